Background: an optimization exercise with open tools, aiming at small area. Do not read the settings as production practice. Where RTL was checked, it was by simulation tests only, not by an equivalence proof against the original. The runs stand in the order in which they began. Some may have run side by side, so a run need not build on the results above it, and the first need not be the original design. The series may have gaps, and a smaller design here may also do less where the tests do not look. For runs 4 to 6 and 10, only the layout was checked, not whether the RTL still works. Power and IR drop assume default switching activity.

File: flow/constraint.sdc
create_clock -name core_clock -period 10.0 [get_ports {clk}]
set_input_delay 2.0000 -clock core_clock [delete_from_list [all_inputs] [get_ports {clk}]]
set_output_delay 2.0000 -clock core_clock [all_outputs]
set_load 0.01 [all_outputs]
File: flow/config.mk
export PLATFORM = sky130hd
export DESIGN_NAME = badapple_top
export DESIGN_NICKNAME = badapple_top
export VERILOG_FILES = /design/flow/design.v
export SDC_FILE = /design/flow/constraint.sdc
export NUM_CORES = 4
export LEC_CHECK = 0
export CAP_MARGIN = 20
export CORE_MARGIN = 2
export CORE_UTILIZATION = 40
export PLACE_DENSITY = 0.6
export SLEW_MARGIN = 20
File: flow/run.sh
#!/bin/bash
# synth_recipe.tcl (not shown) runs the flow's synth.tcl, then flattens the netlist and writes it again
# the make line also repeats each setting of config.mk as NAME=value (left out here)
make -C /OpenROAD-flow-scripts/flow DESIGN_CONFIG=/design/flow/config.mk WORK_HOME=/design/flow/orfs CLKGATE_MAP_FILE= SYNTH_SCRIPT=/design/flow/synth_recipe.tcl finish
File: flow/design.v
module spi_master
(
	output reg sck,
	output reg miso,
	output reg cs,
	input rst,                   
	input spi_send,
	input[7:0] spi_data_out,
	output reg spi_send_done,
	input clk,
	input dc_in,
	output dc_out,
	output reg sck_reg,
	output sck_rise,
	output sck_fall
);
   assign dc_out= (!cs)?dc_in:0;
   reg [3:0]count;
   localparam IDLE=0,
   	      CS_L=1,
   	      DATA=2,
   	      FINISH=3;
   reg [4:0]cur_st,nxt_st;
   reg [7:0] reg_data;
   reg [31:0]delay_count;
   always@(posedge clk)
   if(~rst)
      delay_count<=0;
   else if(delay_count==50)
      delay_count<=0;
   else delay_count<=delay_count+1;
   always@(posedge clk)
   if(~rst)
      sck_reg<=0;
   else if(delay_count==50)
      sck_reg<=!sck_reg;
   assign sck_rise = (delay_count==50) && !sck_reg;
   assign sck_fall = (delay_count==50) && sck_reg;
	always@(*)
	if(cs) sck=1;
	else if(cur_st==FINISH) sck=1;
	else if(!cs) sck=sck_reg;
	else sck=1;
   always@(posedge clk)
   if(~rst)
   	cur_st<=0;
   else if(sck_rise)
   	cur_st<=nxt_st;
   always@(*)
   begin
   	nxt_st=cur_st;
   	case(cur_st)
   		IDLE:if(spi_send) nxt_st=CS_L;
   		CS_L:nxt_st=DATA;
   		DATA:if(count==7) nxt_st=FINISH;
   		FINISH:nxt_st=IDLE;
   	  default:nxt_st=IDLE;
   	endcase
   end
   always@(*)
   if(~rst)
      spi_send_done=0;
   else if(cur_st==FINISH)
      spi_send_done=1;
   else spi_send_done=0;
   always@(posedge clk)
   	if(~rst) cs<=1;
   	else if(sck_rise) begin
   	   if(cur_st==CS_L) cs<=0;
   	   else if(cur_st==DATA) cs<=0;
   	   else cs<=1;
   	end
   always@(posedge clk)
   	if(~rst)
   		count<=0;
   	else if(sck_rise) begin
   	   if(cur_st==DATA)
   		count<=count+1;
   	   else if(cur_st==IDLE | cur_st==FINISH)
   		count<=0;
   	end
   always@(posedge clk)
   	if(~rst) begin
   		miso<=0;
   		reg_data<=0;
   	end
   	else if(sck_fall) begin
   	   if(cur_st==DATA)
   	   begin
   		reg_data[7:1]<=reg_data[6:0];
   		miso<=reg_data[7];
   	   end
   	   else if(spi_send)
   		reg_data<=spi_data_out;
   	end
endmodule
module oled_init(
    input clk,
    input en,                   
    input reset,
    input send_done,
    output spi_send,
    output reg [7:0]spi_data,
    output init_done,
    output dc
    );
    assign dc=0;  
    wire[7:0]   Display_on=8'haf,
                Display_off=8'hae,
                Set_display_clock_0=8'hd5,
                Set_display_clock_1=8'h80,
                Set_charge_pump_0=8'h8d,
                Set_charge_pump_1=8'h14,
                Set_contrast_0=8'h81,
                Set_contrast_1=8'hcf,
                Set_precharge_0=8'hd9,
                Set_inverse=8'ha0,
                Set_precharge_1=8'hf1;
    reg [5:0]cur_st,nxt_st;
    assign init_done=(cur_st==11)?1:0;
    assign spi_send=(cur_st!=11)?1:0;
    always@(posedge clk)
        if(reset)
            cur_st<=0;
        else if(en && send_done)
            cur_st<=nxt_st;
    always@(*)
    begin
        spi_data=0;
        nxt_st=cur_st;
        case(cur_st)
            0:begin spi_data=Display_off;        nxt_st=1;  end
            1:begin spi_data=Set_display_clock_0;nxt_st=2;  end
            2:begin spi_data=Set_display_clock_1;nxt_st=3;  end
            3:begin spi_data=Set_charge_pump_0;  nxt_st=4 ; end
            4:begin spi_data=Set_charge_pump_1;  nxt_st=5 ; end
            5:begin spi_data=Set_contrast_0;     nxt_st=6 ; end
            6:begin spi_data=Set_contrast_1;     nxt_st=7;  end
            7:begin spi_data=Set_precharge_0;    nxt_st=8;  end
            8:begin spi_data=Set_precharge_1;    nxt_st=9;  end
            9:begin spi_data=Set_inverse;        nxt_st=10; end
            10:begin spi_data=Display_on;         nxt_st=11; end
            11:begin spi_data=0;                  nxt_st=11;  end
            default:begin spi_data=0;nxt_st=0;end
        endcase
    end
endmodule
module oled_clear(
    input clk,
    input en,                   
    input reset,
    input send_done,
    input clear_start,
    output reg spi_send,
    output reg[7:0] spi_data,
    output clear_done,
    output dc
);
    assign dc=(cur_st==4)?1:0;  
    assign clear_done=(cur_st==6)?1:0;
    reg [3:0]cur_st,nxt_st;
    always@(posedge clk)
        if(reset)
            cur_st<=0;
        else if(en) begin
            if(cur_st==1 | cur_st==2 | cur_st==3 | cur_st==4) begin
                if(send_done)
                    cur_st<=nxt_st;
            end
            else
                cur_st<=nxt_st;
        end
    always@(*) begin
        nxt_st=cur_st;
        case(cur_st)
            0:begin if(clear_start)  nxt_st=cur_st+1; end
            1:begin nxt_st=cur_st+1; end
            2:begin nxt_st=cur_st+1; end
            3:begin nxt_st=cur_st+1; end
            4:begin nxt_st=cur_st+1; end
            5:if(x_tmp==127 && y_tmp==7) begin nxt_st=6;         end
              else begin nxt_st=1;   end
            6:begin nxt_st=0;        end
            default:begin nxt_st=0;  end
        endcase
    end
    wire [7:0] Set_pos_0= 8'hb0 | y_tmp,
               Set_pos_1= (x_tmp[7:4] & 4'hf) | 8'h10,
               Set_pos_2= (x_tmp[3:0] & 4'hf) | 8'h00;
    always@(*) begin
        spi_data=0;
        spi_send=0;
        if(!reset) begin
            case(cur_st)
                1:begin spi_data = Set_pos_0; spi_send=1;    end
                2:begin spi_data = Set_pos_1; spi_send=1;    end
                3:begin spi_data = Set_pos_2; spi_send=1;    end
                4:begin spi_data = 0;         spi_send=1;    end
                default:begin spi_data = 0;   spi_send=0;    end
            endcase
        end
    end
    reg [7:0]x_tmp,y_tmp;  
    reg [47:0]write_data_tmp;
    reg [3:0]count;
    always@(posedge clk)
        if(reset) begin
            x_tmp<=0;
            y_tmp<=0;
            count<=0;
            write_data_tmp<=0;
        end
        else if(en) case(cur_st)
            0:begin
                x_tmp<=0;
                y_tmp<=0;
                count<=0;
            end
            5:begin
                if(x_tmp==127) begin
                    if(y_tmp==7) y_tmp<=0; else y_tmp<=y_tmp+1;
                    x_tmp<=0;
                end
                else
                    x_tmp<=x_tmp+1;
            end
        endcase
endmodule
module oled_write_data(
    input clk,
    input en,                   
    input reset,
    input send_done,
    input [7:0]write_data,
    input [7:0]set_pos_x,
    input [7:0]set_pos_y,
    input write_start,
    output reg spi_send,
    output reg[7:0] spi_data,
    output dc,
    output write_done,
    output write_done_rise      
);
    assign dc=(cur_st==4)?1:0;  
    assign write_done=(cur_st==6)?1:0;
    assign write_done_rise = en && !reset && cur_st==5;
    wire [7:0]  Set_pos_0=8'hb0 | set_pos_y,
                Set_pos_1= (set_pos_x[7:4] & 4'hf) | 8'h10,
                Set_pos_2= (set_pos_x[3:0] & 4'hf) | 8'h00;
    reg [3:0]cur_st,nxt_st;
    always@(posedge clk)
        if(reset)
            cur_st<=0;
        else if(en) begin
            if(cur_st==1 | cur_st==2 | cur_st==3 | cur_st==4 )
               begin if(send_done)  cur_st<=nxt_st; end
            else cur_st<=nxt_st;
        end
    always@(*) begin
        nxt_st=cur_st;
        case(cur_st)
            0:begin if(write_start)  nxt_st=cur_st+1; end
            1:begin                  nxt_st=cur_st+1; end
            2:begin                  nxt_st=cur_st+1; end
            3:begin                  nxt_st=cur_st+1; end
            4:begin                  nxt_st=cur_st+1; end
            5:nxt_st=6;
            6:nxt_st=0;
            default:nxt_st=0;
        endcase
    end
    always@(*) begin
        spi_data=0;
        spi_send=0;
        if(!reset) begin
            case(cur_st)
                1:begin spi_data = Set_pos_0;   spi_send=1;    end
                2:begin spi_data = Set_pos_1;   spi_send=1;    end
                3:begin spi_data = Set_pos_2;   spi_send=1;    end
                4:begin spi_data = write_data;  spi_send=1;    end
                default:begin spi_data = 0;     spi_send=0;    end
            endcase
        end
    end
endmodule
module clk_div_50M (
	input clk,
	input rst,
	output reg clk_out,
	output c50_rise,
	output c50_fall
    );
	always@(posedge clk)
		if(rst) clk_out <= 0;
		else    clk_out <= ~clk_out;
	assign c50_rise = !clk_out;
	assign c50_fall = clk_out;
endmodule
module clk_div_uart(
	input clk,
	input rst,
	output reg clk_out,
	output uart_rise
    );
	localparam Baud_Rate = 115200;
	localparam div_num = 'd100_000_000 / Baud_Rate / 2;
	reg[15:0] num;
	always@(posedge clk)  begin
		if(rst) begin
			num <= 0;
			clk_out <= 0;
		end
		else if(num==div_num) begin
			num <= 1;
			clk_out <= ~clk_out;
		end
		else begin
			num <= num + 1;
		end
	end
	assign uart_rise = (num==div_num) && !clk_out;
endmodule
module uart_rx(
	input clk,
	input rst,
	input en,
	input rxd,
	output receive_ack,         
	output receive_ack_rise,    
	output reg[7:0] data_i,
	output data_finish
	);
	localparam IDLE = 0,
			   RECEIVE = 1,
			   RECEIVE_END = 2;
	reg[3:0] cur_st,nxt_st;
	reg[4:0] count;
	reg[7:0] data_i_tmp;
	always @(posedge clk)
		if(rst) cur_st <= IDLE;
		else if(en) cur_st <= nxt_st;
	always @ * begin
		nxt_st = cur_st;
		case(cur_st)
			IDLE: if(!rxd) nxt_st = RECEIVE;
			RECEIVE: if(count==7) nxt_st = RECEIVE_END;
			RECEIVE_END:if(rxd) nxt_st = IDLE;
			default: nxt_st = IDLE;
		endcase
	end
	always @(posedge clk)
		if(rst) count <= 0;
		else if(en) begin
			if(cur_st == RECEIVE)
				count <= count + 1;
			else if(cur_st==IDLE | cur_st==RECEIVE_END)
				count <= 0;
		end
	always @(posedge clk)
		if(rst) data_i_tmp <= 0;
		else if(en && cur_st==RECEIVE) begin
			data_i_tmp[6:0] <= data_i_tmp[7:1];
			data_i_tmp[7] <= rxd;
		end
	assign receive_ack_rise = en && cur_st==RECEIVE && count==7;
	always @(posedge clk)
		if(rst) data_i <= 0;
		else if(receive_ack_rise)
			data_i <= {rxd, data_i_tmp[7:1]};
	assign receive_ack = cur_st == RECEIVE_END ? 1'b1 : 1'b0;
	assign data_finish = 0;
endmodule
module sram_ctrl(
    input wire	clk,
    input wire	rst,
    input wire  c50_rise,
    input wire  c50_fall,
    input selec,
    input write,
    input read,
    input [15:0] data_wr_in,
	output reg [15:0] data_wr_out,
	input wire [18:0] addr_wr,
	input  wire [15:0] sram_data_in,
	output wire [15:0] sram_data_out,
	output wire        sram_data_oe,
	output wire [18:0] sram_addr,
    output reg		  sram_oe_r,
    output reg		  sram_ce_r,
    output reg		  sram_we_r,
    output reg		  sram_ub_r,
    output reg		  sram_lb_r
);
assign sram_addr = addr_wr;
reg	en;
reg[15:0] data_wr;
assign sram_data_out = data_wr;
assign sram_data_oe = !en;
wire [15:0] sram_data = en ? sram_data_in : data_wr;
always @(posedge clk)
	if(rst) begin
        sram_oe_r <= 1'b1;
        sram_we_r <= 1'b1;
        sram_ce_r <= 1'b1;
        sram_ub_r <= 1'b1;
        sram_lb_r <= 1'b1;
		en <= 1;
	end
	else if(c50_rise && selec)
		if(write ==1'b1 && read==1'b0) begin    
			sram_oe_r <= 1'b1;
			sram_ce_r <= 1'b0;
			sram_we_r <= 1'b0;
			sram_ub_r <= 1'b0;
			sram_lb_r <= 1'b0;
			en <= 0;
		end
		else if(read==1'b1 && write==1'b0) begin    
			sram_oe_r <= 1'b0;
			sram_ce_r <= 1'b0;
			sram_we_r <= 1'b1;
			sram_ub_r <= 1'b0;
			sram_lb_r <= 1'b0;
			en <= 1;
		end
		else begin
			sram_oe_r <= 1'b1;
			sram_ce_r <= 1'b1;
			sram_we_r <= 1'b1;
			sram_ub_r <= 1'b1;
			sram_lb_r <= 1'b1;
			en <= 1;
		end
always @(posedge clk)
	if(rst)
		data_wr <= 0;
	else if(c50_fall && write ==1'b1 && read==1'b0)
		data_wr <= data_wr_in;
always @(posedge clk)
	if(rst)
		data_wr_out <= 0;
	else if(c50_fall && read==1'b1 && write==1'b0)
		data_wr_out <= sram_data;
endmodule
module sram_write_unit(
	input clk,
	input rst,
	input en,
	input sram_write_start,
	input [7:0] data_i,
	input receive_ack,
	input receive_ack_rise,
	output sram_write_selec,
	output sram_write_write,
	output sram_write_read,
	output [15:0]sram_write_data,
	output [18:0]sram_write_addr,
	output sram_write_finish,
	output[19:0]sram_write_count
    );
	reg[18:0] addr_tmp;
	reg[15:0] data_tmp;
	assign sram_write_data = data_tmp;
	assign sram_write_addr = addr_tmp;
	parameter N = 256;  
	reg[19:0] count;  
	assign sram_write_count = count;
	always @(posedge clk)
		if(rst)
			count <= 0;
		else if(receive_ack_rise && sram_write_start)
			count <= count + 1;
	localparam st_IDLE1 = 0,
			   st_D1 = 1,
			   st_D2 = 2,
			   st_SEND = 3,
			   st_FINISH = 4,
			   st_IDLE2 = 5,
			   st_WRITE_DONE=6;
	reg[3:0] cur_st,nxt_st;
	always@(posedge clk)
		if(rst) cur_st <= st_IDLE1;
		else if(en) cur_st <= nxt_st;
	always @ * begin
		nxt_st = cur_st;
		case(cur_st)
			st_IDLE1:if(sram_write_start)if(receive_ack)nxt_st=st_D1;
			st_D1:nxt_st=st_IDLE2;
			st_IDLE2:if(sram_write_start)if(receive_ack)nxt_st=st_D2;
			st_D2:nxt_st=st_SEND;
			st_SEND:if(count>=N)nxt_st=st_FINISH;else nxt_st=st_WRITE_DONE;
			st_WRITE_DONE:nxt_st=st_IDLE1;
			st_FINISH:nxt_st=st_FINISH;
			default:nxt_st=st_FINISH;
		endcase
	end
	always @(posedge clk)
		if(rst)
			addr_tmp <= 0;
		else if(en && cur_st==st_SEND && !(count>=N))
			addr_tmp <= addr_tmp + 1;
	always @ (posedge clk)
		if(rst)
			data_tmp <= 0;
		else if(en) begin
			if(cur_st == st_D1)
				data_tmp[15:8] <= data_i;
			else if(cur_st == st_D2)
				data_tmp[7:0] <= data_i;
		end
	assign sram_write_write = cur_st == st_SEND ? 1'b1 : 1'b0;
	assign sram_write_read = 0;
	assign sram_write_selec = cur_st == st_SEND ? 1'b1 : 1'b0;
	assign sram_write_finish = cur_st == st_FINISH ? 1'b1 : 1'b0;
endmodule
module sram_read_unit(
	input clk,
	input rst,
	input en,
	input sram_read_start,
	input write_done,
	input write_done_rise,
	output reg[7:0]data_after_chuli,
	output sram_read_loadbytedone,
	output loadbyte_rise,           
	output sram_read_selec,
	output sram_read_read,
	output sram_read_write,
	input[15:0]data_from_sram,
	output[18:0] sram_read_addr,
	output sram_read_finish,
	output[19:0]sram_read_count,
	output read_pause,
	input addr_reset
    );
	reg[18:0] addr_tmp;
	assign sram_read_addr = addr_tmp;
	assign read_pause = ((addr_tmp % 512) == 0) ? 1'b1 : 1'b0;
	parameter M = 256;  
	reg[19:0] count;
	assign sram_read_count = count;
	always@(posedge clk)
		if(rst)
			count <= 0;
		else if(write_done_rise) begin
			if(addr_reset)
				count <= 0;
			else if(sram_read_start)
				count <= count + 1;
		end
	localparam st_IDLE1 = 0,
			   st_D1 = 1,
			   st_IDLE2 = 2,
			   st_D2 = 3,
			   st_READ_DOWN1 = 4,
			   st_READ_DOWN2 = 5,
			   st_FINISH = 6;
	reg[3:0] cur_st,nxt_st;
	always @ (posedge clk)
		if(rst) cur_st <= st_IDLE1;
		else if(en) cur_st <= nxt_st;
	always @ * begin
		nxt_st = cur_st;
		case(cur_st)
			st_IDLE1:if(sram_read_start)if(write_done)nxt_st=st_READ_DOWN1;
			st_READ_DOWN1:if(count>=M)nxt_st=st_FINISH;else nxt_st=st_IDLE2;
			st_IDLE2:if(sram_read_start)if(write_done)nxt_st=st_READ_DOWN2;
			st_READ_DOWN2:if(count>=M)nxt_st=st_FINISH;else nxt_st=st_IDLE1;
			st_FINISH:if(count<M)nxt_st=st_IDLE1; else nxt_st=st_FINISH;
			default:nxt_st=st_IDLE1;
		endcase
	end
	wire enter_rd1 = en && cur_st==st_IDLE1 && sram_read_start && write_done;
	wire enter_rd2 = en && cur_st==st_IDLE2 && sram_read_start && write_done;
	assign loadbyte_rise = enter_rd1 || enter_rd2;
	always @(posedge clk)
		if(rst)
			addr_tmp <= 0;
		else if(enter_rd1) begin
			if(addr_reset)
				addr_tmp <= 0;
			else
				addr_tmp <= addr_tmp + 1;
		end
	always @ (posedge clk)
		if(rst)
			data_after_chuli <= 0;
		else if(en) begin
			if(cur_st==st_IDLE1)
				data_after_chuli <= data_from_sram[15:8];
			else if(cur_st==st_IDLE2)
				data_after_chuli <= data_from_sram[7:0];
		end
	assign sram_read_loadbytedone = cur_st==st_READ_DOWN1 || cur_st==st_READ_DOWN2 ? 1'b1 : 1'b0;
	assign sram_read_read = cur_st==st_IDLE1 ? 1'b1 : 1'b0;
	assign sram_read_write = 0;
	assign sram_read_selec = cur_st==st_IDLE1 ? 1'b1 : 1'b0;
	assign sram_read_finish = cur_st==st_FINISH ? 1'b1 : 1'b0;
endmodule
module badapple_top(
    input clk,
    input rst,              
    output sck,             
    output miso,            
    output reg reset_oled,  
    output dc,              
    output sck_reg,         
    input rxd,              
    output reg st_init,
    output reg st_clear,
    output reg st_wait,
    output reg st_write,
    input  [15:0] sram_data_in,
    output [15:0] sram_data_out,
    output        sram_data_oe,
    output [18:0] sram_addr,
    output        sram_oe_r,
    output        sram_ce_r,
    output        sram_we_r,
    output        sram_ub_r,
    output        sram_lb_r,
    input keepgoing,
    output showdelay,
    input addr_reset
    );
    reg [31:0]reset_count;
    reg reset_n;
    always@(posedge clk)
        if(rst)
            reset_count<=0;
        else if(reset_count>=30000)
            reset_count<=30000;
        else reset_count<=reset_count+1;
    always@(posedge clk)
        if(rst) begin
            reset_oled<=0;
            reset_n<=0;
        end
        else if(reset_count==10) begin
            reset_oled<=1;
            reset_n<=1;
        end
        else if(reset_count==10000) begin
            reset_oled<=0;
            reset_n<=0;
        end
        else if(reset_count==30000) begin
            reset_oled<=1;
            reset_n<=1;
        end
    reg spi_send;
    reg [7:0]spi_data_out;
    wire spi_send_done;
    reg dc_in;
    wire reset=!reset_n;
    wire cs;
    wire sck_rise, sck_fall;
    spi_master spi_master
    (
        .sck    (sck),
        .miso   (miso),
        .cs     (cs),
        .rst    (!rst),
        .spi_send   (spi_send),
        .spi_data_out   (spi_data_out),
        .spi_send_done  (spi_send_done),
        .clk    (clk),
        .dc_in  (dc_in),
        .dc_out (dc),
        .sck_reg (sck_reg),
        .sck_rise (sck_rise),
        .sck_fall (sck_fall)
    );
    wire spi_send_init;
    wire [7:0]spi_data_init;
    wire dc_init;
    wire init_done;
    oled_init oled_init
    (
        .send_done  (spi_send_done),
        .spi_send   (spi_send_init),
        .spi_data   (spi_data_init),
        .clk        (clk),
        .en         (sck_rise),
        .init_done  (init_done),
        .dc         (dc_init),
        .reset      (reset)
    );
    wire spi_send_write;
    wire [7:0]spi_data_write;
    wire dc_write;
    wire write_done;
    wire write_done_rise;
    reg [7:0]write_data;
    reg [7:0]set_pos_x_reg,set_pos_y_reg;
    wire[7:0]set_pos_x,set_pos_y;
    reg write_start;
    assign set_pos_x = set_pos_x_reg;
    assign set_pos_y = set_pos_y_reg;
    oled_write_data oled_write_data(
        .send_done  (spi_send_done),
        .spi_send   (spi_send_write),
        .spi_data   (spi_data_write),
        .clk        (clk),
        .en         (sck_rise),
        .dc         (dc_write),
        .write_start(write_start),
        .write_done (write_done),
        .write_done_rise (write_done_rise),
        .write_data (write_data),
        .set_pos_x  (set_pos_x),
        .set_pos_y  (set_pos_y),
        .reset  (reset)
    );
    wire spi_send_clear;
    wire [7:0]spi_data_clear;
    wire dc_clear;
    reg clear_start;
    wire clear_done;
    oled_clear oled_clear
    (
        .send_done  (spi_send_done),
        .spi_send   (spi_send_clear),
        .spi_data   (spi_data_clear),
        .clk        (clk),
        .en         (sck_rise),
        .dc         (dc_clear),
        .clear_start(clear_start),
        .clear_done (clear_done),
        .reset  (reset)
    );
    wire clk_out_uart;
    wire uart_rise;
    clk_div_uart clk_div_uart
    (
        .clk(clk),
        .rst(rst),
        .clk_out(clk_out_uart),
        .uart_rise(uart_rise)
    );
    wire receive_ack;
    wire receive_ack_rise;
    wire data_finish;
    wire[7:0] data_i;
    uart_rx uart_rx
    (
        .clk(clk),
        .rst(rst),
        .en(uart_rise),
        .rxd(rxd),
        .receive_ack(receive_ack),
        .receive_ack_rise(receive_ack_rise),
        .data_i(data_i),
        .data_finish(data_finish)
    );
    wire clk_out_50M;
    wire c50_rise, c50_fall;
    clk_div_50M clk_div_50M
    (
        .clk(clk),
        .rst(rst),
        .clk_out(clk_out_50M),
        .c50_rise(c50_rise),
        .c50_fall(c50_fall)
    );
    wire sram_selec;
    wire sram_write;
    wire sram_read;
    wire[15:0] data_wr_in;
    wire[15:0] data_wr_out;
    wire[18:0] addr_wr;
    sram_ctrl sram_ctrl(
        .clk(clk),
        .rst(rst),
        .c50_rise(c50_rise),
        .c50_fall(c50_fall),
        .selec(sram_selec),
        .write(sram_write),
        .read(sram_read),
        .data_wr_in(data_wr_in),
        .data_wr_out(data_wr_out),
        .addr_wr(addr_wr),
        .sram_data_in(sram_data_in),
        .sram_data_out(sram_data_out),
        .sram_data_oe(sram_data_oe),
        .sram_addr(sram_addr),
        .sram_oe_r(sram_oe_r),
        .sram_ce_r(sram_ce_r),
        .sram_we_r(sram_we_r),
        .sram_ub_r(sram_ub_r),
        .sram_lb_r(sram_lb_r)
    );
    wire sram_write_start;
    wire sram_write_read;
    wire sram_write_write;
    wire sram_write_selec;
    wire [15:0] write_data_wr;
    wire [18:0] write_addr_wr;
    wire sram_write_finish;
    wire[19:0] sram_write_count;
    sram_write_unit sram_write_unit(
        .clk(clk),
        .rst(rst),
        .en(uart_rise),
        .sram_write_start(sram_write_start),
        .data_i(data_i),
        .receive_ack(receive_ack),
        .receive_ack_rise(receive_ack_rise),
        .sram_write_selec(sram_write_selec),
        .sram_write_write(sram_write_write),
        .sram_write_read(sram_write_read),
        .sram_write_data(write_data_wr),
        .sram_write_addr(write_addr_wr),
        .sram_write_finish(sram_write_finish),
        .sram_write_count(sram_write_count)
    );
    wire sram_read_start;
    wire[7:0] data_after_chuli;
    wire sram_read_loadbytedone;
    wire loadbyte_rise;
    wire sram_read_selec;
    wire sram_read_read;
    wire sram_read_write;
    wire [15:0] read_data_wr;
    wire [18:0] read_addr_wr;
    wire sram_read_finish;
    wire [19:0] sram_read_count;
    wire read_pause;
    sram_read_unit sram_read_unit(
        .clk(clk),
        .rst(rst),
        .en(sck_rise),
        .sram_read_start(sram_read_start),
        .write_done(write_done),
        .write_done_rise(write_done_rise),
        .data_after_chuli(data_after_chuli),
        .sram_read_loadbytedone(sram_read_loadbytedone),
        .loadbyte_rise(loadbyte_rise),
        .sram_read_selec(sram_read_selec),
        .sram_read_read(sram_read_read),
        .sram_read_write(sram_read_write),
        .data_from_sram(read_data_wr),
        .sram_read_addr(read_addr_wr),
        .sram_read_finish(sram_read_finish),
        .sram_read_count(sram_read_count),
        .read_pause(read_pause),
        .addr_reset(addr_reset)
    );
    reg delay_signal;
    reg read_pause_d;
    assign showdelay = delay_signal;
    parameter zhenshu = 1100*7/5/2;
    parameter yimiaozhexiexia = 100_000_000;
    parameter duoshaoxiayizhen = yimiaozhexiexia / zhenshu;
    reg[26:0] zhencount;
    always @(posedge clk)
        if(rst) begin
            delay_signal <= 0;
            read_pause_d <= 0;
        end
        else begin
            read_pause_d <= read_pause;
            if(zhencount>=duoshaoxiayizhen)
                delay_signal <= 0;
            else if(read_pause && !read_pause_d)
                delay_signal <= 1;
        end
    always @ (posedge clk)
        if(rst)
            zhencount <= 0;
        else if(delay_signal && keepgoing)
            zhencount <= zhencount + 1;
        else
            zhencount <= 0;
    localparam INIT = 0,
               CLEAR = 1,
               WAIT = 2,
               WRITE = 3,
               BADAPPLE_FINISH = 4,
               LOAD = 5,
               DELAY = 6;
    reg [5:0]cur_st,nxt_st;
    assign sram_read = cur_st==LOAD ? sram_write_read : sram_read_read;
    assign sram_write = cur_st==LOAD ? sram_write_write : sram_read_write;
    assign sram_selec = cur_st==LOAD ? sram_write_selec : sram_read_selec;
    assign addr_wr = cur_st==LOAD ? write_addr_wr : read_addr_wr;
    assign data_wr_in = write_data_wr;
    assign read_data_wr = data_wr_out;
    always@(posedge clk)
        if(rst)
            cur_st<=INIT;
        else if(sck_rise) begin
            if(reset)
                cur_st<=INIT;
            else
                cur_st<=nxt_st;
        end
    always@(*)
    begin
        nxt_st=cur_st;
        case(cur_st)
            INIT:if(init_done)     nxt_st=CLEAR;
            CLEAR:if(clear_done)    nxt_st=LOAD;
            LOAD:if(sram_write_finish) nxt_st=WRITE;
            WAIT:if(delay_signal)nxt_st=DELAY; else nxt_st=WRITE;
            WRITE:if(write_done)    nxt_st=WAIT;
            DELAY:if(!delay_signal) nxt_st=WRITE;
            BADAPPLE_FINISH:nxt_st=BADAPPLE_FINISH;
            default:nxt_st=BADAPPLE_FINISH;
        endcase
    end
    assign sram_write_start = cur_st==LOAD ? 1'b1 : 1'b0;
    assign sram_read_start = cur_st==WAIT || cur_st==WRITE ? 1'b1 : 1'b0;
    always @(posedge clk)
        if(rst) begin
            set_pos_x_reg <= 0;
            set_pos_y_reg <= 0;
        end
        else if(loadbyte_rise) begin
            if(delay_signal) begin
                set_pos_x_reg <= 0;
                set_pos_y_reg <= 0;
            end
            else if(set_pos_x_reg < 127) begin
                set_pos_x_reg <= set_pos_x_reg + 1;
            end
            else begin
                set_pos_x_reg <= 0;
                if(set_pos_y_reg < 7) begin
                    set_pos_y_reg <= set_pos_y_reg + 1;
                end
                else begin
                    set_pos_y_reg <= 0;
                end
            end
        end
    always@(*) begin
        write_data=0;
        write_start=0;
        if(!reset) begin
            write_data=data_after_chuli;
            write_start=(cur_st==WRITE);
        end
    end
    always@(*)
        if(reset) clear_start=0;
        else if(cur_st==CLEAR) clear_start=1;
        else clear_start=0;
    always@(*)
        if(reset)   dc_in=0;
        else if(cur_st==INIT)  dc_in=dc_init;
        else if(cur_st==CLEAR)  dc_in=dc_clear;
        else if(cur_st==WRITE)  dc_in=dc_write;
        else dc_in=0;
    always@(*)
        if(reset)   spi_data_out=0;
        else if(cur_st==INIT)  spi_data_out=spi_data_init;
        else if(cur_st==CLEAR)  spi_data_out=spi_data_clear;
        else if(cur_st==WRITE)  spi_data_out=spi_data_write;
        else spi_data_out=0;
    always@(*)
        if(reset) spi_send=0;
        else if(cur_st==INIT) spi_send=spi_send_init;
        else if(cur_st==CLEAR) spi_send=spi_send_clear;
        else if(cur_st==WRITE) spi_send=spi_send_write;
        else spi_send = 0;
    always@(*) begin
        case(cur_st)
            INIT:begin st_init=1;st_clear=0;st_wait=0;st_write=0;end
            CLEAR:begin st_init=1;st_clear=1;st_wait=0;st_write=0;end
            LOAD:begin st_init=0;st_clear=1;st_wait=0;st_write=0;end
            WAIT: begin st_init=0;st_clear=0;st_wait=1;st_write=0;end
            WRITE:begin st_init=0;st_clear=0;st_wait=0;st_write=1;end
            BADAPPLE_FINISH:begin st_init=1;st_clear=1;st_wait=1;st_write=1;end
            default:begin st_init=1;st_clear=0;st_wait=1;st_write=1;end
        endcase
    end
endmodule
==> flow_metrics.env, run 1 <==
export IMPL_maximum_achievable_frequency_mhz=192
export IMPL_buffer_ports_inserted=71
export IMPL_antenna_found_initial=0
export IMPL_critical_path_peak_fanout=25
export IMPL_post_route_drc_count=0
export IMPL_quantity_of_gates_resized_following_cts=0
export IMPL_area_delta_synth_final_pct=15.6
export IMPL_grt_usage_pct=18.0
export IMPL_netlist_cell_type_count=73
export IMPL_cts_root_buf="sky130_fd_sc_hd__clkbuf_16"
export IMPL_cts_made_buffers=40
export IMPL_design_portCount=72
export IMPL_power_density_mw_per_mm2=160
export IMPL_yosys_warnings=11
export IMPL_worst_hold_slack_ns=0.442
export IMPL_design_die_area_mm2=0.0432
export IMPL_fin_setup_tns_ns=0
export IMPL_via_count_of_the_first_global_routing_pass=13183
export IMPL_timing_worst_setup_path_type="reg -> out"
export IMPL_final_layout_size_suffix_gt1_share_pct=4.96
export IMPL_detailedRoute_firstIterationViolations=831
export IMPL_timing_critical_path_from_type="flip-flop"
export IMPL_cap_viol_max_count=0
export IMPL_hold_viol=0
export IMPL_antenna_diode_count=0
export IMPL_ys_dominant_reg_cell="sky130_fd_sc_hd__dfxtp_1"
export IMPL_seq_area_frac_synth_pct=42.5
export IMPL_regs_by_ff_count="reset_count x32, spi_master.delay_count x32, zhencount x27"
export IMPL_finClkSkew_ns=0.0183
export IMPL_worst_path_stages=4
export IMPL_required_ns=8.00
export IMPL_overflow=0
export IMPL_gp_routability_congestion=0.825
export IMPL_worst_setup_hold_path_clk_slew_ns=0.06
export IMPL_grt_pass1_wl_um=65900
export IMPL_max_slew_vio_count=0
export IMPL_mappedNetlistArea_mm2=0.0166
export IMPL_floorplan_initialDensity_pct=40.6
export IMPL_cell_with_the_most_instances_after_synthesis="sky130_fd_sc_hd__dfxtp_1"
export IMPL_cts_setup_buffers=0
export IMPL_rows=74
export IMPL_synth_top_cell_by_area="sky130_fd_sc_hd__dfxtp_1"
export IMPL_synthTopCellsByArea="sky130_fd_sc_hd__dfxtp_1 (43%), sky130_fd_sc_hd__nor2_1 (5.8%), sky130_fd_sc_hd__nand2_1 (5.3%), sky130_fd_sc_hd__xor2_1 (5.1%), sky130_fd_sc_hd__mux2i_1 (3.7%)"
export IMPL_1st_pass_router_iterations=5
export IMPL_detail_route_wl_per_cell_um=15.3
export IMPL_crit_chain="or2_2, a21oi_1, a2111oi_1, clkdlybuf4s50_1"
export IMPL_finalCritPeriodShare_pct=52.0
export IMPL_fp_dieW_um=208
export IMPL_power_static_leakage_nw=7.00
export IMPL_synth_ff_latch_count=353
export IMPL_grt_max_degree=79
export IMPL_synth_top_cell_area_share_pct=42.5
export IMPL_clock_path_buffers=3
export IMPL_setup_violations_final=0
export IMPL_rsz0062_at_grt="no"
export IMPL_via_per_inst=5.41
export IMPL_clk_insertion_delay_late_ns=0.57
export IMPL_route_vias_total=13998
export IMPL_reg2reg_path_depth=6
export IMPL_holdBufCountCts=0
export IMPL_post_synthesis_instance_total=1983
export IMPL_final_antenna_net_count=0
export IMPL_yosys_top_cells_count="sky130_fd_sc_hd__dfxtp_1 (353), sky130_fd_sc_hd__nor2_1 (258), sky130_fd_sc_hd__nand2_1 (236)"
export IMPL_timing_critical_path_buf_inv=1
export IMPL_setup_worst_path_end_class="output port"
export IMPL_die_h_um=208
export IMPL_coreArea_mm2=0.0409
export IMPL_postRouteWirelength_um=39700
export IMPL_fin_crit_ns=5.20
export IMPL_nets=2089
export IMPL_max_incr_delay_on_cp_ns=0.80
export IMPL_cts_num_sinks=353
export IMPL_async_reset_ff_share_pct=0
export IMPL_cts_htree_levels=2
export IMPL_tritoncts_clock_tree="built"
export IMPL_relSlewSlack_pct=27.7
export IMPL_dp_final_hpwl_um=27300
export IMPL_tightestPinTransition_ns=1.08
export IMPL_hold_path_depth=1
export IMPL_outcome="no timing/DRC/antenna violations"
export IMPL_number_of_synthesized_flops_with_an_enable_pin=0
export IMPL_syn_area_per_cell_um2=8.38
export IMPL_path_delay_family="compound AO/OA/AOI/OAI gates"
export IMPL_worst_endpoint_arrival_ns=3.20
export IMPL_timing_critical_path_slowest_stage_cell="sky130_fd_sc_hd__dfxtp_1"
export IMPL_ir_drop_v=0.000110
export IMPL_holdCritPathClass="reg -> reg"
[metal layers]
metal / routed length, um / part of all wire [%] / track usage (%)
met5: 0 / 0 / 0
met4: 1090 / 2.8 / 6.09
met3: 1530 / 3.9 / 3.13
met2: 17600 / 44 / 28.6
met1: 19500 / 49 / 24.8
[cells by family after synthesis]
family,Yosys count,synth area share [%]
compound gates,301,11.5
xor+xnor,149,7.85
fa+ha+maj,44,3.31
buf+inv,150,3.49
flops,353,42.5
mux,65,3.95
other cells,1,0.0226
simple gates,920,27.4
[stage by stage]
stage / total power, W / instances / setup WS [ns] / instance area [um2] / utilization [%]
4_1_cts: 0.00312 / 2585 / 4.64 / 19200 / 46.9
2_1_floorplan: 0.00150 / 1999 / 5.91 / 16700 / -
5_1_grt: 0.00319 / 2587 / 4.65 / 19200 / 46.9
3_3_place_gp: 0.00153 / 2512 / 5.30 / 17800 / 43.4
6_report: 0.00307 / 2587 / 4.80 / 19200 / 46.9
3_5_place_dp: 0.00153 / 2512 / 5.25 / 17800 / 43.4
[placed cells by master (no fill, tap or decap), drive strengths merged, types with 61 or more instances in the layout]
master | Yosys | routed
a21oi | 106 | 106
clkdlybuf4s50 | 0 | 70
dfxtp | 353 | 353
mux2i | 61 | 61
nand2 | 236 | 236
nand3 | 94 | 94
nor2 | 258 | 258
o21ai | 63 | 63
xor2 | 97 | 97
[final cells by class]
class / instances / area [um2]
timing repair buffer: 87 / 833
fill: 4016 / 21700
clock inverter: 14 / 258
sequential: 353 / 7070
tap: 532 / 666
clock buffer: 59 / 1170
multi-input combinational: 1496 / 9040
inverter: 46 / 173
[where the power goes]
part | leakage, nW | total (W) | switching (W) | internal, W
clock network | 0.691 | 0.00157 | 0.000599 | 0.000976
registers | 2.86 | 0.00143 | 0.0000120 | 0.00142
logic | 3.45 | 0.0000671 | 0.0000413 | 0.0000258
[final timing paths]
kind	start	endpoint	slack, ns
worst max register to register	cur_st[0]	spi_master.cur_st[1]	6.64
worst min-delay path	clk_div_50M.clk_out	clk_div_50M.clk_out	0.44
worst max-delay path	cur_st[1]	dc	4.80
worst min register to register	clk_div_50M.clk_out	clk_div_50M.clk_out	0.44
==> inputs of run 2 (changes only) <==
==> flow/design.v (replaced) <==
module badapple_top(
    input clk,
    input rst,              
    output sck,             
    output reg miso,        
    output reg reset_oled,  
    output dc,              
    output reg sck_reg,     
    input rxd,              
    output st_init,
    output st_clear,
    output st_wait,
    output st_write,
    input  [15:0] sram_data_in,
    output reg [15:0] sram_data_out,
    output        sram_data_oe,
    output reg [18:0] sram_addr,
    output        sram_oe_r,
    output reg    sram_ce_r,
    output        sram_we_r,
    output        sram_ub_r,
    output        sram_lb_r,
    input keepgoing,
    output reg showdelay,
    input addr_reset
    );
    reg [5:0] p;
    wire p_end    = (p == 6'd50);
    wire sck_rise = p_end & ~sck_reg;
    wire sck_fall = p_end & sck_reg;
    wire pre_rise = (p == 6'd49) & ~sck_reg;    
    wire c50      = p[0] ^ sck_reg;             
    always @(posedge clk)
        if (rst) begin
            p <= 0;
            sck_reg <= 0;
        end else begin
            p <= p_end ? 6'd0 : p + 6'd1;
            if (p_end) sck_reg <= ~sck_reg;
        end
    reg [9:0] ud;
    wire ud_end = (ud == 10'd867);
    wire uart_en = (ud == 10'd434);
    always @(posedge clk)
        if (rst) ud <= 0;
        else ud <= ud_end ? 10'd0 : ud + 10'd1;
    localparam [3:0] S_INIT  = 4'b1000,
                     S_CLEAR = 4'b1100,
                     S_LOAD  = 4'b0100,
                     S_WAIT  = 4'b0010,
                     S_WRITE = 4'b0001,
                     S_DELAY = 4'b1011;
    reg [3:0] st;
    assign {st_init, st_clear, st_wait, st_write} = st;
    wire is_init  = st[3] & ~st[2] & ~st[1];
    wire is_clear = st[3] & st[2];
    wire is_load  = ~st[3] & st[2];
    wire is_write = ~st[3] & st[0];
    wire is_play  = ~st[2] & (st[1] | st[0]);    
    reg [2:0]  e;       
    reg [9:0]  pos;     
    reg [2:0]  u;       
    reg [19:0] cnt;     
    reg [7:0]  hb;      
    reg [7:0]  sr;      
    reg [3:0]  ss;      
    reg [3:0]  us;      
    reg [7:0]  rd;      
    reg        rmode;   
    reg        rp_d;
    reg [16:0] z;
    wire send_done = (ss == 4'd0);
    wire spi_data_ph = ss[3];
    wire cnt_ge = |cnt[19:8];
    wire init_done = (pos[3:0] == 4'd11);
    wire eng_done = (e == 3'd6);
    always @(posedge clk)
        if (rst) reset_oled <= 0;
        else if (is_init & ~sck_reg) begin
            if (cnt[8:0] == 9'd0 && p == 6'd10) reset_oled <= 1;
            else if (cnt[8:0] == 9'd98 && p == 6'd4) reset_oled <= 0;
            else if (cnt[8:0] == 9'd294 && p == 6'd12) reset_oled <= 1;
        end
    always @(posedge clk)
        if (rst) st <= S_INIT;
        else if (sck_rise)
            case (st)
                S_INIT:  if (init_done) st <= S_CLEAR;
                S_CLEAR: if (eng_done) st <= S_LOAD;
                S_LOAD:  if (u == 3'd6) st <= S_WRITE;
                S_WAIT:  st <= showdelay ? S_DELAY : S_WRITE;
                S_WRITE: if (eng_done) st <= S_WAIT;
                S_DELAY: if (!showdelay) st <= S_WRITE;
                default: st <= S_INIT;
            endcase
    wire load_end = sck_rise & is_load & (u == 3'd6);
    wire last_col = (pos == 10'h3ff);
    always @(posedge clk)
        if (rst) e <= 0;
        else if (sck_rise)
            case (e)
                3'd0: if (is_clear | is_write) e <= 3'd1;
                3'd1, 3'd2, 3'd3, 3'd4: if (send_done) e <= e + 3'd1;
                3'd5: e <= (is_clear & ~last_col) ? 3'd1 : 3'd6;
                default: e <= 3'd0;
            endcase
    wire rd_go = sck_rise & is_write & eng_done;
    wire byte_taken = rd_go & (u == 3'd0 | u == 3'd2);
    always @(posedge clk)
        if (~reset_oled) pos <= 0;
        else if (sck_rise & is_init & send_done & ~init_done) pos <= pos + 10'd1;
        else if (sck_rise & is_clear & e == 3'd0) pos <= 0;
        else if (sck_rise & is_clear & e == 3'd5) pos <= pos + 10'd1;
        else if (byte_taken) pos <= showdelay ? 10'd0 : pos + 10'd1;
    reg [7:0] init_byte;
    always @(*)
        case (pos[3:0])
            4'd0: init_byte = 8'hae;
            4'd1: init_byte = 8'hd5;
            4'd2: init_byte = 8'h80;
            4'd3: init_byte = 8'h8d;
            4'd4: init_byte = 8'h14;
            4'd5: init_byte = 8'h81;
            4'd6: init_byte = 8'hcf;
            4'd7: init_byte = 8'hd9;
            4'd8: init_byte = 8'hf1;
            4'd9: init_byte = 8'ha0;
            4'd10: init_byte = 8'haf;
            default: init_byte = 8'h00;
        endcase
    wire spi_send = (is_init & reset_oled & ~init_done) |
                    (e != 3'd0 && e <= 3'd4);
    reg [7:0] spi_data;
    always @(*)
        case (e)
            3'd1: spi_data = {5'b10110, pos[9:7]};
            3'd2: spi_data = {5'b00010, pos[6:4]};
            3'd3: spi_data = {4'b0000, pos[3:0]};
            3'd4: spi_data = is_write ? hb : 8'h00;
            default: spi_data = init_byte;
        endcase
    always @(posedge clk)
        if (rst) ss <= 4'd6;
        else if (sck_rise) begin
            if (ss == 4'd6) begin
                if (spi_send) ss <= 4'd7;
            end else if (ss == 4'd0) ss <= 4'd6;
            else ss <= ss + 4'd1;
        end
    always @(posedge clk)
        if (rst) miso <= 0;
        else if (sck_fall & spi_data_ph) miso <= rd[7];
    always @(posedge clk)
        if (sck_fall) begin
            if (spi_data_ph) rd <= {rd[6:0], 1'b0};
            else if (spi_send) rd <= spi_data;
        end
    assign sck = spi_data_ph ? sck_reg : 1'b1;
    assign dc = (spi_data_ph | send_done) & (e == 3'd4);
    always @(posedge clk)
        if (rst) us <= 4'd7;
        else if (uart_en) begin
            if (us == 4'd7) begin
                if (!rxd) us <= 4'd8;
            end else if (us == 4'd0) begin
                if (rxd) us <= 4'd7;
            end else us <= us + 4'd1;
        end
    wire ack = (us == 4'd0);
    wire ack_rise = uart_en & (us == 4'd15);
    always @(posedge clk)
        if (rst) u <= 0;
        else if (load_end) u <= 0;
        else if (is_load) begin
            if (uart_en)
                case (u)
                    3'd0: if (ack) u <= 3'd1;
                    3'd1: u <= 3'd2;
                    3'd2: if (ack) u <= 3'd3;
                    3'd3: u <= 3'd4;
                    3'd4: u <= cnt_ge ? 3'd6 : 3'd5;
                    3'd5: u <= 3'd0;
                    default: u <= 3'd6;
                endcase
        end else if (sck_rise & is_play)
            case (u)
                3'd0: if (is_write & eng_done) u <= 3'd1;
                3'd1: u <= cnt_ge ? 3'd4 : 3'd2;
                3'd2: if (is_write & eng_done) u <= 3'd3;
                3'd3: u <= cnt_ge ? 3'd4 : 3'd0;
                default: u <= cnt_ge ? 3'd4 : 3'd0;
            endcase
    always @(posedge clk)
        if (rst | load_end) sram_addr <= 0;
        else if (is_load & uart_en & u == 3'd4 & ~cnt_ge) sram_addr <= sram_addr + 19'd1;
        else if (rd_go & u == 3'd0) sram_addr <= addr_reset ? 19'd0 : sram_addr + 19'd1;
    wire write_done_rise = sck_rise & is_write & (e == 3'd5);
    always @(posedge clk)
        if (rst | load_end | is_clear) cnt <= 0;
        else if (is_init) begin
            if (sck_fall && cnt[8:0] != 9'd294) cnt <= cnt + 20'd1;
        end else if (is_load) begin
            if (ack_rise) cnt <= cnt + 20'd1;
        end else if (write_done_rise) cnt <= addr_reset ? 20'd0 : cnt + 20'd1;
    always @(posedge clk)
        if (is_play) begin
            if (pre_rise & u == 3'd0) sr <= sram_data_in[7:0];
        end else if (uart_en & us[3]) sr <= {rxd, sr[7:1]};
    always @(posedge clk)
        if (is_play) begin
            if (pre_rise & u == 3'd0) hb <= sram_data_in[15:8];
            else if (pre_rise & u == 3'd2) hb <= sr;
        end else if (is_load & uart_en & u == 3'd1) hb <= sr;
    always @(posedge clk) sram_ce_r <= rst;
    always @(posedge clk)
        if (~c50) begin
            if (is_load) begin
                if (u == 3'd4) rmode <= 0;
            end else if (u == 3'd0) rmode <= 1;
        end
    assign sram_oe_r = sram_ce_r | ~rmode;
    assign sram_we_r = sram_ce_r | rmode;
    assign sram_ub_r = sram_ce_r;
    assign sram_lb_r = sram_ce_r;
    assign sram_data_oe = ~sram_we_r;
    always @(posedge clk)
        if (rst) sram_data_out <= 0;
        else if (c50 & is_load & u == 3'd4) sram_data_out <= {hb, sr};
    localparam [16:0] NDELAY = 17'd129870;
    wire rp = is_load | (sram_addr[8:0] == 9'd0);
    wire delay_end = (z == NDELAY) | (~showdelay & z[0]);
    always @(posedge clk)
        if (rst) begin
            showdelay <= 0;
            rp_d <= 0;
        end else begin
            rp_d <= rp;
            if (delay_end) showdelay <= 0;
            else if (rp & ~rp_d) showdelay <= 1;
        end
    always @(posedge clk)
        if (rst | ~(showdelay & keepgoing)) z <= 0;
        else z <= z + 17'd1;
endmodule
==> run 2 against run 1 <==
  * Count of clock-buffer cells in the layout decreased by 39
  * Area after synthesis decreased by 52%
  * Routed wire length decreased by 52%
  * Maximum frequency increased by 21%
  * Worst setup slack improved by 0.89 ns
  * Sequential share of layout area decreased by 1.4 points
  * Largest power group unchanged
==> flow_metrics.env, run 2 <==
export IMPL_dpl_cell_count=1207
export IMPL_synthSimpleGateAreaFrac_pct=25.6
export IMPL_synth_xor_xnor_area_share_pct=6.08
export IMPL_path_delay_family="buffers and inverters"
export IMPL_final_layout_size_suffix_gt1_share_pct=5.95
export IMPL_area_delta_synth_final_pct=19.6
export IMPL_top_register="cnt"
export IMPL_cts_setup_buffers=0
export IMPL_yosys_top_cells_count="sky130_fd_sc_hd__dfxtp_1 (130), sky130_fd_sc_hd__nor2_1 (104), sky130_fd_sc_hd__nand2_1 (80)"
export IMPL_timing_worst_setup_path_type="reg -> out"
export IMPL_post_route_drc_count=0
export IMPL_largest_reg_flops=20
export IMPL_route_vias_total=6623
export IMPL_fp_dieW_um=145
export IMPL_detail_route_wl_per_cell_um=15.5
export IMPL_async_reset_ff_share_pct=0
export IMPL_cts_htree_levels=4
export IMPL_setup_violations_final=0
export IMPL_worst_hold_slack_ns=0.476
export IMPL_number_of_synthesized_flops_with_an_enable_pin=25
export IMPL_relSlewSlack_pct=38.8
export IMPL_timing_rr_end="init_byte[4]"
export IMPL_via_count_of_the_first_global_routing_pass=6098
export IMPL_antenna_found_initial=0
export IMPL_ys_dominant_reg_cell="sky130_fd_sc_hd__dfxtp_1"
export IMPL_fin_crit_ns=4.31
export IMPL_worst_endpoint_arrival_ns=2.31
export IMPL_worst_path_stages=3
export IMPL_worst_setup_hold_path_clk_slew_ns=0.07
export IMPL_mappedNetlistArea_mm2=0.00792
export IMPL_outcome="no timing/DRC/antenna violations"
export IMPL_seq_area_frac_synth_pct=42.4
export IMPL_hold_viol=0
export IMPL_cap_viol_max_count=0
export IMPL_holdBufCountCts=0
export IMPL_setup_worst_path_end_class="output port"
export IMPL_final_cell_mix="sky130_fd_sc_hd__dfxtp_1 (130), sky130_fd_sc_hd__nor2_1 (103), sky130_fd_sc_hd__nand2_1 (80)"
export IMPL_grt_usage_pct=19.0
export IMPL_cp_endpoint="dc"
export IMPL_placedInstanceArea_mm2=0.00885
export IMPL_power_density_mw_per_mm2=140
export IMPL_launching_element_of_the_worst_setup_path="ss[3]"
export IMPL_cts_made_buffers=17
export IMPL_main_combinational_cell_family_by_area_after_synthesis="simple AND/OR/NAND/NOR gates"
export IMPL_muxShareOfSynthArea_pct=3.95
export IMPL_cts_root_buf="sky130_fd_sc_hd__clkbuf_16"
export IMPL_netlist_cell_type_count=67
export IMPL_worst_r2r_setup_slack_ns=6.47
export IMPL_post_route_cell_area_mm2=0.00947
export IMPL_clk_insertion_delay_late_ns=0.43
export IMPL_final_antenna_net_count=0
export IMPL_reg2reg_from="p[4]"
export IMPL_timing_critical_path_buf_inv=2
export IMPL_floorplan_initialDensity_pct=40.7
export IMPL_crit_chain="clkinv_1, a21boi_0, clkdlybuf4s50_1"
export IMPL_grt_pass1_wl_um=31600
export IMPL_reg2reg_path_depth=8
export IMPL_critical_path_peak_fanout=17
export IMPL_ir_drop_v=0.0000989
export IMPL_maximum_achievable_frequency_mhz=232
export IMPL_synth_top_cell_area_share_pct=32.9
export IMPL_required_ns=8.00
export IMPL_fin_setup_tns_ns=0
export IMPL_dp_final_hpwl_um=13900
export IMPL_design_die_area_mm2=0.0209
export IMPL_timing_critical_path_slowest_stage_cell="sky130_fd_sc_hd__dfxtp_1"
export IMPL_1st_pass_router_iterations=5
export IMPL_clock_path_buffers=2
export IMPL_rows=51
export IMPL_power_static_leakage_nw=3.25
export IMPL_syn_area_per_cell_um2=8.78
export IMPL_synth_ff_latch_count=155
export IMPL_grt_max_degree=42
export IMPL_post_synthesis_instance_total=902
export IMPL_timing_critical_path_from_type="flip-flop"
export IMPL_leading_cell_type_in_the_layout_fill_and_taps_excluded="sky130_fd_sc_hd__dfxtp_1"
export IMPL_holdCritPathClass="reg -> reg"
export IMPL_via_per_inst=5.35
export IMPL_quantity_of_gates_resized_following_cts=0
export IMPL_nets=1014
export IMPL_gp_routability_congestion=0.847
export IMPL_finalCritPeriodShare_pct=43.1
export IMPL_synth_top_cell_by_area="sky130_fd_sc_hd__dfxtp_1"
export IMPL_rsz0062_at_grt="no"
export IMPL_buffer_ports_inserted=71
export IMPL_max_incr_delay_on_cp_ns=0.68
export IMPL_cts_num_sinks=155
export IMPL_tightestPinTransition_ns=0.918
export IMPL_total_power_w=0.00132
export IMPL_antenna_diode_count=0
export IMPL_detailedRoute_firstIterationViolations=341
export IMPL_tritoncts_clock_tree="built"
export IMPL_synth_compound_gate_area_share_pct=12.9
export IMPL_coreArea_mm2=0.0195
export IMPL_finClkSkew_ns=0.0116
export IMPL_postRouteWirelength_um=19200
export IMPL_yosys_warnings=1
export IMPL_die_h_um=145
export IMPL_regs_by_ff_count="cnt x20, sram_addr x19, z x17"
export IMPL_overflow=0
export IMPL_synthTopCellsByArea="sky130_fd_sc_hd__dfxtp_1 (33%), sky130_fd_sc_hd__edfxtp_1 (9.5%), sky130_fd_sc_hd__ha_1 (5.1%), sky130_fd_sc_hd__nor2_1 (4.9%), sky130_fd_sc_hd__nand2_1 (3.8%)"
export IMPL_design_portCount=72
export IMPL_synth_adder_area_share_pct=5.06
export IMPL_final_cell_count_no_fill=1239
export IMPL_cell_with_the_most_instances_after_synthesis="sky130_fd_sc_hd__dfxtp_1"
export IMPL_max_slew_vio_count=0
## run 2: cell count changes in the layout (fill, tap and decap cells not counted), moves of 24 or more
cell / before / now
sky130_fd_sc_hd__dfxtp_1: 353 / 130
sky130_fd_sc_hd__nand2_1: 236 / 80
sky130_fd_sc_hd__nor2_1: 258 / 103
sky130_fd_sc_hd__xor2_1: 97 / 28
sky130_fd_sc_hd__a21oi_1: 106 / 48
sky130_fd_sc_hd__nand3_1: 94 / 41
sky130_fd_sc_hd__mux2i_1: 61 / 20
sky130_fd_sc_hd__o21ai_0: 62 / 30
sky130_fd_sc_hd__a211oi_1: 34 / 3
sky130_fd_sc_hd__nand4_1: 59 / 28
sky130_fd_sc_hd__nor4_1: 42 / 15
sky130_fd_sc_hd__edfxtp_1: 0 / 25
sky130_fd_sc_hd__xnor2_1: 52 / 27
sky130_fd_sc_hd__and3_1: 43 / 19
## run 2: worst min path at each step
stage	from	end	slack [ns]	depth (start not counted)
5_1_grt	ud[0]	ud[0]	0.50	1
6_report	ud[0]	ud[0]	0.48	1
3_5_place_dp	ud[0]	ud[0]	0.47	1
3_3_place_gp	rd[7]	miso	0.46	2
4_1_cts	ud[0]	ud[0]	0.48	1
2_1_floorplan	ud[0]	ud[0]	0.44	1
## run 2: power breakdown
group | total (W) | leakage, nW | internal [W] | switching [W]
clock network | 0.000654 | 0.291 | 0.000378 | 0.000276
registers | 0.000639 | 1.27 | 0.000634 | 0.00000434
logic | 0.0000297 | 1.70 | 0.0000147 | 0.0000150
## run 2: layout make-up
| class | instances | area [um2] |
|---|---|---|
| well taps | 265 | 332 |
| inverters | 44 | 165 |
| repair buffers | 77 | 756 |
| clock inverters | 12 | 126 |
| fillers | 1868 | 9990 |
| multi-input cells | 666 | 4260 |
| clock buffers | 20 | 478 |
| flip-flops and latches | 155 | 3350 |
## run 2: worst reg2reg max path, cell delays in order, from the launching register on
cell and delay (ns):
sky130_fd_sc_hd__dfxtp_1 0.47, sky130_fd_sc_hd__nor4bb_1 0.63, sky130_fd_sc_hd__and2_1 0.54, sky130_fd_sc_hd__a22o_1 0.34, sky130_fd_sc_hd__mux2_2 0.36, sky130_fd_sc_hd__nand2_1 0.21, sky130_fd_sc_hd__ha_1 0.29, sky130_fd_sc_hd__or4_1 0.53
sky130_fd_sc_hd__o211ai_1 0.09
## run 2: cell families (layout without fill, tap and decap cells)
kind of cell / Yosys count / in the layout
adder cells (fa/ha/maj): 32 / 32
buffers and inverters: 81 / 153
AND/OR/NAND/NOR: 395 / 395
flip-flops: 155 / 155
multiplexers: 30 / 30
XOR/XNOR: 55 / 55
AO/OA/AOI/OAI: 154 / 154
## run 2: routing by layer
layer / part of all wire, % / global-route usage (%)
met3: 4.0 / 3.75
met4: 1.2 / 5.42
met2: 46 / 30.2
met1: 49 / 26.2
met5: 0 / 0
## run 2: through the flow
stage | setup slack, ns | util [%]
6_report | 5.69 | 48.7
5_1_grt | 5.45 | 48.7
4_1_cts | 5.67 | 48.6
3_5_place_dp | 5.45 | 45.5
3_3_place_gp | 5.52 | 45.5
2_1_floorplan | 6.93 | -
==> inputs of run 3 (changes only) <==
--- a/flow/design.v
+++ b/flow/design.v
@@ -40,8 +40,9 @@
         end
+    localparam [9:0] UD_RESET = 10'h281, UD_END = 10'h166;
     reg [9:0] ud;
-    wire ud_end = (ud == 10'd867);
-    wire uart_en = (ud == 10'd434);
-    always @(posedge clk)
-        if (rst) ud <= 0;
-        else ud <= ud_end ? 10'd0 : ud + 10'd1;
+    wire uart_en = (ud == UD_END);
+    always @(posedge clk)
+        if (rst) ud <= UD_RESET;
+        else if (uart_en) ud <= 10'd0;
+        else ud <= {ud[8:0], ~(ud[9] ^ ud[6])};
     localparam [3:0] S_INIT  = 4'b1000,
@@ -62,3 +63,4 @@
     reg [2:0]  u;       
-    reg [19:0] cnt;     
+    reg [7:0]  cnt_lo;
+    reg [11:0] cnt_hi;
     reg [7:0]  hb;      
@@ -73,3 +75,10 @@
     wire spi_data_ph = ss[3];
-    wire cnt_ge = |cnt[19:8];
+    wire cnt_ge = |cnt_hi;                          
+    localparam [7:0] CLO_38 = 8'h4d, CLO_98 = 8'ha2, CLO_255 = 8'h80;
+    wire [7:0]  cnt_lo_inc = {cnt_lo[6:0], cnt_lo[7] ^ cnt_lo[5] ^ cnt_lo[4] ^ cnt_lo[3] ^ (cnt_lo[6:0] == 7'd0)};
+    wire [11:0] cnt_hi_inc = {cnt_hi[10:0], cnt_hi[11] ^ cnt_hi[10] ^ cnt_hi[9] ^ cnt_hi[3] ^ (cnt_hi[10:0] == 11'd0)};
+    wire cnt_carry = (cnt_lo == CLO_255);
+    wire k_0   = ~cnt_hi[0] & (cnt_lo == 8'd0);
+    wire k_98  = ~cnt_hi[0] & (cnt_lo == CLO_98);
+    wire k_294 = cnt_hi[0] & (cnt_lo == CLO_38);
     wire init_done = (pos[3:0] == 4'd11);
@@ -79,5 +88,5 @@
         else if (is_init & ~sck_reg) begin
-            if (cnt[8:0] == 9'd0 && p == 6'd10) reset_oled <= 1;
-            else if (cnt[8:0] == 9'd98 && p == 6'd4) reset_oled <= 0;
-            else if (cnt[8:0] == 9'd294 && p == 6'd12) reset_oled <= 1;
+            if (k_0 && p == 6'd10) reset_oled <= 1;
+            else if (k_98 && p == 6'd4) reset_oled <= 0;
+            else if (k_294 && p == 6'd12) reset_oled <= 1;
         end
@@ -197,9 +206,13 @@
     wire write_done_rise = sck_rise & is_write & (e == 3'd5);
-    always @(posedge clk)
-        if (rst | load_end | is_clear) cnt <= 0;
-        else if (is_init) begin
-            if (sck_fall && cnt[8:0] != 9'd294) cnt <= cnt + 20'd1;
-        end else if (is_load) begin
-            if (ack_rise) cnt <= cnt + 20'd1;
-        end else if (write_done_rise) cnt <= addr_reset ? 20'd0 : cnt + 20'd1;
+    wire cnt_step = is_init ? (sck_fall & ~k_294) :
+                    is_load ? ack_rise : (write_done_rise & ~addr_reset);
+    wire cnt_clr = rst | load_end | is_clear | (write_done_rise & addr_reset);
+    always @(posedge clk)
+        if (cnt_clr) begin
+            cnt_lo <= 0;
+            cnt_hi <= 0;
+        end else if (cnt_step) begin
+            cnt_lo <= cnt_lo_inc;
+            if (cnt_carry) cnt_hi <= cnt_hi_inc;
+        end
     always @(posedge clk)
@@ -228,5 +241,5 @@
         else if (c50 & is_load & u == 3'd4) sram_data_out <= {hb, sr};
-    localparam [16:0] NDELAY = 17'd129870;
+    localparam [16:0] Z_END = 17'h00256;
     wire rp = is_load | (sram_addr[8:0] == 9'd0);
-    wire delay_end = (z == NDELAY) | (~showdelay & z[0]);
+    wire delay_end = (z == Z_END) | (~showdelay & z[0]);
     always @(posedge clk)
@@ -242,3 +255,3 @@
         if (rst | ~(showdelay & keepgoing)) z <= 0;
-        else z <= z + 17'd1;
+        else z <= {z[15:0], ~(z[16] ^ z[13])};
 endmodule
==> run 3 against run 2 <==
  * Core utilization down 0.42 points
  * Global-route usage fell by 1.2 points
  * Area after synthesis shrank 4.4%
  * Worst hold slack got worse by 0.028 ns
  * Non-clock buffer count did not move
  * Maximum frequency is 1.7% lower
  * Critical path depth is the same
==> flow_metrics.env, run 3 <==
export IMPL_cap_viol_max_count=0
export IMPL_synth_ff_latch_count=155
export IMPL_outcome="no timing/DRC/antenna violations"
export IMPL_finish_utilization_pct=48.2
export IMPL_crit_chain="clkinv_1, a21boi_0, clkdlybuf4s50_1"
export IMPL_floorplan_initialDensity_pct=40.6
export IMPL_route_vias_total=5907
export IMPL_tightestPinTransition_ns=0.941
export IMPL_largest_reg_flops=19
export IMPL_worst_setup_hold_path_clk_slew_ns=0.06
export IMPL_filler_cell_count=1797
export IMPL_ys_dominant_reg_cell="sky130_fd_sc_hd__dfxtp_1"
export IMPL_power_static_leakage_nw=3.39
export IMPL_grt_max_degree=43
export IMPL_yosys_top_cells_count="sky130_fd_sc_hd__dfxtp_1 (130), sky130_fd_sc_hd__nor2_1 (94), sky130_fd_sc_hd__nand2_1 (55)"
export IMPL_setup_violations_final=0
export IMPL_timing_critical_path_slowest_stage_cell="sky130_fd_sc_hd__dfxtp_1"
export IMPL_regs_by_ff_count="sram_addr x19, z x17, sram_data_out x16"
export IMPL_final_antenna_net_count=0
export IMPL_cell_with_the_most_instances_after_synthesis="sky130_fd_sc_hd__dfxtp_1"
export IMPL_buffer_ports_inserted=71
export IMPL_post_synthesis_instance_total=803
export IMPL_fin_setup_tns_ns=0
export IMPL_maximum_achievable_frequency_mhz=228
export IMPL_clk_insertion_delay_late_ns=0.42
export IMPL_leading_cell_type_in_the_layout_fill_and_taps_excluded="sky130_fd_sc_hd__dfxtp_1"
export IMPL_final_layout_size_suffix_gt1_share_pct=9.52
export IMPL_required_ns=8.00
export IMPL_design_die_area_mm2=0.0200
export IMPL_async_reset_ff_share_pct=0
export IMPL_timing_critical_path_from_type="flip-flop"
export IMPL_overflow=0
export IMPL_post_route_drc_count=0
export IMPL_via_count_of_the_first_global_routing_pass=5466
export IMPL_nets=906
export IMPL_design_portCount=72
export IMPL_timing_worst_setup_path_type="reg -> out"
export IMPL_synth_top_cell_by_area="sky130_fd_sc_hd__dfxtp_1"
export IMPL_coreArea_mm2=0.0186
export IMPL_final_setup_worst_slack_ns=5.61
export IMPL_cts_num_sinks=155
export IMPL_via_per_inst=5.34
export IMPL_1st_pass_router_iterations=6
export IMPL_synth_top_cell_area_share_pct=34.4
export IMPL_max_slew_vio_count=0
export IMPL_synthTopCellsByArea="sky130_fd_sc_hd__dfxtp_1 (34%), sky130_fd_sc_hd__edfxtp_1 (9.9%), sky130_fd_sc_hd__mux2i_1 (5.2%), sky130_fd_sc_hd__nor2_1 (4.7%), sky130_fd_sc_hd__ha_1 (4.3%)"
export IMPL_critical_path_peak_fanout=17
export IMPL_holdCritPathClass="reg -> reg"
export IMPL_cts_setup_buffers=0
export IMPL_cts_root_buf="sky130_fd_sc_hd__clkbuf_16"
export IMPL_grt_pass1_wl_um=28500
export IMPL_worst_endpoint_arrival_ns=2.39
export IMPL_dp_final_hpwl_um=12500
export IMPL_antenna_diode_count=0
export IMPL_rsz0062_at_grt="no"
export IMPL_tritoncts_clock_tree="built"
export IMPL_grt_usage_pct=17.8
export IMPL_mappedNetlistArea_mm2=0.00757
export IMPL_cts_made_buffers=17
export IMPL_placedInstanceArea_mm2=0.00841
export IMPL_number_of_synthesized_flops_with_an_enable_pin=25
export IMPL_finClkSkew_ns=0.00663
export IMPL_quantity_of_gates_resized_following_cts=0
export IMPL_relSlewSlack_pct=37.1
export IMPL_setup_worst_path_end_class="output port"
export IMPL_holdBufCountCts=0
export IMPL_fin_crit_ns=4.39
export IMPL_die_h_um=142
export IMPL_ir_drop_v=0.000120
export IMPL_yosys_warnings=1
export IMPL_cts_htree_levels=4
export IMPL_postRouteWirelength_um=17400
export IMPL_fp_dieW_um=142
export IMPL_seq_area_frac_synth_pct=44.3
export IMPL_detailedRoute_firstIterationViolations=352
export IMPL_gp_routability_congestion=0.837
export IMPL_max_incr_delay_on_cp_ns=0.68
export IMPL_finalCritPeriodShare_pct=43.9
export IMPL_post_route_cell_area_mm2=0.00899
export IMPL_syn_area_per_cell_um2=9.43
export IMPL_netlist_cell_type_count=73
export IMPL_rows=50
export IMPL_hold_viol=0
export IMPL_antenna_found_initial=0
export IMPL_top_register="sram_addr"
export IMPL_detail_route_wl_per_cell_um=15.7
export IMPL_area_delta_synth_final_pct=18.8
export IMPL_final_cell_mix="sky130_fd_sc_hd__dfxtp_1 (130), sky130_fd_sc_hd__nor2_1 (94), sky130_fd_sc_hd__clkdlybuf4s50_1 (71)"
export IMPL_clock_path_buffers=2
export IMPL_pre_cts_ws_ns=5.48
export IMPL_power_density_mw_per_mm2=145
-- run 3: metrics by stage --
step	instances	hold slack [ns]	power (W)
finish	1106	0.448	0.00130
global route	1106	0.470	0.00135
CTS	1106	0.453	0.00132
detailed placement	1074	0.437	0.000681
global placement	1073	0.428	0.000681
floorplan	803	0.420	0.000667
-- run 3: routing by layer --
layer	wire (um)	GRT usage, %	part of all wire [%]	vias to the layer above
met3	664	3.48	3.8	17
met2	7950	27.9	46	107
met5	0	0	0	-
li1	-	-	-	2985
met4	236	6.00	1.4	0
met1	8550	24.7	49	2798
-- run 3: path summary, 6_finish.rpt --
check | depth (start not counted) | from | endpoint | slack, ns
worst max register to register | 9 | st[3] | init_byte[3] | 6.70
worst min register to register | 1 | z[6] | z[7] | 0.45
worst max-delay path | 3 | ss[3] | dc | 5.61
worst min-delay path | 1 | z[6] | z[7] | 0.45
-- run 3: kinds of logic (layout without fill, tap and decap cells) --
kind of cell | Yosys count | after routing | synth area share (%)
simple gates | 316 | 316 | 21.9
xor+xnor | 30 | 30 | 3.47
mux | 60 | 60 | 8.31
compound gates | 144 | 144 | 13.4
flops | 155 | 155 | 44.3
buf+inv | 72 | 141 | 4.33
fa+ha+maj | 26 | 26 | 4.30
-- run 3: final cells by class --
class | count | area, um2 | area share, %
multi-input combinational | 576 | 3890 | 43.3
sequential | 155 | 3350 | 37.3
timing repair buffer | 77 | 753 | 8.38
clock buffer | 19 | 453 | 5.04
tap | 234 | 293 | 3.26
clock inverter | 13 | 128 | 1.42
inverter | 32 | 120 | 1.34
-- run 3: where the power goes --
group / internal [W] / switching (W) / total (W)
logic: 0.0000141 / 0.0000143 / 0.0000284
clock network: 0.000362 / 0.000272 / 0.000634
registers: 0.000635 / 0.00000410 / 0.000639
-- run 3: worst max-delay path, delay by kind of cell, from the launching register on --
kind / cells / cell delay, ns
AOI/OAI and AO/OA: 1 / 0.31
buffers and inverters: 2 / 0.98
DFF: 1 / 0.68
==> inputs of run 4 (changes only) <==
--- a/flow/design.v
+++ b/flow/design.v
@@ -123,18 +123,13 @@
         else if (byte_taken) pos <= showdelay ? 10'd0 : pos + 10'd1;
-    reg [7:0] init_byte;
-    always @(*)
-        case (pos[3:0])
-            4'd0: init_byte = 8'hae;
-            4'd1: init_byte = 8'hd5;
-            4'd2: init_byte = 8'h80;
-            4'd3: init_byte = 8'h8d;
-            4'd4: init_byte = 8'h14;
-            4'd5: init_byte = 8'h81;
-            4'd6: init_byte = 8'hcf;
-            4'd7: init_byte = 8'hd9;
-            4'd8: init_byte = 8'hf1;
-            4'd9: init_byte = 8'ha0;
-            4'd10: init_byte = 8'haf;
-            default: init_byte = 8'h00;
-        endcase
+    wire [7:0] init_byte;
+    wire [15:0] ib7 = 16'b0000111111101111;
+    wire [15:0] ib6 = 16'b1111000111000010;
+    wire [15:0] ib5 = 16'b1111111100000001;
+    wire [15:0] ib4 = 16'b1001000110010010;
+    wire [15:0] ib3 = 16'b1100110011001001;
+    wire [15:0] ib2 = 16'b0101010001011011;
+    wire [15:0] ib1 = 16'b1111110001000001;
+    wire [15:0] ib0 = 16'b0101010111101010;
+    assign init_byte = {ib7[pos[3:0]], ib6[pos[3:0]], ib5[pos[3:0]], ib4[pos[3:0]],
+                        ib3[pos[3:0]], ib2[pos[3:0]], ib1[pos[3:0]], ib0[pos[3:0]]};
     wire spi_send = (is_init & reset_oled & ~init_done) |
--- a/flow/config.mk
+++ b/flow/config.mk
@@ -7,2 +7,3 @@
 export LEC_CHECK = 0
+export ABC_AREA = 1
 export CAP_MARGIN = 20
==> run 4 against run 3 <==
  * Critical endpoint unchanged
  * Worst setup slack got worse by 0.061 ns
  * Combinational power grew about 20%
  * Sequential power decreased by 5.0%
  * Clock power shrank 3.6%
  * Worst hold slack got worse by 0.024 ns
  * Final cell count grew 26%
  * Die area increased by 0.34%
  * Critical path depth is 3 higher
  * Count of clock-buffer cells in the layout is 2 lower
  * Power is 3.8% lower
  * Clock skew increased by 0.0045 ns
  * Routed wire length up 5.8%
==> flow_metrics.env, run 4 <==
export IMPL_cts_num_sinks=147
export IMPL_final_cell_mix="sky130_fd_sc_hd__nand2_1 (261), sky130_fd_sc_hd__nor2_1 (203), sky130_fd_sc_hd__inv_1 (140)"
export IMPL_switching_power_w=0.000291
export IMPL_ir_drop_v=0.000112
export IMPL_placedInstanceArea_mm2=0.00848
export IMPL_fin_setup_tns_ns=0
export IMPL_power_density_mw_per_mm2=138
export IMPL_power_combinational_fraction_pct=2.7
export IMPL_required_ns=8.00
export IMPL_cts_root_buf="sky130_fd_sc_hd__clkbuf_16"
export IMPL_relSlewSlack_pct=39.5
export IMPL_fp_dieW_um=142
export IMPL_fin_crit_ns=4.45
export IMPL_antenna_found_initial=0
export IMPL_worst_setup_hold_path_clk_slew_ns=0.06
export IMPL_1st_pass_router_iterations=5
export IMPL_detailedRoute_firstIterationViolations=339
export IMPL_dp_final_hpwl_um=13700
export IMPL_seq_area_frac_synth_pct=42.0
export IMPL_gp_routability_congestion=0.831
export IMPL_syn_area_per_cell_um2=7.01
export IMPL_seqPwrFrac_pct=48.5
export IMPL_top_register="sram_addr"
export IMPL_synth_top_cell_area_share_pct=32.1
export IMPL_quantity_of_gates_resized_following_cts=0
export IMPL_floorplan_initialDensity_pct=40.8
export IMPL_overflow=0
export IMPL_finish_utilization_pct=48.5
export IMPL_detail_route_wl_per_cell_um=13.2
export IMPL_clock_power_share_pct=48.8
export IMPL_cts_htree_levels=4
export IMPL_worst_hold_slack_ns=0.424
export IMPL_cts_made_buffers=17
export IMPL_setup_violations_final=0
export IMPL_max_slew_vio_count=0
export IMPL_tritoncts_clock_tree="built"
export IMPL_coreArea_mm2=0.0186
export IMPL_finalCritPeriodShare_pct=44.5
export IMPL_design_die_area_mm2=0.0201
export IMPL_rsz0062_at_grt="no"
export IMPL_cap_viol_max_count=0
export IMPL_regs_by_ff_count="sram_addr x19, z x17, sram_data_out x16"
export IMPL_area_delta_synth_final_pct=19.0
export IMPL_pre_cts_ws_ns=5.61
export IMPL_post_route_drc_count=0
export IMPL_grt_max_degree=33
export IMPL_via_count_of_the_first_global_routing_pass=6192
export IMPL_number_of_synthesized_flops_with_an_enable_pin=25
export IMPL_final_setup_worst_slack_ns=5.55
export IMPL_design_portCount=72
export IMPL_outcome="no timing/DRC/antenna violations"
export IMPL_netlist_cell_type_count=44
export IMPL_buffer_ports_inserted=71
export IMPL_nets=1198
export IMPL_grt_pass1_wl_um=30100
export IMPL_grt_usage_pct=18.7
export IMPL_timing_worst_setup_path_type="reg -> out"
export IMPL_final_layout_size_suffix_gt1_share_pct=5.84
export IMPL_holdBufCountCts=0
export IMPL_cell_with_the_most_instances_after_synthesis="sky130_fd_sc_hd__nand2_1"
export IMPL_power_static_leakage_nw=3.72
export IMPL_ys_dominant_reg_cell="sky130_fd_sc_hd__dfxtp_1"
export IMPL_via_per_inst=4.86
export IMPL_synth_ff_latch_count=147
export IMPL_antenna_diode_count=0
export IMPL_setup_worst_path_end_class="output port"
export IMPL_cts_setup_buffers=0
export IMPL_tightestPinTransition_ns=0.907
export IMPL_maximum_achievable_frequency_mhz=225
export IMPL_power_internal_w=0.000961
export IMPL_largest_reg_flops=19
export IMPL_postRouteWirelength_um=18400
export IMPL_holdCritPathClass="reg -> reg"
export IMPL_finClkSkew_ns=0.0111
export IMPL_switching_share_pct=23.2
export IMPL_post_route_cell_area_mm2=0.00904
export IMPL_post_synthesis_instance_total=1084
export IMPL_leading_cell_type_in_the_layout_fill_and_taps_excluded="sky130_fd_sc_hd__nand2_1"
export IMPL_yosys_warnings=1
export IMPL_yosys_top_cells_count="sky130_fd_sc_hd__nand2_1 (261), sky130_fd_sc_hd__nor2_1 (203), sky130_fd_sc_hd__inv_1 (140)"
export IMPL_synth_top_cell_by_area="sky130_fd_sc_hd__dfxtp_1"
export IMPL_final_antenna_net_count=0
export IMPL_rows=50
export IMPL_synthTopCellsByArea="sky130_fd_sc_hd__dfxtp_1 (32%), sky130_fd_sc_hd__nand2_1 (13%), sky130_fd_sc_hd__nor2_1 (10%), sky130_fd_sc_hd__edfxtp_1 (9.9%), sky130_fd_sc_hd__inv_1 (6.9%)"
export IMPL_die_h_um=142
export IMPL_mappedNetlistArea_mm2=0.00760
export IMPL_timing_critical_path_from_type="flip-flop"
export IMPL_clk_insertion_delay_late_ns=0.44
export IMPL_async_reset_ff_share_pct=0
export IMPL_hold_viol=0
export IMPL_worst_endpoint_arrival_ns=2.45
export IMPL_clock_path_buffers=2
export IMPL_route_vias_total=6797
export IMPL_critical_path_peak_fanout=13
==> run 4: cell count changes after synthesis, moves of 17 or more <==
cell	delta
sky130_fd_sc_hd__inv_1	+110
sky130_fd_sc_hd__nand3_1	+42
sky130_fd_sc_hd__and2_1	-23
sky130_fd_sc_hd__xnor2_1	-17
sky130_fd_sc_hd__nor2_1	+109
sky130_fd_sc_hd__mux2i_1	-39
sky130_fd_sc_hd__nand2_1	+206
sky130_fd_sc_hd__o21ai_0	+21
==> run 4: layer usage <==
metal | share of wire [%] | track usage (%) | up-vias
met1 | 50 | 25.4 | 3064
met2 | 45 | 30.2 | 116
met4 | 1.1 | 6.11 | 0
met5 | 0 | 0 | -
li1 | - | - | 3601
met3 | 3.5 | 3.54 | 16
==> run 4: critical path, stage by stage (launching register included) <==
cell	delay (ns)
sky130_fd_sc_hd__dfxtp_1	0.45
sky130_fd_sc_hd__inv_1	0.31
sky130_fd_sc_hd__nand2_1	0.08
sky130_fd_sc_hd__nor2_1	0.25
sky130_fd_sc_hd__inv_1	0.15
sky130_fd_sc_hd__a21oi_1	0.21
sky130_fd_sc_hd__clkdlybuf4s50_1	0.57
==> run 4: power by group through the flow <==
stage / Clock (W) / Combinational, W / Sequential, W
after floorplan: 0 / 0.0000191 / 0.000619
after global placement: 0 / 0.0000340 / 0.000620
after detailed placement: 0 / 0.0000342 / 0.000620
after CTS: 0.000628 / 0.0000343 / 0.000607
after global routing: 0.000650 / 0.0000379 / 0.000607
final: 0.000611 / 0.0000340 / 0.000607
==> run 4: worst paths after layout <==
| check | depth (start not counted) | slack (ns) | start | to |
|---|---|---|---|---|
| max reg2reg | 11 | 7.49 | e[0] | pos[9] |
| min | 2 | 0.42 | z[14] | z[15] |
| min reg2reg | 2 | 0.42 | z[14] | z[15] |
| max | 6 | 5.55 | ss[3] | dc |
==> run 4: logic make-up (layout without fill, tap and decap cells) <==
kind of cell               Yosys count  count (layout)  share of synthesized area (%)
DFF                                147             147                           42.0
AOI/OAI and AO/OA                  122             122                           8.86
xor gates and xnor gates            13              13                           1.50
buffers and inverters              174             255                           9.27
adders and majority gates           25              25                           4.12
and+or+nand+nor                    595             595                           33.0
muxes                                8               8                           1.19
==> run 4: final cells by class <==
class	count	area (um2)
fill	1896	9600
multi-input combinational	763	3700
sequential	147	3190
timing repair buffer	76	746
inverter	147	552
clock buffer	17	425
tap	234	293
clock inverter	15	133
==> run 4: through the flow <==
step	total power [W]	cells
6_report	0.00125	1399
5_1_grt	0.00130	1399
4_1_cts	0.00127	1399
3_5_place_dp	0.000654	1367
3_3_place_gp	0.000654	1366
2_1_floorplan	0.000638	1084
==> inputs of run 5 (changes only) <==
--- a/flow/config.mk
+++ b/flow/config.mk
@@ -7,3 +7,2 @@
 export LEC_CHECK = 0
-export ABC_AREA = 1
 export CAP_MARGIN = 20
@@ -11,2 +10,5 @@
 export CORE_UTILIZATION = 40
+export CTS_BUF_LIST = sky130_fd_sc_hd__clkbuf_8
+export CTS_CLUSTER_DIAMETER = 100
+export CTS_CLUSTER_SIZE = 30
 export PLACE_DENSITY = 0.6
==> run 5 against run 4 <==
  * Routed wire length shrank 0.24%
  * Die area shrank 3.1%
  * Combinational power shrank about 10%
  * Register-to-register slack lost 0.10 ns
  * Area after synthesis shrank 3.2%
  * Global-route usage grew 0.56 points
  * Sequential share of layout area grew 2.0 points
  * Maximum frequency grew 3.9%
  * Worst setup slack gained 0.17 ns
  * Largest cell class unchanged
==> flow_metrics.env, run 5 <==
export IMPL_synth_top_cell_by_area="sky130_fd_sc_hd__dfxtp_1"
export IMPL_coreArea_mm2=0.0180
export IMPL_grt_usage_pct=19.3
export IMPL_critical_path_peak_fanout=4
export IMPL_setup_worst_path_end_class="output port"
export IMPL_ir_drop_v=0.0000870
export IMPL_route_vias_total=6065
export IMPL_async_reset_ff_share_pct=0
export IMPL_power_density_mw_per_mm2=126
export IMPL_launching_element_of_the_worst_setup_path="ss[0]"
export IMPL_synth_ff_latch_count=147
export IMPL_holdBufCountCts=0
export IMPL_cts_num_sinks=147
export IMPL_ys_dominant_reg_cell="sky130_fd_sc_hd__dfxtp_1"
export IMPL_leading_cell_type_in_the_layout_fill_and_taps_excluded="sky130_fd_sc_hd__dfxtp_1"
export IMPL_tritoncts_clock_tree="built"
export IMPL_worst_r2r_setup_slack_ns=7.39
export IMPL_timing_rr_end="cnt_hi[4]"
export IMPL_fin_setup_tns_ns=0
export IMPL_via_per_inst=5.64
export IMPL_hold_viol=0
export IMPL_worst_endpoint_arrival_ns=2.28
export IMPL_filler_cell_count=1727
export IMPL_relSlewSlack_pct=31.6
export IMPL_buffer_ports_inserted=71
export IMPL_floorplan_initialDensity_pct=40.8
export IMPL_detailedRoute_firstIterationViolations=464
export IMPL_synthTopCellsByArea="sky130_fd_sc_hd__dfxtp_1 (33%), sky130_fd_sc_hd__edfxtp_1 (10%), sky130_fd_sc_hd__mux2i_1 (4.5%), sky130_fd_sc_hd__ha_1 (4.3%), sky130_fd_sc_hd__a21oi_1 (3.3%)"
export IMPL_worst_setup_hold_path_clk_slew_ns=0.09
export IMPL_syn_area_per_cell_um2=9.43
export IMPL_antenna_diode_count=0
export IMPL_cts_made_buffers=17
export IMPL_required_ns=8.00
export IMPL_top_usage_layer="met2"
export IMPL_finish_utilization_pct=47.5
export IMPL_top_register="sram_addr"
export IMPL_reg2reg_from="p[0]"
export IMPL_synth_top_cell_area_share_pct=33.2
export IMPL_detail_route_wl_per_cell_um=17.1
export IMPL_nets=880
export IMPL_timing_critical_path_from_type="flip-flop"
export IMPL_seq_area_frac_synth_pct=43.4
export IMPL_postRouteWirelength_um=18400
export IMPL_max_slew_vio_count=0
export IMPL_area_delta_synth_final_pct=16.5
export IMPL_largest_reg_flops=19
export IMPL_via_count_of_the_first_global_routing_pass=6002
export IMPL_post_route_drc_count=0
export IMPL_design_die_area_mm2=0.0195
export IMPL_reg2reg_path_depth=7
export IMPL_netlist_cell_type_count=80
export IMPL_maximum_achievable_frequency_mhz=234
export IMPL_yosys_top_cells_count="sky130_fd_sc_hd__dfxtp_1 (122), sky130_fd_sc_hd__nor2_1 (63), sky130_fd_sc_hd__nand2_1 (51)"
export IMPL_yosys_warnings=1
export IMPL_final_layout_size_suffix_gt1_share_pct=8.38
export IMPL_post_synthesis_instance_total=780
export IMPL_fp_dieW_um=140
export IMPL_final_antenna_net_count=0
export IMPL_quantity_of_gates_resized_following_cts=0
export IMPL_power_static_leakage_nw=2.93
export IMPL_overflow=0
export IMPL_gr_usage_met1_pct=24.8
export IMPL_final_cell_mix="sky130_fd_sc_hd__dfxtp_1 (122), sky130_fd_sc_hd__clkdlybuf4s50_1 (70), sky130_fd_sc_hd__nor2_1 (63)"
export IMPL_clk_insertion_delay_late_ns=0.47
export IMPL_timing_worst_setup_path_type="reg -> out"
export IMPL_setup_violations_final=0
export IMPL_cell_with_the_most_instances_after_synthesis="sky130_fd_sc_hd__dfxtp_1"
export IMPL_grt_pass1_wl_um=30700
export IMPL_number_of_synthesized_flops_with_an_enable_pin=25
export IMPL_finalCritPeriodShare_pct=42.8
export IMPL_clock_path_buffers=2
export IMPL_antenna_found_initial=0
export IMPL_tightestPinTransition_ns=1.02
export IMPL_cp_endpoint="dc"
export IMPL_rows=49
export IMPL_gr_usage_met3_pct=4.37
export IMPL_gp_routability_congestion=0.817
export IMPL_rsz0062_at_grt="no"
export IMPL_die_h_um=140
export IMPL_outcome="no timing/DRC/antenna violations"
export IMPL_grt_util_met2_pct=32.3
export IMPL_design_portCount=72
export IMPL_cap_viol_max_count=0
export IMPL_fin_crit_ns=4.28
export IMPL_cts_setup_buffers=0
export IMPL_1st_pass_router_iterations=5
export IMPL_cts_htree_levels=4
export IMPL_dp_final_hpwl_um=13100
export IMPL_mappedNetlistArea_mm2=0.00735
export IMPL_finClkSkew_ns=0.0174
export IMPL_grt_max_degree=52
export IMPL_cts_root_buf="sky130_fd_sc_hd__clkbuf_8"
export IMPL_holdCritPathClass="reg -> reg"
export IMPL_regs_by_ff_count="sram_addr x19, z x17, sram_data_out x16"
run 5: cell types whose count changed in the layout (fill, tap and decap cells not counted), sizes merged, moves of 15 or more:
cell   before  now
and2        0   26
inv       149   39
mux2i       0   33
nand2     267   51
nand3      66   19
nor2      208   63
o21ai      56   28
o31ai       2   17
run 5: stage by stage:
stage | instances | hold WS [ns] | power [W] | setup WS (ns) | cell area, um2
finish | 1076 | 0.458 | 0.00108 | 5.72 | 8570
global route | 1076 | 0.491 | 0.00112 | 5.60 | 8570
CTS | 1076 | 0.462 | 0.00109 | 5.70 | 8570
detailed placement | 1044 | 0.439 | 0.000652 | 5.93 | 8200
global placement | 1044 | 0.434 | 0.000651 | 6.02 | 8200
floorplan | 780 | 0.420 | 0.000636 | 6.76 | 7350
run 5: routing by layer:
layer  routed length, um  up-vias  part of all wire [%]
li1                    -     2989                     -
met1                8470     2940                    46
met3                 679       13                   3.7
met5                   0        -                     0
met4                 201        0                   1.1
met2                9020      123                    49
run 5: power by group:
| part | switching [W] | internal [W] | total (W) |
|---|---|---|---|
| Clock | 0.000256 | 0.000187 | 0.000443 |
| Sequential | 0.00000465 | 0.000603 | 0.000607 |
| Combinational | 0.0000152 | 0.0000153 | 0.0000305 |
| Total | 0.000276 | 0.000805 | 0.00108 |
run 5: layout make-up:
class	instances	area, um2	area share [%]
clock buffers	18	248	2.89
clock inverters	14	120	1.40
inverters	29	109	1.27
multi-input cells	563	3870	45.1
flip-flops and latches	147	3190	37.3
well taps	229	287	3.35
repair buffers	76	743	8.68
run 5: cells by family (layout without fill, tap and decap cells):
logic type	Yosys count	after routing	synth area share, %
compound gates	172	172	16.0
fa+ha+maj	25	25	4.25
flops	147	147	43.4
mux	49	49	6.94
buf+inv	70	137	4.08
simple gates	293	293	22.4
xor+xnor	24	24	2.86
run 5: worst min path at each step:
stage	from	end	depth (start not counted)
finish	z[9]	z[10]	1
global route	z[6]	z[7]	1
CTS	z[9]	z[10]	1
detailed placement	z[9]	z[10]	1
global placement	z[9]	z[10]	1
floorplan	z[1]	z[2]	1
run 5: critical path: stages (launching register included):
cell	delay [ns]
sky130_fd_sc_hd__dfxtp_1	0.33
sky130_fd_sc_hd__inv_1	0.13
sky130_fd_sc_hd__ha_1	0.18
sky130_fd_sc_hd__or3b_2	0.46
sky130_fd_sc_hd__a21oi_1	0.16
sky130_fd_sc_hd__clkdlybuf4s50_1	0.55
==> inputs of run 6 (changes only) <==
--- a/flow/config.mk
+++ b/flow/config.mk
@@ -10,5 +10,2 @@
 export CORE_UTILIZATION = 40
-export CTS_BUF_LIST = sky130_fd_sc_hd__clkbuf_8
-export CTS_CLUSTER_DIAMETER = 100
-export CTS_CLUSTER_SIZE = 30
 export PLACE_DENSITY = 0.6
==> run 6 against run 5 <==
  * Cell area grew 2.2%
  * Worst setup slack gained 0.036 ns
  * Maximum frequency increased by 0.86%
  * Final cell count stayed put
  * Routed wire length increased by 0.78%
  * Non-clock buffer count is the same
  * Area after synthesis unchanged
  * Register-to-register slack about the same
  * Combinational power barely moved
  * Largest power group is now clock
  * Flip-flop and latch count stayed put
  * Synthesized cell count did not move
  * Sequential share of layout area shrank 0.81 points
==> flow_metrics.env, run 6 <==
export IMPL_outcome="no timing/DRC/antenna violations"
export IMPL_final_setup_worst_slack_ns=5.76
export IMPL_largest_reg_flops=19
export IMPL_number_of_synthesized_flops_with_an_enable_pin=25
export IMPL_holdCritPathClass="reg -> reg"
export IMPL_gp_routability_congestion=0.817
export IMPL_via_count_of_the_first_global_routing_pass=6057
export IMPL_synthTopCellsByArea="sky130_fd_sc_hd__dfxtp_1 (33%), sky130_fd_sc_hd__edfxtp_1 (10%), sky130_fd_sc_hd__mux2i_1 (4.5%), sky130_fd_sc_hd__ha_1 (4.3%), sky130_fd_sc_hd__a21oi_1 (3.3%)"
export IMPL_synth_top_cell_by_area="sky130_fd_sc_hd__dfxtp_1"
export IMPL_fin_setup_tns_ns=0
export IMPL_synth_ff_latch_count=147
export IMPL_clk_insertion_delay_late_ns=0.44
export IMPL_holdBufCountCts=0
export IMPL_required_ns=8.00
export IMPL_finish_utilization_pct=48.6
export IMPL_nets=880
export IMPL_overflow=0
export IMPL_filler_cell_count=1703
export IMPL_cts_num_sinks=147
export IMPL_netlist_cell_type_count=80
export IMPL_mappedNetlistArea_mm2=0.00735
export IMPL_worst_r2r_setup_slack_ns=7.40
export IMPL_hold_path_depth=1
export IMPL_final_antenna_net_count=0
export IMPL_top_register="sram_addr"
export IMPL_hold_viol=0
export IMPL_grt_max_degree=52
export IMPL_dp_final_hpwl_um=13100
export IMPL_cts_root_buf="sky130_fd_sc_hd__clkbuf_16"
export IMPL_rsz0062_at_grt="no"
export IMPL_final_cell_count_no_fill=1076
export IMPL_post_route_drc_count=0
export IMPL_worst_hold_slack_ns=0.452
export IMPL_antenna_diode_count=0
export IMPL_finalCritPeriodShare_pct=42.4
export IMPL_coreArea_mm2=0.0180
export IMPL_tightestPinTransition_ns=1.03
export IMPL_finClkSkew_ns=0.0128
export IMPL_maximum_achievable_frequency_mhz=236
export IMPL_seq_area_frac_synth_pct=43.4
export IMPL_relSlewSlack_pct=30.6
export IMPL_die_h_um=140
export IMPL_fp_dieW_um=140
export IMPL_1st_pass_router_iterations=5
export IMPL_design_portCount=72
export IMPL_yosys_warnings=1
export IMPL_grt_pass1_wl_um=31000
export IMPL_ir_drop_v=0.000118
export IMPL_yosys_top_cells_count="sky130_fd_sc_hd__dfxtp_1 (122), sky130_fd_sc_hd__nor2_1 (63), sky130_fd_sc_hd__nand2_1 (51)"
export IMPL_buffer_ports_inserted=71
export IMPL_regs_by_ff_count="sram_addr x19, z x17, sram_data_out x16"
export IMPL_detail_route_wl_per_cell_um=17.2
export IMPL_timing_worst_setup_path_type="reg -> out"
export IMPL_setup_violations_final=0
export IMPL_via_per_inst=5.69
export IMPL_floorplan_initialDensity_pct=40.8
export IMPL_setup_worst_path_end_class="output port"
export IMPL_reg2reg_path_depth=7
export IMPL_grt_usage_pct=19.5
export IMPL_rows=49
export IMPL_cap_viol_max_count=0
export IMPL_clock_path_buffers=2
export IMPL_tritoncts_clock_tree="built"
export IMPL_syn_area_per_cell_um2=9.43
export IMPL_area_delta_synth_final_pct=19.1
export IMPL_cell_with_the_most_instances_after_synthesis="sky130_fd_sc_hd__dfxtp_1"
export IMPL_route_vias_total=6122
export IMPL_dpl_cell_count=1044
export IMPL_cts_made_buffers=17
export IMPL_critical_path_peak_fanout=4
export IMPL_reg2reg_from="p[0]"
export IMPL_final_cell_mix="sky130_fd_sc_hd__dfxtp_1 (122), sky130_fd_sc_hd__clkdlybuf4s50_1 (70), sky130_fd_sc_hd__nor2_1 (63)"
export IMPL_cts_setup_buffers=0
export IMPL_synth_top_cell_area_share_pct=33.2
export IMPL_cts_htree_levels=4
export IMPL_power_static_leakage_nw=3.02
export IMPL_pre_cts_ws_ns=5.93
export IMPL_async_reset_ff_share_pct=0
export IMPL_hold_path_startpoint="z[9]"
export IMPL_detailedRoute_firstIterationViolations=461
export IMPL_quantity_of_gates_resized_following_cts=0
export IMPL_fin_crit_ns=4.24
export IMPL_timing_rr_end="cnt_hi[4]"
export IMPL_worst_endpoint_arrival_ns=2.24
export IMPL_leading_cell_type_in_the_layout_fill_and_taps_excluded="sky130_fd_sc_hd__dfxtp_1"
export IMPL_power_density_mw_per_mm2=143
export IMPL_worst_setup_hold_path_clk_slew_ns=0.06
export IMPL_min_delay_worst_endpoint="z[10]"
export IMPL_timing_critical_path_from_type="flip-flop"
export IMPL_antenna_found_initial=0
export IMPL_ys_dominant_reg_cell="sky130_fd_sc_hd__dfxtp_1"
export IMPL_max_slew_vio_count=0
export IMPL_post_synthesis_instance_total=780
export IMPL_final_layout_size_suffix_gt1_share_pct=8.38
export IMPL_postRouteWirelength_um=18500
export IMPL_design_die_area_mm2=0.0195
## run 6: where the power goes
part / total [W] / internal [W] / switching [W]
clock: 0.000611 / 0.000334 / 0.000278
sequential: 0.000608 / 0.000603 / 0.00000465
combinational: 0.0000306 / 0.0000153 / 0.0000153
total: 0.00125 / 0.000952 / 0.000297
## run 6: logic make-up after synthesis
logic type | count (synthesis) | synth area share, %
buffers and inverters | 70 | 4.08
DFF | 147 | 43.4
xor gates and xnor gates | 24 | 2.86
AOI/OAI and AO/OA | 172 | 16.0
and+or+nand+nor | 293 | 22.4
adders and majority gates | 25 | 4.25
muxes | 49 | 6.94
## run 6: worst max-delay path by stage
stage / slack [ns] / end / cells past startpoint / from
detailed placement: 5.93 / cnt_hi[4] / 5 / addr_reset
finish: 5.76 / dc / 5 / ss[0]
CTS: 5.75 / dc / 5 / ss[0]
global placement: 6.02 / cnt_hi[0] / 5 / addr_reset
floorplan: 6.76 / dc / 4 / ss[0]
global route: 5.65 / dc / 5 / ss[0]
## run 6: cell type report
| type | instances | area [um2] | share of cell area [%] |
|---|---|---|---|
| clock buffer | 19 | 443 | 5.06 |
| inverter | 29 | 109 | 1.24 |
| sequential | 147 | 3190 | 36.5 |
| tap | 229 | 287 | 3.27 |
| timing repair buffer | 76 | 743 | 8.49 |
| multi-input combinational | 563 | 3870 | 44.1 |
| clock inverter | 13 | 116 | 1.33 |
## run 6: through the flow
stage,power [W],instance area [um2]
2_1_floorplan,0.000636,7350
3_3_place_gp,0.000651,8200
3_5_place_dp,0.000652,8200
4_1_cts,0.00126,8760
5_1_grt,0.00129,8760
6_report,0.00125,8760
## run 6: routing by layer
metal  share of wire [%]  vias to the layer above  routed length [um]  track usage (%)
li1                    -                     2992                   -                -
met1                  46                     2984                8550             25.0
met2                  49                      128                9090             32.8
met3                 3.5                       18                 646             4.40
met4                 1.2                        0                 231             5.95
met5                   0                        -                   0                0
## run 6: critical path, cell delays in order (launching register included)
cell                              delay (ns)
sky130_fd_sc_hd__dfxtp_1                0.33
sky130_fd_sc_hd__inv_1                  0.13
sky130_fd_sc_hd__ha_1                   0.18
sky130_fd_sc_hd__or3b_2                 0.46
sky130_fd_sc_hd__a21oi_1                0.16
sky130_fd_sc_hd__clkdlybuf4s50_1        0.56
==> inputs of run 7 (changes only) <==
--- a/flow/design.v
+++ b/flow/design.v
@@ -117,8 +117,7 @@
     wire byte_taken = rd_go & (u == 3'd0 | u == 3'd2);
-    always @(posedge clk)
-        if (~reset_oled) pos <= 0;
-        else if (sck_rise & is_init & send_done & ~init_done) pos <= pos + 10'd1;
-        else if (sck_rise & is_clear & e == 3'd0) pos <= 0;
-        else if (sck_rise & is_clear & e == 3'd5) pos <= pos + 10'd1;
-        else if (byte_taken) pos <= showdelay ? 10'd0 : pos + 10'd1;
+    wire pos_inc = (sck_rise & is_init & send_done & ~init_done) |
+                   (sck_rise & is_clear & e == 3'd5) | (byte_taken & ~showdelay);
+    wire pos_clr = ~reset_oled | (sck_rise & is_clear & e == 3'd0) | (byte_taken & showdelay);
+    always @(posedge clk)
+        pos <= pos_clr ? 10'd0 : pos + {9'd0, pos_inc};
     wire [7:0] init_byte;
@@ -196,6 +195,6 @@
             endcase
-    always @(posedge clk)
-        if (rst | load_end) sram_addr <= 0;
-        else if (is_load & uart_en & u == 3'd4 & ~cnt_ge) sram_addr <= sram_addr + 19'd1;
-        else if (rd_go & u == 3'd0) sram_addr <= addr_reset ? 19'd0 : sram_addr + 19'd1;
+    wire addr_inc = (is_load & uart_en & u == 3'd4 & ~cnt_ge) | (rd_go & u == 3'd0);
+    wire addr_clr = rst | load_end | (rd_go & u == 3'd0 & addr_reset);
+    always @(posedge clk)
+        sram_addr <= addr_clr ? 19'd0 : sram_addr + {18'd0, addr_inc};
     wire write_done_rise = sck_rise & is_write & (e == 3'd5);
--- a/flow/config.mk
+++ b/flow/config.mk
@@ -10,2 +10,5 @@
 export CORE_UTILIZATION = 40
+export CTS_BUF_LIST = sky130_fd_sc_hd__clkbuf_8
+export CTS_CLUSTER_DIAMETER = 100
+export CTS_CLUSTER_SIZE = 30
 export PLACE_DENSITY = 0.6
==> run 7 against run 6 <==
  * Via count is 7.4% lower
  * Clock skew is 0.0022 ns higher
  * Sequential share of layout area grew 1.3 points
  * Clock power down 14%
  * Count of clock-buffer cells in the layout is 2 lower
  * Power down 6.9%
  * Cell area decreased by 3.5%
  * First-iteration DRC count shrank 23%
  * Non-clock buffer count fell by 2
==> flow_metrics.env, run 7 <==
export IMPL_outcome="no timing/DRC/antenna violations"
export IMPL_pre_cts_ws_ns=5.99
export IMPL_filler_cell_count=1671
export IMPL_cts_made_buffers=17
export IMPL_hold_viol=0
export IMPL_mappedNetlistArea_mm2=0.00721
export IMPL_setup_violations_final=0
export IMPL_final_setup_worst_slack_ns=5.56
export IMPL_cell_with_the_most_instances_after_synthesis="sky130_fd_sc_hd__dfxtp_1"
export IMPL_clock_path_buffers=2
export IMPL_multi_input_area_mm2=0.00369
export IMPL_design_portCount=72
export IMPL_required_ns=8.00
export IMPL_maximum_achievable_frequency_mhz=225
export IMPL_tritoncts_clock_tree="built"
export IMPL_grt_util_met2_pct=29.0
export IMPL_gr_usage_met1_pct=23.0
export IMPL_dp_final_hpwl_um=11800
export IMPL_timing_critical_path_from_type="flip-flop"
export IMPL_netlist_cell_type_count=71
export IMPL_design_die_area_mm2=0.0191
export IMPL_yosys_top_cells_count="sky130_fd_sc_hd__dfxtp_1 (122), sky130_fd_sc_hd__nor2_1 (81), sky130_fd_sc_hd__nand2_1 (56)"
export IMPL_power_density_mw_per_mm2=138
export IMPL_path_delay_family="simple AND/OR/NAND/NOR gates"
export IMPL_grt_max_degree=55
export IMPL_die_h_um=138
export IMPL_tightestPinTransition_ns=0.855
export IMPL_regs_by_ff_count="sram_addr x19, z x17, sram_data_out x16"
export IMPL_worst_r2r_setup_slack_ns=6.89
export IMPL_max_incr_delay_on_cp_ns=0.68
export IMPL_clk_insertion_delay_late_ns=0.45
export IMPL_synth_top_cell_by_area="sky130_fd_sc_hd__dfxtp_1"
export IMPL_rsz0062_at_grt="no"
export IMPL_final_antenna_net_count=0
export IMPL_finalCritPeriodShare_pct=44.4
export IMPL_setup_worst_path_end_class="output port"
export IMPL_critical_path_peak_fanout=6
export IMPL_top_register="sram_addr"
export IMPL_number_of_synthesized_flops_with_an_enable_pin=25
export IMPL_finish_utilization_pct=47.4
export IMPL_antenna_diode_count=0
export IMPL_max_slew_vio_count=0
export IMPL_postRouteWirelength_um=16500
export IMPL_coreArea_mm2=0.0178
export IMPL_synth_ff_latch_count=147
export IMPL_nets=853
export IMPL_layout_area_seq_mm2=0.00319
export IMPL_total_power_w=0.00116
export IMPL_grt_pass1_wl_um=27500
export IMPL_post_route_drc_count=0
export IMPL_ys_dominant_reg_cell="sky130_fd_sc_hd__dfxtp_1"
export IMPL_cts_root_buf="sky130_fd_sc_hd__clkbuf_8"
export IMPL_area_delta_synth_final_pct=17.3
export IMPL_cts_num_sinks=147
export IMPL_route_vias_total=5667
export IMPL_final_layout_size_suffix_gt1_share_pct=8.44
export IMPL_power_static_leakage_nw=3.12
export IMPL_cts_setup_buffers=0
export IMPL_ir_drop_v=0.000111
export IMPL_detailedRoute_firstIterationViolations=357
export IMPL_fp_dieW_um=138
export IMPL_holdBufCountCts=0
export IMPL_overflow=0
export IMPL_worst_setup_hold_path_clk_slew_ns=0.09
export IMPL_antenna_found_initial=0
export IMPL_1st_pass_router_iterations=5
export IMPL_seq_area_frac_synth_pct=44.3
export IMPL_finClkSkew_ns=0.0150
export IMPL_timing_critical_path_buf_inv=2
export IMPL_quantity_of_gates_resized_following_cts=0
export IMPL_cap_viol_max_count=0
export IMPL_largest_reg_flops=19
export IMPL_crit_chain="inv_1, ha_1, nor3b_1, o21a_1, clkdlybuf4s50_1"
export IMPL_via_per_inst=5.41
export IMPL_floorplan_initialDensity_pct=40.4
export IMPL_syn_area_per_cell_um2=9.60
export IMPL_fin_setup_tns_ns=0
export IMPL_gr_usage_met3_pct=4.19
export IMPL_final_cell_mix="sky130_fd_sc_hd__dfxtp_1 (122), sky130_fd_sc_hd__nor2_1 (81), sky130_fd_sc_hd__clkdlybuf4s50_1 (70)"
export IMPL_rows=49
export IMPL_gp_routability_congestion=0.847
export IMPL_worst_endpoint_arrival_ns=2.44
export IMPL_via_count_of_the_first_global_routing_pass=5567
export IMPL_leading_cell_type_in_the_layout_fill_and_taps_excluded="sky130_fd_sc_hd__dfxtp_1"
export IMPL_grt_usage_pct=17.4
export IMPL_detail_route_wl_per_cell_um=15.7
export IMPL_post_synthesis_instance_total=751
export IMPL_cts_htree_levels=4
export IMPL_synthTopCellsByArea="sky130_fd_sc_hd__dfxtp_1 (34%), sky130_fd_sc_hd__edfxtp_1 (10%), sky130_fd_sc_hd__mux2i_1 (5.4%), sky130_fd_sc_hd__ha_1 (4.7%), sky130_fd_sc_hd__nor2_1 (4.2%)"
export IMPL_timing_critical_path_slowest_stage_cell="sky130_fd_sc_hd__nor3b_1"
export IMPL_buffer_ports_inserted=71
export IMPL_synth_top_cell_area_share_pct=33.9
export IMPL_yosys_warnings=1
export IMPL_relSlewSlack_pct=43.0
export IMPL_top_usage_layer="met2"
export IMPL_fin_crit_ns=4.44
export IMPL_holdCritPathClass="reg -> reg"
export IMPL_async_reset_ff_share_pct=0
export IMPL_timing_worst_setup_path_type="reg -> out"
==> run 7: power by group <==
part,total [W],leakage (nW),switching [W],internal [W]
Combinational,0.0000297,1.69,0.0000148,0.0000149
Clock,0.000526,0.226,0.000231,0.000295
Sequential,0.000607,1.21,0.00000434,0.000603
Total,0.00116,3.12,0.000250,0.000913
==> run 7: layout make-up <==
cell class / instances / area share (%)
inverters: 29 / 1.29
multi-input cells: 536 / 43.6
clock inverters: 15 / 2.53
clock buffers: 17 / 2.77
repair buffers: 74 / 8.61
well taps: 229 / 3.39
flip-flops and latches: 147 / 37.8
==> run 7: kinds of logic after synthesis <==
| kind of cell | synth area share [%] |
|---|---|
| AND/OR/NAND/NOR | 22.1 |
| flip-flops | 44.3 |
| AO/OA/AOI/OAI | 11.4 |
| buffers and inverters | 4.55 |
| multiplexers | 8.07 |
| XOR/XNOR | 4.86 |
| adder cells (fa/ha/maj) | 4.69 |
==> run 7: final timing paths <==
path                             from       endpoint  cells after the start
worst max register to register  st[2]  sram_addr[18]                     10
worst min-delay path             z[9]          z[10]                      1
worst min register to register   z[9]          z[10]                      1
worst max-delay path            ss[0]             dc                      5
==> run 7: metrics by stage <==
step,cell area (um2),std cells,hold slack [ns]
global route,8450,1047,0.469
detailed placement,8010,1015,0.440
CTS,8450,1047,0.452
global placement,8010,1015,0.427
finish,8450,1047,0.445
floorplan,7210,751,0.418
==> run 7: worst register-to-register path, cell delays in order (launching register included) <==
cell and delay (ns):
sky130_fd_sc_hd__dfxtp_1 0.78, sky130_fd_sc_hd__and2b_1 0.40, sky130_fd_sc_hd__inv_2 0.15, sky130_fd_sc_hd__nor4_1 0.31
sky130_fd_sc_hd__a21o_1 0.20, sky130_fd_sc_hd__ha_1 0.21, sky130_fd_sc_hd__ha_1 0.26, sky130_fd_sc_hd__nand2_1 0.14
sky130_fd_sc_hd__nor4_1 0.34, sky130_fd_sc_hd__xnor2_1 0.16, sky130_fd_sc_hd__nor2_1 0.05
==> run 7: metal layers <==
layer / vias to the layer above / routed length, um
li1: 2776 / -
met1: 2764 / 7690
met2: 117 / 8010
met3: 10 / 622
met4: 0 / 127
met5: - / 0
==> inputs of run 8 (changes only) <==
==> flow/flow/run.sh (new file) <==
#!/bin/bash
# The standard layout (standard.sh: ORFS from synthesis to finish) with two
# changes passed through ORFS's own variables: port buffers are buf_1 cells,
# and clock tree synthesis uses clkbuf_8 cells and inserts no dummy loads.
set -euo pipefail
export BUFFER_PORTS_ARGS="-buffer_cell sky130_fd_sc_hd__buf_1"
export CTS_ARGS="-sink_clustering_enable -repair_clock_nets -dont_use_dummy_load -buf_list sky130_fd_sc_hd__clkbuf_8 -sink_clustering_size 30 -sink_clustering_max_diameter 100"
bash standard.sh > standard_flow.log 2>&1
==> flow/standard.sh (new file) <==
#!/bin/bash
# synth_recipe.tcl (not shown) runs the flow's synth.tcl, then flattens the netlist and writes it again
# the make line also repeats each setting of config.mk as NAME=value (left out here)
make -C /OpenROAD-flow-scripts/flow DESIGN_CONFIG=/design/flow/config.mk WORK_HOME=/design/flow/orfs CLKGATE_MAP_FILE= SYNTH_SCRIPT=/design/flow/synth_recipe.tcl "${@:-finish}"
--- a/flow/config.mk
+++ b/flow/config.mk
@@ -10,5 +10,2 @@
 export CORE_UTILIZATION = 40
-export CTS_BUF_LIST = sky130_fd_sc_hd__clkbuf_8
-export CTS_CLUSTER_DIAMETER = 100
-export CTS_CLUSTER_SIZE = 30
 export PLACE_DENSITY = 0.6
removed: flow/run.sh
==> run 8 against run 7 <==
  * Sequential power about the same
  * Flip-flop and latch count unchanged
  * Non-clock buffer count increased by 1
  * Die area unchanged
==> flow_metrics.env, run 8 <==
export IMPL_overflow=0
export IMPL_1st_pass_router_iterations=5
export IMPL_ys_dominant_reg_cell="sky130_fd_sc_hd__dfxtp_1"
export IMPL_floorplan_initialDensity_pct=40.4
export IMPL_async_reset_ff_share_pct=0
export IMPL_cts_setup_buffers=0
export IMPL_crit_chain="inv_1, ha_1, nor3b_1, o21a_1, buf_1"
export IMPL_cts_num_sinks=147
export IMPL_synth_top_cell_by_area="sky130_fd_sc_hd__dfxtp_1"
export IMPL_ir_drop_v=0.000121
export IMPL_timing_critical_path_buf_inv=2
export IMPL_yosys_top_cells_count="sky130_fd_sc_hd__dfxtp_1 (122), sky130_fd_sc_hd__nor2_1 (81), sky130_fd_sc_hd__nand2_1 (56)"
export IMPL_clock_path_buffers=2
export IMPL_netlist_cell_type_count=71
export IMPL_detail_route_wl_per_cell_um=14.9
export IMPL_final_cell_mix="sky130_fd_sc_hd__dfxtp_1 (122), sky130_fd_sc_hd__nor2_1 (81), sky130_fd_sc_hd__buf_1 (70)"
export IMPL_antenna_diode_count=0
export IMPL_main_combinational_cell_family_by_area_after_synthesis="simple AND/OR/NAND/NOR gates"
export IMPL_gp_routability_congestion=0.807
export IMPL_design_die_area_mm2=0.0191
export IMPL_total_power_w=0.000969
export IMPL_finish_utilization_pct=43.8
export IMPL_cts_made_buffers=17
export IMPL_synth_ff_latch_count=147
export IMPL_worst_setup_hold_path_clk_slew_ns=0.08
export IMPL_buffer_ports_inserted=71
export IMPL_synth_top_cell_area_share_pct=33.9
export IMPL_synth_compound_gate_area_share_pct=11.4
export IMPL_timing_worst_setup_path_type="reg -> out"
export IMPL_fin_setup_tns_ns=0
export IMPL_fp_dieW_um=138
export IMPL_tritoncts_clock_tree="built"
export IMPL_timing_critical_path_from_type="flip-flop"
export IMPL_seqPwrFrac_pct=62.7
export IMPL_grt_usage_pct=16.7
export IMPL_die_h_um=138
export IMPL_finalCritPeriodShare_pct=39.7
export IMPL_clock_power_share_pct=35.0
export IMPL_regs_by_ff_count="sram_addr x19, z x17, sram_data_out x16"
export IMPL_via_count_of_the_first_global_routing_pass=5245
export IMPL_coreArea_mm2=0.0178
export IMPL_timing_critical_path_slowest_stage_cell="sky130_fd_sc_hd__nor3b_1"
export IMPL_relSlewSlack_pct=45.5
export IMPL_grt_max_degree=55
export IMPL_final_cell_count_no_fill=1033
export IMPL_leading_cell_type_in_the_layout_fill_and_taps_excluded="sky130_fd_sc_hd__dfxtp_1"
export IMPL_postRouteWirelength_um=15400
export IMPL_route_vias_total=5471
export IMPL_holdBufCountCts=0
export IMPL_synth_xor_xnor_area_share_pct=4.86
export IMPL_design_portCount=72
export IMPL_detailedRoute_firstIterationViolations=358
export IMPL_cts_root_buf="sky130_fd_sc_hd__clkbuf_8"
export IMPL_rows=49
export IMPL_worst_hold_slack_ns=0.438
export IMPL_worst_endpoint_arrival_ns=1.97
export IMPL_mappedNetlistArea_mm2=0.00721
export IMPL_cts_htree_levels=4
export IMPL_switching_power_w=0.000208
export IMPL_syn_area_per_cell_um2=9.60
export IMPL_quantity_of_gates_resized_following_cts=0
export IMPL_maximum_achievable_frequency_mhz=252
export IMPL_yosys_warnings=1
export IMPL_finClkSkew_ns=0.0261
export IMPL_power_density_mw_per_mm2=124
export IMPL_largest_reg_flops=19
export IMPL_setup_worst_path_end_class="output port"
export IMPL_post_synthesis_instance_total=751
export IMPL_final_antenna_net_count=0
export IMPL_power_static_leakage_nw=2.85
export IMPL_muxShareOfSynthArea_pct=8.07
export IMPL_power_internal_w=0.000761
export IMPL_critical_path_peak_fanout=6
export IMPL_number_of_synthesized_flops_with_an_enable_pin=25
export IMPL_cap_viol_max_count=0
export IMPL_rsz0062_at_grt="no"
export IMPL_dp_final_hpwl_um=10900
export IMPL_final_layout_size_suffix_gt1_share_pct=7.21
export IMPL_holdCritPathClass="reg -> reg"
export IMPL_top_register="sram_addr"
export IMPL_required_ns=8.00
export IMPL_hold_viol=0
export IMPL_seq_area_frac_synth_pct=44.3
export IMPL_via_per_inst=5.30
export IMPL_max_incr_delay_on_cp_ns=0.61
export IMPL_nets=854
export IMPL_setup_violations_final=0
export IMPL_post_route_drc_count=0
export IMPL_synth_adder_area_share_pct=4.69
export IMPL_synthSimpleGateAreaFrac_pct=22.1
export IMPL_grt_pass1_wl_um=26400
export IMPL_switching_share_pct=21.4
export IMPL_synthTopCellsByArea="sky130_fd_sc_hd__dfxtp_1 (34%), sky130_fd_sc_hd__edfxtp_1 (10%), sky130_fd_sc_hd__mux2i_1 (5.4%), sky130_fd_sc_hd__ha_1 (4.7%), sky130_fd_sc_hd__nor2_1 (4.2%)"
export IMPL_dpl_cell_count=1016
export IMPL_cell_with_the_most_instances_after_synthesis="sky130_fd_sc_hd__dfxtp_1"
export IMPL_clk_insertion_delay_late_ns=0.45
export IMPL_area_delta_synth_final_pct=8.31
export IMPL_path_delay_family="simple AND/OR/NAND/NOR gates"
export IMPL_fin_crit_ns=3.97
export IMPL_tightestPinTransition_ns=0.818
export IMPL_outcome="no timing/DRC/antenna violations"
export IMPL_max_slew_vio_count=0
export IMPL_antenna_found_initial=0
export IMPL_power_combinational_fraction_pct=2.3
[run 8: cell counts after synthesis]
No cell type changed its count.
[run 8: kinds of logic (layout without fill, tap and decap cells)]
logic type               Yosys count  after routing
flip-flops                       147            147
multiplexers                      56             56
AND/OR/NAND/NOR                  298            298
XOR/XNOR                          40             40
AO/OA/AOI/OAI                    115            115
buffers and inverters             68            121
adder cells (fa/ha/maj)           27             27
[run 8: final cells by class]
type,instances,area [um2]
repair buffers,75,298
well taps,229,287
flip-flops and latches,147,3190
clock buffers,17,234
multi-input cells,536,3690
fillers,1756,10000
inverters,29,109
[run 8: layer usage]
layer | up-vias | part of all wire (%) | global-route usage, %
met3 | 13 | 3.6 | 4.12
met5 | - | 0 | 0
met4 | 0 | 1.3 | 4.56
li1 | 2770 | - | -
met2 | 74 | 45 | 25.5
met1 | 2614 | 50 | 23.6
[run 8: metrics by stage]
stage / setup WS (ns) / area (um2)
2_1_floorplan: 6.79 / 7210
3_3_place_gp: 6.21 / 7570
3_5_place_dp: 6.15 / 7570
4_1_cts: 5.97 / 7810
5_1_grt: 5.73 / 7810
6_report: 6.03 / 7810
[run 8: path summary, 6_finish.rpt]
path / to / cells past startpoint / from / slack [ns]
setup / recovery: dc / 5 / ss[0] / 6.03
hold / removal: ud[5] / 1 / ud[4] / 0.44
setup reg to reg: sram_addr[17] / 11 / p[0] / 6.99
hold reg to reg: ud[5] / 1 / ud[4] / 0.44
[run 8: power groups by stage]
stage / Clock (W) / Combinational (W) / Sequential [W]
after floorplan: 0 / 0.0000176 / 0.000619
after global placement: 0 / 0.0000231 / 0.000621
after detailed placement: 0 / 0.0000231 / 0.000621
after CTS: 0.000354 / 0.0000232 / 0.000607
after global routing: 0.000380 / 0.0000256 / 0.000608
final: 0.000339 / 0.0000228 / 0.000607
==> inputs of run 9 (changes only) <==
==> flow/flow/run.sh (replaced) <==
#!/bin/bash
# Layout flow:
# 1. the standard synthesis (standard.sh synth);
# 2. its combinational logic re-mapped for area by Yosys/ABC (flow/resyn.ys,
#    flow/resyn.abc) with every register cell kept, name and type;
# 3. the standard layout from floorplan to finish (standard.sh), with port
#    buffers of buf_1 cells and a clock tree of clkbuf_8 cells without dummy
#    loads.
# Each step's full output goes to its own log in this folder; ORFS's
# per-stage logs are under orfs/logs.
set -euo pipefail
W=$(pwd)
R=$W/orfs/results/$FLOW_PLATFORM/badapple_top/base
LIB=$FLOW_HOME/platforms/sky130hd/lib/sky130_fd_sc_hd__tt_025C_1v80.lib
YOSYS=$FLOW_HOME/../tools/install/yosys/bin/yosys
[[ -x $YOSYS ]] || YOSYS=yosys

bash standard.sh synth > synth.log 2>&1
cp "$R/1_2_yosys.v" "$W/standard_1_2_yosys.v"
sed -e "s#@LIB@#$LIB#g" -e "s#@IN@#$W/standard_1_2_yosys.v#" \
    -e "s#@OUT@#$W/resyn_1_2_yosys.v#" -e "s#@ABC@#$W/flow/resyn.abc#" \
    flow/resyn.ys > resyn_run.ys
"$YOSYS" -s resyn_run.ys > resyn.log 2>&1
cp "$W/resyn_1_2_yosys.v" "$R/1_2_yosys.v"
rm -f "$R/1_synth.odb" "$R/1_synth.sdc"

export BUFFER_PORTS_ARGS="-buffer_cell sky130_fd_sc_hd__buf_1"
export CTS_ARGS="-sink_clustering_enable -repair_clock_nets -dont_use_dummy_load -buf_list sky130_fd_sc_hd__clkbuf_8 -sink_clustering_size 30 -sink_clustering_max_diameter 100"
bash standard.sh > layout.log 2>&1
==> flow/flow/resyn.abc (new file) <==
strash
&get -n
&fraig -x
&put
scorr
dc2
strash
&get -n
&dch -f
&nf -R 1000 -p -F 10 -A 10 -a
&put
==> flow/flow/resyn.ys (new file) <==
# Re-maps the combinational logic of the standard synthesis netlist for area.
# Register cells are black boxes here, so every register keeps its instance
# name and cell type; only the logic between them is rebuilt.
read_liberty -ignore_miss_func @LIB@
blackbox sky130_fd_sc_hd__*df* sky130_fd_sc_hd__*dl* sky130_fd_sc_hd__*dfx*
read_verilog @IN@
hierarchy -top badapple_top
flatten
hierarchy -top badapple_top
rename -hide w:*.*
opt -purge
abc -script @ABC@ -liberty @LIB@ -dont_use sky130_fd_sc_hd__lpflow_bleeder_1 -dont_use sky130_fd_sc_hd__lpflow_clkbufkapwr_1 -dont_use sky130_fd_sc_hd__lpflow_clkbufkapwr_16 -dont_use sky130_fd_sc_hd__lpflow_clkbufkapwr_2 -dont_use sky130_fd_sc_hd__lpflow_clkbufkapwr_4 -dont_use sky130_fd_sc_hd__lpflow_clkbufkapwr_8 -dont_use sky130_fd_sc_hd__lpflow_clkinvkapwr_1 -dont_use sky130_fd_sc_hd__lpflow_clkinvkapwr_16 -dont_use sky130_fd_sc_hd__lpflow_clkinvkapwr_2 -dont_use sky130_fd_sc_hd__lpflow_clkinvkapwr_4 -dont_use sky130_fd_sc_hd__lpflow_clkinvkapwr_8 -dont_use sky130_fd_sc_hd__lpflow_decapkapwr_12 -dont_use sky130_fd_sc_hd__lpflow_decapkapwr_3 -dont_use sky130_fd_sc_hd__lpflow_decapkapwr_4 -dont_use sky130_fd_sc_hd__lpflow_decapkapwr_6 -dont_use sky130_fd_sc_hd__lpflow_decapkapwr_8 -dont_use sky130_fd_sc_hd__lpflow_inputiso0n_1 -dont_use sky130_fd_sc_hd__lpflow_inputiso0p_1 -dont_use sky130_fd_sc_hd__lpflow_inputiso1n_1 -dont_use sky130_fd_sc_hd__lpflow_inputiso1p_1 -dont_use sky130_fd_sc_hd__lpflow_inputisolatch_1 -dont_use sky130_fd_sc_hd__lpflow_isobufsrc_1 -dont_use sky130_fd_sc_hd__lpflow_isobufsrc_16 -dont_use sky130_fd_sc_hd__lpflow_isobufsrc_2 -dont_use sky130_fd_sc_hd__lpflow_isobufsrc_4 -dont_use sky130_fd_sc_hd__lpflow_isobufsrc_8 -dont_use sky130_fd_sc_hd__lpflow_isobufsrckapwr_16 -dont_use sky130_fd_sc_hd__lpflow_lsbuf_lh_hl_isowell_tap_1 -dont_use sky130_fd_sc_hd__lpflow_lsbuf_lh_hl_isowell_tap_2 -dont_use sky130_fd_sc_hd__lpflow_lsbuf_lh_hl_isowell_tap_4 -dont_use sky130_fd_sc_hd__lpflow_lsbuf_lh_isowell_4 -dont_use sky130_fd_sc_hd__lpflow_lsbuf_lh_isowell_tap_1 -dont_use sky130_fd_sc_hd__lpflow_lsbuf_lh_isowell_tap_2 -dont_use sky130_fd_sc_hd__lpflow_lsbuf_lh_isowell_tap_4 -dont_use sky130_fd_sc_hd__probe_p_8 -dont_use sky130_fd_sc_hd__probec_p_8 
opt_clean -purge
hilomap -singleton -hicell sky130_fd_sc_hd__conb_1 HI -locell sky130_fd_sc_hd__conb_1 LO
insbuf -buf sky130_fd_sc_hd__buf_1 A X
opt_clean -purge
stat -liberty @LIB@
write_verilog -noattr -nohex -nodec @OUT@
==> run 9 against run 8 <==
  * Area after synthesis decreased by 14%
  * Global-route usage grew 1.9 points
  * Cell area decreased by 11%
  * Via count is 2.4% lower
  * Register-to-register slack got worse by 1.9 ns
  * Maximum frequency is 19% lower
  * Critical path type is now reg -> reg
  * Largest power group unchanged
==> flow_metrics.env, run 9 <==
export IMPL_final_layout_size_suffix_gt1_share_pct=3.16
export IMPL_top_register="sram_addr"
export IMPL_worst_endpoint_arrival_ns=5.22
export IMPL_leading_cell_type_in_the_layout_fill_and_taps_excluded="sky130_fd_sc_hd__dfxtp_1"
export IMPL_critical_path_peak_fanout=16
export IMPL_dp_final_hpwl_um=10700
export IMPL_overflow=0
export IMPL_power_density_mw_per_mm2=138
export IMPL_post_route_drc_count=0
export IMPL_ir_drop_v=0.000108
export IMPL_cap_viol_max_count=0
export IMPL_fin_setup_tns_ns=0
export IMPL_setup_worst_path_end_class="flip-flop"
export IMPL_clk_insertion_delay_late_ns=0.44
export IMPL_detail_route_wl_per_cell_um=15.3
export IMPL_finClkSkew_ns=0.0184
export IMPL_die_h_um=129
export IMPL_final_cell_mix="sky130_fd_sc_hd__dfxtp_1 (122), sky130_fd_sc_hd__nand2_1 (88), sky130_fd_sc_hd__a21oi_1 (79)"
export IMPL_cp_endpoint="sram_addr[18]"
export IMPL_design_die_area_mm2=0.0165
export IMPL_worst_path_stages=18
export IMPL_clock_path_buffers=2
export IMPL_cts_setup_buffers=0
export IMPL_hold_viol=0
export IMPL_buffer_ports_inserted=71
export IMPL_holdCritPathClass="reg -> reg"
export IMPL_maximum_achievable_frequency_mhz=203
export IMPL_gp_routability_congestion=0.818
export IMPL_worst_setup_hold_path_clk_slew_ns=0.08
export IMPL_timing_critical_path_slowest_stage_cell="sky130_fd_sc_hd__dfxtp_1"
export IMPL_antenna_found_initial=0
export IMPL_finalCritPeriodShare_pct=49.1
export IMPL_timing_critical_path_from_type="flip-flop"
export IMPL_floorplan_initialDensity_pct=40.9
export IMPL_timing_rr_end="sram_addr[18]"
export IMPL_rsz0062_at_grt="no"
export IMPL_cts_root_buf="sky130_fd_sc_hd__clkbuf_8"
export IMPL_detailedRoute_firstIterationViolations=343
export IMPL_max_slew_vio_count=0
export IMPL_required_ns=10.31
export IMPL_outcome="no timing/DRC/antenna violations"
export IMPL_reg2reg_path_depth=18
export IMPL_postRouteWirelength_um=15000
export IMPL_worst_r2r_setup_slack_ns=5.09
export IMPL_route_vias_total=5341
export IMPL_relSlewSlack_pct=26.0
export IMPL_final_antenna_net_count=0
export IMPL_rows=45
export IMPL_largest_reg_flops=19
export IMPL_post_route_cell_area_mm2=0.00699
export IMPL_fin_crit_ns=4.91
export IMPL_cts_num_sinks=147
export IMPL_grt_max_degree=39
export IMPL_setup_violations_final=0
export IMPL_design_portCount=72
export IMPL_path_delay_family="simple AND/OR/NAND/NOR gates"
export IMPL_crit_chain="nor2b_1, clkinv_1, nor3_1, nand3_1, o31ai_1, and3_1, and3_1, and3_1, and2_0, and3_1, and2_0, and3_1, and2_0, and3_1, and2_0, and3_1, xnor2_1, nor2_1"
export IMPL_coreArea_mm2=0.0152
export IMPL_reg2reg_from="st[2]"
export IMPL_regs_by_ff_count="sram_addr x19, z x17, sram_data_out x16"
export IMPL_max_incr_delay_on_cp_ns=0.62
export IMPL_filler_cell_count=1507
export IMPL_cts_htree_levels=4
export IMPL_mappedNetlistArea_mm2=0.00621
export IMPL_power_static_leakage_nw=2.33
export IMPL_syn_area_per_cell_um2=8.89
export IMPL_fp_dieW_um=129
export IMPL_cts_made_buffers=17
export IMPL_via_per_inst=5.46
export IMPL_finish_utilization_pct=46.0
export IMPL_area_delta_synth_final_pct=12.5
export IMPL_placedInstanceArea_mm2=0.00675
export IMPL_via_count_of_the_first_global_routing_pass=5071
export IMPL_timing_worst_setup_path_type="reg -> reg"
export IMPL_launching_element_of_the_worst_setup_path="st[2]"
export IMPL_total_power_w=0.000964
export IMPL_grt_pass1_wl_um=24500
export IMPL_yosys_warnings=1
export IMPL_timing_critical_path_buf_inv=1
export IMPL_timing_critical_path_mode_cell="sky130_fd_sc_hd__and3_1"
export IMPL_tritoncts_clock_tree="built"
export IMPL_nets=814
export IMPL_quantity_of_gates_resized_following_cts=0
export IMPL_post_synthesis_instance_total=699
export IMPL_holdBufCountCts=0
export IMPL_1st_pass_router_iterations=5
export IMPL_tightestPinTransition_ns=1.11
export IMPL_antenna_diode_count=0
export IMPL_grt_usage_pct=18.6
[run 9: worst min-delay path by stage]
stage                            end  depth (start not counted)  slack, ns             start
finish                          z[5]                          1       0.44              z[4]
CTS                             z[5]                          1       0.44              z[4]
floorplan                      ud[9]                          1       0.43             ud[8]
global placement               ud[2]                          1       0.44             ud[1]
detailed placement  sram_data_out[2]                          2       0.45  sram_data_out[2]
global route                    z[5]                          1       0.45              z[4]
[run 9: worst reg2reg max path, delay by kind of cell (launching register included)]
| family | cells | cell delay [ns] |
|---|---|---|
| compound gates | 1 | 0.11 |
| simple gates | 15 | 3.59 |
| buf+inv | 1 | 0.34 |
| xor+xnor | 1 | 0.12 |
| flops | 1 | 0.62 |
[run 9: report_power, final]
group	switching [W]	total, W	internal [W]	leakage (nW)
Combinational	0.0000142	0.0000212	0.00000700	1.01
Sequential	0.00000353	0.000607	0.000603	1.20
Clock	0.000187	0.000337	0.000150	0.122
[run 9: routing by layer]
metal  global-route usage (%)  wire [um]  share of wire, %
met1                     23.5       7040                47
met2                     30.5       6910                46
met3                     4.91        669               4.5
met4                     7.23        357               2.4
met5                        0          0                 0
[run 9: through the flow]
step	hold WS, ns	worst slack, ns	std cells
floorplan	0.426	5.79	699
global placement	0.440	5.40	961
detailed placement	0.449	5.17	961
CTS	0.441	5.16	978
global route	0.449	4.66	979
finish	0.442	5.09	979
[run 9: layout make-up]
| cell class | instances | area, um2 | share of cell area [%] |
|---|---|---|---|
| clock buffer | 17 | 234 | 3.35 |
| tap | 188 | 235 | 3.37 |
| multi-input combinational | 537 | 2970 | 42.5 |
| timing repair buffer | 77 | 310 | 4.44 |
| sequential | 147 | 3190 | 45.7 |
| inverter | 13 | 48.8 | 0.698 |
==> inputs of run 10 (changes only) <==
--- a/flow/design.v
+++ b/flow/design.v
@@ -40,9 +40,2 @@
         end
-    localparam [9:0] UD_RESET = 10'h281, UD_END = 10'h166;
-    reg [9:0] ud;
-    wire uart_en = (ud == UD_END);
-    always @(posedge clk)
-        if (rst) ud <= UD_RESET;
-        else if (uart_en) ud <= 10'd0;
-        else ud <= {ud[8:0], ~(ud[9] ^ ud[6])};
     localparam [3:0] S_INIT  = 4'b1000,
@@ -60,2 +53,5 @@
     wire is_play  = ~st[2] & (st[1] | st[0]);    
+    reg [9:0]  ud;      
+    reg [3:0]  us;      
+    wire       uart_en, hi_step, hi_clr;
     reg [2:0]  e;       
@@ -64,3 +60,4 @@
     reg [7:0]  cnt_lo;
-    reg [11:0] cnt_hi;
+    reg        cnt_hi0;
+    wire [11:0] cnt_hi;
     reg [7:0]  hb;      
@@ -68,3 +65,2 @@
     reg [3:0]  ss;      
-    reg [3:0]  us;      
     reg [7:0]  rd;      
@@ -75,2 +71,3 @@
     wire spi_data_ph = ss[3];
+    assign cnt_hi = is_play ? {ud, us[0], cnt_hi0} : {11'd0, cnt_hi0};
     wire cnt_ge = |cnt_hi;                          
@@ -80,5 +77,5 @@
     wire cnt_carry = (cnt_lo == CLO_255);
-    wire k_0   = ~cnt_hi[0] & (cnt_lo == 8'd0);
-    wire k_98  = ~cnt_hi[0] & (cnt_lo == CLO_98);
-    wire k_294 = cnt_hi[0] & (cnt_lo == CLO_38);
+    wire k_0   = ~cnt_hi0 & (cnt_lo == 8'd0);
+    wire k_98  = ~cnt_hi0 & (cnt_lo == CLO_98);
+    wire k_294 = cnt_hi0 & (cnt_lo == CLO_38);
     wire init_done = (pos[3:0] == 4'd11);
@@ -164,3 +161,6 @@
         if (rst) us <= 4'd7;
-        else if (uart_en) begin
+        else if (hi_clr) us <= 4'd0;
+        else if (is_play) begin
+            if (hi_step) us[0] <= cnt_hi_inc[1];
+        end else if (uart_en) begin
             if (us == 4'd7) begin
@@ -203,2 +203,3 @@
     wire cnt_clr = rst | load_end | is_clear | (write_done_rise & addr_reset);
+    assign hi_step = cnt_step & cnt_carry;
     always @(posedge clk)
@@ -206,7 +207,17 @@
             cnt_lo <= 0;
-            cnt_hi <= 0;
+            cnt_hi0 <= 0;
         end else if (cnt_step) begin
             cnt_lo <= cnt_lo_inc;
-            if (cnt_carry) cnt_hi <= cnt_hi_inc;
-        end
+            if (cnt_carry) cnt_hi0 <= cnt_hi_inc[0];
+        end
+    localparam [9:0] UD_RESET = 10'h281, UD_END = 10'h166;
+    assign uart_en = (ud == UD_END);
+    assign hi_clr = load_end | (write_done_rise & addr_reset);
+    always @(posedge clk)
+        if (rst) ud <= UD_RESET;
+        else if (hi_clr) ud <= 10'd0;
+        else if (is_play) begin
+            if (hi_step) ud <= cnt_hi_inc[11:2];
+        end else if (uart_en) ud <= 10'd0;
+        else ud <= {ud[8:0], ~(ud[9] ^ ud[6])};
     always @(posedge clk)
==> run 10 against run 9 <==
  * Critical endpoint is now sram_addr[16]
  * Cell area is 2.1% lower
  * Largest power group unchanged
  * Flip-flop and latch count is 11 lower
  * Combinational power is 5% higher
  * Via count is 1.7% higher
  * Highest routed layer unchanged
  * Clock power is 3% lower
  * Maximum frequency hardly changed
  * Non-clock buffer count is 1 lower
  * Sequential power is 7.1% lower
  * Area after synthesis is 2.4% lower
  * First-iteration DRC count is 36% higher
  * Core utilization is 0.48 points lower
==> flow_metrics.env, run 10 <==
export IMPL_cts_setup_buffers=0
export IMPL_top_register="sram_addr"
export IMPL_final_antenna_net_count=0
export IMPL_fin_crit_ns=4.92
export IMPL_via_count_of_the_first_global_routing_pass=4959
export IMPL_fp_dieW_um=127
export IMPL_hold_viol=0
export IMPL_cts_htree_levels=4
export IMPL_largest_reg_flops=19
export IMPL_route_vias_total=5433
export IMPL_holdCritPathClass="reg -> reg"
export IMPL_cts_root_buf="sky130_fd_sc_hd__clkbuf_8"
export IMPL_final_layout_size_suffix_gt1_share_pct=3.10
export IMPL_nets=797
export IMPL_grt_max_degree=46
export IMPL_outcome="no timing/DRC/antenna violations"
export IMPL_rsz0062_at_grt="no"
export IMPL_timing_worst_setup_path_type="reg -> reg"
export IMPL_mappedNetlistArea_mm2=0.00607
export IMPL_maximum_achievable_frequency_mhz=203
export IMPL_antenna_found_initial=0
export IMPL_dp_final_hpwl_um=10700
export IMPL_antenna_diode_count=0
export IMPL_postRouteWirelength_um=14800
export IMPL_relSlewSlack_pct=43.0
export IMPL_cts_made_buffers=17
export IMPL_detail_route_wl_per_cell_um=15.4
export IMPL_worst_endpoint_arrival_ns=5.29
export IMPL_final_setup_worst_slack_ns=5.08
export IMPL_finish_utilization_pct=45.5
export IMPL_pre_cts_ws_ns=5.22
export IMPL_design_die_area_mm2=0.0162
export IMPL_post_route_drc_count=0
export IMPL_clock_path_buffers=2
export IMPL_grt_pass1_wl_um=24100
export IMPL_filler_cell_count=1460
export IMPL_power_static_leakage_nw=2.38
export IMPL_leading_cell_type_in_the_layout_fill_and_taps_excluded="sky130_fd_sc_hd__dfxtp_1"
export IMPL_quantity_of_gates_resized_following_cts=0
export IMPL_floorplan_initialDensity_pct=40.4
export IMPL_rows=45
export IMPL_tritoncts_clock_tree="built"
export IMPL_cts_num_sinks=136
export IMPL_holdBufCountCts=0
export IMPL_die_h_um=127
export IMPL_syn_area_per_cell_um2=8.88
export IMPL_via_per_inst=5.65
export IMPL_grt_usage_pct=18.6
export IMPL_finClkSkew_ns=0.0261
export IMPL_timing_critical_path_from_type="flip-flop"
export IMPL_coreArea_mm2=0.0150
export IMPL_setup_worst_path_end_class="flip-flop"
export IMPL_buffer_ports_inserted=71
export IMPL_max_slew_vio_count=0
export IMPL_cap_viol_max_count=0
export IMPL_worst_setup_hold_path_clk_slew_ns=0.07
export IMPL_overflow=0
export IMPL_1st_pass_router_iterations=7
export IMPL_final_cell_mix="sky130_fd_sc_hd__dfxtp_1 (111), sky130_fd_sc_hd__nor2_1 (99), sky130_fd_sc_hd__buf_1 (70)"
export IMPL_max_incr_delay_on_cp_ns=0.44
export IMPL_gp_routability_congestion=0.892
export IMPL_fin_setup_tns_ns=0
export IMPL_yosys_warnings=1
export IMPL_area_delta_synth_final_pct=12.7
export IMPL_regs_by_ff_count="sram_addr x19, z x17, sram_data_out x16"
export IMPL_design_portCount=72
export IMPL_tightestPinTransition_ns=0.855
export IMPL_power_density_mw_per_mm2=134
export IMPL_detailedRoute_firstIterationViolations=467
export IMPL_critical_path_peak_fanout=8
export IMPL_crit_chain="or3b_1, nor3_1, nand2b_1, nor3_1, a31o_1, and2_0, nand3_1, nor2b_1, and3_1, and2_0, nand3_1, nor2b_1, and3_1, and4_1, a21o_1, nand2_1, a31oi_1"
export IMPL_timing_critical_path_slowest_stage_cell="sky130_fd_sc_hd__or3b_1"
export IMPL_setup_violations_final=0
export IMPL_clk_insertion_delay_late_ns=0.45
export IMPL_finalCritPeriodShare_pct=49.2
export IMPL_required_ns=10.37
export IMPL_ir_drop_v=0.0000823
export IMPL_post_synthesis_instance_total=683
[run 10: layout make-up]
class	count	area (um2)	area share (%)
Timing Repair Buffer	76	305	4.46
Multi-Input combinational cell	530	3030	44.4
Inverter	15	56.3	0.823
Sequential cell	136	2970	43.5
Clock buffer	17	234	3.42
Tap cell	188	235	3.44
[run 10: worst paths after layout]
check                         start           endpoint  slack [ns]  cells after the start
hold reg to reg   sram_data_out[15]  sram_data_out[15]        0.45                      2
setup / recovery               p[0]      sram_addr[16]        5.08                     17
hold / removal    sram_data_out[15]  sram_data_out[15]        0.45                      2
setup reg to reg               p[0]      sram_addr[16]        5.08                     17
[run 10: through the flow]
step / total power [W] / instance area [um2] / std cells / hold slack [ns]
after floorplan: 0.000587 / 6070 / 683 / 0.429
after global placement: 0.000598 / 6600 / 945 / 0.440
after detailed placement: 0.000599 / 6600 / 945 / 0.449
after CTS: 0.000923 / 6830 / 962 / 0.459
after global routing: 0.000949 / 6840 / 962 / 0.480
final: 0.000913 / 6840 / 962 / 0.455
[run 10: power by group]
group	switching, W	internal, W	total, W
Sequential	0.00000474	0.000559	0.000564
Combinational	0.0000140	0.00000836	0.0000223
Clock	0.000178	0.000149	0.000327
Total	0.000196	0.000717	0.000913
[run 10: critical path: cells and delay by family, from the launching register on]
family / cells / cell delay (ns)
AND/OR/NAND/NOR: 14 / 3.96
flip-flops: 1 / 0.36
AO/OA/AOI/OAI: 3 / 0.53
[run 10: per-layer routing]
metal / GRT usage (%) / up-vias / part of all wire, %
met1: 23.0 / 2577 / 46
met4: 9.37 / 0 / 3.0
met5: 0 / - / 0
li1: - / 2673 / -
met3: 4.52 / 37 / 4.2
met2: 30.3 / 146 / 47
==> inputs of run 11 (changes only) <==
--- a/flow/design.v
+++ b/flow/design.v
@@ -65,3 +65,2 @@
     reg [3:0]  ss;      
-    reg [7:0]  rd;      
     reg        rmode;   
@@ -151,8 +150,3 @@
         if (rst) miso <= 0;
-        else if (sck_fall & spi_data_ph) miso <= rd[7];
-    always @(posedge clk)
-        if (sck_fall) begin
-            if (spi_data_ph) rd <= {rd[6:0], 1'b0};
-            else if (spi_send) rd <= spi_data;
-        end
+        else if (sck_fall & spi_data_ph) miso <= spi_data[~ss[2:0]];
     assign sck = spi_data_ph ? sck_reg : 1'b1;
@@ -222,2 +216,3 @@
         else ud <= {ud[8:0], ~(ud[9] ^ ud[6])};
+    wire hb_hold = (e == 3'd4) & ((ss == 4'd7) | (ss[3] & (ss[2:0] != 3'd7)));
     always @(posedge clk)
@@ -228,4 +223,4 @@
         if (is_play) begin
-            if (pre_rise & u == 3'd0) hb <= sram_data_in[15:8];
-            else if (pre_rise & u == 3'd2) hb <= sr;
+            if (pre_rise & u == 3'd0 & ~hb_hold) hb <= sram_data_in[15:8];
+            else if (pre_rise & u == 3'd2 & ~hb_hold) hb <= sr;
         end else if (is_load & uart_en & u == 3'd1) hb <= sr;
==> run 11 against run 10 <==
  * Synthesized cell count shrank 0.44%
  * Highest routed layer unchanged
  * Cell area decreased by 4.4%
  * Core utilization grew 1.2 points
  * Routed wire length rose by 1.7%
  * Via count down 2.7%
  * Maximum frequency shrank 5.0%
  * Clock power is 2% lower
  * Sequential power shrank 6.2%
  * Final cell count is 1.4% lower
==> flow_metrics.env, run 11 <==
export IMPL_grt_max_degree=46
export IMPL_mappedNetlistArea_mm2=0.00577
export IMPL_floorplan_initialDensity_pct=41.3
export IMPL_cts_root_buf="sky130_fd_sc_hd__clkbuf_8"
export IMPL_ir_drop_v=0.000102
export IMPL_antenna_diode_count=0
export IMPL_post_synthesis_instance_total=680
export IMPL_hold_path_startpoint="z[4]"
export IMPL_grt_usage_pct=20.3
export IMPL_crit_chain="nor2_1, nor2_1, o21ai_0, nand2_1, o21bai_1, and2_0, and3_1, and2_0, and3_1, and2_0, and3_1, and2_0, and3_1, and2_0, and3_1, and2_0, and3_1, and2_0, nor3_1"
export IMPL_largest_reg_flops=19
export IMPL_die_h_um=124
export IMPL_final_layout_size_suffix_gt1_share_pct=2.86
export IMPL_route_vias_total=5288
export IMPL_area_delta_synth_final_pct=13.2
export IMPL_clk_insertion_delay_late_ns=0.44
export IMPL_maximum_achievable_frequency_mhz=193
export IMPL_timing_critical_path_from_type="flip-flop"
export IMPL_cts_htree_levels=4
export IMPL_design_portCount=72
export IMPL_via_count_of_the_first_global_routing_pass=4854
export IMPL_fin_crit_ns=5.18
export IMPL_timing_worst_setup_path_type="reg -> reg"
export IMPL_antenna_found_initial=0
export IMPL_coreArea_mm2=0.0140
export IMPL_clock_path_buffers=2
export IMPL_hold_viol=0
export IMPL_detailedRoute_firstIterationViolations=570
export IMPL_syn_area_per_cell_um2=8.49
export IMPL_cts_setup_buffers=0
export IMPL_hold_path_depth=1
export IMPL_tightestPinTransition_ns=1.05
export IMPL_timing_critical_path_mode_cell="sky130_fd_sc_hd__and2_0"
export IMPL_nets=792
export IMPL_rows=43
export IMPL_leading_cell_type_in_the_layout_fill_and_taps_excluded="sky130_fd_sc_hd__dfxtp_1"
export IMPL_timing_rr_end="sram_addr[18]"
export IMPL_worst_hold_slack_ns=0.445
export IMPL_max_incr_delay_on_cp_ns=0.82
export IMPL_detail_route_wl_per_cell_um=15.9
export IMPL_finClkSkew_ns=0.0209
export IMPL_setup_worst_path_end_class="flip-flop"
export IMPL_final_cell_mix="sky130_fd_sc_hd__dfxtp_1 (111), sky130_fd_sc_hd__nand2_1 (106), sky130_fd_sc_hd__nor2_1 (84)"
export IMPL_relSlewSlack_pct=29.7
export IMPL_max_slew_vio_count=0
export IMPL_critical_path_peak_fanout=16
export IMPL_placedInstanceArea_mm2=0.00629
export IMPL_total_power_w=0.000871
export IMPL_1st_pass_router_iterations=6
export IMPL_fp_dieW_um=124
export IMPL_setup_violations_final=0
export IMPL_finalCritPeriodShare_pct=51.8
export IMPL_regs_by_ff_count="sram_addr x19, z x17, sram_data_out x16"
export IMPL_min_delay_worst_endpoint="z[5]"
export IMPL_rsz0062_at_grt="no"
export IMPL_holdCritPathClass="reg -> reg"
export IMPL_post_route_cell_area_mm2=0.00653
export IMPL_reg2reg_from="st[1]"
export IMPL_overflow=0
export IMPL_outcome="no timing/DRC/antenna violations"
export IMPL_reg2reg_path_depth=19
export IMPL_cap_viol_max_count=0
export IMPL_worst_endpoint_arrival_ns=5.53
export IMPL_buffer_ports_inserted=71
export IMPL_worst_r2r_setup_slack_ns=4.82
export IMPL_final_antenna_net_count=0
export IMPL_holdBufCountCts=0
export IMPL_required_ns=10.36
export IMPL_yosys_warnings=1
export IMPL_timing_critical_path_slowest_stage_cell="sky130_fd_sc_hd__nor2_1"
export IMPL_gp_routability_congestion=0.830
export IMPL_via_per_inst=5.57
export IMPL_post_route_drc_count=0
export IMPL_fin_setup_tns_ns=0
export IMPL_postRouteWirelength_um=15100
export IMPL_worst_setup_hold_path_clk_slew_ns=0.07
export IMPL_grt_pass1_wl_um=24400
export IMPL_cts_num_sinks=128
export IMPL_tritoncts_clock_tree="built"
export IMPL_dp_final_hpwl_um=10700
export IMPL_design_die_area_mm2=0.0154
export IMPL_power_density_mw_per_mm2=133
export IMPL_quantity_of_gates_resized_following_cts=0
export IMPL_cts_made_buffers=17
export IMPL_power_static_leakage_nw=2.34
export IMPL_finish_utilization_pct=46.7
export IMPL_top_register="sram_addr"
## run 11: stage by stage
step                      std cells  setup WS [ns]
after global routing            949           4.28
after floorplan                 680           5.63
after detailed placement        932           4.84
after CTS                       949           4.91
final                           949           4.82
after global placement          932           5.03
## run 11: critical path: cells and delay by family (launching register included)
kind	cells	cell delay (ns)
DFF	1	0.52
AOI/OAI and AO/OA	2	0.40
and+or+nand+nor	17	4.18
## run 11: final cells by class
type	count	area, um2
inverter	6	22.5
fill	1406	7450
multi-input combinational	544	3030
tap	180	225
sequential	128	2730
timing repair buffer	74	290
clock buffer	17	234
## run 11: metal layers
metal,vias up,GRT usage [%],part of all wire [%]
met5,-,0,0
met4,0,5.41,1.4
met3,18,5.17,5.4
met2,159,32.2,46
met1,2473,27.4,47
li1,2638,-,-
## run 11: worst max path at each step
| stage | from | end | depth (start not counted) |
|---|---|---|---|
| 6_report | st[1] | sram_addr[18] | 19 |
| 5_1_grt | st[1] | sram_addr[18] | 19 |
| 4_1_cts | st[1] | sram_addr[18] | 19 |
| 3_5_place_dp | st[1] | sram_addr[18] | 19 |
| 3_3_place_gp | st[1] | sram_addr[18] | 19 |
| 2_1_floorplan | st[1] | sram_addr[18] | 19 |
## run 11: power by group
group,leakage [nW],switching (W),internal (W)
Combinational,1.17,0.0000139,0.00000861
Clock,0.122,0.000170,0.000149
Sequential,1.05,0.00000536,0.000523
==> inputs of run 12 (changes only) <==
--- a/flow/flow/run.sh
+++ b/flow/flow/run.sh
@@ -27,3 +27,3 @@
 export BUFFER_PORTS_ARGS="-buffer_cell sky130_fd_sc_hd__buf_1"
-export CTS_ARGS="-sink_clustering_enable -repair_clock_nets -dont_use_dummy_load -buf_list sky130_fd_sc_hd__clkbuf_8 -sink_clustering_size 30 -sink_clustering_max_diameter 100"
+export CTS_ARGS="-sink_clustering_enable -repair_clock_nets -dont_use_dummy_load -buf_list sky130_fd_sc_hd__clkbuf_8 -sink_clustering_size 50 -sink_clustering_max_diameter 150"
 bash standard.sh > layout.log 2>&1
==> run 12 against run 11 <==
  * Count of clock-buffer cells in the layout unchanged
  * Critical endpoint unchanged
  * Synthesized cell count did not move
  * Combinational power barely moved
  * Highest routed layer unchanged
  * Power is the same
  * First-iteration DRC count did not move
  * Via count is the same
  * Still clean on timing, DRC and antenna
  * Area after synthesis stayed put
  * Final cell count unchanged
  * Global-route usage stayed put
  * Worst hold slack unchanged
==> flow_metrics.env, run 12 <==
export IMPL_route_vias_total=5288
export IMPL_cts_setup_buffers=0
export IMPL_quantity_of_gates_resized_following_cts=0
export IMPL_gp_routability_congestion=0.830
export IMPL_design_die_area_mm2=0.0154
export IMPL_design_portCount=72
export IMPL_post_route_drc_count=0
export IMPL_placedInstanceArea_mm2=0.00629
export IMPL_floorplan_initialDensity_pct=41.3
export IMPL_gr_usage_met1_pct=27.4
export IMPL_post_synthesis_instance_total=680
export IMPL_nets=792
export IMPL_cts_made_buffers=17
export IMPL_holdBufCountCts=0
export IMPL_tritoncts_clock_tree="built"
export IMPL_critical_path_peak_fanout=16
export IMPL_cts_htree_levels=4
export IMPL_tightestPinTransition_ns=1.05
export IMPL_holdCritPathClass="reg -> reg"
export IMPL_required_ns=10.36
export IMPL_timing_critical_path_from_type="flip-flop"
export IMPL_regs_by_ff_count="sram_addr x19, z x17, sram_data_out x16"
export IMPL_hold_viol=0
export IMPL_gr_usage_met3_pct=5.17
export IMPL_die_h_um=124
export IMPL_coreArea_mm2=0.0140
export IMPL_postRouteWirelength_um=15100
export IMPL_power_static_leakage_nw=2.34
export IMPL_detail_route_wl_per_cell_um=15.9
export IMPL_largest_reg_flops=19
export IMPL_setup_worst_path_end_class="flip-flop"
export IMPL_finClkSkew_ns=0.0209
export IMPL_setup_violations_final=0
export IMPL_cts_num_sinks=128
export IMPL_outcome="no timing/DRC/antenna violations"
export IMPL_via_per_inst=5.57
export IMPL_power_density_mw_per_mm2=133
export IMPL_fin_setup_tns_ns=0
export IMPL_finalCritPeriodShare_pct=51.8
export IMPL_maximum_achievable_frequency_mhz=193
export IMPL_relSlewSlack_pct=29.7
export IMPL_via_count_of_the_first_global_routing_pass=4854
export IMPL_max_slew_vio_count=0
export IMPL_syn_area_per_cell_um2=8.49
export IMPL_dp_final_hpwl_um=10700
export IMPL_cap_viol_max_count=0
export IMPL_cts_root_buf="sky130_fd_sc_hd__clkbuf_8"
export IMPL_fp_dieW_um=124
export IMPL_overflow=0
export IMPL_mappedNetlistArea_mm2=0.00577
export IMPL_clk_insertion_delay_late_ns=0.44
export IMPL_grt_usage_pct=20.3
export IMPL_timing_worst_setup_path_type="reg -> reg"
export IMPL_buffer_ports_inserted=71
export IMPL_ir_drop_v=0.000102
export IMPL_final_antenna_net_count=0
export IMPL_1st_pass_router_iterations=6
export IMPL_post_route_cell_area_mm2=0.00653
export IMPL_top_register="sram_addr"
export IMPL_top_usage_layer="met2"
export IMPL_detailedRoute_firstIterationViolations=570
export IMPL_grt_util_met2_pct=32.2
export IMPL_rsz0062_at_grt="no"
export IMPL_antenna_found_initial=0
export IMPL_worst_setup_hold_path_clk_slew_ns=0.07
export IMPL_antenna_diode_count=0
export IMPL_final_cell_mix="sky130_fd_sc_hd__dfxtp_1 (111), sky130_fd_sc_hd__nand2_1 (106), sky130_fd_sc_hd__nor2_1 (84)"
export IMPL_grt_max_degree=46
export IMPL_rows=43
export IMPL_finish_utilization_pct=46.7
export IMPL_area_delta_synth_final_pct=13.2
export IMPL_filler_cell_count=1406
export IMPL_clock_path_buffers=2
export IMPL_fin_crit_ns=5.18
export IMPL_leading_cell_type_in_the_layout_fill_and_taps_excluded="sky130_fd_sc_hd__dfxtp_1"
export IMPL_final_layout_size_suffix_gt1_share_pct=2.86
export IMPL_worst_endpoint_arrival_ns=5.53
export IMPL_grt_pass1_wl_um=24400
export IMPL_yosys_warnings=1
[run 12: cell counts in the layout (fill, tap and decap cells not counted)]
Identical to the previous run, type by type.
[run 12: critical path, stage by stage (launching register included)]
cell and delay [ns]:
sky130_fd_sc_hd__dfxtp_1 0.52, sky130_fd_sc_hd__nor2_1 0.18, sky130_fd_sc_hd__nor2_1 0.82, sky130_fd_sc_hd__o21ai_0 0.28, sky130_fd_sc_hd__nand2_1 0.23, sky130_fd_sc_hd__o21bai_1 0.12
sky130_fd_sc_hd__and2_0 0.23, sky130_fd_sc_hd__and3_1 0.23, sky130_fd_sc_hd__and2_0 0.21, sky130_fd_sc_hd__and3_1 0.22, sky130_fd_sc_hd__and2_0 0.21, sky130_fd_sc_hd__and3_1 0.23
sky130_fd_sc_hd__and2_0 0.22, sky130_fd_sc_hd__and3_1 0.23, sky130_fd_sc_hd__and2_0 0.23, sky130_fd_sc_hd__and3_1 0.23, sky130_fd_sc_hd__and2_0 0.22, sky130_fd_sc_hd__and3_1 0.23
sky130_fd_sc_hd__and2_0 0.15, sky130_fd_sc_hd__nor3_1 0.11
[run 12: final timing paths]
| check | end | startpoint | depth (start not counted) | slack [ns] |
|---|---|---|---|---|
| worst max-delay path | sram_addr[18] | st[1] | 19 | 4.82 |
| worst min-delay path | z[5] | z[4] | 1 | 0.44 |
| worst max register to register | sram_addr[18] | st[1] | 19 | 4.82 |
| worst min register to register | z[5] | z[4] | 1 | 0.44 |
[run 12: where the power goes]
| part | leakage (nW) | total, W | internal (W) | switching [W] |
|---|---|---|---|---|
| sequential | 1.05 | 0.000529 | 0.000523 | 0.00000536 |
| clock | 0.122 | 0.000320 | 0.000149 | 0.000170 |
| combinational | 1.17 | 0.0000225 | 0.00000861 | 0.0000139 |
[run 12: final cells by class]
| cell class | count | area, um2 | area share (%) |
|---|---|---|---|
| well taps | 180 | 225 | 3.45 |
| repair buffers | 74 | 290 | 4.44 |
| clock buffers | 17 | 234 | 3.58 |
| multi-input cells | 544 | 3030 | 46.4 |
| flip-flops and latches | 128 | 2730 | 41.8 |
| inverters | 6 | 22.5 | 0.345 |
[run 12: through the flow]
step	std cells	power (W)	hold WS, ns	worst slack (ns)
6_report	949	0.000871	0.445	4.82
5_1_grt	949	0.000904	0.480	4.28
4_1_cts	949	0.000881	0.452	4.91
3_5_place_dp	932	0.000563	0.449	4.84
3_3_place_gp	932	0.000562	0.442	5.03
2_1_floorplan	680	0.000550	0.424	5.63
[run 12: routing by layer]
layer / wire (um) / up-vias / part of all wire, %
li1: - / 2638 / -
met1: 7050 / 2473 / 47
met2: 7000 / 159 / 46
met3: 810 / 18 / 5.4
met4: 214 / 0 / 1.4
met5: 0 / - / 0
==> inputs of run 13 (changes only) <==
--- a/flow/flow/run.sh
+++ b/flow/flow/run.sh
@@ -27,3 +27,3 @@
 export BUFFER_PORTS_ARGS="-buffer_cell sky130_fd_sc_hd__buf_1"
-export CTS_ARGS="-sink_clustering_enable -repair_clock_nets -dont_use_dummy_load -buf_list sky130_fd_sc_hd__clkbuf_8 -sink_clustering_size 50 -sink_clustering_max_diameter 150"
+export CTS_ARGS="-sink_clustering_enable -repair_clock_nets -dont_use_dummy_load -buf_list sky130_fd_sc_hd__clkbuf_4 -sink_clustering_size 20 -sink_clustering_max_diameter 60"
 bash standard.sh > layout.log 2>&1
==> run 13 against run 12 <==
  * Still clean on timing, DRC and antenna
  * Sequential power hardly changed
  * Non-clock buffer count unchanged
  * Combinational power about the same
  * Area after synthesis is the same
  * Global-route usage grew 0.050 points
  * Routed wire length fell by 0.40%
  * Final cell count unchanged
  * Sequential share of layout area grew 0.69 points
  * Die area unchanged
  * Synthesized cell count stayed put
  * Core utilization decreased by 0.76 points
  * Critical path type unchanged
  * Largest power group unchanged
==> flow_metrics.env, run 13 <==
export IMPL_final_cell_count_no_fill=949
export IMPL_tritoncts_clock_tree="built"
export IMPL_met3_length_um=815
export IMPL_timing_critical_path_from_type="flip-flop"
export IMPL_final_antenna_net_count=0
export IMPL_hold_path_startpoint="z[4]"
export IMPL_syn_area_per_cell_um2=8.49
export IMPL_grt_max_degree=46
export IMPL_grt_pass1_wl_um=24400
export IMPL_quantity_of_gates_resized_following_cts=0
export IMPL_outcome="no timing/DRC/antenna violations"
export IMPL_topRoutingLayerUsed="met4"
export IMPL_rsz0062_at_grt="no"
export IMPL_cts_setup_buffers=0
export IMPL_detailedRoute_firstIterationViolations=547
export IMPL_via_count_of_the_first_global_routing_pass=4877
export IMPL_reg2reg_from="st[1]"
export IMPL_worst_setup_hold_path_clk_slew_ns=0.11
export IMPL_cts_num_sinks=128
export IMPL_overflow=0
export IMPL_worst_r2r_setup_slack_ns=4.84
export IMPL_cap_viol_max_count=0
export IMPL_total_power_w=0.000790
export IMPL_hold_path_depth=1
export IMPL_largest_reg_flops=19
export IMPL_coreArea_mm2=0.0140
export IMPL_dpl_cell_count=932
export IMPL_mappedNetlistArea_mm2=0.00577
export IMPL_finalCritPeriodShare_pct=51.6
export IMPL_tightestPinTransition_ns=1.06
export IMPL_worst_endpoint_arrival_ns=5.61
export IMPL_post_synthesis_instance_total=680
export IMPL_hold_viol=0
export IMPL_clock_path_buffers=2
export IMPL_setup_violations_final=0
export IMPL_fp_dieW_um=124
export IMPL_holdBufCountCts=0
export IMPL_grt_usage_pct=20.3
export IMPL_detail_route_wl_per_cell_um=15.8
export IMPL_final_setup_worst_slack_ns=4.84
export IMPL_maximum_achievable_frequency_mhz=194
export IMPL_max_slew_vio_count=0
export IMPL_reg2reg_path_depth=19
export IMPL_ir_drop_v=0.000137
export IMPL_1st_pass_router_iterations=5
export IMPL_dp_final_hpwl_um=10700
export IMPL_area_delta_synth_final_pct=11.3
export IMPL_route_vias_total=5301
export IMPL_cts_made_buffers=17
export IMPL_fin_setup_tns_ns=0
export IMPL_post_route_drc_count=0
export IMPL_met1_length_um=7020
export IMPL_final_layout_size_suffix_gt1_share_pct=2.86
export IMPL_gp_routability_congestion=0.830
export IMPL_clk_insertion_delay_late_ns=0.53
export IMPL_final_cell_mix="sky130_fd_sc_hd__dfxtp_1 (111), sky130_fd_sc_hd__nand2_1 (106), sky130_fd_sc_hd__nor2_1 (84)"
export IMPL_regs_by_ff_count="sram_addr x19, z x17, sram_data_out x16"
export IMPL_power_density_mw_per_mm2=123
export IMPL_design_die_area_mm2=0.0154
export IMPL_leading_cell_type_in_the_layout_fill_and_taps_excluded="sky130_fd_sc_hd__dfxtp_1"
export IMPL_fin_crit_ns=5.16
export IMPL_top_register="sram_addr"
export IMPL_pre_cts_ws_ns=4.84
export IMPL_yosys_warnings=1
export IMPL_cts_root_buf="sky130_fd_sc_hd__clkbuf_4"
export IMPL_filler_cell_count=1426
export IMPL_design_portCount=72
export IMPL_required_ns=10.45
export IMPL_antenna_found_initial=0
export IMPL_nets=792
export IMPL_postRouteWirelength_um=15000
export IMPL_finClkSkew_ns=0.0356
export IMPL_min_delay_worst_endpoint="z[5]"
export IMPL_timing_worst_setup_path_type="reg -> reg"
export IMPL_timing_rr_end="sram_addr[18]"
export IMPL_rows=43
export IMPL_power_static_leakage_nw=2.30
export IMPL_die_h_um=124
export IMPL_critical_path_peak_fanout=16
export IMPL_setup_worst_path_end_class="flip-flop"
export IMPL_route_met2_wl_um=7020
export IMPL_antenna_diode_count=0
export IMPL_buffer_ports_inserted=71
export IMPL_via_per_inst=5.59
export IMPL_relSlewSlack_pct=29.4
export IMPL_floorplan_initialDensity_pct=41.3
export IMPL_holdCritPathClass="reg -> reg"
export IMPL_cts_htree_levels=4
run 13: critical path: stages (launching register included):
cell and delay, ns:
sky130_fd_sc_hd__dfxtp_1 0.53, sky130_fd_sc_hd__nor2_1 0.18, sky130_fd_sc_hd__nor2_1 0.83, sky130_fd_sc_hd__o21ai_0 0.28, sky130_fd_sc_hd__nand2_1 0.23, sky130_fd_sc_hd__o21bai_1 0.12, sky130_fd_sc_hd__and2_0 0.23, sky130_fd_sc_hd__and3_1 0.23
sky130_fd_sc_hd__and2_0 0.21, sky130_fd_sc_hd__and3_1 0.22, sky130_fd_sc_hd__and2_0 0.22, sky130_fd_sc_hd__and3_1 0.23, sky130_fd_sc_hd__and2_0 0.22, sky130_fd_sc_hd__and3_1 0.23, sky130_fd_sc_hd__and2_0 0.22, sky130_fd_sc_hd__and3_1 0.23
sky130_fd_sc_hd__and2_0 0.22, sky130_fd_sc_hd__and3_1 0.23, sky130_fd_sc_hd__and2_0 0.15, sky130_fd_sc_hd__nor3_1 0.11
run 13: layout make-up:
| type | count | area, um2 | area share [%] |
|---|---|---|---|
| multi-input cells | 544 | 3030 | 47.1 |
| flip-flops and latches | 128 | 2730 | 42.5 |
| repair buffers | 74 | 290 | 4.52 |
| well taps | 180 | 225 | 3.50 |
| clock buffers | 17 | 128 | 1.99 |
| inverters | 6 | 22.5 | 0.350 |
run 13: power breakdown:
group          internal (W)   total, W  switching (W)  leakage (nW)
Combinational    0.00000861  0.0000224      0.0000138          1.17
Clock             0.0000776   0.000240       0.000162        0.0782
Sequential         0.000523   0.000528     0.00000527          1.05
Total              0.000609   0.000790       0.000181          2.30
run 13: worst max-delay path by stage:
stage               start       endpoint  slack, ns  cells past startpoint
floorplan           st[1]  sram_addr[18]       5.63                     19
global placement    st[1]  sram_addr[18]       5.03                     19
detailed placement  st[1]  sram_addr[18]       4.84                     19
CTS                 st[1]  sram_addr[18]       4.91                     19
global route        st[1]  sram_addr[18]       4.28                     19
finish              st[1]  sram_addr[18]       4.84                     19
run 13: per-stage QoR:
stage                     cell area, um2  utilization (%)  hold WS, ns
after detailed placement            6290             45.0        0.449
after CTS                           6420             45.9        0.444
after global routing                6430             45.9        0.469
final                               6430             45.9        0.442
after global placement              6290             45.0        0.442
after floorplan                     5770                -        0.424
run 13: layer usage:
| metal | vias to the layer above | global-route usage, % |
|---|---|---|
| li1 | 2650 | - |
| met1 | 2467 | 27.5 |
| met2 | 167 | 32.1 |
| met3 | 17 | 5.13 |
| met4 | 0 | 5.90 |
| met5 | - | 0 |
==> inputs of run 14 (changes only) <==
--- a/flow/flow/run.sh
+++ b/flow/flow/run.sh
@@ -3,6 +3,7 @@
 # 1. the standard synthesis (standard.sh synth);
-# 2. its combinational logic re-mapped for area by Yosys/ABC (flow/resyn.ys,
-#    flow/resyn.abc) with every register cell kept, name and type;
+# 2. its combinational logic re-mapped for area by Yosys/ABC (flow/resyn.ys
+#    with each flow/resyn*.abc script; the smallest result is kept), with
+#    every register cell kept, name and type;
 # 3. the standard layout from floorplan to finish (standard.sh), with port
-#    buffers of buf_1 cells and a clock tree of clkbuf_8 cells without dummy
+#    buffers of buf_1 cells and a clock tree of clkbuf_4 cells without dummy
 #    loads.
@@ -19,6 +20,18 @@
 cp "$R/1_2_yosys.v" "$W/standard_1_2_yosys.v"
-sed -e "s#@LIB@#$LIB#g" -e "s#@IN@#$W/standard_1_2_yosys.v#" \
-    -e "s#@OUT@#$W/resyn_1_2_yosys.v#" -e "s#@ABC@#$W/flow/resyn.abc#" \
-    flow/resyn.ys > resyn_run.ys
-"$YOSYS" -s resyn_run.ys > resyn.log 2>&1
+# try each ABC script, keep the smallest result
+best=""; best_area=""
+for abc in flow/resyn*.abc; do
+  n=$(basename "$abc" .abc)
+  sed -e "s#@LIB@#$LIB#g" -e "s#@IN@#$W/standard_1_2_yosys.v#" \
+      -e "s#@OUT@#$W/${n}_1_2_yosys.v#" -e "s#@ABC@#$W/$abc#" \
+      flow/resyn.ys > "${n}_run.ys"
+  "$YOSYS" -s "${n}_run.ys" > "${n}.log" 2>&1
+  area=$(grep "Chip area for module" "${n}.log" | tail -1 | awk '{print $NF}')
+  echo "$n $area" >> resyn_areas.txt
+  if [[ -z "$best" ]] || awk -v a="$area" -v b="$best_area" 'BEGIN{exit !(a < b)}'; then
+    best=$n; best_area=$area
+  fi
+done
+echo "best $best $best_area" >> resyn_areas.txt
+cp "$W/${best}_1_2_yosys.v" "$W/resyn_1_2_yosys.v"
 cp "$W/resyn_1_2_yosys.v" "$R/1_2_yosys.v"
==> flow/flow/resyn1.abc (new file) <==
strash
&get -n
&fraig -x
&put
scorr
dc2
strash
&get -n
&dch -f
&nf -R 1000 -p -F 10 -A 10 -a
&put
==> flow/flow/resyn2.abc (new file) <==
strash
&get -n
&fraig -x
&put
scorr
dc2
strash
&get -n
&dch -f
&nf -R 1000 -a -E 100 -F 10 -A 10
&put
==> flow/flow/resyn3.abc (new file) <==
strash
&get -n
&fraig -x
&put
scorr
dc2
strash
&get -n
&dch -f
&nf -R 1000 -a -E 100 -p
&put
==> flow/flow/resyn4.abc (new file) <==
strash
&get -n
&fraig -x
&put
scorr
dc2
strash
&get -n
&dch -f
&nf -R 1000 -p -a -C 32
&put
removed: flow/flow/resyn.abc
==> run 14 against run 13 <==
  * Area after synthesis shrank 0.98%
  * Worst hold slack gained 0.0058 ns
  * Worst setup slack gained 0.47 ns
  * Maximum frequency grew 10%
  * Sequential power is essentially flat
  * Critical endpoint is now sram_addr[17]
  * First-iteration DRC count shrank 1.5%
  * Still clean on timing, DRC and antenna
  * Clock power shrank 2%
  * Cell area shrank 1.2%
  * Sequential share of layout area grew 0.51 points
  * Count of clock-buffer cells in the layout is the same
  * Global-route usage shrank 1.0 points
  * Die area shrank 0.94%
  * Largest power group unchanged
  * Critical path type unchanged
==> flow_metrics.env, run 14 <==
export IMPL_timing_worst_setup_path_type="reg -> reg"
export IMPL_design_die_area_mm2=0.0153
export IMPL_timing_critical_path_from_type="flip-flop"
export IMPL_die_h_um=124
export IMPL_final_layout_size_suffix_gt1_share_pct=2.68
export IMPL_clk_insertion_delay_late_ns=0.54
export IMPL_regs_by_ff_count="sram_addr x19, z x17, sram_data_out x16"
export IMPL_antenna_diode_count=0
export IMPL_grt_usage_pct=19.3
export IMPL_leading_cell_type_in_the_layout_fill_and_taps_excluded="sky130_fd_sc_hd__dfxtp_1"
export IMPL_postRouteWirelength_um=14000
export IMPL_worst_setup_hold_path_clk_slew_ns=0.12
export IMPL_worst_endpoint_arrival_ns=5.10
export IMPL_grt_pass1_wl_um=23200
export IMPL_grt_max_degree=32
export IMPL_outcome="no timing/DRC/antenna violations"
export IMPL_setup_violations_final=0
export IMPL_via_per_inst=5.61
export IMPL_detail_route_wl_per_cell_um=15.1
export IMPL_clock_path_buffers=2
export IMPL_yosys_warnings=1
export IMPL_overflow=0
export IMPL_finish_utilization_pct=45.6
export IMPL_syn_area_per_cell_um2=8.69
export IMPL_final_cell_mix="sky130_fd_sc_hd__dfxtp_1 (111), sky130_fd_sc_hd__nand2_1 (83), sky130_fd_sc_hd__nor2_1 (76)"
export IMPL_setup_worst_path_end_class="flip-flop"
export IMPL_power_density_mw_per_mm2=124
export IMPL_finClkSkew_ns=0.0390
export IMPL_power_static_leakage_nw=2.20
export IMPL_via_count_of_the_first_global_routing_pass=4754
export IMPL_coreArea_mm2=0.0139
export IMPL_finalCritPeriodShare_pct=46.9
export IMPL_antenna_found_initial=0
export IMPL_rsz0062_at_grt="no"
export IMPL_largest_reg_flops=19
export IMPL_post_synthesis_instance_total=658
export IMPL_buffer_ports_inserted=71
export IMPL_quantity_of_gates_resized_following_cts=0
export IMPL_gp_routability_congestion=0.909
export IMPL_design_portCount=72
export IMPL_route_vias_total=5202
export IMPL_cts_root_buf="sky130_fd_sc_hd__clkbuf_4"
export IMPL_path_delay_family="simple AND/OR/NAND/NOR gates"
export IMPL_tightestPinTransition_ns=1.04
export IMPL_fp_dieW_um=124
export IMPL_mappedNetlistArea_mm2=0.00572
export IMPL_cts_made_buffers=17
export IMPL_floorplan_initialDensity_pct=41.0
export IMPL_cts_setup_buffers=0
export IMPL_hold_viol=0
export IMPL_cap_viol_max_count=0
export IMPL_final_antenna_net_count=0
export IMPL_max_incr_delay_on_cp_ns=0.58
export IMPL_nets=770
export IMPL_timing_critical_path_slowest_stage_cell="sky130_fd_sc_hd__dfxtp_1"
export IMPL_relSlewSlack_pct=29.9
export IMPL_required_ns=10.42
export IMPL_timing_critical_path_mode_cell="sky130_fd_sc_hd__and3_1"
export IMPL_top_register="sram_addr"
export IMPL_holdBufCountCts=0
export IMPL_detailedRoute_firstIterationViolations=539
export IMPL_post_route_drc_count=0
export IMPL_ir_drop_v=0.0000879
export IMPL_filler_cell_count=1397
export IMPL_critical_path_peak_fanout=14
export IMPL_fin_setup_tns_ns=0
export IMPL_holdCritPathClass="reg -> reg"
export IMPL_fin_crit_ns=4.69
export IMPL_timing_critical_path_buf_inv=1
export IMPL_cts_htree_levels=4
export IMPL_area_delta_synth_final_pct=11.1
export IMPL_cts_num_sinks=128
export IMPL_rows=43
export IMPL_dp_final_hpwl_um=9990
export IMPL_tritoncts_clock_tree="built"
export IMPL_1st_pass_router_iterations=7
export IMPL_crit_chain="clkinv_1, nor2_1, nand2_1, nor3_1, nand2_1, o21bai_1, and3_1, and3_1, and2_0, and3_1, and2_0, and3_1, and3_1, and3_1, and3_1, a21oi_1, a311oi_1"
export IMPL_max_slew_vio_count=0
export IMPL_worst_hold_slack_ns=0.448
export IMPL_maximum_achievable_frequency_mhz=213
==> run 14: worst paths after layout <==
path / startpoint / to / slack [ns] / cells after the start
min: z[2] / z[3] / 0.45 / 1
min reg2reg: z[2] / z[3] / 0.45 / 1
max reg2reg: st[2] / sram_addr[17] / 5.31 / 17
max: st[2] / sram_addr[17] / 5.31 / 17
==> run 14: routing by layer <==
metal | share of wire [%] | vias up | wire [um] | GRT usage [%]
met4 | 1.9 | 0 | 272 | 7.10
li1 | - | 2604 | - | -
met5 | 0 | - | 0 | 0
met3 | 5.4 | 21 | 762 | 5.03
met1 | 45 | 2425 | 6340 | 25.2
met2 | 47 | 152 | 6660 | 30.6
==> run 14: through the flow <==
stage	instances	setup WS [ns]	instance area [um2]	power, W
floorplan	658	5.74	5720	0.000555
global placement	910	5.61	6220	0.000567
detailed placement	910	5.43	6220	0.000567
CTS	927	5.35	6350	0.000800
global route	927	4.74	6350	0.000828
finish	927	5.31	6350	0.000790
==> run 14: power by group <==
group          total (W)  leakage (nW)  switching [W]  internal, W
clock network   0.000235        0.0782       0.000157    0.0000775
registers       0.000529          1.05     0.00000589     0.000523
logic          0.0000267          1.08      0.0000170   0.00000970
total           0.000790          2.20       0.000180     0.000610
==> run 14: cell type report <==
| type | instances | area (um2) | area share [%] |
|---|---|---|---|
| clock buffer | 17 | 128 | 2.01 |
| multi-input combinational | 513 | 2920 | 46.0 |
| sequential | 128 | 2730 | 43.0 |
| inverter | 15 | 56.3 | 0.887 |
| tap | 180 | 225 | 3.55 |
| timing repair buffer | 74 | 289 | 4.55 |
==> inputs of run 15 (changes only) <==
--- a/flow/flow/run.sh
+++ b/flow/flow/run.sh
@@ -40,3 +40,3 @@
 export BUFFER_PORTS_ARGS="-buffer_cell sky130_fd_sc_hd__buf_1"
-export CTS_ARGS="-sink_clustering_enable -repair_clock_nets -dont_use_dummy_load -buf_list sky130_fd_sc_hd__clkbuf_4 -sink_clustering_size 20 -sink_clustering_max_diameter 60"
+export CTS_ARGS="-repair_clock_nets -dont_use_dummy_load -buf_list sky130_fd_sc_hd__clkbuf_4"
 bash standard.sh > layout.log 2>&1
==> run 15 against run 14 <==
  * Count of clock-buffer cells in the layout unchanged
  * Clock power about the same
  * Routed wire length did not move
  * Area after synthesis unchanged
  * Cell area is the same
  * Sequential power hardly changed
  * Non-clock buffer count unchanged
  * Clock skew did not move
  * Sequential share of layout area stayed put
  * Via count did not move
  * Core utilization unchanged
  * First-iteration DRC count unchanged
  * Critical path type unchanged
==> flow_metrics.env, run 15 <==
export IMPL_outcome="no timing/DRC/antenna violations"
export IMPL_hold_path_depth=1
export IMPL_coreArea_mm2=0.0139
export IMPL_timing_critical_path_mode_cell="sky130_fd_sc_hd__and3_1"
export IMPL_gp_routability_congestion=0.909
export IMPL_min_delay_worst_endpoint="z[3]"
export IMPL_route_vias_total=5202
export IMPL_grt_usage_pct=19.3
export IMPL_worst_r2r_setup_slack_ns=5.31
export IMPL_clock_power_share_pct=29.7
export IMPL_max_slew_vio_count=0
export IMPL_tightestPinTransition_ns=1.04
export IMPL_critical_path_peak_fanout=14
export IMPL_grt_max_degree=32
export IMPL_holdBufCountCts=0
export IMPL_timing_worst_setup_path_type="reg -> reg"
export IMPL_cts_setup_buffers=0
export IMPL_finalCritPeriodShare_pct=46.9
export IMPL_floorplan_initialDensity_pct=41.0
export IMPL_power_combinational_fraction_pct=3.4
export IMPL_final_cell_mix="sky130_fd_sc_hd__dfxtp_1 (111), sky130_fd_sc_hd__nand2_1 (83), sky130_fd_sc_hd__nor2_1 (76)"
export IMPL_holdCritPathClass="reg -> reg"
export IMPL_regs_by_ff_count="sram_addr x19, z x17, sram_data_out x16"
export IMPL_cts_num_sinks=128
export IMPL_largest_reg_flops=19
export IMPL_ir_drop_v=0.0000879
export IMPL_power_internal_w=0.000610
export IMPL_fp_dieW_um=124
export IMPL_post_route_drc_count=0
export IMPL_via_count_of_the_first_global_routing_pass=4754
export IMPL_dp_final_hpwl_um=9990
export IMPL_antenna_diode_count=0
export IMPL_yosys_warnings=1
export IMPL_clock_path_buffers=2
export IMPL_setup_violations_final=0
export IMPL_leading_cell_type_in_the_layout_fill_and_taps_excluded="sky130_fd_sc_hd__dfxtp_1"
export IMPL_top_register="sram_addr"
export IMPL_worst_hold_slack_ns=0.448
export IMPL_reg2reg_from="st[2]"
export IMPL_detail_route_wl_per_cell_um=15.1
export IMPL_required_ns=10.42
export IMPL_timing_critical_path_from_type="flip-flop"
export IMPL_setup_worst_path_end_class="flip-flop"
export IMPL_1st_pass_router_iterations=7
export IMPL_overflow=0
export IMPL_via_per_inst=5.61
export IMPL_design_die_area_mm2=0.0153
export IMPL_timing_critical_path_slowest_stage_cell="sky130_fd_sc_hd__dfxtp_1"
export IMPL_power_density_mw_per_mm2=124
export IMPL_postRouteWirelength_um=14000
export IMPL_detailedRoute_firstIterationViolations=539
export IMPL_cts_htree_levels=4
export IMPL_power_static_leakage_nw=2.20
export IMPL_seqPwrFrac_pct=66.9
export IMPL_hold_path_startpoint="z[2]"
export IMPL_filler_cell_count=1397
export IMPL_rows=43
export IMPL_clk_insertion_delay_late_ns=0.54
export IMPL_worst_setup_hold_path_clk_slew_ns=0.12
export IMPL_total_power_w=0.000790
export IMPL_final_antenna_net_count=0
export IMPL_area_delta_synth_final_pct=11.1
export IMPL_cts_made_buffers=17
export IMPL_die_h_um=124
export IMPL_switching_share_pct=22.8
export IMPL_hold_viol=0
export IMPL_final_layout_size_suffix_gt1_share_pct=2.68
export IMPL_antenna_found_initial=0
export IMPL_tritoncts_clock_tree="built"
export IMPL_crit_chain="clkinv_1, nor2_1, nand2_1, nor3_1, nand2_1, o21bai_1, and3_1, and3_1, and2_0, and3_1, and2_0, and3_1, and3_1, and3_1, and3_1, a21oi_1, a311oi_1"
export IMPL_worst_endpoint_arrival_ns=5.10
export IMPL_final_cell_count_no_fill=927
export IMPL_design_portCount=72
export IMPL_switching_power_w=0.000180
export IMPL_fin_crit_ns=4.69
export IMPL_reg2reg_path_depth=17
export IMPL_dpl_cell_count=910
export IMPL_buffer_ports_inserted=71
export IMPL_post_synthesis_instance_total=658
export IMPL_fin_setup_tns_ns=0
export IMPL_nets=770
export IMPL_rsz0062_at_grt="no"
export IMPL_cts_root_buf="sky130_fd_sc_hd__clkbuf_4"
export IMPL_grt_pass1_wl_um=23200
export IMPL_mappedNetlistArea_mm2=0.00572
export IMPL_relSlewSlack_pct=29.9
export IMPL_cap_viol_max_count=0
export IMPL_timing_rr_end="sram_addr[17]"
export IMPL_max_incr_delay_on_cp_ns=0.58
export IMPL_finClkSkew_ns=0.0390
export IMPL_syn_area_per_cell_um2=8.69
export IMPL_maximum_achievable_frequency_mhz=213
export IMPL_quantity_of_gates_resized_following_cts=0
-- run 15: cell type report --
cell class	count	area [um2]	share of cell area (%)
multi-input cells	513	2920	46.0
flip-flops and latches	128	2730	43.0
repair buffers	74	289	4.55
well taps	180	225	3.55
clock buffers	17	128	2.01
inverters	15	56.3	0.887
-- run 15: power groups by stage --
stage	clock network [W]	logic (W)	registers [W]
3_5_place_dp	0	0.0000266	0.000541
6_report	0.000235	0.0000267	0.000529
3_3_place_gp	0	0.0000263	0.000540
5_1_grt	0.000268	0.0000302	0.000530
2_1_floorplan	0	0.0000152	0.000539
4_1_cts	0.000244	0.0000267	0.000529
-- run 15: how the worst max path moves through the flow --
stage	slack, ns	cells after the start	startpoint	endpoint
global placement	5.61	17	st[2]	sram_addr[17]
detailed placement	5.43	17	st[2]	sram_addr[17]
finish	5.31	17	st[2]	sram_addr[17]
floorplan	5.74	16	st[1]	sram_addr[18]
CTS	5.35	17	st[2]	sram_addr[17]
global route	4.74	17	st[2]	sram_addr[17]
-- run 15: metrics by stage --
step | utilization (%) | setup slack [ns] | instance area (um2)
5_1_grt | 45.6 | 4.74 | 6350
2_1_floorplan | - | 5.74 | 5720
6_report | 45.6 | 5.31 | 6350
3_5_place_dp | 44.7 | 5.43 | 6220
3_3_place_gp | 44.7 | 5.61 | 6220
4_1_cts | 45.6 | 5.35 | 6350
-- run 15: worst max-delay path, delay by kind of cell, from the launching register on --
kind                   cells  cell delay, ns
AND/OR/NAND/NOR           13            3.24
flip-flops                 1            0.58
AO/OA/AOI/OAI              3            0.58
buffers and inverters      1            0.17
-- run 15: layer usage --
layer	vias to the layer above	routed length, um	track usage [%]
met1	2425	6340	25.2
met4	0	272	7.10
met3	21	762	5.03
li1	2604	-	-
met2	152	6660	30.6
met5	-	0	0
==> inputs of run 16 (changes only) <==
--- a/flow/flow/run.sh
+++ b/flow/flow/run.sh
@@ -40,3 +40,3 @@
 export BUFFER_PORTS_ARGS="-buffer_cell sky130_fd_sc_hd__buf_1"
-export CTS_ARGS="-repair_clock_nets -dont_use_dummy_load -buf_list sky130_fd_sc_hd__clkbuf_4"
+export CTS_ARGS="-sink_clustering_enable -repair_clock_nets -dont_use_dummy_load -buf_list sky130_fd_sc_hd__clkbuf_4"
 bash standard.sh > layout.log 2>&1
==> run 16 against run 15 <==
  * Still clean on timing, DRC and antenna
  * Clock power about the same
  * Flip-flop and latch count is the same
  * Power unchanged
  * Critical path type unchanged
  * Critical endpoint unchanged
  * Highest routed layer unchanged
==> flow_metrics.env, run 16 <==
export IMPL_outcome="no timing/DRC/antenna violations"
export IMPL_via_count_of_the_first_global_routing_pass=4754
export IMPL_setup_worst_path_end_class="flip-flop"
export IMPL_total_power_w=0.000790
export IMPL_worst_endpoint_arrival_ns=5.10
export IMPL_power_density_mw_per_mm2=124
export IMPL_timing_critical_path_slowest_stage_cell="sky130_fd_sc_hd__dfxtp_1"
export IMPL_fin_setup_tns_ns=0
export IMPL_rsz0062_at_grt="no"
export IMPL_regs_by_ff_count="sram_addr x19, z x17, sram_data_out x16"
export IMPL_worst_r2r_setup_slack_ns=5.31
export IMPL_grt_usage_pct=19.3
export IMPL_die_h_um=124
export IMPL_grt_max_degree=32
export IMPL_hold_path_startpoint="z[2]"
export IMPL_cap_viol_max_count=0
export IMPL_final_cell_mix="sky130_fd_sc_hd__dfxtp_1 (111), sky130_fd_sc_hd__nand2_1 (83), sky130_fd_sc_hd__nor2_1 (76)"
export IMPL_timing_critical_path_mode_cell="sky130_fd_sc_hd__and3_1"
export IMPL_yosys_warnings=1
export IMPL_design_die_area_mm2=0.0153
export IMPL_switching_power_w=0.000180
export IMPL_clock_power_share_pct=29.7
export IMPL_cts_htree_levels=4
export IMPL_detail_route_wl_per_cell_um=15.1
export IMPL_timing_critical_path_from_type="flip-flop"
export IMPL_coreArea_mm2=0.0139
export IMPL_overflow=0
export IMPL_pre_cts_ws_ns=5.43
export IMPL_design_portCount=72
export IMPL_top_register="sram_addr"
export IMPL_antenna_found_initial=0
export IMPL_final_antenna_net_count=0
export IMPL_route_vias_total=5202
export IMPL_rows=43
export IMPL_cts_setup_buffers=0
export IMPL_dp_final_hpwl_um=9990
export IMPL_max_incr_delay_on_cp_ns=0.58
export IMPL_cts_num_sinks=128
export IMPL_seqPwrFrac_pct=66.9
export IMPL_crit_chain="clkinv_1, nor2_1, nand2_1, nor3_1, nand2_1, o21bai_1, and3_1, and3_1, and2_0, and3_1, and2_0, and3_1, and3_1, and3_1, and3_1, a21oi_1, a311oi_1"
export IMPL_timing_worst_setup_path_type="reg -> reg"
export IMPL_critical_path_peak_fanout=14
export IMPL_ir_drop_v=0.0000879
export IMPL_via_per_inst=5.61
export IMPL_finalCritPeriodShare_pct=46.9
export IMPL_filler_cell_count=1397
export IMPL_power_internal_w=0.000610
export IMPL_worst_hold_slack_ns=0.448
export IMPL_largest_reg_flops=19
export IMPL_1st_pass_router_iterations=7
export IMPL_power_combinational_fraction_pct=3.4
export IMPL_fp_dieW_um=124
export IMPL_leading_cell_type_in_the_layout_fill_and_taps_excluded="sky130_fd_sc_hd__dfxtp_1"
export IMPL_antenna_diode_count=0
export IMPL_timing_rr_end="sram_addr[17]"
export IMPL_tritoncts_clock_tree="built"
export IMPL_switching_share_pct=22.8
export IMPL_mappedNetlistArea_mm2=0.00572
export IMPL_cts_made_buffers=17
export IMPL_clock_path_buffers=2
export IMPL_floorplan_initialDensity_pct=41.0
export IMPL_min_delay_worst_endpoint="z[3]"
export IMPL_worst_setup_hold_path_clk_slew_ns=0.12
export IMPL_relSlewSlack_pct=29.9
export IMPL_finClkSkew_ns=0.0390
export IMPL_buffer_ports_inserted=71
export IMPL_post_route_drc_count=0
export IMPL_holdCritPathClass="reg -> reg"
export IMPL_cts_root_buf="sky130_fd_sc_hd__clkbuf_4"
export IMPL_post_synthesis_instance_total=658
export IMPL_gp_routability_congestion=0.909
export IMPL_max_slew_vio_count=0
export IMPL_tightestPinTransition_ns=1.04
export IMPL_syn_area_per_cell_um2=8.69
export IMPL_grt_pass1_wl_um=23200
export IMPL_hold_viol=0
export IMPL_final_layout_size_suffix_gt1_share_pct=2.68
export IMPL_reg2reg_path_depth=17
export IMPL_holdBufCountCts=0
export IMPL_fin_crit_ns=4.69
export IMPL_postRouteWirelength_um=14000
export IMPL_final_setup_worst_slack_ns=5.31
export IMPL_maximum_achievable_frequency_mhz=213
export IMPL_detailedRoute_firstIterationViolations=539
export IMPL_hold_path_depth=1
export IMPL_nets=770
export IMPL_clk_insertion_delay_late_ns=0.54
export IMPL_area_delta_synth_final_pct=11.1
export IMPL_reg2reg_from="st[2]"
export IMPL_required_ns=10.42
export IMPL_quantity_of_gates_resized_following_cts=0
export IMPL_power_static_leakage_nw=2.20
export IMPL_setup_violations_final=0
==> run 16: layer usage <==
layer | routed length [um] | part of all wire [%] | vias up | track usage (%)
li1 | - | - | 2604 | -
met1 | 6340 | 45 | 2425 | 25.2
met2 | 6660 | 47 | 152 | 30.6
met3 | 762 | 5.4 | 21 | 5.03
met4 | 272 | 1.9 | 0 | 7.10
met5 | 0 | 0 | - | 0
==> run 16: worst max-delay path: cells and delay by family (launching register included) <==
family | cells | cell delay [ns]
buf+inv | 1 | 0.17
flops | 1 | 0.58
compound gates | 3 | 0.58
simple gates | 13 | 3.24
==> run 16: worst max path at each step <==
| stage | endpoint | startpoint | slack, ns | cells after the start |
|---|---|---|---|---|
| 3_3_place_gp | sram_addr[17] | st[2] | 5.61 | 17 |
| 2_1_floorplan | sram_addr[18] | st[1] | 5.74 | 16 |
| 3_5_place_dp | sram_addr[17] | st[2] | 5.43 | 17 |
| 6_report | sram_addr[17] | st[2] | 5.31 | 17 |
| 4_1_cts | sram_addr[17] | st[2] | 5.35 | 17 |
| 5_1_grt | sram_addr[17] | st[2] | 4.74 | 17 |
==> run 16: cell type report <==
| class | count | area [um2] | area share [%] |
|---|---|---|---|
| Inverter | 15 | 56.3 | 0.887 |
| Tap cell | 180 | 225 | 3.55 |
| Clock buffer | 17 | 128 | 2.01 |
| Multi-Input combinational cell | 513 | 2920 | 46.0 |
| Sequential cell | 128 | 2730 | 43.0 |
| Timing Repair Buffer | 74 | 289 | 4.55 |
==> run 16: power groups by stage <==
| stage | clock network (W) | registers, W | logic, W |
|---|---|---|---|
| 6_report | 0.000235 | 0.000529 | 0.0000267 |
| 5_1_grt | 0.000268 | 0.000530 | 0.0000302 |
| 3_5_place_dp | 0 | 0.000541 | 0.0000266 |
| 3_3_place_gp | 0 | 0.000540 | 0.0000263 |
| 4_1_cts | 0.000244 | 0.000529 | 0.0000267 |
| 2_1_floorplan | 0 | 0.000539 | 0.0000152 |
==> run 16: per-stage QoR <==
step	util (%)	cell area, um2	cells
final	45.6	6350	927
after global routing	45.6	6350	927
after CTS	45.6	6350	927
after detailed placement	44.7	6220	910
after global placement	44.7	6220	910
after floorplan	-	5720	658
==> inputs of run 17 (changes only) <==
--- a/flow/flow/run.sh
+++ b/flow/flow/run.sh
@@ -40,3 +40,3 @@
 export BUFFER_PORTS_ARGS="-buffer_cell sky130_fd_sc_hd__buf_1"
-export CTS_ARGS="-sink_clustering_enable -repair_clock_nets -dont_use_dummy_load -buf_list sky130_fd_sc_hd__clkbuf_4"
+export CTS_ARGS="-sink_clustering_enable -repair_clock_nets -dont_use_dummy_load -buf_list sky130_fd_sc_hd__clkbuf_4 -sink_clustering_size 20 -sink_clustering_max_diameter 60"
 bash standard.sh > layout.log 2>&1
--- a/flow/config.mk
+++ b/flow/config.mk
@@ -9,4 +9,4 @@
 export CORE_MARGIN = 2
-export CORE_UTILIZATION = 40
-export PLACE_DENSITY = 0.6
+export CORE_UTILIZATION = 65
+export PLACE_DENSITY = 0.8
 export SLEW_MARGIN = 20
==> run 17 against run 16 <==
  * Largest cell class unchanged
  * Cell area fell by 1.5%
  * Largest power group unchanged
  * Worst setup slack improved by 0.0062 ns
  * Highest routed layer unchanged
  * Critical endpoint unchanged
  * Combinational power fell by 3%
==> flow_metrics.env, run 17 <==
export IMPL_outcome="no timing/DRC/antenna violations"
export IMPL_detail_route_wl_per_cell_um=15.7
export IMPL_overflow=0
export IMPL_timing_critical_path_from_type="flip-flop"
export IMPL_buffer_ports_inserted=71
export IMPL_top_register="sram_addr"
export IMPL_route_met2_wl_um=6470
export IMPL_gp_routability_congestion=0.925
export IMPL_fp_dieW_um=97.8
export IMPL_route_vias_total=5273
export IMPL_seqPwrFrac_pct=67.4
export IMPL_antenna_diode_count=0
export IMPL_switching_power_w=0.000175
export IMPL_regs_by_ff_count="sram_addr x19, z x17, sram_data_out x16"
export IMPL_floorplan_initialDensity_pct=66.2
export IMPL_rsz0062_at_grt="no"
export IMPL_cts_root_buf="sky130_fd_sc_hd__clkbuf_4"
export IMPL_holdBufCountCts=0
export IMPL_antenna_found_initial=0
export IMPL_detailedRoute_firstIterationViolations=409
export IMPL_final_cell_mix="sky130_fd_sc_hd__dfxtp_1 (111), sky130_fd_sc_hd__nand2_1 (83), sky130_fd_sc_hd__nor2_1 (76)"
export IMPL_area_delta_synth_final_pct=9.39
export IMPL_post_synthesis_instance_total=658
export IMPL_rows=34
export IMPL_setup_worst_path_end_class="flip-flop"
export IMPL_grt_usage_pct=28.0
export IMPL_final_cell_count_no_fill=854
export IMPL_syn_area_per_cell_um2=8.69
export IMPL_hold_viol=0
export IMPL_final_layout_size_suffix_gt1_share_pct=2.55
export IMPL_ir_drop_v=0.0000793
export IMPL_met3_length_um=791
export IMPL_finalCritPeriodShare_pct=46.8
export IMPL_grt_max_degree=32
export IMPL_clock_path_buffers=2
export IMPL_nets=769
export IMPL_postRouteWirelength_um=13400
export IMPL_cts_htree_levels=4
export IMPL_dp_final_hpwl_um=9660
export IMPL_cts_made_buffers=17
export IMPL_power_combinational_fraction_pct=3.3
export IMPL_mappedNetlistArea_mm2=0.00572
export IMPL_topRoutingLayerUsed="met4"
export IMPL_worst_hold_slack_ns=0.452
export IMPL_quantity_of_gates_resized_following_cts=0
export IMPL_via_per_inst=6.17
export IMPL_dpl_cell_count=837
export IMPL_final_antenna_net_count=0
export IMPL_switching_share_pct=22.3
export IMPL_power_static_leakage_nw=2.20
export IMPL_coreArea_mm2=0.00864
export IMPL_maximum_achievable_frequency_mhz=214
export IMPL_tritoncts_clock_tree="built"
export IMPL_relSlewSlack_pct=35.1
export IMPL_die_h_um=97.8
export IMPL_power_internal_w=0.000610
export IMPL_largest_reg_flops=19
export IMPL_worst_setup_hold_path_clk_slew_ns=0.10
export IMPL_worst_endpoint_arrival_ns=5.08
export IMPL_via_count_of_the_first_global_routing_pass=4786
export IMPL_post_route_drc_count=0
export IMPL_design_portCount=72
export IMPL_cts_num_sinks=128
export IMPL_fin_crit_ns=4.68
export IMPL_timing_worst_setup_path_type="reg -> reg"
export IMPL_design_die_area_mm2=0.00956
export IMPL_grt_pass1_wl_um=21900
export IMPL_yosys_warnings=1
export IMPL_tightestPinTransition_ns=0.964
export IMPL_holdCritPathClass="reg -> reg"
export IMPL_fin_setup_tns_ns=0
export IMPL_max_slew_vio_count=0
export IMPL_cap_viol_max_count=0
export IMPL_cts_setup_buffers=0
export IMPL_required_ns=10.40
export IMPL_met1_length_um=5850
export IMPL_1st_pass_router_iterations=8
export IMPL_clk_insertion_delay_late_ns=0.53
export IMPL_finClkSkew_ns=0.0406
export IMPL_setup_violations_final=0
export IMPL_power_density_mw_per_mm2=126
export IMPL_critical_path_peak_fanout=14
export IMPL_clock_power_share_pct=29.4
export IMPL_leading_cell_type_in_the_layout_fill_and_taps_excluded="sky130_fd_sc_hd__dfxtp_1"
run 17: critical path, cell delays in order, from the launching register on:
cell	delay (ns)
sky130_fd_sc_hd__dfxtp_1	0.58
sky130_fd_sc_hd__clkinv_1	0.17
sky130_fd_sc_hd__nor2_1	0.54
sky130_fd_sc_hd__nand2_1	0.15
sky130_fd_sc_hd__nor3_1	0.23
sky130_fd_sc_hd__nand2_1	0.10
sky130_fd_sc_hd__o21bai_1	0.24
sky130_fd_sc_hd__and3_1	0.28
sky130_fd_sc_hd__and3_1	0.22
sky130_fd_sc_hd__and2_0	0.23
sky130_fd_sc_hd__and3_1	0.22
sky130_fd_sc_hd__and2_0	0.24
sky130_fd_sc_hd__and3_1	0.26
sky130_fd_sc_hd__and3_1	0.25
sky130_fd_sc_hd__and3_1	0.24
sky130_fd_sc_hd__and3_1	0.30
sky130_fd_sc_hd__a21oi_1	0.10
sky130_fd_sc_hd__a311oi_1	0.24
run 17: power by group through the flow:
stage | clock network (W) | registers, W | logic, W
after floorplan | 0 | 0.000539 | 0.0000152
after global placement | 0 | 0.000540 | 0.0000251
after detailed placement | 0 | 0.000541 | 0.0000255
after CTS | 0.000236 | 0.000529 | 0.0000256
after global routing | 0.000254 | 0.000530 | 0.0000286
final | 0.000231 | 0.000529 | 0.0000259
run 17: layout make-up:
| type | instances | area [um2] |
|---|---|---|
| timing repair buffer | 73 | 282 |
| fill | 705 | 2380 |
| inverter | 15 | 56.3 |
| tap | 108 | 135 |
| sequential | 128 | 2730 |
| multi-input combinational | 513 | 2920 |
| clock buffer | 17 | 128 |
run 17: layer usage:
layer  up-vias  global-route usage [%]
li1       2620                       -
met1      2422                    36.2
met2       203                    46.5
met3        28                    6.44
met4         0                    9.83
met5         -                       0
run 17: final timing paths:
check	from	cells after the start	to	slack (ns)
setup / recovery	st[2]	17	sram_addr[17]	5.32
hold / removal	z[8]	1	z[9]	0.45
setup reg to reg	st[2]	17	sram_addr[17]	5.32
hold reg to reg	z[8]	1	z[9]	0.45
run 17: per-stage QoR:
stage,cell area (um2),power [W],worst slack [ns],utilization (%)
floorplan,5720,0.000555,5.74,-
global route,6250,0.000813,4.88,72.4
global placement,6130,0.000565,5.70,70.9
CTS,6250,0.000790,5.40,72.4
finish,6250,0.000785,5.32,72.4
detailed placement,6130,0.000566,5.42,70.9
==> inputs of run 18 (changes only) <==
--- a/flow/design.v
+++ b/flow/design.v
@@ -58,3 +58,4 @@
     reg [9:0]  pos;     
-    reg [2:0]  u;       
+    wire [2:0] wu;
+    wire [2:0] ru;
     reg [7:0]  cnt_lo;
@@ -94,3 +95,3 @@
                 S_CLEAR: if (eng_done) st <= S_LOAD;
-                S_LOAD:  if (u == 3'd6) st <= S_WRITE;
+                S_LOAD:  if (wu == 3'd6) st <= S_WRITE;
                 S_WAIT:  st <= showdelay ? S_DELAY : S_WRITE;
@@ -100,3 +101,3 @@
             endcase
-    wire load_end = sck_rise & is_load & (u == 3'd6);
+    wire load_end = sck_rise & is_load & (wu == 3'd6);
     wire last_col = (pos == 10'h3ff);
@@ -112,8 +113,14 @@
     wire rd_go = sck_rise & is_write & eng_done;
-    wire byte_taken = rd_go & (u == 3'd0 | u == 3'd2);
+    wire byte_taken = rd_go & (ru == 3'd0 | ru == 3'd2);
     wire pos_inc = (sck_rise & is_init & send_done & ~init_done) |
                    (sck_rise & is_clear & e == 3'd5) | (byte_taken & ~showdelay);
-    wire pos_clr = ~reset_oled | (sck_rise & is_clear & e == 3'd0) | (byte_taken & showdelay);
-    always @(posedge clk)
-        pos <= pos_clr ? 10'd0 : pos + {9'd0, pos_inc};
+    wire pos_clr = ~reset_oled | load_end | (sck_rise & is_clear & e == 3'd0) |
+                   (byte_taken & showdelay);
+    reg [2:0] wu_next;
+    always @(posedge clk)
+        if (pos_clr) pos <= 10'd0;
+        else if (is_load) begin
+            if (uart_en) pos[2:0] <= wu_next;
+        end else pos <= pos + {9'd0, pos_inc};
+    assign wu = pos[2:0];
     wire [7:0] init_byte;
@@ -155,5 +162,7 @@
         if (rst) us <= 4'd7;
-        else if (hi_clr) us <= 4'd0;
+        else if (load_end) us <= 4'd0;
         else if (is_play) begin
-            if (hi_step) us[0] <= cnt_hi_inc[1];
+            if (hi_clr) us[0] <= 1'b0;
+            else if (hi_step) us[0] <= cnt_hi_inc[1];
+            if (sck_rise) us[3:1] <= ru_next;
         end else if (uart_en) begin
@@ -165,28 +174,26 @@
         end
+    assign ru = us[3:1];
     wire ack = (us == 4'd0);
     wire ack_rise = uart_en & (us == 4'd15);
-    always @(posedge clk)
-        if (rst) u <= 0;
-        else if (load_end) u <= 0;
-        else if (is_load) begin
-            if (uart_en)
-                case (u)
-                    3'd0: if (ack) u <= 3'd1;
-                    3'd1: u <= 3'd2;
-                    3'd2: if (ack) u <= 3'd3;
-                    3'd3: u <= 3'd4;
-                    3'd4: u <= cnt_ge ? 3'd6 : 3'd5;
-                    3'd5: u <= 3'd0;
-                    default: u <= 3'd6;
-                endcase
-        end else if (sck_rise & is_play)
-            case (u)
-                3'd0: if (is_write & eng_done) u <= 3'd1;
-                3'd1: u <= cnt_ge ? 3'd4 : 3'd2;
-                3'd2: if (is_write & eng_done) u <= 3'd3;
-                3'd3: u <= cnt_ge ? 3'd4 : 3'd0;
-                default: u <= cnt_ge ? 3'd4 : 3'd0;
-            endcase
-    wire addr_inc = (is_load & uart_en & u == 3'd4 & ~cnt_ge) | (rd_go & u == 3'd0);
-    wire addr_clr = rst | load_end | (rd_go & u == 3'd0 & addr_reset);
+    always @(*)
+        case (wu)
+            3'd0: wu_next = ack ? 3'd1 : 3'd0;
+            3'd1: wu_next = 3'd2;
+            3'd2: wu_next = ack ? 3'd3 : 3'd2;
+            3'd3: wu_next = 3'd4;
+            3'd4: wu_next = cnt_ge ? 3'd6 : 3'd5;
+            3'd5: wu_next = 3'd0;
+            default: wu_next = 3'd6;
+        endcase
+    reg [2:0] ru_next;
+    always @(*)
+        case (ru)
+            3'd0: ru_next = (is_write & eng_done) ? 3'd1 : 3'd0;
+            3'd1: ru_next = cnt_ge ? 3'd4 : 3'd2;
+            3'd2: ru_next = (is_write & eng_done) ? 3'd3 : 3'd2;
+            3'd3: ru_next = cnt_ge ? 3'd4 : 3'd0;
+            default: ru_next = cnt_ge ? 3'd4 : 3'd0;
+        endcase
+    wire addr_inc = (is_load & uart_en & wu == 3'd4 & ~cnt_ge) | (rd_go & ru == 3'd0);
+    wire addr_clr = rst | load_end | (rd_go & ru == 3'd0 & addr_reset);
     always @(posedge clk)
@@ -219,3 +226,3 @@
         if (is_play) begin
-            if (pre_rise & u == 3'd0) sr <= sram_data_in[7:0];
+            if (pre_rise & ru == 3'd0) sr <= sram_data_in[7:0];
         end else if (uart_en & us[3]) sr <= {rxd, sr[7:1]};
@@ -223,5 +230,5 @@
         if (is_play) begin
-            if (pre_rise & u == 3'd0 & ~hb_hold) hb <= sram_data_in[15:8];
-            else if (pre_rise & u == 3'd2 & ~hb_hold) hb <= sr;
-        end else if (is_load & uart_en & u == 3'd1) hb <= sr;
+            if (pre_rise & ru == 3'd0 & ~hb_hold) hb <= sram_data_in[15:8];
+            else if (pre_rise & ru == 3'd2 & ~hb_hold) hb <= sr;
+        end else if (is_load & uart_en & wu == 3'd1) hb <= sr;
     always @(posedge clk) sram_ce_r <= rst;
@@ -230,4 +237,4 @@
             if (is_load) begin
-                if (u == 3'd4) rmode <= 0;
-            end else if (u == 3'd0) rmode <= 1;
+                if (wu == 3'd4) rmode <= 0;
+            end else if (~is_play | ru == 3'd0) rmode <= 1;
         end
@@ -240,3 +247,3 @@
         if (rst) sram_data_out <= 0;
-        else if (c50 & is_load & u == 3'd4) sram_data_out <= {hb, sr};
+        else if (c50 & is_load & wu == 3'd4) sram_data_out <= {hb, sr};
     localparam [16:0] Z_END = 17'h00256;
--- a/flow/config.mk
+++ b/flow/config.mk
@@ -9,4 +9,4 @@
 export CORE_MARGIN = 2
-export CORE_UTILIZATION = 65
-export PLACE_DENSITY = 0.8
+export CORE_UTILIZATION = 40
+export PLACE_DENSITY = 0.6
 export SLEW_MARGIN = 20
==> run 18 against run 17 <==
  * Area after synthesis about the same
  * First-iteration DRC count down 15%
  * Maximum frequency down 4.9%
  * Die area up 60%
  * Worst setup slack worse by 0.24 ns
  * Power down 1.8%
  * Sequential share of layout area down 1.8 points
  * Flip-flop and latch count down 3
  * Synthesized cell count up 2.9%
==> flow_metrics.env, run 18 <==
export IMPL_grt_max_degree=48
export IMPL_regs_by_ff_count="sram_addr x19, z x17, sram_data_out x16"
export IMPL_coreArea_mm2=0.0139
export IMPL_timing_critical_path_slowest_stage_cell="sky130_fd_sc_hd__or4_1"
export IMPL_finClkSkew_ns=0.0309
export IMPL_rows=43
export IMPL_final_layout_size_suffix_gt1_share_pct=3.38
export IMPL_detail_route_wl_per_cell_um=15.5
export IMPL_fp_dieW_um=123
export IMPL_cts_root_buf="sky130_fd_sc_hd__clkbuf_4"
export IMPL_power_static_leakage_nw=2.26
export IMPL_via_per_inst=5.61
export IMPL_via_count_of_the_first_global_routing_pass=4794
export IMPL_post_route_drc_count=0
export IMPL_total_power_w=0.000772
export IMPL_outcome="no timing/DRC/antenna violations"
export IMPL_design_die_area_mm2=0.0153
export IMPL_worst_r2r_setup_slack_ns=5.08
export IMPL_maximum_achievable_frequency_mhz=203
export IMPL_filler_cell_count=1407
export IMPL_hold_path_depth=2
export IMPL_min_delay_worst_endpoint="sram_data_out[7]"
export IMPL_timing_worst_setup_path_type="reg -> reg"
export IMPL_reg2reg_path_depth=19
export IMPL_buffer_ports_inserted=71
export IMPL_area_delta_synth_final_pct=11.7
export IMPL_clock_path_buffers=2
export IMPL_max_slew_vio_count=0
export IMPL_hold_viol=0
export IMPL_post_synthesis_instance_total=677
export IMPL_holdBufCountCts=0
export IMPL_syn_area_per_cell_um2=8.44
export IMPL_max_incr_delay_on_cp_ns=0.55
export IMPL_cts_num_sinks=125
export IMPL_yosys_warnings=1
export IMPL_relSlewSlack_pct=30.4
export IMPL_critical_path_peak_fanout=7
export IMPL_reg2reg_from="ud[7]"
export IMPL_required_ns=10.44
export IMPL_nets=793
export IMPL_cts_setup_buffers=0
export IMPL_setup_worst_path_end_class="flip-flop"
export IMPL_worst_setup_hold_path_clk_slew_ns=0.10
export IMPL_grt_pass1_wl_um=23800
export IMPL_timing_critical_path_mode_cell="sky130_fd_sc_hd__and3_1"
export IMPL_timing_rr_end="sram_addr[18]"
export IMPL_detailedRoute_firstIterationViolations=348
export IMPL_floorplan_initialDensity_pct=41.0
export IMPL_fin_crit_ns=4.92
export IMPL_gp_routability_congestion=0.864
export IMPL_1st_pass_router_iterations=5
export IMPL_postRouteWirelength_um=14800
export IMPL_mappedNetlistArea_mm2=0.00571
export IMPL_quantity_of_gates_resized_following_cts=0
export IMPL_multi_input_area_mm2=0.00297
export IMPL_ir_drop_v=0.0000575
export IMPL_final_cell_mix="sky130_fd_sc_hd__dfxtp_1 (108), sky130_fd_sc_hd__nand2_1 (99), sky130_fd_sc_hd__nor2_1 (80)"
export IMPL_cts_htree_levels=4
export IMPL_dp_final_hpwl_um=10500
export IMPL_largest_reg_flops=19
export IMPL_worst_endpoint_arrival_ns=5.36
export IMPL_holdCritPathClass="reg -> reg"
export IMPL_top_register="sram_addr"
export IMPL_design_portCount=72
export IMPL_layout_area_seq_mm2=0.00267
export IMPL_rsz0062_at_grt="no"
export IMPL_die_h_um=123
export IMPL_timing_critical_path_from_type="flip-flop"
export IMPL_cap_viol_max_count=0
export IMPL_finalCritPeriodShare_pct=49.2
export IMPL_cts_made_buffers=17
export IMPL_leading_cell_type_in_the_layout_fill_and_taps_excluded="sky130_fd_sc_hd__dfxtp_1"
export IMPL_antenna_found_initial=1
export IMPL_setup_violations_final=0
export IMPL_fin_setup_tns_ns=0
export IMPL_clk_insertion_delay_late_ns=0.53
export IMPL_grt_usage_pct=20.2
export IMPL_hold_path_startpoint="sram_data_out[7]"
export IMPL_tightestPinTransition_ns=1.04
export IMPL_power_density_mw_per_mm2=121
export IMPL_overflow=0
export IMPL_route_vias_total=5339
export IMPL_tritoncts_clock_tree="built"
export IMPL_final_antenna_net_count=0
export IMPL_crit_chain="or4_1, nor3_1, nand3_1, a21oi_1, and2_0, clkinv_1, nor3_1, o21a_1, and2_0, and3_1, and2_0, and3_1, and2_0, and3_1, and4_1, and3_1, and3_1, a21oi_1, nor3_1"
==> run 18: changes by cell type in the layout (fill, tap and decap cells not counted), sizes merged, moves of 4 or more <==
cell,before,now
and3,17,12
mux2,17,9
buf,73,77
a31oi,5,9
nor2b,7,3
a221oi,1,5
nand3,18,12
a211oi,11,7
nor2,76,81
nand2b,6,13
a21oi,69,74
o2111ai,0,4
nand2,83,99
==> run 18: power by group <==
group	switching [W]	internal (W)
combinational	0.0000129	0.00000847
sequential	0.00000510	0.000511
clock	0.000157	0.0000775
total	0.000175	0.000597
==> run 18: cell type report <==
type,count,share of cell area (%)
flip-flops and latches,125,41.9
well taps,180,3.53
clock buffers,17,2.00
inverters,18,1.06
diodes,1,0.0392
multi-input cells,532,46.5
repair buffers,78,5.02
==> run 18: metal layers <==
layer	up-vias	track usage (%)	part of all wire, %
met2	159	32.1	47
met5	-	0	0
li1	2676	-	-
met1	2490	26.6	46
met4	0	6.96	1.1
met3	14	4.98	5.4
==> run 18: how the worst max path moves through the flow <==
stage | startpoint | depth (start not counted) | to | slack (ns)
final | ud[7] | 19 | sram_addr[18] | 5.08
after global routing | ud[7] | 19 | sram_addr[17] | 4.57
after CTS | ud[7] | 19 | sram_addr[18] | 5.10
after detailed placement | ud[7] | 19 | sram_addr[18] | 5.17
after global placement | ud[7] | 19 | sram_addr[18] | 5.32
after floorplan | ud[7] | 16 | sram_addr[18] | 5.34
==> run 18: critical path: cells and delay by family, from the launching register on <==
| kind | cells | cell delay, ns |
|---|---|---|
| flops | 1 | 0.35 |
| compound gates | 3 | 0.52 |
| simple gates | 15 | 3.87 |
| buf+inv | 1 | 0.09 |
==> run 18: stage by stage <==
step | std cells | area, um2 | hold slack [ns] | util, % | setup slack [ns]
6_report | 951 | 6380 | 0.458 | 45.8 | 5.08
4_1_cts | 950 | 6380 | 0.460 | 45.8 | 5.10
5_1_grt | 951 | 6380 | 0.477 | 45.8 | 4.57
3_3_place_gp | 933 | 6250 | 0.437 | 44.9 | 5.32
3_5_place_dp | 933 | 6250 | 0.446 | 44.9 | 5.17
2_1_floorplan | 677 | 5710 | 0.422 | - | 5.34
==> inputs of run 19 (changes only) <==
--- a/flow/design.v
+++ b/flow/design.v
@@ -52,3 +52,3 @@
     wire is_write = ~st[3] & st[0];
-    wire is_play  = ~st[2] & (st[1] | st[0]);    
+    wire is_play  = st[1] | st[0];               
     reg [9:0]  ud;      
@@ -69,3 +69,5 @@
     reg [16:0] z;
-    wire send_done = (ss == 4'd0);
+    wire send_done = ~ss[3] & ~ss[2];            
+    wire ss_idle   = ~ss[3] & ss[2] & ~ss[0];    
+    wire ss_csl    = ~ss[3] & ss[0];             
     wire spi_data_ph = ss[3];
@@ -81,3 +83,3 @@
     wire init_done = (pos[3:0] == 4'd11);
-    wire eng_done = (e == 3'd6);
+    wire eng_done = e[2] & e[1];                   
     always @(posedge clk)
@@ -89,15 +91,15 @@
         end
+    wire is_wait  = ~st[3] & st[1];
+    wire is_delay = st[3] & st[1];
     always @(posedge clk)
         if (rst) st <= S_INIT;
-        else if (sck_rise)
-            case (st)
-                S_INIT:  if (init_done) st <= S_CLEAR;
-                S_CLEAR: if (eng_done) st <= S_LOAD;
-                S_LOAD:  if (wu == 3'd6) st <= S_WRITE;
-                S_WAIT:  st <= showdelay ? S_DELAY : S_WRITE;
-                S_WRITE: if (eng_done) st <= S_WAIT;
-                S_DELAY: if (!showdelay) st <= S_WRITE;
-                default: st <= S_INIT;
-            endcase
-    wire load_end = sck_rise & is_load & (wu == 3'd6);
+        else if (sck_rise) begin
+            if (is_init & init_done) st <= S_CLEAR;
+            if (is_clear & eng_done) st <= S_LOAD;
+            if (is_load & wu[2] & wu[1]) st <= S_WRITE;
+            if (is_wait) st <= showdelay ? S_DELAY : S_WRITE;
+            if (is_write & eng_done) st <= S_WAIT;
+            if (is_delay & ~showdelay) st <= S_WRITE;
+        end
+    wire load_end = sck_rise & is_load & wu[2] & wu[1];
     wire last_col = (pos == 10'h3ff);
@@ -113,5 +115,5 @@
     wire rd_go = sck_rise & is_write & eng_done;
-    wire byte_taken = rd_go & (ru == 3'd0 | ru == 3'd2);
+    wire byte_taken = rd_go & ~ru[2] & ~ru[0];    
     wire pos_inc = (sck_rise & is_init & send_done & ~init_done) |
-                   (sck_rise & is_clear & e == 3'd5) | (byte_taken & ~showdelay);
+                   (sck_rise & is_clear & e[2] & e[0]) | (byte_taken & ~showdelay);
     wire pos_clr = ~reset_oled | load_end | (sck_rise & is_clear & e == 3'd0) |
@@ -150,5 +152,5 @@
         else if (sck_rise) begin
-            if (ss == 4'd6) begin
+            if (ss_idle) begin
                 if (spi_send) ss <= 4'd7;
-            end else if (ss == 4'd0) ss <= 4'd6;
+            end else if (send_done) ss <= 4'd6;
             else ss <= ss + 4'd1;
@@ -168,5 +170,5 @@
         end else if (uart_en) begin
-            if (us == 4'd7) begin
+            if (~us[3] & us[0]) begin
                 if (!rxd) us <= 4'd8;
-            end else if (us == 4'd0) begin
+            end else if (~us[3] & ~us[0]) begin
                 if (rxd) us <= 4'd7;
@@ -175,3 +177,3 @@
     assign ru = us[3:1];
-    wire ack = (us == 4'd0);
+    wire ack = ~us[3] & ~us[0];                    
     wire ack_rise = uart_en & (us == 4'd15);
@@ -200,3 +202,3 @@
         sram_addr <= addr_clr ? 19'd0 : sram_addr + {18'd0, addr_inc};
-    wire write_done_rise = sck_rise & is_write & (e == 3'd5);
+    wire write_done_rise = sck_rise & is_write & e[2] & e[0];
     wire cnt_step = is_init ? (sck_fall & ~k_294) :
@@ -223,3 +225,3 @@
         else ud <= {ud[8:0], ~(ud[9] ^ ud[6])};
-    wire hb_hold = (e == 3'd4) & ((ss == 4'd7) | (ss[3] & (ss[2:0] != 3'd7)));
+    wire hb_hold = (e == 3'd4) & (ss_csl | (ss[3] & (ss[2:0] != 3'd7)));
     always @(posedge clk)
@@ -231,3 +233,3 @@
             if (pre_rise & ru == 3'd0 & ~hb_hold) hb <= sram_data_in[15:8];
-            else if (pre_rise & ru == 3'd2 & ~hb_hold) hb <= sr;
+            else if (pre_rise & ru[1] & ~ru[0] & ~hb_hold) hb <= sr;
         end else if (is_load & uart_en & wu == 3'd1) hb <= sr;
==> run 19 against run 18 <==
  * Die area shrank 1.4%
  * Via count shrank 1.5%
  * Count of clock-buffer cells in the layout is the same
  * Sequential share of layout area grew 0.58 points
  * Critical path type unchanged
==> flow_metrics.env, run 19 <==
export IMPL_holdCritPathClass="reg -> reg"
export IMPL_power_combinational_fraction_pct=3.7
export IMPL_worst_hold_slack_ns=0.422
export IMPL_crit_chain="or2_0, buf_4, a211oi_1, a21boi_0, nand4_1, o31ai_1, and3_1, and3_1, and2_0, and3_1, and3_1, and3_1, and3_1, and3_1, and3_1, nand3_1, and3b_1"
export IMPL_die_h_um=123
export IMPL_gp_routability_congestion=0.909
export IMPL_final_antenna_net_count=0
export IMPL_via_per_inst=5.59
export IMPL_yosys_warnings=1
export IMPL_worst_endpoint_arrival_ns=4.95
export IMPL_route_vias_total=5258
export IMPL_seqPwrFrac_pct=66.6
export IMPL_floorplan_initialDensity_pct=40.7
export IMPL_final_layout_size_suffix_gt1_share_pct=3.42
export IMPL_overflow=0
export IMPL_final_cell_mix="sky130_fd_sc_hd__dfxtp_1 (108), sky130_fd_sc_hd__nand2_1 (102), sky130_fd_sc_hd__nor2_1 (88)"
export IMPL_clock_power_share_pct=29.7
export IMPL_setup_violations_final=0
export IMPL_path_delay_family="simple AND/OR/NAND/NOR gates"
export IMPL_cp_endpoint="sram_addr[18]"
export IMPL_regs_by_ff_count="sram_addr x19, z x17, sram_data_out x16"
export IMPL_buffer_ports_inserted=71
export IMPL_finish_utilization_pct=45.5
export IMPL_grt_max_degree=47
export IMPL_grt_usage_pct=19.2
export IMPL_rsz0062_at_grt="no"
export IMPL_tightestPinTransition_ns=1.03
export IMPL_top_register="sram_addr"
export IMPL_outcome="no timing/DRC/antenna violations"
export IMPL_antenna_found_initial=0
export IMPL_pre_cts_ws_ns=5.53
export IMPL_finalCritPeriodShare_pct=45.6
export IMPL_cts_setup_buffers=0
export IMPL_switching_power_w=0.000177
export IMPL_timing_critical_path_from_type="flip-flop"
export IMPL_leading_cell_type_in_the_layout_fill_and_taps_excluded="sky130_fd_sc_hd__dfxtp_1"
export IMPL_detailedRoute_firstIterationViolations=450
export IMPL_cap_viol_max_count=0
export IMPL_clock_path_buffers=2
export IMPL_cts_num_sinks=125
export IMPL_power_internal_w=0.000601
export IMPL_design_die_area_mm2=0.0150
export IMPL_timing_rr_end="sram_addr[18]"
export IMPL_tritoncts_clock_tree="built"
export IMPL_coreArea_mm2=0.0138
export IMPL_relSlewSlack_pct=31.5
export IMPL_dp_final_hpwl_um=10300
export IMPL_design_portCount=72
export IMPL_post_route_cell_area_mm2=0.00629
export IMPL_quantity_of_gates_resized_following_cts=0
export IMPL_setup_worst_path_end_class="flip-flop"
export IMPL_cts_root_buf="sky130_fd_sc_hd__clkbuf_4"
export IMPL_holdBufCountCts=0
export IMPL_via_count_of_the_first_global_routing_pass=4662
export IMPL_cts_htree_levels=4
export IMPL_worst_r2r_setup_slack_ns=5.44
export IMPL_timing_critical_path_mode_cell="sky130_fd_sc_hd__and3_1"
export IMPL_reg2reg_from="st[1]"
export IMPL_max_incr_delay_on_cp_ns=0.53
export IMPL_1st_pass_router_iterations=5
export IMPL_placedInstanceArea_mm2=0.00616
export IMPL_timing_worst_setup_path_type="reg -> reg"
export IMPL_required_ns=10.40
export IMPL_timing_critical_path_buf_inv=1
export IMPL_rows=43
export IMPL_post_route_drc_count=0
export IMPL_switching_share_pct=22.8
export IMPL_power_static_leakage_nw=2.18
export IMPL_fin_setup_tns_ns=0
export IMPL_largest_reg_flops=19
export IMPL_fin_crit_ns=4.56
export IMPL_mappedNetlistArea_mm2=0.00563
export IMPL_power_density_mw_per_mm2=124
export IMPL_finClkSkew_ns=0.0448
export IMPL_postRouteWirelength_um=14100
export IMPL_launching_element_of_the_worst_setup_path="st[1]"
export IMPL_post_synthesis_instance_total=668
export IMPL_worst_setup_hold_path_clk_slew_ns=0.12
export IMPL_timing_critical_path_slowest_stage_cell="sky130_fd_sc_hd__a21boi_0"
export IMPL_ir_drop_v=0.000106
export IMPL_area_delta_synth_final_pct=11.9
export IMPL_detail_route_wl_per_cell_um=15.0
export IMPL_syn_area_per_cell_um2=8.42
export IMPL_cts_made_buffers=17
export IMPL_reg2reg_path_depth=17
export IMPL_worst_path_stages=17
export IMPL_max_slew_vio_count=0
export IMPL_grt_pass1_wl_um=22800
export IMPL_final_setup_worst_slack_ns=5.44
export IMPL_antenna_diode_count=0
export IMPL_fp_dieW_um=123
export IMPL_critical_path_peak_fanout=23
export IMPL_maximum_achievable_frequency_mhz=220
export IMPL_clk_insertion_delay_late_ns=0.53
export IMPL_hold_viol=0
export IMPL_filler_cell_count=1378
export IMPL_nets=783
-- run 19: cell types whose count changed in the layout (fill, tap and decap cells not counted), sizes merged, moves of 7 or more --
cell / previous run / this run
nor2b: 3 / 23
a21oi: 74 / 56
and2: 23 / 9
o21ai: 36 / 48
clkinv: 18 / 9
mux2i: 14 / 7
nor2: 81 / 88
-- run 19: power by group through the flow --
stage	Sequential, W	Combinational (W)	Clock (W)
after floorplan	0.000528	0.0000169	0
after global routing	0.000519	0.0000326	0.000261
after CTS	0.000518	0.0000293	0.000243
after global placement	0.000529	0.0000290	0
final	0.000518	0.0000290	0.000231
after detailed placement	0.000529	0.0000291	0
-- run 19: area by class of cell --
type | count | area, um2 | area share, %
Multi-Input combinational cell | 532 | 2930 | 46.5
Sequential cell | 125 | 2670 | 42.5
Timing Repair Buffer | 77 | 310 | 4.93
Tap cell | 180 | 225 | 3.58
Clock buffer | 17 | 128 | 2.03
Inverter | 9 | 33.8 | 0.537
-- run 19: worst min path at each step --
stage | slack, ns | startpoint | depth (start not counted) | to
after floorplan | 0.43 | z[11] | 1 | z[12]
after global placement | 0.44 | sram_data_out[2] | 2 | sram_data_out[2]
after detailed placement | 0.45 | sram_data_out[2] | 2 | sram_data_out[2]
after CTS | 0.43 | z[11] | 1 | z[12]
after global routing | 0.44 | z[11] | 1 | z[12]
final | 0.42 | z[11] | 1 | z[12]
-- run 19: metrics by stage --
step                instances  total power, W
detailed placement        922        0.000558
floorplan                 668        0.000545
CTS                       939        0.000789
global placement          922        0.000558
finish                    940        0.000778
global route              940        0.000813
-- run 19: layer usage --
layer  share of wire, %  track usage (%)
met4                1.2             5.75
met3                4.9             5.53
met5                  0                0
met2                 48             30.5
met1                 46             25.4
==> inputs of run 20 (changes only) <==
--- a/flow/design.v
+++ b/flow/design.v
@@ -27,6 +27,6 @@
     reg [5:0] p;
-    wire p_end    = (p == 6'd50);
+    wire p_end    = p[5] & p[4] & p[1];          
     wire sck_rise = p_end & ~sck_reg;
     wire sck_fall = p_end & sck_reg;
-    wire pre_rise = (p == 6'd49) & ~sck_reg;    
+    wire pre_rise = p[5] & p[4] & p[0] & ~sck_reg;    
     wire c50      = p[0] ^ sck_reg;             
@@ -81,4 +81,4 @@
     wire k_98  = ~cnt_hi0 & (cnt_lo == CLO_98);
-    wire k_294 = cnt_hi0 & (cnt_lo == CLO_38);
-    wire init_done = (pos[3:0] == 4'd11);
+    wire k_294 = cnt_hi0 & cnt_lo[3] & cnt_lo[2] & cnt_lo[0];    
+    wire init_done = pos[3] & pos[1] & pos[0];     
     wire eng_done = e[2] & e[1];                   
==> run 20 against run 19 <==
  * Maximum frequency is 0.12% higher
  * Largest power group unchanged
  * Die area shrank 1.4%
  * Largest cell class unchanged
  * Still clean
  * Cell area fell by 1.7%
  * Global-route usage decreased by 0.11 points
==> flow_metrics.env, run 20 <==
export IMPL_rsz0062_at_grt="no"
export IMPL_finClkSkew_ns=0.0422
export IMPL_design_die_area_mm2=0.0148
export IMPL_worst_path_stages=17
export IMPL_clock_power_share_pct=29.9
export IMPL_yosys_warnings=1
export IMPL_critical_path_peak_fanout=5
export IMPL_quantity_of_gates_resized_following_cts=0
export IMPL_cts_htree_levels=4
export IMPL_setup_violations_final=0
export IMPL_nets=758
export IMPL_final_cell_mix="sky130_fd_sc_hd__dfxtp_1 (108), sky130_fd_sc_hd__nor2_1 (73), sky130_fd_sc_hd__a21oi_1 (71)"
export IMPL_switching_power_w=0.000169
export IMPL_power_density_mw_per_mm2=124
export IMPL_die_h_um=122
export IMPL_fp_dieW_um=122
export IMPL_timing_critical_path_from_type="flip-flop"
export IMPL_rows=43
export IMPL_max_slew_vio_count=0
export IMPL_total_power_w=0.000765
export IMPL_holdCritPathClass="reg -> reg"
export IMPL_timing_critical_path_buf_inv=1
export IMPL_fin_crit_ns=4.55
export IMPL_clock_path_buffers=2
export IMPL_power_combinational_fraction_pct=2.7
export IMPL_grt_max_degree=45
export IMPL_outcome="no timing/DRC/antenna violations"
export IMPL_regs_by_ff_count="sram_addr x19, z x17, sram_data_out x16"
export IMPL_tritoncts_clock_tree="built"
export IMPL_via_count_of_the_first_global_routing_pass=4651
export IMPL_cts_root_buf="sky130_fd_sc_hd__clkbuf_4"
export IMPL_detail_route_wl_per_cell_um=15.0
export IMPL_overflow=0
export IMPL_cts_made_buffers=17
export IMPL_holdBufCountCts=0
export IMPL_detailedRoute_firstIterationViolations=340
export IMPL_grt_pass1_wl_um=22400
export IMPL_seqPwrFrac_pct=67.4
export IMPL_syn_area_per_cell_um2=8.59
export IMPL_crit_chain="nor4_1, nand2_1, o41ai_1, and2_0, clkinv_1, nor3_1, o21a_1, and3_1, and3_1, and3_1, nor2b_1, and3_1, and3_1, and2_0, nand3_1, xor2_1, nor2_1"
export IMPL_worst_r2r_setup_slack_ns=5.45
export IMPL_buffer_ports_inserted=71
export IMPL_gp_routability_congestion=0.852
export IMPL_floorplan_initialDensity_pct=40.4
export IMPL_timing_critical_path_mode_cell="sky130_fd_sc_hd__and3_1"
export IMPL_finalCritPeriodShare_pct=45.5
export IMPL_coreArea_mm2=0.0137
export IMPL_cts_num_sinks=125
export IMPL_switching_share_pct=22.0
export IMPL_hold_viol=0
export IMPL_postRouteWirelength_um=13700
export IMPL_clk_insertion_delay_late_ns=0.53
export IMPL_1st_pass_router_iterations=6
export IMPL_route_vias_total=5039
export IMPL_post_synthesis_instance_total=645
export IMPL_antenna_found_initial=0
export IMPL_worst_setup_hold_path_clk_slew_ns=0.12
export IMPL_largest_reg_flops=19
export IMPL_power_internal_w=0.000596
export IMPL_via_per_inst=5.51
export IMPL_relSlewSlack_pct=33.4
export IMPL_maximum_achievable_frequency_mhz=220
export IMPL_leading_cell_type_in_the_layout_fill_and_taps_excluded="sky130_fd_sc_hd__dfxtp_1"
export IMPL_final_antenna_net_count=0
export IMPL_antenna_diode_count=0
export IMPL_final_layout_size_suffix_gt1_share_pct=2.99
export IMPL_ir_drop_v=0.0000817
export IMPL_worst_endpoint_arrival_ns=4.95
export IMPL_required_ns=10.40
export IMPL_design_portCount=72
export IMPL_cts_setup_buffers=0
export IMPL_timing_critical_path_slowest_stage_cell="sky130_fd_sc_hd__nor4_1"
export IMPL_tightestPinTransition_ns=0.992
export IMPL_max_incr_delay_on_cp_ns=0.46
export IMPL_area_delta_synth_final_pct=11.6
export IMPL_top_register="sram_addr"
export IMPL_timing_worst_setup_path_type="reg -> reg"
export IMPL_power_static_leakage_nw=2.07
export IMPL_cap_viol_max_count=0
export IMPL_reg2reg_from="ud[7]"
export IMPL_setup_worst_path_end_class="flip-flop"
export IMPL_launching_element_of_the_worst_setup_path="ud[7]"
export IMPL_reg2reg_path_depth=17
export IMPL_post_route_drc_count=0
export IMPL_cp_endpoint="sram_addr[18]"
export IMPL_worst_hold_slack_ns=0.458
export IMPL_timing_rr_end="sram_addr[18]"
export IMPL_fin_setup_tns_ns=0
export IMPL_mappedNetlistArea_mm2=0.00554
export IMPL_dp_final_hpwl_um=9900
export IMPL_path_delay_family="simple AND/OR/NAND/NOR gates"
export IMPL_grt_usage_pct=19.1
[run 20: cell type report]
cell class                 instances  area, um2
clock buffer                      17        128
fill                            1422       7530
inverter                          21       78.8
multi-input combinational        497       2780
sequential                       125       2670
tap                              180        225
timing repair buffer              75        298
[run 20: worst min path at each step]
stage	startpoint	endpoint	cells after the start
floorplan	z[11]	z[12]	1
finish	z[3]	z[4]	1
global route	z[3]	z[4]	1
global placement	z[7]	z[8]	1
CTS	z[10]	z[11]	1
detailed placement	z[14]	z[15]	1
[run 20: power by group through the flow]
stage / registers (W) / logic (W) / clock network [W]
after floorplan: 0.000526 / 0.0000113 / 0
final: 0.000516 / 0.0000209 / 0.000228
after CTS: 0.000516 / 0.0000212 / 0.000241
after detailed placement: 0.000527 / 0.0000211 / 0
after global routing: 0.000516 / 0.0000235 / 0.000260
after global placement: 0.000527 / 0.0000206 / 0
[run 20: per-stage QoR]
stage / setup WS, ns / area, um2 / utilization, % / cells
finish: 5.45 / 6190 / 45.1 / 915
detailed placement: 5.54 / 6060 / 44.2 / 898
global route: 5.01 / 6190 / 45.1 / 915
floorplan: 6.17 / 5540 / - / 645
global placement: 5.72 / 6050 / 44.1 / 897
CTS: 5.50 / 6190 / 45.1 / 915
[run 20: routing by layer]
layer	global-route usage, %	share of wire, %	vias up
met1	24.2	46	2341
li1	-	-	2551
met5	0	0	-
met4	7.11	1.6	0
met2	31.4	48	128
met3	4.96	4.7	19
==> inputs of run 21 (changes only) <==
--- a/flow/config.mk
+++ b/flow/config.mk
@@ -7,6 +7,6 @@
 export LEC_CHECK = 0
-export CAP_MARGIN = 20
+export CAP_MARGIN = 0
 export CORE_MARGIN = 2
-export CORE_UTILIZATION = 40
-export PLACE_DENSITY = 0.6
-export SLEW_MARGIN = 20
+export CORE_UTILIZATION = 65
+export PLACE_DENSITY = 0.8
+export SLEW_MARGIN = 0
==> run 21 against run 20 <==
  * Final cell count fell by 8.3%
  * Critical endpoint unchanged
  * Clock power barely moved
  * Non-clock buffer count fell by 1
  * Worst setup slack got worse by 0.024 ns
  * Cell area fell by 1.6%
  * Area after synthesis did not move
  * Routed wire length fell by 3.5%
  * Largest cell class unchanged
==> flow_metrics.env, run 21 <==
export IMPL_outcome="no timing/DRC/antenna violations"
export IMPL_syn_area_per_cell_um2=8.59
export IMPL_timing_worst_setup_path_type="reg -> reg"
export IMPL_met1_length_um=5670
export IMPL_cts_root_buf="sky130_fd_sc_hd__clkbuf_4"
export IMPL_finalCritPeriodShare_pct=45.7
export IMPL_tritoncts_clock_tree="built"
export IMPL_yosys_warnings=1
export IMPL_final_antenna_net_count=0
export IMPL_multi_input_area_mm2=0.00278
export IMPL_grt_max_degree=45
export IMPL_worst_endpoint_arrival_ns=4.97
export IMPL_worst_setup_hold_path_clk_slew_ns=0.11
export IMPL_die_h_um=96.3
export IMPL_route_vias_total=5139
export IMPL_fin_crit_ns=4.57
export IMPL_timing_rr_end="sram_addr[18]"
export IMPL_hold_path_startpoint="z[4]"
export IMPL_ir_drop_v=0.000105
export IMPL_max_slew_vio_count=0
export IMPL_regs_by_ff_count="sram_addr x19, z x17, sram_data_out x16"
export IMPL_finish_utilization_pct=73.7
export IMPL_post_route_drc_count=0
export IMPL_gp_routability_congestion=0.934
export IMPL_overflow=0
export IMPL_antenna_diode_count=0
export IMPL_cts_made_buffers=17
export IMPL_hold_path_depth=1
export IMPL_timing_critical_path_slowest_stage_cell="sky130_fd_sc_hd__nor4_1"
export IMPL_timing_critical_path_mode_cell="sky130_fd_sc_hd__and3_1"
export IMPL_crit_chain="nor4_1, nand2_1, o41ai_1, and2_0, clkinv_1, nor3_1, o21a_1, and3_1, and3_1, and3_1, nor2b_1, and3_1, and3_1, and2_0, nand3_1, xor2_1, nor2_1"
export IMPL_rsz0062_at_grt="no"
export IMPL_final_cell_count_no_fill=839
export IMPL_worst_r2r_setup_slack_ns=5.43
export IMPL_post_synthesis_instance_total=645
export IMPL_via_per_inst=6.13
export IMPL_reg2reg_from="ud[7]"
export IMPL_design_portCount=72
export IMPL_quantity_of_gates_resized_following_cts=0
export IMPL_setup_worst_path_end_class="flip-flop"
export IMPL_buffer_ports_inserted=71
export IMPL_leading_cell_type_in_the_layout_fill_and_taps_excluded="sky130_fd_sc_hd__dfxtp_1"
export IMPL_max_incr_delay_on_cp_ns=0.52
export IMPL_grt_usage_pct=28.9
export IMPL_relSlewSlack_pct=21.5
export IMPL_hold_viol=0
export IMPL_final_setup_worst_slack_ns=5.43
export IMPL_power_static_leakage_nw=2.07
export IMPL_rows=33
export IMPL_1st_pass_router_iterations=5
export IMPL_cts_htree_levels=4
export IMPL_fp_dieW_um=96.3
export IMPL_fin_setup_tns_ns=0
export IMPL_path_delay_family="simple AND/OR/NAND/NOR gates"
export IMPL_cts_setup_buffers=0
export IMPL_timing_critical_path_buf_inv=1
export IMPL_top_register="sram_addr"
export IMPL_cts_num_sinks=125
export IMPL_power_density_mw_per_mm2=126
export IMPL_topRoutingLayerUsed="met4"
export IMPL_holdBufCountCts=0
export IMPL_nets=757
export IMPL_dp_final_hpwl_um=9440
export IMPL_postRouteWirelength_um=13200
export IMPL_min_delay_worst_endpoint="showdelay"
export IMPL_final_cell_mix="sky130_fd_sc_hd__dfxtp_1 (108), sky130_fd_sc_hd__nor2_1 (73), sky130_fd_sc_hd__a21oi_1 (71)"
export IMPL_required_ns=10.39
export IMPL_critical_path_peak_fanout=5
export IMPL_route_met2_wl_um=6460
export IMPL_coreArea_mm2=0.00826
export IMPL_via_count_of_the_first_global_routing_pass=4568
export IMPL_filler_cell_count=663
export IMPL_floorplan_initialDensity_pct=67.1
export IMPL_clk_insertion_delay_late_ns=0.50
export IMPL_layout_area_seq_mm2=0.00267
export IMPL_antenna_found_initial=0
export IMPL_design_die_area_mm2=0.00928
export IMPL_pre_cts_ws_ns=5.60
export IMPL_finClkSkew_ns=0.0340
export IMPL_grt_pass1_wl_um=20800
export IMPL_detail_route_wl_per_cell_um=15.7
export IMPL_final_layout_size_suffix_gt1_share_pct=2.86
export IMPL_reg2reg_path_depth=17
export IMPL_largest_reg_flops=19
export IMPL_setup_violations_final=0
export IMPL_dpl_cell_count=822
export IMPL_met3_length_um=870
export IMPL_maximum_achievable_frequency_mhz=219
export IMPL_timing_critical_path_from_type="flip-flop"
export IMPL_tightestPinTransition_ns=1.17
export IMPL_detailedRoute_firstIterationViolations=318
export IMPL_mappedNetlistArea_mm2=0.00554
export IMPL_cap_viol_max_count=0
export IMPL_holdCritPathClass="reg -> reg"
export IMPL_clock_path_buffers=2
export IMPL_area_delta_synth_final_pct=9.77
-- run 21: stage by stage --
step                power, W  area [um2]  hold slack, ns
global placement    0.000547        5960           0.437
global route        0.000787        6080           0.465
detailed placement  0.000548        5960           0.446
CTS                 0.000769        6080           0.438
finish              0.000764        6080           0.428
floorplan           0.000537        5540           0.422
-- run 21: power breakdown --
| group | total (W) | leakage [nW] | internal, W | switching [W] |
|---|---|---|---|---|
| clock network | 0.000228 | 0.0782 | 0.0000778 | 0.000150 |
| logic | 0.0000206 | 0.965 | 0.00000813 | 0.0000125 |
| registers | 0.000516 | 1.02 | 0.000511 | 0.00000514 |
-- run 21: layout make-up --
class	count	area share [%]
Clock buffer	17	2.10
Sequential cell	125	43.9
Inverter	21	1.30
Tap cell	105	2.16
Timing Repair Buffer	74	4.77
Multi-Input combinational cell	497	45.8
-- run 21: worst max path at each step --
stage | start | end | slack (ns) | depth (start not counted)
after floorplan | ud[7] | sram_addr[18] | 6.17 | 17
after global placement | ud[7] | sram_addr[18] | 5.76 | 17
after detailed placement | ud[7] | sram_addr[18] | 5.60 | 17
after CTS | ud[7] | sram_addr[18] | 5.56 | 17
after global routing | ud[7] | sram_addr[18] | 4.93 | 17
final | ud[7] | sram_addr[18] | 5.43 | 17
-- run 21: routing by layer --
layer,track usage [%],vias to the layer above
met4,9.86,0
met2,48.5,191
met3,6.89,19
met1,36.6,2386
met5,0,-
li1,-,2543
==> inputs of run 22 (changes only) <==
--- a/flow/config.mk
+++ b/flow/config.mk
@@ -7,6 +7,7 @@
 export LEC_CHECK = 0
-export CAP_MARGIN = 0
+export CAP_MARGIN = 20
 export CORE_MARGIN = 2
 export CORE_UTILIZATION = 65
+export GPL_TIMING_DRIVEN = 0
 export PLACE_DENSITY = 0.8
-export SLEW_MARGIN = 0
+export SLEW_MARGIN = 20
==> run 22 against run 21 <==
  * Still clean
  * Combinational power grew 8%
  * Non-clock buffer count is the same
  * Flip-flop and latch count is the same
  * Global-route usage shrank 0.56 points
==> flow_metrics.env, run 22 <==
export IMPL_switching_share_pct=21.1
export IMPL_critical_path_peak_fanout=5
export IMPL_route_vias_total=5139
export IMPL_power_combinational_fraction_pct=2.9
export IMPL_fin_crit_ns=4.59
export IMPL_clock_power_share_pct=29.0
export IMPL_cts_made_buffers=17
export IMPL_design_portCount=72
export IMPL_required_ns=10.40
export IMPL_coreArea_mm2=0.00826
export IMPL_holdCritPathClass="reg -> reg"
export IMPL_holdBufCountCts=0
export IMPL_final_antenna_net_count=0
export IMPL_setup_violations_final=0
export IMPL_syn_area_per_cell_um2=8.59
export IMPL_tritoncts_clock_tree="built"
export IMPL_cts_num_sinks=125
export IMPL_filler_cell_count=675
export IMPL_detailedRoute_firstIterationViolations=434
export IMPL_quantity_of_gates_resized_following_cts=0
export IMPL_die_h_um=96.3
export IMPL_relSlewSlack_pct=34.6
export IMPL_cts_setup_buffers=0
export IMPL_finClkSkew_ns=0.0474
export IMPL_final_layout_size_suffix_gt1_share_pct=2.72
export IMPL_dp_final_hpwl_um=9370
export IMPL_clk_insertion_delay_late_ns=0.50
export IMPL_antenna_diode_count=0
export IMPL_switching_power_w=0.000160
export IMPL_cap_viol_max_count=0
export IMPL_overflow=0
export IMPL_antenna_found_initial=0
export IMPL_seqPwrFrac_pct=68.1
export IMPL_clock_path_buffers=2
export IMPL_mappedNetlistArea_mm2=0.00554
export IMPL_floorplan_initialDensity_pct=67.1
export IMPL_nets=757
export IMPL_hold_viol=0
export IMPL_final_cell_mix="sky130_fd_sc_hd__dfxtp_1 (108), sky130_fd_sc_hd__nor2_1 (73), sky130_fd_sc_hd__buf_1 (72)"
export IMPL_post_synthesis_instance_total=645
export IMPL_max_slew_vio_count=0
export IMPL_power_internal_w=0.000598
export IMPL_yosys_warnings=1
export IMPL_detail_route_wl_per_cell_um=15.3
export IMPL_worst_setup_hold_path_clk_slew_ns=0.12
export IMPL_grt_pass1_wl_um=20500
export IMPL_grt_usage_pct=28.4
export IMPL_rows=33
export IMPL_post_route_drc_count=0
export IMPL_timing_worst_setup_path_type="reg -> reg"
export IMPL_leading_cell_type_in_the_layout_fill_and_taps_excluded="sky130_fd_sc_hd__dfxtp_1"
export IMPL_cts_root_buf="sky130_fd_sc_hd__clkbuf_4"
export IMPL_buffer_ports_inserted=71
export IMPL_area_delta_synth_final_pct=10.0
export IMPL_finalCritPeriodShare_pct=45.9
export IMPL_maximum_achievable_frequency_mhz=218
export IMPL_via_count_of_the_first_global_routing_pass=4579
export IMPL_power_density_mw_per_mm2=124
export IMPL_tightestPinTransition_ns=0.974
export IMPL_cts_htree_levels=4
export IMPL_design_die_area_mm2=0.00928
export IMPL_postRouteWirelength_um=12800
export IMPL_fp_dieW_um=96.3
export IMPL_fin_setup_tns_ns=0
export IMPL_setup_worst_path_end_class="flip-flop"
export IMPL_timing_critical_path_from_type="flip-flop"
export IMPL_via_per_inst=6.13
export IMPL_power_static_leakage_nw=2.07
export IMPL_gp_routability_congestion=0.926
export IMPL_grt_max_degree=26
export IMPL_1st_pass_router_iterations=5
export IMPL_rsz0062_at_grt="no"
export IMPL_regs_by_ff_count="sram_addr x19, z x17, sram_data_out x16"
export IMPL_ir_drop_v=0.0000977
export IMPL_largest_reg_flops=19
export IMPL_finish_utilization_pct=73.9
export IMPL_worst_endpoint_arrival_ns=4.98
export IMPL_outcome="no timing/DRC/antenna violations"
export IMPL_top_register="sram_addr"
-- run 22: worst max-delay path: stages, from the launching register on --
cell and delay (ns):
sky130_fd_sc_hd__dfxtp_1 0.34, sky130_fd_sc_hd__nor4_1 0.47, sky130_fd_sc_hd__nand2_1 0.09, sky130_fd_sc_hd__o41ai_1 0.49, sky130_fd_sc_hd__and2_0 0.30, sky130_fd_sc_hd__clkinv_1 0.10
sky130_fd_sc_hd__nor3_1 0.37, sky130_fd_sc_hd__o21a_1 0.25, sky130_fd_sc_hd__and3_1 0.25, sky130_fd_sc_hd__and3_1 0.25, sky130_fd_sc_hd__and3_1 0.26, sky130_fd_sc_hd__nor2b_1 0.30
sky130_fd_sc_hd__and3_1 0.29, sky130_fd_sc_hd__and3_1 0.21, sky130_fd_sc_hd__and2_0 0.23, sky130_fd_sc_hd__nand3_1 0.13, sky130_fd_sc_hd__xor2_1 0.14, sky130_fd_sc_hd__nor2_1 0.05
-- run 22: worst paths after layout --
check        startpoint       endpoint  slack, ns  depth (start not counted)
min                z[4]      showdelay       0.42                          1
max               ud[7]  sram_addr[18]       5.41                         17
min reg2reg        z[4]      showdelay       0.42                          1
max reg2reg       ud[7]  sram_addr[18]       5.41                         17
-- run 22: per-layer routing --
layer | routed length (um) | vias up | GRT usage, %
met2 | 6240 | 186 | 46.7
met5 | 0 | - | 0
met1 | 5600 | 2378 | 35.5
li1 | - | 2550 | -
met4 | 242 | 0 | 12.3
met3 | 732 | 25 | 6.81
-- run 22: layout make-up --
class / count / area (um2) / area share [%]
plain buffers: 2 / 7.51 / 0.123
flip-flops and latches: 125 / 2670 / 43.8
multi-input cells: 497 / 2790 / 45.7
inverters: 21 / 78.8 / 1.29
repair buffers: 72 / 295 / 4.84
clock buffers: 17 / 128 / 2.09
well taps: 105 / 131 / 2.15
-- run 22: power by group through the flow --
stage	Clock (W)	Sequential, W	Combinational [W]
final	0.000220	0.000516	0.0000223
after global routing	0.000243	0.000516	0.0000249
after CTS	0.000228	0.000515	0.0000222
after detailed placement	0	0.000527	0.0000221
after global placement	0	0.000527	0.0000201
after floorplan	0	0.000526	0.0000113
-- run 22: per-stage QoR --
step / total power (W) / setup WS, ns / cells / area, um2 / hold slack (ns)
floorplan: 0.000537 / 6.17 / 645 / 5540 / 0.422
global placement: 0.000547 / 5.43 / 821 / 5940 / 0.439
detailed placement: 0.000549 / 5.40 / 822 / 5970 / 0.446
CTS: 0.000766 / 5.46 / 839 / 6100 / 0.420
global route: 0.000785 / 4.77 / 839 / 6100 / 0.431
finish: 0.000757 / 5.41 / 839 / 6100 / 0.418
==> inputs of run 23 (changes only) <==
==> flow/flow/resyn5.abc (new file) <==
strash
&get -n
&fraig -x
&put
scorr
dc2
strash
&get -n
&b
&dch -f
&nf -R 1000 -a -E 100 -F 10 -A 10
&put
==> flow/flow/resyn6.abc (new file) <==
strash
&get -n
&fraig -x
&put
scorr
dc2
strash
&get -n
&dch -f -r
&nf -R 1000 -a -E 100 -F 10 -A 10
&put
==> flow/flow/resyn7.abc (new file) <==
strash
dc2
dc2
strash
&get -n
&dch -f
&nf -R 1000 -a -E 100 -F 10 -A 10
&put
--- a/flow/config.mk
+++ b/flow/config.mk
@@ -9,5 +9,4 @@
 export CORE_MARGIN = 2
-export CORE_UTILIZATION = 65
-export GPL_TIMING_DRIVEN = 0
-export PLACE_DENSITY = 0.8
+export CORE_UTILIZATION = 40
+export PLACE_DENSITY = 0.6
 export SLEW_MARGIN = 20
==> run 23 against run 22 <==
  * Still clean
  * Routed wire length is 8.8% higher
  * Sequential power hardly changed
  * Clock skew is 0.018 ns lower
  * Sequential share of layout area is 0.65 points lower
  * Maximum frequency is 2.6% lower
  * Non-clock buffer count is 2 higher
  * Critical path depth stayed put
  * First-iteration DRC count is 2.8% higher
  * Combinational power hardly changed
  * Clock power is 6% higher
  * Largest cell class unchanged
  * Highest routed layer unchanged
==> flow_metrics.env, run 23 <==
export IMPL_fin_crit_ns=4.71
export IMPL_timing_critical_path_buf_inv=0
export IMPL_timing_critical_path_slowest_stage_cell="sky130_fd_sc_hd__or4_1"
export IMPL_regs_by_ff_count="sram_addr x19, z x17, sram_data_out x16"
export IMPL_detailedRoute_firstIterationViolations=446
export IMPL_via_count_of_the_first_global_routing_pass=4713
export IMPL_yosys_warnings=1
export IMPL_detail_route_wl_per_cell_um=15.0
export IMPL_grt_usage_pct=19.9
export IMPL_timing_critical_path_mode_cell="sky130_fd_sc_hd__and3_1"
export IMPL_worst_hold_slack_ns=0.456
export IMPL_postRouteWirelength_um=13900
export IMPL_timing_worst_setup_path_type="reg -> reg"
export IMPL_layout_area_seq_mm2=0.00267
export IMPL_rows=42
export IMPL_leading_cell_type_in_the_layout_fill_and_taps_excluded="sky130_fd_sc_hd__dfxtp_1"
export IMPL_seqPwrFrac_pct=66.9
export IMPL_finish_utilization_pct=46.4
export IMPL_final_layout_size_suffix_gt1_share_pct=3.20
export IMPL_crit_chain="or4_1, o41ai_1, nand3b_1, nor3_1, o21a_1, and2_0, and3_1, and2_0, and3_1, nand2_1, nor2_1, and3_1, and3_1, and2_0, nand3_1, xor2_1, nor2_1"
export IMPL_die_h_um=122
export IMPL_reg2reg_from="ud[7]"
export IMPL_reg2reg_path_depth=17
export IMPL_hold_path_startpoint="sram_data_out[11]"
export IMPL_gp_routability_congestion=0.867
export IMPL_finalCritPeriodShare_pct=47.1
export IMPL_max_slew_vio_count=0
export IMPL_cts_num_sinks=125
export IMPL_filler_cell_count=1362
export IMPL_cap_viol_max_count=0
export IMPL_hold_viol=0
export IMPL_max_incr_delay_on_cp_ns=0.59
export IMPL_tritoncts_clock_tree="built"
export IMPL_path_delay_family="simple AND/OR/NAND/NOR gates"
export IMPL_finClkSkew_ns=0.0291
export IMPL_switching_share_pct=22.7
export IMPL_dp_final_hpwl_um=10000
export IMPL_ir_drop_v=0.0000739
export IMPL_final_antenna_net_count=0
export IMPL_hold_path_depth=2
export IMPL_antenna_found_initial=1
export IMPL_overflow=0
export IMPL_holdBufCountCts=0
export IMPL_outcome="no timing/DRC/antenna violations"
export IMPL_fin_setup_tns_ns=0
export IMPL_largest_reg_flops=19
export IMPL_mappedNetlistArea_mm2=0.00553
export IMPL_clock_path_buffers=2
export IMPL_fp_dieW_um=122
export IMPL_worst_r2r_setup_slack_ns=5.29
export IMPL_coreArea_mm2=0.0133
export IMPL_setup_violations_final=0
export IMPL_power_internal_w=0.000597
export IMPL_top_register="sram_addr"
export IMPL_maximum_achievable_frequency_mhz=212
export IMPL_area_delta_synth_final_pct=11.9
export IMPL_grt_max_degree=45
export IMPL_worst_endpoint_arrival_ns=5.13
export IMPL_multi_input_area_mm2=0.00277
export IMPL_clk_insertion_delay_late_ns=0.54
export IMPL_tightestPinTransition_ns=1.01
export IMPL_grt_pass1_wl_um=23200
export IMPL_route_vias_total=5166
export IMPL_quantity_of_gates_resized_following_cts=0
export IMPL_1st_pass_router_iterations=6
export IMPL_cts_htree_levels=4
export IMPL_buffer_ports_inserted=71
export IMPL_design_die_area_mm2=0.0148
export IMPL_relSlewSlack_pct=32.0
export IMPL_setup_worst_path_end_class="flip-flop"
export IMPL_post_route_drc_count=0
export IMPL_required_ns=10.43
export IMPL_cts_setup_buffers=0
export IMPL_final_cell_mix="sky130_fd_sc_hd__dfxtp_1 (108), sky130_fd_sc_hd__nor2_1 (106), sky130_fd_sc_hd__nand2_1 (72)"
export IMPL_timing_critical_path_from_type="flip-flop"
export IMPL_rsz0062_at_grt="no"
export IMPL_worst_setup_hold_path_clk_slew_ns=0.09
export IMPL_post_synthesis_instance_total=659
export IMPL_nets=773
export IMPL_min_delay_worst_endpoint="sram_data_out[11]"
export IMPL_syn_area_per_cell_um2=8.39
export IMPL_design_portCount=72
export IMPL_power_static_leakage_nw=2.12
export IMPL_via_per_inst=5.55
export IMPL_cts_made_buffers=17
export IMPL_holdCritPathClass="reg -> reg"
export IMPL_cts_root_buf="sky130_fd_sc_hd__clkbuf_4"
export IMPL_clock_power_share_pct=30.3
export IMPL_power_combinational_fraction_pct=2.9
export IMPL_switching_power_w=0.000175
export IMPL_critical_path_peak_fanout=5
export IMPL_floorplan_initialDensity_pct=41.4
export IMPL_power_density_mw_per_mm2=125
export IMPL_timing_rr_end="sram_addr[18]"
[run 23: changes by cell type in the layout (fill, tap and decap cells not counted), moves of 4 or more]
cell,before,now
sky130_fd_sc_hd__o21ai_0,32,39
sky130_fd_sc_hd__buf_4,0,5
sky130_fd_sc_hd__xor2_1,8,12
sky130_fd_sc_hd__mux2_1,16,8
sky130_fd_sc_hd__nor2_1,73,106
sky130_fd_sc_hd__nand3_1,24,13
sky130_fd_sc_hd__and3_1,17,9
sky130_fd_sc_hd__diode_2,0,4
sky130_fd_sc_hd__nor3_1,37,33
[run 23: cell type report]
cell class / instances / area share [%]
inverters: 22 / 1.33
repair buffers: 76 / 4.93
multi-input cells: 510 / 44.8
diodes: 4 / 0.162
well taps: 176 / 3.56
flip-flops and latches: 125 / 43.2
clock buffers: 17 / 2.06
[run 23: worst reg2reg max path, delay by kind of cell, from the launching register on]
family | cells | cell delay [ns]
and+or+nand+nor | 14 | 3.37
xor gates and xnor gates | 1 | 0.15
DFF | 1 | 0.35
AOI/OAI and AO/OA | 2 | 0.77
[run 23: stage by stage]
stage	worst slack [ns]	instances	instance area, um2	total power [W]
2_1_floorplan	5.85	659	5530	0.000538
3_3_place_gp	5.46	909	6050	0.000549
3_5_place_dp	5.33	909	6050	0.000550
4_1_cts	5.30	926	6180	0.000781
5_1_grt	4.74	930	6190	0.000806
6_report	5.29	930	6190	0.000772
[run 23: worst max-delay path by stage]
stage | from | endpoint | slack, ns | cells after the start
6_report | ud[7] | sram_addr[18] | 5.29 | 17
3_3_place_gp | ud[7] | sram_addr[18] | 5.46 | 17
4_1_cts | ud[7] | sram_addr[18] | 5.30 | 17
3_5_place_dp | ud[7] | sram_addr[18] | 5.33 | 17
2_1_floorplan | ud[7] | sram_addr[18] | 5.85 | 17
5_1_grt | ud[7] | sram_addr[18] | 4.74 | 17
[run 23: layer usage]
metal  global-route usage, %  wire, um  up-vias
met2                    30.9      6560      139
met3                    4.35       663       19
met1                    26.8      6410     2430
met5                       0         0        -
met4                    8.19       305        0
li1                        -         -     2578
[run 23: power groups by stage]
stage | sequential [W] | combinational [W] | clock, W
floorplan | 0.000527 | 0.0000118 | 0
global placement | 0.000528 | 0.0000216 | 0
detailed placement | 0.000528 | 0.0000219 | 0
CTS | 0.000516 | 0.0000220 | 0.000242
global route | 0.000517 | 0.0000249 | 0.000263
finish | 0.000516 | 0.0000220 | 0.000234

[separate check: timing with driven ports]
How much do the figures lean on ideal ports? The routed layouts below were timed once more, with nothing changed but the port constraints. Step 1 assumes that a clkbuf_16 drives the clock port and a buf_2 every other input. Step 2, shift: input delay + t, output delay - t, t = (earliest + latest rising clock arrival at the registers) / 2. This alone moves slack from input paths to output paths. Three values: ideal, step 1, step 2; two values: the first two.
run	t (ns)	setup slack, ns	worst setup path at the end
run 1	0.621	4.798 / 4.739 / 5.232	input to register
run 2	0.464	5.689 / 5.645 / 5.438	input to register
run 3	0.461	5.613 / 5.570 / 5.490	input to register
run 4	0.473	5.552 / 5.509 / 5.619	input to register
run 5	0.500	5.720 / 5.683 / 5.928	input to register
run 6	0.471	5.756 / 5.714 / 5.916	input to register
run 7	0.481	5.561 / 5.521 / 5.996	input to register
run 8	0.470	6.026 / 5.993 / 6.203	input to register
run 9	0.475	5.085 / 5.085 / 5.085	register to register
run 10	0.473	5.083 / 5.083 / 5.083	register to register
run 11	0.463	4.823 / 4.823 / 4.823	register to register
run 12	0.463	4.823 / 4.823 / 4.823	register to register
run 13	0.551	4.843 / 4.843 / 4.843	register to register
run 14	0.554	5.314 / 5.314 / 5.314	register to register
run 15	0.554	5.314 / 5.314 / 5.314	register to register
run 16	0.554	5.314 / 5.314 / 5.314	register to register
run 17	0.543	5.320 / 5.320 / 5.320	register to register
run 18	0.555	5.080 / 5.080 / 5.080	register to register
run 19	0.543	5.445 / 5.445 / 5.445	register to register
run 20	0.543	5.450 / 5.450 / 5.450	register to register
run 21	0.517	5.426 / 5.426 / 5.426	register to register
run 22	0.511	5.415 / 5.415 / 5.415	register to register
run 23	0.560	5.292 / 5.292 / 5.292	register to register
After both steps setup and hold are still met in every run listed. The setup slack of run 2, which loses most, moves by -0.044 ns with the drivers and by -0.251 ns with both steps.
